Source: an optimization exercise on an open RTL-to-GDS flow (aim: a short achievable clock period and few clock cycles). Production flows keep margins and buffers that such runs may drop.
Only simulation tests tie the RTL to the original design; equivalence was not proved.
The runs stand in the order in which they began. Some may have run side by side, so a run need not build on the results above it, and the first need not be the original design.
Some runs may be left out. An edit can pass the tests and still lose a function that they never use.

File: run.sh
#!/bin/bash
# synth_recipe.tcl (not shown) runs the flow's synth.tcl, then flattens the netlist and writes it again
# the make line also repeats each setting of config.mk as NAME=value (left out here)
make -C /OpenROAD-flow-scripts/flow DESIGN_CONFIG=/design/flow/config.mk WORK_HOME=/design/flow/orfs CLKGATE_MAP_FILE= SYNTH_SCRIPT=/design/flow/synth_recipe.tcl finish
File: config.mk
export PLATFORM = sky130hd
export DESIGN_NAME = TOP_MIPS
export DESIGN_NICKNAME = TOP_MIPS
export VERILOG_FILES = /design/flow/design.v
export SDC_FILE = /design/flow/constraint.sdc
export NUM_CORES = 4
export LEC_CHECK = 0
export ABC_CLOCK_PERIOD_IN_PS = 4000
export CAP_MARGIN = 20
export CORE_MARGIN = 2
export CORE_UTILIZATION = 40
export SLEW_MARGIN = 20
File: constraint.sdc
create_clock -name core_clock -period 20.0 [get_ports {CLK}]
set_input_delay 4.0000 -clock core_clock [delete_from_list [all_inputs] [get_ports {CLK}]]
set_output_delay 4.0000 -clock core_clock [all_outputs]
set_load 0.01 [all_outputs]
File: design.v
module register_file (
  input  wire        clk,
  input  wire        reset,
  input  wire [4:0]  A1,
  input  wire [4:0]  A2,
  input  wire [4:0]  A3,
  input  wire        WE3,
  input  wire [31:0] WD3,
  output wire [31:0] RD1,
  output wire [31:0] RD2
);
  reg [31:0] regfile [1:31];
  integer i;
  assign RD1 = (A1 == 5'd0) ? 32'd0 : regfile[A1];
  assign RD2 = (A2 == 5'd0) ? 32'd0 : regfile[A2];
  always @(posedge clk or negedge reset) begin
    if (!reset) begin
      for (i = 1; i < 32; i = i + 1) regfile[i] <= 32'd0;
    end else if (WE3 && A3 != 5'd0) begin
      regfile[A3] <= WD3;
    end
  end
endmodule
module mul_s1 (input wire [31:0] a, input wire [31:0] b, output wire [176:0] r);
  wire s1_1 = (a[0] & b[28]) ^ (a[1] & b[27]);
  wire s1_2 = (a[0] & b[28]) & (a[1] & b[27]);
  wire s1_3 = (a[0] & b[29]) ^ (a[1] & b[28]) ^ (a[2] & b[27]);
  wire s1_4 = ((a[0] & b[29]) & (a[1] & b[28])) | ((a[2] & b[27]) & ((a[0] & b[29]) ^ (a[1] & b[28])));
  wire s1_5 = (a[3] & b[26]) ^ (a[4] & b[25]);
  wire s1_6 = (a[3] & b[26]) & (a[4] & b[25]);
  wire s1_7 = (a[0] & b[30]) ^ (a[1] & b[29]) ^ (a[2] & b[28]);
  wire s1_8 = ((a[0] & b[30]) & (a[1] & b[29])) | ((a[2] & b[28]) & ((a[0] & b[30]) ^ (a[1] & b[29])));
  wire s1_9 = (a[3] & b[27]) ^ (a[4] & b[26]) ^ (a[5] & b[25]);
  wire s1_10 = ((a[3] & b[27]) & (a[4] & b[26])) | ((a[5] & b[25]) & ((a[3] & b[27]) ^ (a[4] & b[26])));
  wire s1_11 = (a[6] & b[24]) ^ (a[7] & b[23]);
  wire s1_12 = (a[6] & b[24]) & (a[7] & b[23]);
  wire s1_13 = (a[0] & b[31]) ^ (a[1] & b[30]) ^ (a[2] & b[29]);
  wire s1_14 = ((a[0] & b[31]) & (a[1] & b[30])) | ((a[2] & b[29]) & ((a[0] & b[31]) ^ (a[1] & b[30])));
  wire s1_15 = (a[3] & b[28]) ^ (a[4] & b[27]) ^ (a[5] & b[26]);
  wire s1_16 = ((a[3] & b[28]) & (a[4] & b[27])) | ((a[5] & b[26]) & ((a[3] & b[28]) ^ (a[4] & b[27])));
  wire s1_17 = (a[6] & b[25]) ^ (a[7] & b[24]) ^ (a[8] & b[23]);
  wire s1_18 = ((a[6] & b[25]) & (a[7] & b[24])) | ((a[8] & b[23]) & ((a[6] & b[25]) ^ (a[7] & b[24])));
  wire s1_19 = (a[9] & b[22]) ^ (a[10] & b[21]);
  wire s1_20 = (a[9] & b[22]) & (a[10] & b[21]);
  wire s1_21 = (a[0] & b[19]) ^ (a[1] & b[18]);
  wire s1_22 = (a[0] & b[19]) & (a[1] & b[18]);
  wire s1_23 = (a[0] & b[20]) ^ (a[1] & b[19]) ^ (a[2] & b[18]);
  wire s1_24 = ((a[0] & b[20]) & (a[1] & b[19])) | ((a[2] & b[18]) & ((a[0] & b[20]) ^ (a[1] & b[19])));
  wire s1_25 = (a[3] & b[17]) ^ (a[4] & b[16]);
  wire s1_26 = (a[3] & b[17]) & (a[4] & b[16]);
  wire s1_27 = (a[0] & b[21]) ^ (a[1] & b[20]) ^ (a[2] & b[19]);
  wire s1_28 = ((a[0] & b[21]) & (a[1] & b[20])) | ((a[2] & b[19]) & ((a[0] & b[21]) ^ (a[1] & b[20])));
  wire s1_29 = (a[3] & b[18]) ^ (a[4] & b[17]) ^ (a[5] & b[16]);
  wire s1_30 = ((a[3] & b[18]) & (a[4] & b[17])) | ((a[5] & b[16]) & ((a[3] & b[18]) ^ (a[4] & b[17])));
  wire s1_31 = (a[6] & b[15]) ^ (a[7] & b[14]);
  wire s1_32 = (a[6] & b[15]) & (a[7] & b[14]);
  wire s1_33 = (a[0] & b[22]) ^ (a[1] & b[21]) ^ (a[2] & b[20]);
  wire s1_34 = ((a[0] & b[22]) & (a[1] & b[21])) | ((a[2] & b[20]) & ((a[0] & b[22]) ^ (a[1] & b[21])));
  wire s1_35 = (a[3] & b[19]) ^ (a[4] & b[18]) ^ (a[5] & b[17]);
  wire s1_36 = ((a[3] & b[19]) & (a[4] & b[18])) | ((a[5] & b[17]) & ((a[3] & b[19]) ^ (a[4] & b[18])));
  wire s1_37 = (a[6] & b[16]) ^ (a[7] & b[15]) ^ (a[8] & b[14]);
  wire s1_38 = ((a[6] & b[16]) & (a[7] & b[15])) | ((a[8] & b[14]) & ((a[6] & b[16]) ^ (a[7] & b[15])));
  wire s1_39 = (a[9] & b[13]) ^ (a[10] & b[12]);
  wire s1_40 = (a[9] & b[13]) & (a[10] & b[12]);
  wire s1_41 = (a[0] & b[23]) ^ (a[1] & b[22]) ^ (a[2] & b[21]);
  wire s1_42 = ((a[0] & b[23]) & (a[1] & b[22])) | ((a[2] & b[21]) & ((a[0] & b[23]) ^ (a[1] & b[22])));
  wire s1_43 = (a[3] & b[20]) ^ (a[4] & b[19]) ^ (a[5] & b[18]);
  wire s1_44 = ((a[3] & b[20]) & (a[4] & b[19])) | ((a[5] & b[18]) & ((a[3] & b[20]) ^ (a[4] & b[19])));
  wire s1_45 = (a[6] & b[17]) ^ (a[7] & b[16]) ^ (a[8] & b[15]);
  wire s1_46 = ((a[6] & b[17]) & (a[7] & b[16])) | ((a[8] & b[15]) & ((a[6] & b[17]) ^ (a[7] & b[16])));
  wire s1_47 = (a[9] & b[14]) ^ (a[10] & b[13]) ^ (a[11] & b[12]);
  wire s1_48 = ((a[9] & b[14]) & (a[10] & b[13])) | ((a[11] & b[12]) & ((a[9] & b[14]) ^ (a[10] & b[13])));
  wire s1_49 = (a[12] & b[11]) ^ (a[13] & b[10]);
  wire s1_50 = (a[12] & b[11]) & (a[13] & b[10]);
  wire s1_51 = (a[0] & b[24]) ^ (a[1] & b[23]) ^ (a[2] & b[22]);
  wire s1_52 = ((a[0] & b[24]) & (a[1] & b[23])) | ((a[2] & b[22]) & ((a[0] & b[24]) ^ (a[1] & b[23])));
  wire s1_53 = (a[3] & b[21]) ^ (a[4] & b[20]) ^ (a[5] & b[19]);
  wire s1_54 = ((a[3] & b[21]) & (a[4] & b[20])) | ((a[5] & b[19]) & ((a[3] & b[21]) ^ (a[4] & b[20])));
  wire s1_55 = (a[6] & b[18]) ^ (a[7] & b[17]) ^ (a[8] & b[16]);
  wire s1_56 = ((a[6] & b[18]) & (a[7] & b[17])) | ((a[8] & b[16]) & ((a[6] & b[18]) ^ (a[7] & b[17])));
  wire s1_57 = (a[9] & b[15]) ^ (a[10] & b[14]) ^ (a[11] & b[13]);
  wire s1_58 = ((a[9] & b[15]) & (a[10] & b[14])) | ((a[11] & b[13]) & ((a[9] & b[15]) ^ (a[10] & b[14])));
  wire s1_59 = (a[12] & b[12]) ^ (a[13] & b[11]) ^ (a[14] & b[10]);
  wire s1_60 = ((a[12] & b[12]) & (a[13] & b[11])) | ((a[14] & b[10]) & ((a[12] & b[12]) ^ (a[13] & b[11])));
  wire s1_61 = (a[15] & b[9]) ^ (a[16] & b[8]);
  wire s1_62 = (a[15] & b[9]) & (a[16] & b[8]);
  wire s1_63 = (a[0] & b[25]) ^ (a[1] & b[24]) ^ (a[2] & b[23]);
  wire s1_64 = ((a[0] & b[25]) & (a[1] & b[24])) | ((a[2] & b[23]) & ((a[0] & b[25]) ^ (a[1] & b[24])));
  wire s1_65 = (a[3] & b[22]) ^ (a[4] & b[21]) ^ (a[5] & b[20]);
  wire s1_66 = ((a[3] & b[22]) & (a[4] & b[21])) | ((a[5] & b[20]) & ((a[3] & b[22]) ^ (a[4] & b[21])));
  wire s1_67 = (a[6] & b[19]) ^ (a[7] & b[18]) ^ (a[8] & b[17]);
  wire s1_68 = ((a[6] & b[19]) & (a[7] & b[18])) | ((a[8] & b[17]) & ((a[6] & b[19]) ^ (a[7] & b[18])));
  wire s1_69 = (a[9] & b[16]) ^ (a[10] & b[15]) ^ (a[11] & b[14]);
  wire s1_70 = ((a[9] & b[16]) & (a[10] & b[15])) | ((a[11] & b[14]) & ((a[9] & b[16]) ^ (a[10] & b[15])));
  wire s1_71 = (a[12] & b[13]) ^ (a[13] & b[12]) ^ (a[14] & b[11]);
  wire s1_72 = ((a[12] & b[13]) & (a[13] & b[12])) | ((a[14] & b[11]) & ((a[12] & b[13]) ^ (a[13] & b[12])));
  wire s1_73 = (a[15] & b[10]) ^ (a[16] & b[9]) ^ (a[17] & b[8]);
  wire s1_74 = ((a[15] & b[10]) & (a[16] & b[9])) | ((a[17] & b[8]) & ((a[15] & b[10]) ^ (a[16] & b[9])));
  wire s1_75 = (a[18] & b[7]) ^ (a[19] & b[6]);
  wire s1_76 = (a[18] & b[7]) & (a[19] & b[6]);
  wire s1_77 = (a[0] & b[26]) ^ (a[1] & b[25]) ^ (a[2] & b[24]);
  wire s1_78 = ((a[0] & b[26]) & (a[1] & b[25])) | ((a[2] & b[24]) & ((a[0] & b[26]) ^ (a[1] & b[25])));
  wire s1_79 = (a[3] & b[23]) ^ (a[4] & b[22]) ^ (a[5] & b[21]);
  wire s1_80 = ((a[3] & b[23]) & (a[4] & b[22])) | ((a[5] & b[21]) & ((a[3] & b[23]) ^ (a[4] & b[22])));
  wire s1_81 = (a[6] & b[20]) ^ (a[7] & b[19]) ^ (a[8] & b[18]);
  wire s1_82 = ((a[6] & b[20]) & (a[7] & b[19])) | ((a[8] & b[18]) & ((a[6] & b[20]) ^ (a[7] & b[19])));
  wire s1_83 = (a[9] & b[17]) ^ (a[10] & b[16]) ^ (a[11] & b[15]);
  wire s1_84 = ((a[9] & b[17]) & (a[10] & b[16])) | ((a[11] & b[15]) & ((a[9] & b[17]) ^ (a[10] & b[16])));
  wire s1_85 = (a[12] & b[14]) ^ (a[13] & b[13]) ^ (a[14] & b[12]);
  wire s1_86 = ((a[12] & b[14]) & (a[13] & b[13])) | ((a[14] & b[12]) & ((a[12] & b[14]) ^ (a[13] & b[13])));
  wire s1_87 = (a[15] & b[11]) ^ (a[16] & b[10]) ^ (a[17] & b[9]);
  wire s1_88 = ((a[15] & b[11]) & (a[16] & b[10])) | ((a[17] & b[9]) & ((a[15] & b[11]) ^ (a[16] & b[10])));
  wire s1_89 = (a[18] & b[8]) ^ (a[19] & b[7]) ^ (a[20] & b[6]);
  wire s1_90 = ((a[18] & b[8]) & (a[19] & b[7])) | ((a[20] & b[6]) & ((a[18] & b[8]) ^ (a[19] & b[7])));
  wire s1_91 = (a[21] & b[5]) ^ (a[22] & b[4]);
  wire s1_92 = (a[21] & b[5]) & (a[22] & b[4]);
  wire s1_93 = (a[0] & b[27]) ^ (a[1] & b[26]) ^ (a[2] & b[25]);
  wire s1_94 = ((a[0] & b[27]) & (a[1] & b[26])) | ((a[2] & b[25]) & ((a[0] & b[27]) ^ (a[1] & b[26])));
  wire s1_95 = (a[3] & b[24]) ^ (a[4] & b[23]) ^ (a[5] & b[22]);
  wire s1_96 = ((a[3] & b[24]) & (a[4] & b[23])) | ((a[5] & b[22]) & ((a[3] & b[24]) ^ (a[4] & b[23])));
  wire s1_97 = (a[6] & b[21]) ^ (a[7] & b[20]) ^ (a[8] & b[19]);
  wire s1_98 = ((a[6] & b[21]) & (a[7] & b[20])) | ((a[8] & b[19]) & ((a[6] & b[21]) ^ (a[7] & b[20])));
  wire s1_99 = (a[9] & b[18]) ^ (a[10] & b[17]) ^ (a[11] & b[16]);
  wire s1_100 = ((a[9] & b[18]) & (a[10] & b[17])) | ((a[11] & b[16]) & ((a[9] & b[18]) ^ (a[10] & b[17])));
  wire s1_101 = (a[12] & b[15]) ^ (a[13] & b[14]) ^ (a[14] & b[13]);
  wire s1_102 = ((a[12] & b[15]) & (a[13] & b[14])) | ((a[14] & b[13]) & ((a[12] & b[15]) ^ (a[13] & b[14])));
  wire s1_103 = (a[15] & b[12]) ^ (a[16] & b[11]) ^ (a[17] & b[10]);
  wire s1_104 = ((a[15] & b[12]) & (a[16] & b[11])) | ((a[17] & b[10]) & ((a[15] & b[12]) ^ (a[16] & b[11])));
  wire s1_105 = (a[18] & b[9]) ^ (a[19] & b[8]) ^ (a[20] & b[7]);
  wire s1_106 = ((a[18] & b[9]) & (a[19] & b[8])) | ((a[20] & b[7]) & ((a[18] & b[9]) ^ (a[19] & b[8])));
  wire s1_107 = (a[21] & b[6]) ^ (a[22] & b[5]) ^ (a[23] & b[4]);
  wire s1_108 = ((a[21] & b[6]) & (a[22] & b[5])) | ((a[23] & b[4]) & ((a[21] & b[6]) ^ (a[22] & b[5])));
  wire s1_109 = (a[24] & b[3]) ^ (a[25] & b[2]);
  wire s1_110 = (a[24] & b[3]) & (a[25] & b[2]);
  wire s1_111 = s1_1 ^ (a[2] & b[26]) ^ (a[3] & b[25]);
  wire s1_112 = (s1_1 & (a[2] & b[26])) | ((a[3] & b[25]) & (s1_1 ^ (a[2] & b[26])));
  wire s1_113 = (a[4] & b[24]) ^ (a[5] & b[23]) ^ (a[6] & b[22]);
  wire s1_114 = ((a[4] & b[24]) & (a[5] & b[23])) | ((a[6] & b[22]) & ((a[4] & b[24]) ^ (a[5] & b[23])));
  wire s1_115 = (a[7] & b[21]) ^ (a[8] & b[20]) ^ (a[9] & b[19]);
  wire s1_116 = ((a[7] & b[21]) & (a[8] & b[20])) | ((a[9] & b[19]) & ((a[7] & b[21]) ^ (a[8] & b[20])));
  wire s1_117 = (a[10] & b[18]) ^ (a[11] & b[17]) ^ (a[12] & b[16]);
  wire s1_118 = ((a[10] & b[18]) & (a[11] & b[17])) | ((a[12] & b[16]) & ((a[10] & b[18]) ^ (a[11] & b[17])));
  wire s1_119 = (a[13] & b[15]) ^ (a[14] & b[14]) ^ (a[15] & b[13]);
  wire s1_120 = ((a[13] & b[15]) & (a[14] & b[14])) | ((a[15] & b[13]) & ((a[13] & b[15]) ^ (a[14] & b[14])));
  wire s1_121 = (a[16] & b[12]) ^ (a[17] & b[11]) ^ (a[18] & b[10]);
  wire s1_122 = ((a[16] & b[12]) & (a[17] & b[11])) | ((a[18] & b[10]) & ((a[16] & b[12]) ^ (a[17] & b[11])));
  wire s1_123 = (a[19] & b[9]) ^ (a[20] & b[8]) ^ (a[21] & b[7]);
  wire s1_124 = ((a[19] & b[9]) & (a[20] & b[8])) | ((a[21] & b[7]) & ((a[19] & b[9]) ^ (a[20] & b[8])));
  wire s1_125 = (a[22] & b[6]) ^ (a[23] & b[5]) ^ (a[24] & b[4]);
  wire s1_126 = ((a[22] & b[6]) & (a[23] & b[5])) | ((a[24] & b[4]) & ((a[22] & b[6]) ^ (a[23] & b[5])));
  wire s1_127 = (a[25] & b[3]) ^ (a[26] & b[2]) ^ (a[27] & b[1]);
  wire s1_128 = ((a[25] & b[3]) & (a[26] & b[2])) | ((a[27] & b[1]) & ((a[25] & b[3]) ^ (a[26] & b[2])));
  wire s1_129 = s1_2 ^ s1_3 ^ s1_5;
  wire s1_130 = (s1_2 & s1_3) | (s1_5 & (s1_2 ^ s1_3));
  wire s1_131 = (a[5] & b[24]) ^ (a[6] & b[23]) ^ (a[7] & b[22]);
  wire s1_132 = ((a[5] & b[24]) & (a[6] & b[23])) | ((a[7] & b[22]) & ((a[5] & b[24]) ^ (a[6] & b[23])));
  wire s1_133 = (a[8] & b[21]) ^ (a[9] & b[20]) ^ (a[10] & b[19]);
  wire s1_134 = ((a[8] & b[21]) & (a[9] & b[20])) | ((a[10] & b[19]) & ((a[8] & b[21]) ^ (a[9] & b[20])));
  wire s1_135 = (a[11] & b[18]) ^ (a[12] & b[17]) ^ (a[13] & b[16]);
  wire s1_136 = ((a[11] & b[18]) & (a[12] & b[17])) | ((a[13] & b[16]) & ((a[11] & b[18]) ^ (a[12] & b[17])));
  wire s1_137 = (a[14] & b[15]) ^ (a[15] & b[14]) ^ (a[16] & b[13]);
  wire s1_138 = ((a[14] & b[15]) & (a[15] & b[14])) | ((a[16] & b[13]) & ((a[14] & b[15]) ^ (a[15] & b[14])));
  wire s1_139 = (a[17] & b[12]) ^ (a[18] & b[11]) ^ (a[19] & b[10]);
  wire s1_140 = ((a[17] & b[12]) & (a[18] & b[11])) | ((a[19] & b[10]) & ((a[17] & b[12]) ^ (a[18] & b[11])));
  wire s1_141 = (a[20] & b[9]) ^ (a[21] & b[8]) ^ (a[22] & b[7]);
  wire s1_142 = ((a[20] & b[9]) & (a[21] & b[8])) | ((a[22] & b[7]) & ((a[20] & b[9]) ^ (a[21] & b[8])));
  wire s1_143 = (a[23] & b[6]) ^ (a[24] & b[5]) ^ (a[25] & b[4]);
  wire s1_144 = ((a[23] & b[6]) & (a[24] & b[5])) | ((a[25] & b[4]) & ((a[23] & b[6]) ^ (a[24] & b[5])));
  wire s1_145 = (a[26] & b[3]) ^ (a[27] & b[2]) ^ (a[28] & b[1]);
  wire s1_146 = ((a[26] & b[3]) & (a[27] & b[2])) | ((a[28] & b[1]) & ((a[26] & b[3]) ^ (a[27] & b[2])));
  wire s1_147 = s1_4 ^ s1_6 ^ s1_7;
  wire s1_148 = (s1_4 & s1_6) | (s1_7 & (s1_4 ^ s1_6));
  wire s1_149 = s1_9 ^ s1_11 ^ (a[8] & b[22]);
  wire s1_150 = (s1_9 & s1_11) | ((a[8] & b[22]) & (s1_9 ^ s1_11));
  wire s1_151 = (a[9] & b[21]) ^ (a[10] & b[20]) ^ (a[11] & b[19]);
  wire s1_152 = ((a[9] & b[21]) & (a[10] & b[20])) | ((a[11] & b[19]) & ((a[9] & b[21]) ^ (a[10] & b[20])));
  wire s1_153 = (a[12] & b[18]) ^ (a[13] & b[17]) ^ (a[14] & b[16]);
  wire s1_154 = ((a[12] & b[18]) & (a[13] & b[17])) | ((a[14] & b[16]) & ((a[12] & b[18]) ^ (a[13] & b[17])));
  wire s1_155 = (a[15] & b[15]) ^ (a[16] & b[14]) ^ (a[17] & b[13]);
  wire s1_156 = ((a[15] & b[15]) & (a[16] & b[14])) | ((a[17] & b[13]) & ((a[15] & b[15]) ^ (a[16] & b[14])));
  wire s1_157 = (a[18] & b[12]) ^ (a[19] & b[11]) ^ (a[20] & b[10]);
  wire s1_158 = ((a[18] & b[12]) & (a[19] & b[11])) | ((a[20] & b[10]) & ((a[18] & b[12]) ^ (a[19] & b[11])));
  wire s1_159 = (a[21] & b[9]) ^ (a[22] & b[8]) ^ (a[23] & b[7]);
  wire s1_160 = ((a[21] & b[9]) & (a[22] & b[8])) | ((a[23] & b[7]) & ((a[21] & b[9]) ^ (a[22] & b[8])));
  wire s1_161 = (a[24] & b[6]) ^ (a[25] & b[5]) ^ (a[26] & b[4]);
  wire s1_162 = ((a[24] & b[6]) & (a[25] & b[5])) | ((a[26] & b[4]) & ((a[24] & b[6]) ^ (a[25] & b[5])));
  wire s1_163 = (a[27] & b[3]) ^ (a[28] & b[2]) ^ (a[29] & b[1]);
  wire s1_164 = ((a[27] & b[3]) & (a[28] & b[2])) | ((a[29] & b[1]) & ((a[27] & b[3]) ^ (a[28] & b[2])));
  wire s1_165 = s1_8 ^ s1_10 ^ s1_12;
  wire s1_166 = (s1_8 & s1_10) | (s1_12 & (s1_8 ^ s1_10));
  wire s1_167 = s1_13 ^ s1_15 ^ s1_17;
  wire s1_168 = (s1_13 & s1_15) | (s1_17 & (s1_13 ^ s1_15));
  wire s1_169 = s1_19 ^ (a[11] & b[20]) ^ (a[12] & b[19]);
  wire s1_170 = (s1_19 & (a[11] & b[20])) | ((a[12] & b[19]) & (s1_19 ^ (a[11] & b[20])));
  wire s1_171 = (a[13] & b[18]) ^ (a[14] & b[17]) ^ (a[15] & b[16]);
  wire s1_172 = ((a[13] & b[18]) & (a[14] & b[17])) | ((a[15] & b[16]) & ((a[13] & b[18]) ^ (a[14] & b[17])));
  wire s1_173 = (a[16] & b[15]) ^ (a[17] & b[14]) ^ (a[18] & b[13]);
  wire s1_174 = ((a[16] & b[15]) & (a[17] & b[14])) | ((a[18] & b[13]) & ((a[16] & b[15]) ^ (a[17] & b[14])));
  wire s1_175 = (a[19] & b[12]) ^ (a[20] & b[11]) ^ (a[21] & b[10]);
  wire s1_176 = ((a[19] & b[12]) & (a[20] & b[11])) | ((a[21] & b[10]) & ((a[19] & b[12]) ^ (a[20] & b[11])));
  wire s1_177 = (a[22] & b[9]) ^ (a[23] & b[8]) ^ (a[24] & b[7]);
  wire s1_178 = ((a[22] & b[9]) & (a[23] & b[8])) | ((a[24] & b[7]) & ((a[22] & b[9]) ^ (a[23] & b[8])));
  wire s1_179 = (a[25] & b[6]) ^ (a[26] & b[5]) ^ (a[27] & b[4]);
  wire s1_180 = ((a[25] & b[6]) & (a[26] & b[5])) | ((a[27] & b[4]) & ((a[25] & b[6]) ^ (a[26] & b[5])));
  wire s1_181 = (a[28] & b[3]) ^ (a[29] & b[2]) ^ (a[30] & b[1]);
  wire s1_182 = ((a[28] & b[3]) & (a[29] & b[2])) | ((a[30] & b[1]) & ((a[28] & b[3]) ^ (a[29] & b[2])));
  wire s1_183 = (a[0] & b[13]) ^ (a[1] & b[12]);
  wire s1_184 = (a[0] & b[13]) & (a[1] & b[12]);
  wire s1_185 = (a[0] & b[14]) ^ (a[1] & b[13]) ^ (a[2] & b[12]);
  wire s1_186 = ((a[0] & b[14]) & (a[1] & b[13])) | ((a[2] & b[12]) & ((a[0] & b[14]) ^ (a[1] & b[13])));
  wire s1_187 = (a[3] & b[11]) ^ (a[4] & b[10]);
  wire s1_188 = (a[3] & b[11]) & (a[4] & b[10]);
  wire s1_189 = (a[0] & b[15]) ^ (a[1] & b[14]) ^ (a[2] & b[13]);
  wire s1_190 = ((a[0] & b[15]) & (a[1] & b[14])) | ((a[2] & b[13]) & ((a[0] & b[15]) ^ (a[1] & b[14])));
  wire s1_191 = (a[3] & b[12]) ^ (a[4] & b[11]) ^ (a[5] & b[10]);
  wire s1_192 = ((a[3] & b[12]) & (a[4] & b[11])) | ((a[5] & b[10]) & ((a[3] & b[12]) ^ (a[4] & b[11])));
  wire s1_193 = (a[6] & b[9]) ^ (a[7] & b[8]);
  wire s1_194 = (a[6] & b[9]) & (a[7] & b[8]);
  wire s1_195 = (a[0] & b[16]) ^ (a[1] & b[15]) ^ (a[2] & b[14]);
  wire s1_196 = ((a[0] & b[16]) & (a[1] & b[15])) | ((a[2] & b[14]) & ((a[0] & b[16]) ^ (a[1] & b[15])));
  wire s1_197 = (a[3] & b[13]) ^ (a[4] & b[12]) ^ (a[5] & b[11]);
  wire s1_198 = ((a[3] & b[13]) & (a[4] & b[12])) | ((a[5] & b[11]) & ((a[3] & b[13]) ^ (a[4] & b[12])));
  wire s1_199 = (a[6] & b[10]) ^ (a[7] & b[9]) ^ (a[8] & b[8]);
  wire s1_200 = ((a[6] & b[10]) & (a[7] & b[9])) | ((a[8] & b[8]) & ((a[6] & b[10]) ^ (a[7] & b[9])));
  wire s1_201 = (a[9] & b[7]) ^ (a[10] & b[6]);
  wire s1_202 = (a[9] & b[7]) & (a[10] & b[6]);
  wire s1_203 = (a[0] & b[17]) ^ (a[1] & b[16]) ^ (a[2] & b[15]);
  wire s1_204 = ((a[0] & b[17]) & (a[1] & b[16])) | ((a[2] & b[15]) & ((a[0] & b[17]) ^ (a[1] & b[16])));
  wire s1_205 = (a[3] & b[14]) ^ (a[4] & b[13]) ^ (a[5] & b[12]);
  wire s1_206 = ((a[3] & b[14]) & (a[4] & b[13])) | ((a[5] & b[12]) & ((a[3] & b[14]) ^ (a[4] & b[13])));
  wire s1_207 = (a[6] & b[11]) ^ (a[7] & b[10]) ^ (a[8] & b[9]);
  wire s1_208 = ((a[6] & b[11]) & (a[7] & b[10])) | ((a[8] & b[9]) & ((a[6] & b[11]) ^ (a[7] & b[10])));
  wire s1_209 = (a[9] & b[8]) ^ (a[10] & b[7]) ^ (a[11] & b[6]);
  wire s1_210 = ((a[9] & b[8]) & (a[10] & b[7])) | ((a[11] & b[6]) & ((a[9] & b[8]) ^ (a[10] & b[7])));
  wire s1_211 = (a[12] & b[5]) ^ (a[13] & b[4]);
  wire s1_212 = (a[12] & b[5]) & (a[13] & b[4]);
  wire s1_213 = (a[0] & b[18]) ^ (a[1] & b[17]) ^ (a[2] & b[16]);
  wire s1_214 = ((a[0] & b[18]) & (a[1] & b[17])) | ((a[2] & b[16]) & ((a[0] & b[18]) ^ (a[1] & b[17])));
  wire s1_215 = (a[3] & b[15]) ^ (a[4] & b[14]) ^ (a[5] & b[13]);
  wire s1_216 = ((a[3] & b[15]) & (a[4] & b[14])) | ((a[5] & b[13]) & ((a[3] & b[15]) ^ (a[4] & b[14])));
  wire s1_217 = (a[6] & b[12]) ^ (a[7] & b[11]) ^ (a[8] & b[10]);
  wire s1_218 = ((a[6] & b[12]) & (a[7] & b[11])) | ((a[8] & b[10]) & ((a[6] & b[12]) ^ (a[7] & b[11])));
  wire s1_219 = (a[9] & b[9]) ^ (a[10] & b[8]) ^ (a[11] & b[7]);
  wire s1_220 = ((a[9] & b[9]) & (a[10] & b[8])) | ((a[11] & b[7]) & ((a[9] & b[9]) ^ (a[10] & b[8])));
  wire s1_221 = (a[12] & b[6]) ^ (a[13] & b[5]) ^ (a[14] & b[4]);
  wire s1_222 = ((a[12] & b[6]) & (a[13] & b[5])) | ((a[14] & b[4]) & ((a[12] & b[6]) ^ (a[13] & b[5])));
  wire s1_223 = (a[15] & b[3]) ^ (a[16] & b[2]);
  wire s1_224 = (a[15] & b[3]) & (a[16] & b[2]);
  wire s1_225 = s1_21 ^ (a[2] & b[17]) ^ (a[3] & b[16]);
  wire s1_226 = (s1_21 & (a[2] & b[17])) | ((a[3] & b[16]) & (s1_21 ^ (a[2] & b[17])));
  wire s1_227 = (a[4] & b[15]) ^ (a[5] & b[14]) ^ (a[6] & b[13]);
  wire s1_228 = ((a[4] & b[15]) & (a[5] & b[14])) | ((a[6] & b[13]) & ((a[4] & b[15]) ^ (a[5] & b[14])));
  wire s1_229 = (a[7] & b[12]) ^ (a[8] & b[11]) ^ (a[9] & b[10]);
  wire s1_230 = ((a[7] & b[12]) & (a[8] & b[11])) | ((a[9] & b[10]) & ((a[7] & b[12]) ^ (a[8] & b[11])));
  wire s1_231 = (a[10] & b[9]) ^ (a[11] & b[8]) ^ (a[12] & b[7]);
  wire s1_232 = ((a[10] & b[9]) & (a[11] & b[8])) | ((a[12] & b[7]) & ((a[10] & b[9]) ^ (a[11] & b[8])));
  wire s1_233 = (a[13] & b[6]) ^ (a[14] & b[5]) ^ (a[15] & b[4]);
  wire s1_234 = ((a[13] & b[6]) & (a[14] & b[5])) | ((a[15] & b[4]) & ((a[13] & b[6]) ^ (a[14] & b[5])));
  wire s1_235 = (a[16] & b[3]) ^ (a[17] & b[2]) ^ (a[18] & b[1]);
  wire s1_236 = ((a[16] & b[3]) & (a[17] & b[2])) | ((a[18] & b[1]) & ((a[16] & b[3]) ^ (a[17] & b[2])));
  wire s1_237 = s1_22 ^ s1_23 ^ s1_25;
  wire s1_238 = (s1_22 & s1_23) | (s1_25 & (s1_22 ^ s1_23));
  wire s1_239 = (a[5] & b[15]) ^ (a[6] & b[14]) ^ (a[7] & b[13]);
  wire s1_240 = ((a[5] & b[15]) & (a[6] & b[14])) | ((a[7] & b[13]) & ((a[5] & b[15]) ^ (a[6] & b[14])));
  wire s1_241 = (a[8] & b[12]) ^ (a[9] & b[11]) ^ (a[10] & b[10]);
  wire s1_242 = ((a[8] & b[12]) & (a[9] & b[11])) | ((a[10] & b[10]) & ((a[8] & b[12]) ^ (a[9] & b[11])));
  wire s1_243 = (a[11] & b[9]) ^ (a[12] & b[8]) ^ (a[13] & b[7]);
  wire s1_244 = ((a[11] & b[9]) & (a[12] & b[8])) | ((a[13] & b[7]) & ((a[11] & b[9]) ^ (a[12] & b[8])));
  wire s1_245 = (a[14] & b[6]) ^ (a[15] & b[5]) ^ (a[16] & b[4]);
  wire s1_246 = ((a[14] & b[6]) & (a[15] & b[5])) | ((a[16] & b[4]) & ((a[14] & b[6]) ^ (a[15] & b[5])));
  wire s1_247 = (a[17] & b[3]) ^ (a[18] & b[2]) ^ (a[19] & b[1]);
  wire s1_248 = ((a[17] & b[3]) & (a[18] & b[2])) | ((a[19] & b[1]) & ((a[17] & b[3]) ^ (a[18] & b[2])));
  wire s1_249 = s1_24 ^ s1_26 ^ s1_27;
  wire s1_250 = (s1_24 & s1_26) | (s1_27 & (s1_24 ^ s1_26));
  wire s1_251 = s1_29 ^ s1_31 ^ (a[8] & b[13]);
  wire s1_252 = (s1_29 & s1_31) | ((a[8] & b[13]) & (s1_29 ^ s1_31));
  wire s1_253 = (a[9] & b[12]) ^ (a[10] & b[11]) ^ (a[11] & b[10]);
  wire s1_254 = ((a[9] & b[12]) & (a[10] & b[11])) | ((a[11] & b[10]) & ((a[9] & b[12]) ^ (a[10] & b[11])));
  wire s1_255 = (a[12] & b[9]) ^ (a[13] & b[8]) ^ (a[14] & b[7]);
  wire s1_256 = ((a[12] & b[9]) & (a[13] & b[8])) | ((a[14] & b[7]) & ((a[12] & b[9]) ^ (a[13] & b[8])));
  wire s1_257 = (a[15] & b[6]) ^ (a[16] & b[5]) ^ (a[17] & b[4]);
  wire s1_258 = ((a[15] & b[6]) & (a[16] & b[5])) | ((a[17] & b[4]) & ((a[15] & b[6]) ^ (a[16] & b[5])));
  wire s1_259 = (a[18] & b[3]) ^ (a[19] & b[2]) ^ (a[20] & b[1]);
  wire s1_260 = ((a[18] & b[3]) & (a[19] & b[2])) | ((a[20] & b[1]) & ((a[18] & b[3]) ^ (a[19] & b[2])));
  wire s1_261 = s1_28 ^ s1_30 ^ s1_32;
  wire s1_262 = (s1_28 & s1_30) | (s1_32 & (s1_28 ^ s1_30));
  wire s1_263 = s1_33 ^ s1_35 ^ s1_37;
  wire s1_264 = (s1_33 & s1_35) | (s1_37 & (s1_33 ^ s1_35));
  wire s1_265 = s1_39 ^ (a[11] & b[11]) ^ (a[12] & b[10]);
  wire s1_266 = (s1_39 & (a[11] & b[11])) | ((a[12] & b[10]) & (s1_39 ^ (a[11] & b[11])));
  wire s1_267 = (a[13] & b[9]) ^ (a[14] & b[8]) ^ (a[15] & b[7]);
  wire s1_268 = ((a[13] & b[9]) & (a[14] & b[8])) | ((a[15] & b[7]) & ((a[13] & b[9]) ^ (a[14] & b[8])));
  wire s1_269 = (a[16] & b[6]) ^ (a[17] & b[5]) ^ (a[18] & b[4]);
  wire s1_270 = ((a[16] & b[6]) & (a[17] & b[5])) | ((a[18] & b[4]) & ((a[16] & b[6]) ^ (a[17] & b[5])));
  wire s1_271 = (a[19] & b[3]) ^ (a[20] & b[2]) ^ (a[21] & b[1]);
  wire s1_272 = ((a[19] & b[3]) & (a[20] & b[2])) | ((a[21] & b[1]) & ((a[19] & b[3]) ^ (a[20] & b[2])));
  wire s1_273 = s1_34 ^ s1_36 ^ s1_38;
  wire s1_274 = (s1_34 & s1_36) | (s1_38 & (s1_34 ^ s1_36));
  wire s1_275 = s1_40 ^ s1_41 ^ s1_43;
  wire s1_276 = (s1_40 & s1_41) | (s1_43 & (s1_40 ^ s1_41));
  wire s1_277 = s1_45 ^ s1_47 ^ s1_49;
  wire s1_278 = (s1_45 & s1_47) | (s1_49 & (s1_45 ^ s1_47));
  wire s1_279 = (a[14] & b[9]) ^ (a[15] & b[8]) ^ (a[16] & b[7]);
  wire s1_280 = ((a[14] & b[9]) & (a[15] & b[8])) | ((a[16] & b[7]) & ((a[14] & b[9]) ^ (a[15] & b[8])));
  wire s1_281 = (a[17] & b[6]) ^ (a[18] & b[5]) ^ (a[19] & b[4]);
  wire s1_282 = ((a[17] & b[6]) & (a[18] & b[5])) | ((a[19] & b[4]) & ((a[17] & b[6]) ^ (a[18] & b[5])));
  wire s1_283 = (a[20] & b[3]) ^ (a[21] & b[2]) ^ (a[22] & b[1]);
  wire s1_284 = ((a[20] & b[3]) & (a[21] & b[2])) | ((a[22] & b[1]) & ((a[20] & b[3]) ^ (a[21] & b[2])));
  wire s1_285 = s1_42 ^ s1_44 ^ s1_46;
  wire s1_286 = (s1_42 & s1_44) | (s1_46 & (s1_42 ^ s1_44));
  wire s1_287 = s1_48 ^ s1_50 ^ s1_51;
  wire s1_288 = (s1_48 & s1_50) | (s1_51 & (s1_48 ^ s1_50));
  wire s1_289 = s1_53 ^ s1_55 ^ s1_57;
  wire s1_290 = (s1_53 & s1_55) | (s1_57 & (s1_53 ^ s1_55));
  wire s1_291 = s1_59 ^ s1_61 ^ (a[17] & b[7]);
  wire s1_292 = (s1_59 & s1_61) | ((a[17] & b[7]) & (s1_59 ^ s1_61));
  wire s1_293 = (a[18] & b[6]) ^ (a[19] & b[5]) ^ (a[20] & b[4]);
  wire s1_294 = ((a[18] & b[6]) & (a[19] & b[5])) | ((a[20] & b[4]) & ((a[18] & b[6]) ^ (a[19] & b[5])));
  wire s1_295 = (a[21] & b[3]) ^ (a[22] & b[2]) ^ (a[23] & b[1]);
  wire s1_296 = ((a[21] & b[3]) & (a[22] & b[2])) | ((a[23] & b[1]) & ((a[21] & b[3]) ^ (a[22] & b[2])));
  wire s1_297 = s1_52 ^ s1_54 ^ s1_56;
  wire s1_298 = (s1_52 & s1_54) | (s1_56 & (s1_52 ^ s1_54));
  wire s1_299 = s1_58 ^ s1_60 ^ s1_62;
  wire s1_300 = (s1_58 & s1_60) | (s1_62 & (s1_58 ^ s1_60));
  wire s1_301 = s1_63 ^ s1_65 ^ s1_67;
  wire s1_302 = (s1_63 & s1_65) | (s1_67 & (s1_63 ^ s1_65));
  wire s1_303 = s1_69 ^ s1_71 ^ s1_73;
  wire s1_304 = (s1_69 & s1_71) | (s1_73 & (s1_69 ^ s1_71));
  wire s1_305 = s1_75 ^ (a[20] & b[5]) ^ (a[21] & b[4]);
  wire s1_306 = (s1_75 & (a[20] & b[5])) | ((a[21] & b[4]) & (s1_75 ^ (a[20] & b[5])));
  wire s1_307 = (a[22] & b[3]) ^ (a[23] & b[2]) ^ (a[24] & b[1]);
  wire s1_308 = ((a[22] & b[3]) & (a[23] & b[2])) | ((a[24] & b[1]) & ((a[22] & b[3]) ^ (a[23] & b[2])));
  wire s1_309 = s1_64 ^ s1_66 ^ s1_68;
  wire s1_310 = (s1_64 & s1_66) | (s1_68 & (s1_64 ^ s1_66));
  wire s1_311 = s1_70 ^ s1_72 ^ s1_74;
  wire s1_312 = (s1_70 & s1_72) | (s1_74 & (s1_70 ^ s1_72));
  wire s1_313 = s1_76 ^ s1_77 ^ s1_79;
  wire s1_314 = (s1_76 & s1_77) | (s1_79 & (s1_76 ^ s1_77));
  wire s1_315 = s1_81 ^ s1_83 ^ s1_85;
  wire s1_316 = (s1_81 & s1_83) | (s1_85 & (s1_81 ^ s1_83));
  wire s1_317 = s1_87 ^ s1_89 ^ s1_91;
  wire s1_318 = (s1_87 & s1_89) | (s1_91 & (s1_87 ^ s1_89));
  wire s1_319 = (a[23] & b[3]) ^ (a[24] & b[2]) ^ (a[25] & b[1]);
  wire s1_320 = ((a[23] & b[3]) & (a[24] & b[2])) | ((a[25] & b[1]) & ((a[23] & b[3]) ^ (a[24] & b[2])));
  wire s1_321 = s1_78 ^ s1_80 ^ s1_82;
  wire s1_322 = (s1_78 & s1_80) | (s1_82 & (s1_78 ^ s1_80));
  wire s1_323 = s1_84 ^ s1_86 ^ s1_88;
  wire s1_324 = (s1_84 & s1_86) | (s1_88 & (s1_84 ^ s1_86));
  wire s1_325 = s1_90 ^ s1_92 ^ s1_93;
  wire s1_326 = (s1_90 & s1_92) | (s1_93 & (s1_90 ^ s1_92));
  wire s1_327 = s1_95 ^ s1_97 ^ s1_99;
  wire s1_328 = (s1_95 & s1_97) | (s1_99 & (s1_95 ^ s1_97));
  wire s1_329 = s1_101 ^ s1_103 ^ s1_105;
  wire s1_330 = (s1_101 & s1_103) | (s1_105 & (s1_101 ^ s1_103));
  wire s1_331 = s1_107 ^ s1_109 ^ (a[26] & b[1]);
  wire s1_332 = (s1_107 & s1_109) | ((a[26] & b[1]) & (s1_107 ^ s1_109));
  wire s1_333 = s1_94 ^ s1_96 ^ s1_98;
  wire s1_334 = (s1_94 & s1_96) | (s1_98 & (s1_94 ^ s1_96));
  wire s1_335 = s1_100 ^ s1_102 ^ s1_104;
  wire s1_336 = (s1_100 & s1_102) | (s1_104 & (s1_100 ^ s1_102));
  wire s1_337 = s1_106 ^ s1_108 ^ s1_110;
  wire s1_338 = (s1_106 & s1_108) | (s1_110 & (s1_106 ^ s1_108));
  wire s1_339 = s1_111 ^ s1_113 ^ s1_115;
  wire s1_340 = (s1_111 & s1_113) | (s1_115 & (s1_111 ^ s1_113));
  wire s1_341 = s1_117 ^ s1_119 ^ s1_121;
  wire s1_342 = (s1_117 & s1_119) | (s1_121 & (s1_117 ^ s1_119));
  wire s1_343 = s1_123 ^ s1_125 ^ s1_127;
  wire s1_344 = (s1_123 & s1_125) | (s1_127 & (s1_123 ^ s1_125));
  wire s1_345 = s1_112 ^ s1_114 ^ s1_116;
  wire s1_346 = (s1_112 & s1_114) | (s1_116 & (s1_112 ^ s1_114));
  wire s1_347 = s1_118 ^ s1_120 ^ s1_122;
  wire s1_348 = (s1_118 & s1_120) | (s1_122 & (s1_118 ^ s1_120));
  wire s1_349 = s1_124 ^ s1_126 ^ s1_128;
  wire s1_350 = (s1_124 & s1_126) | (s1_128 & (s1_124 ^ s1_126));
  wire s1_351 = s1_129 ^ s1_131 ^ s1_133;
  wire s1_352 = (s1_129 & s1_131) | (s1_133 & (s1_129 ^ s1_131));
  wire s1_353 = s1_135 ^ s1_137 ^ s1_139;
  wire s1_354 = (s1_135 & s1_137) | (s1_139 & (s1_135 ^ s1_137));
  wire s1_355 = s1_141 ^ s1_143 ^ s1_145;
  wire s1_356 = (s1_141 & s1_143) | (s1_145 & (s1_141 ^ s1_143));
  wire s1_357 = s1_130 ^ s1_132 ^ s1_134;
  wire s1_358 = (s1_130 & s1_132) | (s1_134 & (s1_130 ^ s1_132));
  wire s1_359 = s1_136 ^ s1_138 ^ s1_140;
  wire s1_360 = (s1_136 & s1_138) | (s1_140 & (s1_136 ^ s1_138));
  wire s1_361 = s1_142 ^ s1_144 ^ s1_146;
  wire s1_362 = (s1_142 & s1_144) | (s1_146 & (s1_142 ^ s1_144));
  wire s1_363 = s1_147 ^ s1_149 ^ s1_151;
  wire s1_364 = (s1_147 & s1_149) | (s1_151 & (s1_147 ^ s1_149));
  wire s1_365 = s1_153 ^ s1_155 ^ s1_157;
  wire s1_366 = (s1_153 & s1_155) | (s1_157 & (s1_153 ^ s1_155));
  wire s1_367 = s1_159 ^ s1_161 ^ s1_163;
  wire s1_368 = (s1_159 & s1_161) | (s1_163 & (s1_159 ^ s1_161));
  wire s1_369 = s1_148 ^ s1_150 ^ s1_152;
  wire s1_370 = (s1_148 & s1_150) | (s1_152 & (s1_148 ^ s1_150));
  wire s1_371 = s1_154 ^ s1_156 ^ s1_158;
  wire s1_372 = (s1_154 & s1_156) | (s1_158 & (s1_154 ^ s1_156));
  wire s1_373 = s1_160 ^ s1_162 ^ s1_164;
  wire s1_374 = (s1_160 & s1_162) | (s1_164 & (s1_160 ^ s1_162));
  wire s1_375 = s1_165 ^ s1_167 ^ s1_169;
  wire s1_376 = (s1_165 & s1_167) | (s1_169 & (s1_165 ^ s1_167));
  wire s1_377 = s1_171 ^ s1_173 ^ s1_175;
  wire s1_378 = (s1_171 & s1_173) | (s1_175 & (s1_171 ^ s1_173));
  wire s1_379 = s1_177 ^ s1_179 ^ s1_181;
  wire s1_380 = (s1_177 & s1_179) | (s1_181 & (s1_177 ^ s1_179));
  wire s1_381 = (a[0] & b[9]) ^ (a[1] & b[8]);
  wire s1_382 = (a[0] & b[9]) & (a[1] & b[8]);
  wire s1_383 = (a[0] & b[10]) ^ (a[1] & b[9]) ^ (a[2] & b[8]);
  wire s1_384 = ((a[0] & b[10]) & (a[1] & b[9])) | ((a[2] & b[8]) & ((a[0] & b[10]) ^ (a[1] & b[9])));
  wire s1_385 = (a[3] & b[7]) ^ (a[4] & b[6]);
  wire s1_386 = (a[3] & b[7]) & (a[4] & b[6]);
  wire s1_387 = (a[0] & b[11]) ^ (a[1] & b[10]) ^ (a[2] & b[9]);
  wire s1_388 = ((a[0] & b[11]) & (a[1] & b[10])) | ((a[2] & b[9]) & ((a[0] & b[11]) ^ (a[1] & b[10])));
  wire s1_389 = (a[3] & b[8]) ^ (a[4] & b[7]) ^ (a[5] & b[6]);
  wire s1_390 = ((a[3] & b[8]) & (a[4] & b[7])) | ((a[5] & b[6]) & ((a[3] & b[8]) ^ (a[4] & b[7])));
  wire s1_391 = (a[6] & b[5]) ^ (a[7] & b[4]);
  wire s1_392 = (a[6] & b[5]) & (a[7] & b[4]);
  wire s1_393 = (a[0] & b[12]) ^ (a[1] & b[11]) ^ (a[2] & b[10]);
  wire s1_394 = ((a[0] & b[12]) & (a[1] & b[11])) | ((a[2] & b[10]) & ((a[0] & b[12]) ^ (a[1] & b[11])));
  wire s1_395 = (a[3] & b[9]) ^ (a[4] & b[8]) ^ (a[5] & b[7]);
  wire s1_396 = ((a[3] & b[9]) & (a[4] & b[8])) | ((a[5] & b[7]) & ((a[3] & b[9]) ^ (a[4] & b[8])));
  wire s1_397 = (a[6] & b[6]) ^ (a[7] & b[5]) ^ (a[8] & b[4]);
  wire s1_398 = ((a[6] & b[6]) & (a[7] & b[5])) | ((a[8] & b[4]) & ((a[6] & b[6]) ^ (a[7] & b[5])));
  wire s1_399 = (a[9] & b[3]) ^ (a[10] & b[2]);
  wire s1_400 = (a[9] & b[3]) & (a[10] & b[2]);
  wire s1_401 = s1_183 ^ (a[2] & b[11]) ^ (a[3] & b[10]);
  wire s1_402 = (s1_183 & (a[2] & b[11])) | ((a[3] & b[10]) & (s1_183 ^ (a[2] & b[11])));
  wire s1_403 = (a[4] & b[9]) ^ (a[5] & b[8]) ^ (a[6] & b[7]);
  wire s1_404 = ((a[4] & b[9]) & (a[5] & b[8])) | ((a[6] & b[7]) & ((a[4] & b[9]) ^ (a[5] & b[8])));
  wire s1_405 = (a[7] & b[6]) ^ (a[8] & b[5]) ^ (a[9] & b[4]);
  wire s1_406 = ((a[7] & b[6]) & (a[8] & b[5])) | ((a[9] & b[4]) & ((a[7] & b[6]) ^ (a[8] & b[5])));
  wire s1_407 = (a[10] & b[3]) ^ (a[11] & b[2]) ^ (a[12] & b[1]);
  wire s1_408 = ((a[10] & b[3]) & (a[11] & b[2])) | ((a[12] & b[1]) & ((a[10] & b[3]) ^ (a[11] & b[2])));
  wire s1_409 = s1_184 ^ s1_185 ^ s1_187;
  wire s1_410 = (s1_184 & s1_185) | (s1_187 & (s1_184 ^ s1_185));
  wire s1_411 = (a[5] & b[9]) ^ (a[6] & b[8]) ^ (a[7] & b[7]);
  wire s1_412 = ((a[5] & b[9]) & (a[6] & b[8])) | ((a[7] & b[7]) & ((a[5] & b[9]) ^ (a[6] & b[8])));
  wire s1_413 = (a[8] & b[6]) ^ (a[9] & b[5]) ^ (a[10] & b[4]);
  wire s1_414 = ((a[8] & b[6]) & (a[9] & b[5])) | ((a[10] & b[4]) & ((a[8] & b[6]) ^ (a[9] & b[5])));
  wire s1_415 = (a[11] & b[3]) ^ (a[12] & b[2]) ^ (a[13] & b[1]);
  wire s1_416 = ((a[11] & b[3]) & (a[12] & b[2])) | ((a[13] & b[1]) & ((a[11] & b[3]) ^ (a[12] & b[2])));
  wire s1_417 = s1_186 ^ s1_188 ^ s1_189;
  wire s1_418 = (s1_186 & s1_188) | (s1_189 & (s1_186 ^ s1_188));
  wire s1_419 = s1_191 ^ s1_193 ^ (a[8] & b[7]);
  wire s1_420 = (s1_191 & s1_193) | ((a[8] & b[7]) & (s1_191 ^ s1_193));
  wire s1_421 = (a[9] & b[6]) ^ (a[10] & b[5]) ^ (a[11] & b[4]);
  wire s1_422 = ((a[9] & b[6]) & (a[10] & b[5])) | ((a[11] & b[4]) & ((a[9] & b[6]) ^ (a[10] & b[5])));
  wire s1_423 = (a[12] & b[3]) ^ (a[13] & b[2]) ^ (a[14] & b[1]);
  wire s1_424 = ((a[12] & b[3]) & (a[13] & b[2])) | ((a[14] & b[1]) & ((a[12] & b[3]) ^ (a[13] & b[2])));
  wire s1_425 = s1_190 ^ s1_192 ^ s1_194;
  wire s1_426 = (s1_190 & s1_192) | (s1_194 & (s1_190 ^ s1_192));
  wire s1_427 = s1_195 ^ s1_197 ^ s1_199;
  wire s1_428 = (s1_195 & s1_197) | (s1_199 & (s1_195 ^ s1_197));
  wire s1_429 = s1_201 ^ (a[11] & b[5]) ^ (a[12] & b[4]);
  wire s1_430 = (s1_201 & (a[11] & b[5])) | ((a[12] & b[4]) & (s1_201 ^ (a[11] & b[5])));
  wire s1_431 = (a[13] & b[3]) ^ (a[14] & b[2]) ^ (a[15] & b[1]);
  wire s1_432 = ((a[13] & b[3]) & (a[14] & b[2])) | ((a[15] & b[1]) & ((a[13] & b[3]) ^ (a[14] & b[2])));
  wire s1_433 = s1_196 ^ s1_198 ^ s1_200;
  wire s1_434 = (s1_196 & s1_198) | (s1_200 & (s1_196 ^ s1_198));
  wire s1_435 = s1_202 ^ s1_203 ^ s1_205;
  wire s1_436 = (s1_202 & s1_203) | (s1_205 & (s1_202 ^ s1_203));
  wire s1_437 = s1_207 ^ s1_209 ^ s1_211;
  wire s1_438 = (s1_207 & s1_209) | (s1_211 & (s1_207 ^ s1_209));
  wire s1_439 = (a[14] & b[3]) ^ (a[15] & b[2]) ^ (a[16] & b[1]);
  wire s1_440 = ((a[14] & b[3]) & (a[15] & b[2])) | ((a[16] & b[1]) & ((a[14] & b[3]) ^ (a[15] & b[2])));
  wire s1_441 = s1_204 ^ s1_206 ^ s1_208;
  wire s1_442 = (s1_204 & s1_206) | (s1_208 & (s1_204 ^ s1_206));
  wire s1_443 = s1_210 ^ s1_212 ^ s1_213;
  wire s1_444 = (s1_210 & s1_212) | (s1_213 & (s1_210 ^ s1_212));
  wire s1_445 = s1_215 ^ s1_217 ^ s1_219;
  wire s1_446 = (s1_215 & s1_217) | (s1_219 & (s1_215 ^ s1_217));
  wire s1_447 = s1_221 ^ s1_223 ^ (a[17] & b[1]);
  wire s1_448 = (s1_221 & s1_223) | ((a[17] & b[1]) & (s1_221 ^ s1_223));
  wire s1_449 = s1_214 ^ s1_216 ^ s1_218;
  wire s1_450 = (s1_214 & s1_216) | (s1_218 & (s1_214 ^ s1_216));
  wire s1_451 = s1_220 ^ s1_222 ^ s1_224;
  wire s1_452 = (s1_220 & s1_222) | (s1_224 & (s1_220 ^ s1_222));
  wire s1_453 = s1_225 ^ s1_227 ^ s1_229;
  wire s1_454 = (s1_225 & s1_227) | (s1_229 & (s1_225 ^ s1_227));
  wire s1_455 = s1_231 ^ s1_233 ^ s1_235;
  wire s1_456 = (s1_231 & s1_233) | (s1_235 & (s1_231 ^ s1_233));
  wire s1_457 = s1_226 ^ s1_228 ^ s1_230;
  wire s1_458 = (s1_226 & s1_228) | (s1_230 & (s1_226 ^ s1_228));
  wire s1_459 = s1_232 ^ s1_234 ^ s1_236;
  wire s1_460 = (s1_232 & s1_234) | (s1_236 & (s1_232 ^ s1_234));
  wire s1_461 = s1_237 ^ s1_239 ^ s1_241;
  wire s1_462 = (s1_237 & s1_239) | (s1_241 & (s1_237 ^ s1_239));
  wire s1_463 = s1_243 ^ s1_245 ^ s1_247;
  wire s1_464 = (s1_243 & s1_245) | (s1_247 & (s1_243 ^ s1_245));
  wire s1_465 = s1_238 ^ s1_240 ^ s1_242;
  wire s1_466 = (s1_238 & s1_240) | (s1_242 & (s1_238 ^ s1_240));
  wire s1_467 = s1_244 ^ s1_246 ^ s1_248;
  wire s1_468 = (s1_244 & s1_246) | (s1_248 & (s1_244 ^ s1_246));
  wire s1_469 = s1_249 ^ s1_251 ^ s1_253;
  wire s1_470 = (s1_249 & s1_251) | (s1_253 & (s1_249 ^ s1_251));
  wire s1_471 = s1_255 ^ s1_257 ^ s1_259;
  wire s1_472 = (s1_255 & s1_257) | (s1_259 & (s1_255 ^ s1_257));
  wire s1_473 = s1_250 ^ s1_252 ^ s1_254;
  wire s1_474 = (s1_250 & s1_252) | (s1_254 & (s1_250 ^ s1_252));
  wire s1_475 = s1_256 ^ s1_258 ^ s1_260;
  wire s1_476 = (s1_256 & s1_258) | (s1_260 & (s1_256 ^ s1_258));
  wire s1_477 = s1_261 ^ s1_263 ^ s1_265;
  wire s1_478 = (s1_261 & s1_263) | (s1_265 & (s1_261 ^ s1_263));
  wire s1_479 = s1_267 ^ s1_269 ^ s1_271;
  wire s1_480 = (s1_267 & s1_269) | (s1_271 & (s1_267 ^ s1_269));
  wire s1_481 = s1_262 ^ s1_264 ^ s1_266;
  wire s1_482 = (s1_262 & s1_264) | (s1_266 & (s1_262 ^ s1_264));
  wire s1_483 = s1_268 ^ s1_270 ^ s1_272;
  wire s1_484 = (s1_268 & s1_270) | (s1_272 & (s1_268 ^ s1_270));
  wire s1_485 = s1_273 ^ s1_275 ^ s1_277;
  wire s1_486 = (s1_273 & s1_275) | (s1_277 & (s1_273 ^ s1_275));
  wire s1_487 = s1_279 ^ s1_281 ^ s1_283;
  wire s1_488 = (s1_279 & s1_281) | (s1_283 & (s1_279 ^ s1_281));
  wire s1_489 = s1_274 ^ s1_276 ^ s1_278;
  wire s1_490 = (s1_274 & s1_276) | (s1_278 & (s1_274 ^ s1_276));
  wire s1_491 = s1_280 ^ s1_282 ^ s1_284;
  wire s1_492 = (s1_280 & s1_282) | (s1_284 & (s1_280 ^ s1_282));
  wire s1_493 = s1_285 ^ s1_287 ^ s1_289;
  wire s1_494 = (s1_285 & s1_287) | (s1_289 & (s1_285 ^ s1_287));
  wire s1_495 = s1_291 ^ s1_293 ^ s1_295;
  wire s1_496 = (s1_291 & s1_293) | (s1_295 & (s1_291 ^ s1_293));
  wire s1_497 = s1_286 ^ s1_288 ^ s1_290;
  wire s1_498 = (s1_286 & s1_288) | (s1_290 & (s1_286 ^ s1_288));
  wire s1_499 = s1_292 ^ s1_294 ^ s1_296;
  wire s1_500 = (s1_292 & s1_294) | (s1_296 & (s1_292 ^ s1_294));
  wire s1_501 = s1_297 ^ s1_299 ^ s1_301;
  wire s1_502 = (s1_297 & s1_299) | (s1_301 & (s1_297 ^ s1_299));
  wire s1_503 = s1_303 ^ s1_305 ^ s1_307;
  wire s1_504 = (s1_303 & s1_305) | (s1_307 & (s1_303 ^ s1_305));
  wire s1_505 = s1_298 ^ s1_300 ^ s1_302;
  wire s1_506 = (s1_298 & s1_300) | (s1_302 & (s1_298 ^ s1_300));
  wire s1_507 = s1_304 ^ s1_306 ^ s1_308;
  wire s1_508 = (s1_304 & s1_306) | (s1_308 & (s1_304 ^ s1_306));
  wire s1_509 = s1_309 ^ s1_311 ^ s1_313;
  wire s1_510 = (s1_309 & s1_311) | (s1_313 & (s1_309 ^ s1_311));
  wire s1_511 = s1_315 ^ s1_317 ^ s1_319;
  wire s1_512 = (s1_315 & s1_317) | (s1_319 & (s1_315 ^ s1_317));
  wire s1_513 = s1_310 ^ s1_312 ^ s1_314;
  wire s1_514 = (s1_310 & s1_312) | (s1_314 & (s1_310 ^ s1_312));
  wire s1_515 = s1_316 ^ s1_318 ^ s1_320;
  wire s1_516 = (s1_316 & s1_318) | (s1_320 & (s1_316 ^ s1_318));
  wire s1_517 = s1_321 ^ s1_323 ^ s1_325;
  wire s1_518 = (s1_321 & s1_323) | (s1_325 & (s1_321 ^ s1_323));
  wire s1_519 = s1_327 ^ s1_329 ^ s1_331;
  wire s1_520 = (s1_327 & s1_329) | (s1_331 & (s1_327 ^ s1_329));
  wire s1_521 = s1_322 ^ s1_324 ^ s1_326;
  wire s1_522 = (s1_322 & s1_324) | (s1_326 & (s1_322 ^ s1_324));
  wire s1_523 = s1_328 ^ s1_330 ^ s1_332;
  wire s1_524 = (s1_328 & s1_330) | (s1_332 & (s1_328 ^ s1_330));
  wire s1_525 = s1_333 ^ s1_335 ^ s1_337;
  wire s1_526 = (s1_333 & s1_335) | (s1_337 & (s1_333 ^ s1_335));
  wire s1_527 = s1_339 ^ s1_341 ^ s1_343;
  wire s1_528 = (s1_339 & s1_341) | (s1_343 & (s1_339 ^ s1_341));
  wire s1_529 = s1_334 ^ s1_336 ^ s1_338;
  wire s1_530 = (s1_334 & s1_336) | (s1_338 & (s1_334 ^ s1_336));
  wire s1_531 = s1_340 ^ s1_342 ^ s1_344;
  wire s1_532 = (s1_340 & s1_342) | (s1_344 & (s1_340 ^ s1_342));
  wire s1_533 = s1_345 ^ s1_347 ^ s1_349;
  wire s1_534 = (s1_345 & s1_347) | (s1_349 & (s1_345 ^ s1_347));
  wire s1_535 = s1_351 ^ s1_353 ^ s1_355;
  wire s1_536 = (s1_351 & s1_353) | (s1_355 & (s1_351 ^ s1_353));
  wire s1_537 = s1_346 ^ s1_348 ^ s1_350;
  wire s1_538 = (s1_346 & s1_348) | (s1_350 & (s1_346 ^ s1_348));
  wire s1_539 = s1_352 ^ s1_354 ^ s1_356;
  wire s1_540 = (s1_352 & s1_354) | (s1_356 & (s1_352 ^ s1_354));
  wire s1_541 = s1_357 ^ s1_359 ^ s1_361;
  wire s1_542 = (s1_357 & s1_359) | (s1_361 & (s1_357 ^ s1_359));
  wire s1_543 = s1_363 ^ s1_365 ^ s1_367;
  wire s1_544 = (s1_363 & s1_365) | (s1_367 & (s1_363 ^ s1_365));
  wire s1_545 = s1_358 ^ s1_360 ^ s1_362;
  wire s1_546 = (s1_358 & s1_360) | (s1_362 & (s1_358 ^ s1_360));
  wire s1_547 = s1_364 ^ s1_366 ^ s1_368;
  wire s1_548 = (s1_364 & s1_366) | (s1_368 & (s1_364 ^ s1_366));
  wire s1_549 = s1_369 ^ s1_371 ^ s1_373;
  wire s1_550 = (s1_369 & s1_371) | (s1_373 & (s1_369 ^ s1_371));
  wire s1_551 = s1_375 ^ s1_377 ^ s1_379;
  wire s1_552 = (s1_375 & s1_377) | (s1_379 & (s1_375 ^ s1_377));
  wire s1_553 = (a[0] & b[6]) ^ (a[1] & b[5]);
  wire s1_554 = (a[0] & b[6]) & (a[1] & b[5]);
  wire s1_555 = (a[0] & b[7]) ^ (a[1] & b[6]) ^ (a[2] & b[5]);
  wire s1_556 = ((a[0] & b[7]) & (a[1] & b[6])) | ((a[2] & b[5]) & ((a[0] & b[7]) ^ (a[1] & b[6])));
  wire s1_557 = (a[3] & b[4]) ^ (a[4] & b[3]);
  wire s1_558 = (a[3] & b[4]) & (a[4] & b[3]);
  wire s1_559 = (a[0] & b[8]) ^ (a[1] & b[7]) ^ (a[2] & b[6]);
  wire s1_560 = ((a[0] & b[8]) & (a[1] & b[7])) | ((a[2] & b[6]) & ((a[0] & b[8]) ^ (a[1] & b[7])));
  wire s1_561 = (a[3] & b[5]) ^ (a[4] & b[4]) ^ (a[5] & b[3]);
  wire s1_562 = ((a[3] & b[5]) & (a[4] & b[4])) | ((a[5] & b[3]) & ((a[3] & b[5]) ^ (a[4] & b[4])));
  wire s1_563 = (a[6] & b[2]) ^ (a[7] & b[1]);
  wire s1_564 = (a[6] & b[2]) & (a[7] & b[1]);
  wire s1_565 = s1_381 ^ (a[2] & b[7]) ^ (a[3] & b[6]);
  wire s1_566 = (s1_381 & (a[2] & b[7])) | ((a[3] & b[6]) & (s1_381 ^ (a[2] & b[7])));
  wire s1_567 = (a[4] & b[5]) ^ (a[5] & b[4]) ^ (a[6] & b[3]);
  wire s1_568 = ((a[4] & b[5]) & (a[5] & b[4])) | ((a[6] & b[3]) & ((a[4] & b[5]) ^ (a[5] & b[4])));
  wire s1_569 = (a[7] & b[2]) ^ (a[8] & b[1]) ^ (a[9] & b[0]);
  wire s1_570 = ((a[7] & b[2]) & (a[8] & b[1])) | ((a[9] & b[0]) & ((a[7] & b[2]) ^ (a[8] & b[1])));
  wire s1_571 = s1_382 ^ s1_383 ^ s1_385;
  wire s1_572 = (s1_382 & s1_383) | (s1_385 & (s1_382 ^ s1_383));
  wire s1_573 = (a[5] & b[5]) ^ (a[6] & b[4]) ^ (a[7] & b[3]);
  wire s1_574 = ((a[5] & b[5]) & (a[6] & b[4])) | ((a[7] & b[3]) & ((a[5] & b[5]) ^ (a[6] & b[4])));
  wire s1_575 = (a[8] & b[2]) ^ (a[9] & b[1]) ^ (a[10] & b[0]);
  wire s1_576 = ((a[8] & b[2]) & (a[9] & b[1])) | ((a[10] & b[0]) & ((a[8] & b[2]) ^ (a[9] & b[1])));
  wire s1_577 = s1_384 ^ s1_386 ^ s1_387;
  wire s1_578 = (s1_384 & s1_386) | (s1_387 & (s1_384 ^ s1_386));
  wire s1_579 = s1_389 ^ s1_391 ^ (a[8] & b[3]);
  wire s1_580 = (s1_389 & s1_391) | ((a[8] & b[3]) & (s1_389 ^ s1_391));
  wire s1_581 = (a[9] & b[2]) ^ (a[10] & b[1]) ^ (a[11] & b[0]);
  wire s1_582 = ((a[9] & b[2]) & (a[10] & b[1])) | ((a[11] & b[0]) & ((a[9] & b[2]) ^ (a[10] & b[1])));
  wire s1_583 = s1_388 ^ s1_390 ^ s1_392;
  wire s1_584 = (s1_388 & s1_390) | (s1_392 & (s1_388 ^ s1_390));
  wire s1_585 = s1_393 ^ s1_395 ^ s1_397;
  wire s1_586 = (s1_393 & s1_395) | (s1_397 & (s1_393 ^ s1_395));
  wire s1_587 = s1_399 ^ (a[11] & b[1]) ^ (a[12] & b[0]);
  wire s1_588 = (s1_399 & (a[11] & b[1])) | ((a[12] & b[0]) & (s1_399 ^ (a[11] & b[1])));
  wire s1_589 = s1_394 ^ s1_396 ^ s1_398;
  wire s1_590 = (s1_394 & s1_396) | (s1_398 & (s1_394 ^ s1_396));
  wire s1_591 = s1_400 ^ s1_401 ^ s1_403;
  wire s1_592 = (s1_400 & s1_401) | (s1_403 & (s1_400 ^ s1_401));
  wire s1_593 = s1_405 ^ s1_407 ^ (a[13] & b[0]);
  wire s1_594 = (s1_405 & s1_407) | ((a[13] & b[0]) & (s1_405 ^ s1_407));
  wire s1_595 = s1_402 ^ s1_404 ^ s1_406;
  wire s1_596 = (s1_402 & s1_404) | (s1_406 & (s1_402 ^ s1_404));
  wire s1_597 = s1_408 ^ s1_409 ^ s1_411;
  wire s1_598 = (s1_408 & s1_409) | (s1_411 & (s1_408 ^ s1_409));
  wire s1_599 = s1_413 ^ s1_415 ^ (a[14] & b[0]);
  wire s1_600 = (s1_413 & s1_415) | ((a[14] & b[0]) & (s1_413 ^ s1_415));
  wire s1_601 = s1_410 ^ s1_412 ^ s1_414;
  wire s1_602 = (s1_410 & s1_412) | (s1_414 & (s1_410 ^ s1_412));
  wire s1_603 = s1_416 ^ s1_417 ^ s1_419;
  wire s1_604 = (s1_416 & s1_417) | (s1_419 & (s1_416 ^ s1_417));
  wire s1_605 = s1_421 ^ s1_423 ^ (a[15] & b[0]);
  wire s1_606 = (s1_421 & s1_423) | ((a[15] & b[0]) & (s1_421 ^ s1_423));
  wire s1_607 = s1_418 ^ s1_420 ^ s1_422;
  wire s1_608 = (s1_418 & s1_420) | (s1_422 & (s1_418 ^ s1_420));
  wire s1_609 = s1_424 ^ s1_425 ^ s1_427;
  wire s1_610 = (s1_424 & s1_425) | (s1_427 & (s1_424 ^ s1_425));
  wire s1_611 = s1_429 ^ s1_431 ^ (a[16] & b[0]);
  wire s1_612 = (s1_429 & s1_431) | ((a[16] & b[0]) & (s1_429 ^ s1_431));
  wire s1_613 = s1_426 ^ s1_428 ^ s1_430;
  wire s1_614 = (s1_426 & s1_428) | (s1_430 & (s1_426 ^ s1_428));
  wire s1_615 = s1_432 ^ s1_433 ^ s1_435;
  wire s1_616 = (s1_432 & s1_433) | (s1_435 & (s1_432 ^ s1_433));
  wire s1_617 = s1_437 ^ s1_439 ^ (a[17] & b[0]);
  wire s1_618 = (s1_437 & s1_439) | ((a[17] & b[0]) & (s1_437 ^ s1_439));
  wire s1_619 = s1_434 ^ s1_436 ^ s1_438;
  wire s1_620 = (s1_434 & s1_436) | (s1_438 & (s1_434 ^ s1_436));
  wire s1_621 = s1_440 ^ s1_441 ^ s1_443;
  wire s1_622 = (s1_440 & s1_441) | (s1_443 & (s1_440 ^ s1_441));
  wire s1_623 = s1_445 ^ s1_447 ^ (a[18] & b[0]);
  wire s1_624 = (s1_445 & s1_447) | ((a[18] & b[0]) & (s1_445 ^ s1_447));
  wire s1_625 = s1_442 ^ s1_444 ^ s1_446;
  wire s1_626 = (s1_442 & s1_444) | (s1_446 & (s1_442 ^ s1_444));
  wire s1_627 = s1_448 ^ s1_449 ^ s1_451;
  wire s1_628 = (s1_448 & s1_449) | (s1_451 & (s1_448 ^ s1_449));
  wire s1_629 = s1_453 ^ s1_455 ^ (a[19] & b[0]);
  wire s1_630 = (s1_453 & s1_455) | ((a[19] & b[0]) & (s1_453 ^ s1_455));
  wire s1_631 = s1_450 ^ s1_452 ^ s1_454;
  wire s1_632 = (s1_450 & s1_452) | (s1_454 & (s1_450 ^ s1_452));
  wire s1_633 = s1_456 ^ s1_457 ^ s1_459;
  wire s1_634 = (s1_456 & s1_457) | (s1_459 & (s1_456 ^ s1_457));
  wire s1_635 = s1_461 ^ s1_463 ^ (a[20] & b[0]);
  wire s1_636 = (s1_461 & s1_463) | ((a[20] & b[0]) & (s1_461 ^ s1_463));
  wire s1_637 = s1_458 ^ s1_460 ^ s1_462;
  wire s1_638 = (s1_458 & s1_460) | (s1_462 & (s1_458 ^ s1_460));
  wire s1_639 = s1_464 ^ s1_465 ^ s1_467;
  wire s1_640 = (s1_464 & s1_465) | (s1_467 & (s1_464 ^ s1_465));
  wire s1_641 = s1_469 ^ s1_471 ^ (a[21] & b[0]);
  wire s1_642 = (s1_469 & s1_471) | ((a[21] & b[0]) & (s1_469 ^ s1_471));
  wire s1_643 = s1_466 ^ s1_468 ^ s1_470;
  wire s1_644 = (s1_466 & s1_468) | (s1_470 & (s1_466 ^ s1_468));
  wire s1_645 = s1_472 ^ s1_473 ^ s1_475;
  wire s1_646 = (s1_472 & s1_473) | (s1_475 & (s1_472 ^ s1_473));
  wire s1_647 = s1_477 ^ s1_479 ^ (a[22] & b[0]);
  wire s1_648 = (s1_477 & s1_479) | ((a[22] & b[0]) & (s1_477 ^ s1_479));
  wire s1_649 = s1_474 ^ s1_476 ^ s1_478;
  wire s1_650 = (s1_474 & s1_476) | (s1_478 & (s1_474 ^ s1_476));
  wire s1_651 = s1_480 ^ s1_481 ^ s1_483;
  wire s1_652 = (s1_480 & s1_481) | (s1_483 & (s1_480 ^ s1_481));
  wire s1_653 = s1_485 ^ s1_487 ^ (a[23] & b[0]);
  wire s1_654 = (s1_485 & s1_487) | ((a[23] & b[0]) & (s1_485 ^ s1_487));
  wire s1_655 = s1_482 ^ s1_484 ^ s1_486;
  wire s1_656 = (s1_482 & s1_484) | (s1_486 & (s1_482 ^ s1_484));
  wire s1_657 = s1_488 ^ s1_489 ^ s1_491;
  wire s1_658 = (s1_488 & s1_489) | (s1_491 & (s1_488 ^ s1_489));
  wire s1_659 = s1_493 ^ s1_495 ^ (a[24] & b[0]);
  wire s1_660 = (s1_493 & s1_495) | ((a[24] & b[0]) & (s1_493 ^ s1_495));
  wire s1_661 = s1_490 ^ s1_492 ^ s1_494;
  wire s1_662 = (s1_490 & s1_492) | (s1_494 & (s1_490 ^ s1_492));
  wire s1_663 = s1_496 ^ s1_497 ^ s1_499;
  wire s1_664 = (s1_496 & s1_497) | (s1_499 & (s1_496 ^ s1_497));
  wire s1_665 = s1_501 ^ s1_503 ^ (a[25] & b[0]);
  wire s1_666 = (s1_501 & s1_503) | ((a[25] & b[0]) & (s1_501 ^ s1_503));
  wire s1_667 = s1_498 ^ s1_500 ^ s1_502;
  wire s1_668 = (s1_498 & s1_500) | (s1_502 & (s1_498 ^ s1_500));
  wire s1_669 = s1_504 ^ s1_505 ^ s1_507;
  wire s1_670 = (s1_504 & s1_505) | (s1_507 & (s1_504 ^ s1_505));
  wire s1_671 = s1_509 ^ s1_511 ^ (a[26] & b[0]);
  wire s1_672 = (s1_509 & s1_511) | ((a[26] & b[0]) & (s1_509 ^ s1_511));
  wire s1_673 = s1_506 ^ s1_508 ^ s1_510;
  wire s1_674 = (s1_506 & s1_508) | (s1_510 & (s1_506 ^ s1_508));
  wire s1_675 = s1_512 ^ s1_513 ^ s1_515;
  wire s1_676 = (s1_512 & s1_513) | (s1_515 & (s1_512 ^ s1_513));
  wire s1_677 = s1_517 ^ s1_519 ^ (a[27] & b[0]);
  wire s1_678 = (s1_517 & s1_519) | ((a[27] & b[0]) & (s1_517 ^ s1_519));
  wire s1_679 = s1_514 ^ s1_516 ^ s1_518;
  wire s1_680 = (s1_514 & s1_516) | (s1_518 & (s1_514 ^ s1_516));
  wire s1_681 = s1_520 ^ s1_521 ^ s1_523;
  wire s1_682 = (s1_520 & s1_521) | (s1_523 & (s1_520 ^ s1_521));
  wire s1_683 = s1_525 ^ s1_527 ^ (a[28] & b[0]);
  wire s1_684 = (s1_525 & s1_527) | ((a[28] & b[0]) & (s1_525 ^ s1_527));
  wire s1_685 = s1_522 ^ s1_524 ^ s1_526;
  wire s1_686 = (s1_522 & s1_524) | (s1_526 & (s1_522 ^ s1_524));
  wire s1_687 = s1_528 ^ s1_529 ^ s1_531;
  wire s1_688 = (s1_528 & s1_529) | (s1_531 & (s1_528 ^ s1_529));
  wire s1_689 = s1_533 ^ s1_535 ^ (a[29] & b[0]);
  wire s1_690 = (s1_533 & s1_535) | ((a[29] & b[0]) & (s1_533 ^ s1_535));
  wire s1_691 = s1_530 ^ s1_532 ^ s1_534;
  wire s1_692 = (s1_530 & s1_532) | (s1_534 & (s1_530 ^ s1_532));
  wire s1_693 = s1_536 ^ s1_537 ^ s1_539;
  wire s1_694 = (s1_536 & s1_537) | (s1_539 & (s1_536 ^ s1_537));
  wire s1_695 = s1_541 ^ s1_543 ^ (a[30] & b[0]);
  wire s1_696 = (s1_541 & s1_543) | ((a[30] & b[0]) & (s1_541 ^ s1_543));
  wire s1_697 = s1_538 ^ s1_540 ^ s1_542;
  wire s1_698 = (s1_538 & s1_540) | (s1_542 & (s1_538 ^ s1_540));
  wire s1_699 = s1_544 ^ s1_545 ^ s1_547;
  wire s1_700 = (s1_544 & s1_545) | (s1_547 & (s1_544 ^ s1_545));
  wire s1_701 = s1_549 ^ s1_551 ^ (a[31] & b[0]);
  wire s1_702 = (s1_549 & s1_551) | ((a[31] & b[0]) & (s1_549 ^ s1_551));
  assign r[0] = (a[0] & b[0]);
  assign r[1] = (a[0] & b[1]);
  assign r[2] = (a[1] & b[0]);
  assign r[3] = (a[0] & b[2]);
  assign r[4] = (a[1] & b[1]);
  assign r[5] = (a[2] & b[0]);
  assign r[6] = (a[0] & b[3]);
  assign r[7] = (a[1] & b[2]);
  assign r[8] = (a[2] & b[1]);
  assign r[9] = (a[3] & b[0]);
  assign r[10] = (a[0] & b[4]);
  assign r[11] = (a[1] & b[3]);
  assign r[12] = (a[2] & b[2]);
  assign r[13] = (a[3] & b[1]);
  assign r[14] = (a[4] & b[0]);
  assign r[15] = (a[0] & b[5]);
  assign r[16] = (a[1] & b[4]);
  assign r[17] = (a[2] & b[3]);
  assign r[18] = (a[3] & b[2]);
  assign r[19] = (a[4] & b[1]);
  assign r[20] = (a[5] & b[0]);
  assign r[21] = s1_553;
  assign r[22] = (a[2] & b[4]);
  assign r[23] = (a[3] & b[3]);
  assign r[24] = (a[4] & b[2]);
  assign r[25] = (a[5] & b[1]);
  assign r[26] = (a[6] & b[0]);
  assign r[27] = s1_554;
  assign r[28] = s1_555;
  assign r[29] = s1_557;
  assign r[30] = (a[5] & b[2]);
  assign r[31] = (a[6] & b[1]);
  assign r[32] = (a[7] & b[0]);
  assign r[33] = s1_556;
  assign r[34] = s1_558;
  assign r[35] = s1_559;
  assign r[36] = s1_561;
  assign r[37] = s1_563;
  assign r[38] = (a[8] & b[0]);
  assign r[39] = s1_560;
  assign r[40] = s1_562;
  assign r[41] = s1_564;
  assign r[42] = s1_565;
  assign r[43] = s1_567;
  assign r[44] = s1_569;
  assign r[45] = s1_566;
  assign r[46] = s1_568;
  assign r[47] = s1_570;
  assign r[48] = s1_571;
  assign r[49] = s1_573;
  assign r[50] = s1_575;
  assign r[51] = s1_572;
  assign r[52] = s1_574;
  assign r[53] = s1_576;
  assign r[54] = s1_577;
  assign r[55] = s1_579;
  assign r[56] = s1_581;
  assign r[57] = s1_578;
  assign r[58] = s1_580;
  assign r[59] = s1_582;
  assign r[60] = s1_583;
  assign r[61] = s1_585;
  assign r[62] = s1_587;
  assign r[63] = s1_584;
  assign r[64] = s1_586;
  assign r[65] = s1_588;
  assign r[66] = s1_589;
  assign r[67] = s1_591;
  assign r[68] = s1_593;
  assign r[69] = s1_590;
  assign r[70] = s1_592;
  assign r[71] = s1_594;
  assign r[72] = s1_595;
  assign r[73] = s1_597;
  assign r[74] = s1_599;
  assign r[75] = s1_596;
  assign r[76] = s1_598;
  assign r[77] = s1_600;
  assign r[78] = s1_601;
  assign r[79] = s1_603;
  assign r[80] = s1_605;
  assign r[81] = s1_602;
  assign r[82] = s1_604;
  assign r[83] = s1_606;
  assign r[84] = s1_607;
  assign r[85] = s1_609;
  assign r[86] = s1_611;
  assign r[87] = s1_608;
  assign r[88] = s1_610;
  assign r[89] = s1_612;
  assign r[90] = s1_613;
  assign r[91] = s1_615;
  assign r[92] = s1_617;
  assign r[93] = s1_614;
  assign r[94] = s1_616;
  assign r[95] = s1_618;
  assign r[96] = s1_619;
  assign r[97] = s1_621;
  assign r[98] = s1_623;
  assign r[99] = s1_620;
  assign r[100] = s1_622;
  assign r[101] = s1_624;
  assign r[102] = s1_625;
  assign r[103] = s1_627;
  assign r[104] = s1_629;
  assign r[105] = s1_626;
  assign r[106] = s1_628;
  assign r[107] = s1_630;
  assign r[108] = s1_631;
  assign r[109] = s1_633;
  assign r[110] = s1_635;
  assign r[111] = s1_632;
  assign r[112] = s1_634;
  assign r[113] = s1_636;
  assign r[114] = s1_637;
  assign r[115] = s1_639;
  assign r[116] = s1_641;
  assign r[117] = s1_638;
  assign r[118] = s1_640;
  assign r[119] = s1_642;
  assign r[120] = s1_643;
  assign r[121] = s1_645;
  assign r[122] = s1_647;
  assign r[123] = s1_644;
  assign r[124] = s1_646;
  assign r[125] = s1_648;
  assign r[126] = s1_649;
  assign r[127] = s1_651;
  assign r[128] = s1_653;
  assign r[129] = s1_650;
  assign r[130] = s1_652;
  assign r[131] = s1_654;
  assign r[132] = s1_655;
  assign r[133] = s1_657;
  assign r[134] = s1_659;
  assign r[135] = s1_656;
  assign r[136] = s1_658;
  assign r[137] = s1_660;
  assign r[138] = s1_661;
  assign r[139] = s1_663;
  assign r[140] = s1_665;
  assign r[141] = s1_662;
  assign r[142] = s1_664;
  assign r[143] = s1_666;
  assign r[144] = s1_667;
  assign r[145] = s1_669;
  assign r[146] = s1_671;
  assign r[147] = s1_668;
  assign r[148] = s1_670;
  assign r[149] = s1_672;
  assign r[150] = s1_673;
  assign r[151] = s1_675;
  assign r[152] = s1_677;
  assign r[153] = s1_674;
  assign r[154] = s1_676;
  assign r[155] = s1_678;
  assign r[156] = s1_679;
  assign r[157] = s1_681;
  assign r[158] = s1_683;
  assign r[159] = s1_680;
  assign r[160] = s1_682;
  assign r[161] = s1_684;
  assign r[162] = s1_685;
  assign r[163] = s1_687;
  assign r[164] = s1_689;
  assign r[165] = s1_686;
  assign r[166] = s1_688;
  assign r[167] = s1_690;
  assign r[168] = s1_691;
  assign r[169] = s1_693;
  assign r[170] = s1_695;
  assign r[171] = s1_692;
  assign r[172] = s1_694;
  assign r[173] = s1_696;
  assign r[174] = s1_697;
  assign r[175] = s1_699;
  assign r[176] = s1_701;
endmodule
module mul_s2 (input wire [176:0] r, output wire [31:0] p);
  wire s2_1 = r[10] ^ r[11];
  wire s2_2 = r[10] & r[11];
  wire s2_3 = r[15] ^ r[16] ^ r[17];
  wire s2_4 = (r[15] & r[16]) | (r[17] & (r[15] ^ r[16]));
  wire s2_5 = r[18] ^ r[19];
  wire s2_6 = r[18] & r[19];
  wire s2_7 = r[21] ^ r[22] ^ r[23];
  wire s2_8 = (r[21] & r[22]) | (r[23] & (r[21] ^ r[22]));
  wire s2_9 = r[24] ^ r[25] ^ r[26];
  wire s2_10 = (r[24] & r[25]) | (r[26] & (r[24] ^ r[25]));
  wire s2_11 = r[27] ^ r[28] ^ r[29];
  wire s2_12 = (r[27] & r[28]) | (r[29] & (r[27] ^ r[28]));
  wire s2_13 = r[30] ^ r[31] ^ r[32];
  wire s2_14 = (r[30] & r[31]) | (r[32] & (r[30] ^ r[31]));
  wire s2_15 = r[33] ^ r[34] ^ r[35];
  wire s2_16 = (r[33] & r[34]) | (r[35] & (r[33] ^ r[34]));
  wire s2_17 = r[36] ^ r[37] ^ r[38];
  wire s2_18 = (r[36] & r[37]) | (r[38] & (r[36] ^ r[37]));
  wire s2_19 = r[39] ^ r[40] ^ r[41];
  wire s2_20 = (r[39] & r[40]) | (r[41] & (r[39] ^ r[40]));
  wire s2_21 = r[42] ^ r[43] ^ r[44];
  wire s2_22 = (r[42] & r[43]) | (r[44] & (r[42] ^ r[43]));
  wire s2_23 = r[45] ^ r[46] ^ r[47];
  wire s2_24 = (r[45] & r[46]) | (r[47] & (r[45] ^ r[46]));
  wire s2_25 = r[48] ^ r[49] ^ r[50];
  wire s2_26 = (r[48] & r[49]) | (r[50] & (r[48] ^ r[49]));
  wire s2_27 = r[51] ^ r[52] ^ r[53];
  wire s2_28 = (r[51] & r[52]) | (r[53] & (r[51] ^ r[52]));
  wire s2_29 = r[54] ^ r[55] ^ r[56];
  wire s2_30 = (r[54] & r[55]) | (r[56] & (r[54] ^ r[55]));
  wire s2_31 = r[57] ^ r[58] ^ r[59];
  wire s2_32 = (r[57] & r[58]) | (r[59] & (r[57] ^ r[58]));
  wire s2_33 = r[60] ^ r[61] ^ r[62];
  wire s2_34 = (r[60] & r[61]) | (r[62] & (r[60] ^ r[61]));
  wire s2_35 = r[63] ^ r[64] ^ r[65];
  wire s2_36 = (r[63] & r[64]) | (r[65] & (r[63] ^ r[64]));
  wire s2_37 = r[66] ^ r[67] ^ r[68];
  wire s2_38 = (r[66] & r[67]) | (r[68] & (r[66] ^ r[67]));
  wire s2_39 = r[69] ^ r[70] ^ r[71];
  wire s2_40 = (r[69] & r[70]) | (r[71] & (r[69] ^ r[70]));
  wire s2_41 = r[72] ^ r[73] ^ r[74];
  wire s2_42 = (r[72] & r[73]) | (r[74] & (r[72] ^ r[73]));
  wire s2_43 = r[75] ^ r[76] ^ r[77];
  wire s2_44 = (r[75] & r[76]) | (r[77] & (r[75] ^ r[76]));
  wire s2_45 = r[78] ^ r[79] ^ r[80];
  wire s2_46 = (r[78] & r[79]) | (r[80] & (r[78] ^ r[79]));
  wire s2_47 = r[81] ^ r[82] ^ r[83];
  wire s2_48 = (r[81] & r[82]) | (r[83] & (r[81] ^ r[82]));
  wire s2_49 = r[84] ^ r[85] ^ r[86];
  wire s2_50 = (r[84] & r[85]) | (r[86] & (r[84] ^ r[85]));
  wire s2_51 = r[87] ^ r[88] ^ r[89];
  wire s2_52 = (r[87] & r[88]) | (r[89] & (r[87] ^ r[88]));
  wire s2_53 = r[90] ^ r[91] ^ r[92];
  wire s2_54 = (r[90] & r[91]) | (r[92] & (r[90] ^ r[91]));
  wire s2_55 = r[93] ^ r[94] ^ r[95];
  wire s2_56 = (r[93] & r[94]) | (r[95] & (r[93] ^ r[94]));
  wire s2_57 = r[96] ^ r[97] ^ r[98];
  wire s2_58 = (r[96] & r[97]) | (r[98] & (r[96] ^ r[97]));
  wire s2_59 = r[99] ^ r[100] ^ r[101];
  wire s2_60 = (r[99] & r[100]) | (r[101] & (r[99] ^ r[100]));
  wire s2_61 = r[102] ^ r[103] ^ r[104];
  wire s2_62 = (r[102] & r[103]) | (r[104] & (r[102] ^ r[103]));
  wire s2_63 = r[105] ^ r[106] ^ r[107];
  wire s2_64 = (r[105] & r[106]) | (r[107] & (r[105] ^ r[106]));
  wire s2_65 = r[108] ^ r[109] ^ r[110];
  wire s2_66 = (r[108] & r[109]) | (r[110] & (r[108] ^ r[109]));
  wire s2_67 = r[111] ^ r[112] ^ r[113];
  wire s2_68 = (r[111] & r[112]) | (r[113] & (r[111] ^ r[112]));
  wire s2_69 = r[114] ^ r[115] ^ r[116];
  wire s2_70 = (r[114] & r[115]) | (r[116] & (r[114] ^ r[115]));
  wire s2_71 = r[117] ^ r[118] ^ r[119];
  wire s2_72 = (r[117] & r[118]) | (r[119] & (r[117] ^ r[118]));
  wire s2_73 = r[120] ^ r[121] ^ r[122];
  wire s2_74 = (r[120] & r[121]) | (r[122] & (r[120] ^ r[121]));
  wire s2_75 = r[123] ^ r[124] ^ r[125];
  wire s2_76 = (r[123] & r[124]) | (r[125] & (r[123] ^ r[124]));
  wire s2_77 = r[126] ^ r[127] ^ r[128];
  wire s2_78 = (r[126] & r[127]) | (r[128] & (r[126] ^ r[127]));
  wire s2_79 = r[129] ^ r[130] ^ r[131];
  wire s2_80 = (r[129] & r[130]) | (r[131] & (r[129] ^ r[130]));
  wire s2_81 = r[132] ^ r[133] ^ r[134];
  wire s2_82 = (r[132] & r[133]) | (r[134] & (r[132] ^ r[133]));
  wire s2_83 = r[135] ^ r[136] ^ r[137];
  wire s2_84 = (r[135] & r[136]) | (r[137] & (r[135] ^ r[136]));
  wire s2_85 = r[138] ^ r[139] ^ r[140];
  wire s2_86 = (r[138] & r[139]) | (r[140] & (r[138] ^ r[139]));
  wire s2_87 = r[141] ^ r[142] ^ r[143];
  wire s2_88 = (r[141] & r[142]) | (r[143] & (r[141] ^ r[142]));
  wire s2_89 = r[144] ^ r[145] ^ r[146];
  wire s2_90 = (r[144] & r[145]) | (r[146] & (r[144] ^ r[145]));
  wire s2_91 = r[147] ^ r[148] ^ r[149];
  wire s2_92 = (r[147] & r[148]) | (r[149] & (r[147] ^ r[148]));
  wire s2_93 = r[150] ^ r[151] ^ r[152];
  wire s2_94 = (r[150] & r[151]) | (r[152] & (r[150] ^ r[151]));
  wire s2_95 = r[153] ^ r[154] ^ r[155];
  wire s2_96 = (r[153] & r[154]) | (r[155] & (r[153] ^ r[154]));
  wire s2_97 = r[156] ^ r[157] ^ r[158];
  wire s2_98 = (r[156] & r[157]) | (r[158] & (r[156] ^ r[157]));
  wire s2_99 = r[159] ^ r[160] ^ r[161];
  wire s2_100 = (r[159] & r[160]) | (r[161] & (r[159] ^ r[160]));
  wire s2_101 = r[162] ^ r[163] ^ r[164];
  wire s2_102 = (r[162] & r[163]) | (r[164] & (r[162] ^ r[163]));
  wire s2_103 = r[165] ^ r[166] ^ r[167];
  wire s2_104 = (r[165] & r[166]) | (r[167] & (r[165] ^ r[166]));
  wire s2_105 = r[168] ^ r[169] ^ r[170];
  wire s2_106 = (r[168] & r[169]) | (r[170] & (r[168] ^ r[169]));
  wire s2_107 = r[171] ^ r[172] ^ r[173];
  wire s2_108 = (r[171] & r[172]) | (r[173] & (r[171] ^ r[172]));
  wire s2_109 = r[174] ^ r[175] ^ r[176];
  wire s2_110 = (r[174] & r[175]) | (r[176] & (r[174] ^ r[175]));
  wire s2_111 = r[6] ^ r[7];
  wire s2_112 = r[6] & r[7];
  wire s2_113 = s2_1 ^ r[12] ^ r[13];
  wire s2_114 = (s2_1 & r[12]) | (r[13] & (s2_1 ^ r[12]));
  wire s2_115 = s2_2 ^ s2_3 ^ s2_5;
  wire s2_116 = (s2_2 & s2_3) | (s2_5 & (s2_2 ^ s2_3));
  wire s2_117 = s2_4 ^ s2_6 ^ s2_7;
  wire s2_118 = (s2_4 & s2_6) | (s2_7 & (s2_4 ^ s2_6));
  wire s2_119 = s2_8 ^ s2_10 ^ s2_11;
  wire s2_120 = (s2_8 & s2_10) | (s2_11 & (s2_8 ^ s2_10));
  wire s2_121 = s2_12 ^ s2_14 ^ s2_15;
  wire s2_122 = (s2_12 & s2_14) | (s2_15 & (s2_12 ^ s2_14));
  wire s2_123 = s2_16 ^ s2_18 ^ s2_19;
  wire s2_124 = (s2_16 & s2_18) | (s2_19 & (s2_16 ^ s2_18));
  wire s2_125 = s2_20 ^ s2_22 ^ s2_23;
  wire s2_126 = (s2_20 & s2_22) | (s2_23 & (s2_20 ^ s2_22));
  wire s2_127 = s2_24 ^ s2_26 ^ s2_27;
  wire s2_128 = (s2_24 & s2_26) | (s2_27 & (s2_24 ^ s2_26));
  wire s2_129 = s2_28 ^ s2_30 ^ s2_31;
  wire s2_130 = (s2_28 & s2_30) | (s2_31 & (s2_28 ^ s2_30));
  wire s2_131 = s2_32 ^ s2_34 ^ s2_35;
  wire s2_132 = (s2_32 & s2_34) | (s2_35 & (s2_32 ^ s2_34));
  wire s2_133 = s2_36 ^ s2_38 ^ s2_39;
  wire s2_134 = (s2_36 & s2_38) | (s2_39 & (s2_36 ^ s2_38));
  wire s2_135 = s2_40 ^ s2_42 ^ s2_43;
  wire s2_136 = (s2_40 & s2_42) | (s2_43 & (s2_40 ^ s2_42));
  wire s2_137 = s2_44 ^ s2_46 ^ s2_47;
  wire s2_138 = (s2_44 & s2_46) | (s2_47 & (s2_44 ^ s2_46));
  wire s2_139 = s2_48 ^ s2_50 ^ s2_51;
  wire s2_140 = (s2_48 & s2_50) | (s2_51 & (s2_48 ^ s2_50));
  wire s2_141 = s2_52 ^ s2_54 ^ s2_55;
  wire s2_142 = (s2_52 & s2_54) | (s2_55 & (s2_52 ^ s2_54));
  wire s2_143 = s2_56 ^ s2_58 ^ s2_59;
  wire s2_144 = (s2_56 & s2_58) | (s2_59 & (s2_56 ^ s2_58));
  wire s2_145 = s2_60 ^ s2_62 ^ s2_63;
  wire s2_146 = (s2_60 & s2_62) | (s2_63 & (s2_60 ^ s2_62));
  wire s2_147 = s2_64 ^ s2_66 ^ s2_67;
  wire s2_148 = (s2_64 & s2_66) | (s2_67 & (s2_64 ^ s2_66));
  wire s2_149 = s2_68 ^ s2_70 ^ s2_71;
  wire s2_150 = (s2_68 & s2_70) | (s2_71 & (s2_68 ^ s2_70));
  wire s2_151 = s2_72 ^ s2_74 ^ s2_75;
  wire s2_152 = (s2_72 & s2_74) | (s2_75 & (s2_72 ^ s2_74));
  wire s2_153 = s2_76 ^ s2_78 ^ s2_79;
  wire s2_154 = (s2_76 & s2_78) | (s2_79 & (s2_76 ^ s2_78));
  wire s2_155 = s2_80 ^ s2_82 ^ s2_83;
  wire s2_156 = (s2_80 & s2_82) | (s2_83 & (s2_80 ^ s2_82));
  wire s2_157 = s2_84 ^ s2_86 ^ s2_87;
  wire s2_158 = (s2_84 & s2_86) | (s2_87 & (s2_84 ^ s2_86));
  wire s2_159 = s2_88 ^ s2_90 ^ s2_91;
  wire s2_160 = (s2_88 & s2_90) | (s2_91 & (s2_88 ^ s2_90));
  wire s2_161 = s2_92 ^ s2_94 ^ s2_95;
  wire s2_162 = (s2_92 & s2_94) | (s2_95 & (s2_92 ^ s2_94));
  wire s2_163 = s2_96 ^ s2_98 ^ s2_99;
  wire s2_164 = (s2_96 & s2_98) | (s2_99 & (s2_96 ^ s2_98));
  wire s2_165 = s2_100 ^ s2_102 ^ s2_103;
  wire s2_166 = (s2_100 & s2_102) | (s2_103 & (s2_100 ^ s2_102));
  wire s2_167 = s2_104 ^ s2_106 ^ s2_107;
  wire s2_168 = (s2_104 & s2_106) | (s2_107 & (s2_104 ^ s2_106));
  wire s2_169 = r[3] ^ r[4];
  wire s2_170 = r[3] & r[4];
  wire s2_171 = s2_111 ^ r[8] ^ r[9];
  wire s2_172 = (s2_111 & r[8]) | (r[9] & (s2_111 ^ r[8]));
  wire s2_173 = s2_112 ^ s2_113 ^ r[14];
  wire s2_174 = (s2_112 & s2_113) | (r[14] & (s2_112 ^ s2_113));
  wire s2_175 = s2_114 ^ s2_115 ^ r[20];
  wire s2_176 = (s2_114 & s2_115) | (r[20] & (s2_114 ^ s2_115));
  wire s2_177 = s2_116 ^ s2_117 ^ s2_9;
  wire s2_178 = (s2_116 & s2_117) | (s2_9 & (s2_116 ^ s2_117));
  wire s2_179 = s2_118 ^ s2_119 ^ s2_13;
  wire s2_180 = (s2_118 & s2_119) | (s2_13 & (s2_118 ^ s2_119));
  wire s2_181 = s2_120 ^ s2_121 ^ s2_17;
  wire s2_182 = (s2_120 & s2_121) | (s2_17 & (s2_120 ^ s2_121));
  wire s2_183 = s2_122 ^ s2_123 ^ s2_21;
  wire s2_184 = (s2_122 & s2_123) | (s2_21 & (s2_122 ^ s2_123));
  wire s2_185 = s2_124 ^ s2_125 ^ s2_25;
  wire s2_186 = (s2_124 & s2_125) | (s2_25 & (s2_124 ^ s2_125));
  wire s2_187 = s2_126 ^ s2_127 ^ s2_29;
  wire s2_188 = (s2_126 & s2_127) | (s2_29 & (s2_126 ^ s2_127));
  wire s2_189 = s2_128 ^ s2_129 ^ s2_33;
  wire s2_190 = (s2_128 & s2_129) | (s2_33 & (s2_128 ^ s2_129));
  wire s2_191 = s2_130 ^ s2_131 ^ s2_37;
  wire s2_192 = (s2_130 & s2_131) | (s2_37 & (s2_130 ^ s2_131));
  wire s2_193 = s2_132 ^ s2_133 ^ s2_41;
  wire s2_194 = (s2_132 & s2_133) | (s2_41 & (s2_132 ^ s2_133));
  wire s2_195 = s2_134 ^ s2_135 ^ s2_45;
  wire s2_196 = (s2_134 & s2_135) | (s2_45 & (s2_134 ^ s2_135));
  wire s2_197 = s2_136 ^ s2_137 ^ s2_49;
  wire s2_198 = (s2_136 & s2_137) | (s2_49 & (s2_136 ^ s2_137));
  wire s2_199 = s2_138 ^ s2_139 ^ s2_53;
  wire s2_200 = (s2_138 & s2_139) | (s2_53 & (s2_138 ^ s2_139));
  wire s2_201 = s2_140 ^ s2_141 ^ s2_57;
  wire s2_202 = (s2_140 & s2_141) | (s2_57 & (s2_140 ^ s2_141));
  wire s2_203 = s2_142 ^ s2_143 ^ s2_61;
  wire s2_204 = (s2_142 & s2_143) | (s2_61 & (s2_142 ^ s2_143));
  wire s2_205 = s2_144 ^ s2_145 ^ s2_65;
  wire s2_206 = (s2_144 & s2_145) | (s2_65 & (s2_144 ^ s2_145));
  wire s2_207 = s2_146 ^ s2_147 ^ s2_69;
  wire s2_208 = (s2_146 & s2_147) | (s2_69 & (s2_146 ^ s2_147));
  wire s2_209 = s2_148 ^ s2_149 ^ s2_73;
  wire s2_210 = (s2_148 & s2_149) | (s2_73 & (s2_148 ^ s2_149));
  wire s2_211 = s2_150 ^ s2_151 ^ s2_77;
  wire s2_212 = (s2_150 & s2_151) | (s2_77 & (s2_150 ^ s2_151));
  wire s2_213 = s2_152 ^ s2_153 ^ s2_81;
  wire s2_214 = (s2_152 & s2_153) | (s2_81 & (s2_152 ^ s2_153));
  wire s2_215 = s2_154 ^ s2_155 ^ s2_85;
  wire s2_216 = (s2_154 & s2_155) | (s2_85 & (s2_154 ^ s2_155));
  wire s2_217 = s2_156 ^ s2_157 ^ s2_89;
  wire s2_218 = (s2_156 & s2_157) | (s2_89 & (s2_156 ^ s2_157));
  wire s2_219 = s2_158 ^ s2_159 ^ s2_93;
  wire s2_220 = (s2_158 & s2_159) | (s2_93 & (s2_158 ^ s2_159));
  wire s2_221 = s2_160 ^ s2_161 ^ s2_97;
  wire s2_222 = (s2_160 & s2_161) | (s2_97 & (s2_160 ^ s2_161));
  wire s2_223 = s2_162 ^ s2_163 ^ s2_101;
  wire s2_224 = (s2_162 & s2_163) | (s2_101 & (s2_162 ^ s2_163));
  wire s2_225 = s2_164 ^ s2_165 ^ s2_105;
  wire s2_226 = (s2_164 & s2_165) | (s2_105 & (s2_164 ^ s2_165));
  wire s2_227 = s2_166 ^ s2_167 ^ s2_109;
  wire s2_228 = (s2_166 & s2_167) | (s2_109 & (s2_166 ^ s2_167));
  wire [31:0] x = {s2_226, s2_224, s2_222, s2_220, s2_218, s2_216, s2_214, s2_212, s2_210, s2_208, s2_206, s2_204, s2_202, s2_200, s2_198, s2_196, s2_194, s2_192, s2_190, s2_188, s2_186, s2_184, s2_182, s2_180, s2_178, s2_176, s2_174, s2_172, s2_170, s2_169, r[1], r[0]};
  wire [31:0] y = {s2_227, s2_225, s2_223, s2_221, s2_219, s2_217, s2_215, s2_213, s2_211, s2_209, s2_207, s2_205, s2_203, s2_201, s2_199, s2_197, s2_195, s2_193, s2_191, s2_189, s2_187, s2_185, s2_183, s2_181, s2_179, s2_177, s2_175, s2_173, s2_171, r[5], r[2], 1'b0};
  assign p = x + y;
endmodule
module TOP_MIPS (
    input           CLK,
    input           Reset,
    output   [31:0] imem_addr,
    input    [31:0] imem_rdata,
    output   [31:0] dmem_addr,
    output   [31:0] dmem_wdata,
    output          dmem_we,
    input    [31:0] dmem_rdata
);
    localparam MB = 177;    
    reg  [31:0] pcF;
    reg  [31:0] instD, pcp4D;
    reg  [31:0] rsvE, rtvE, immE;
    reg  [4:0]  destE;
    reg         wrE, isLwE, isSwE, isMulE, isSubE, isSltE, useImmE, fwdAE, fwdBE;
    reg  [31:0] aluOutM, wdataM;
    reg  [4:0]  destM;
    reg         wrM, isLwM, isMulM, weM;
    reg  [MB-1:0] rowsM;
    wire [31:0] pcp4F  = pcF + 32'd4;
    wire [31:0] instF  = imem_rdata;
    wire        jF     = (instF[31:26] == 6'b000010);
    wire [31:0] jtargF = {pcp4F[31:28], instF[25:0], 2'b00};
    wire [5:0]  opD  = instD[31:26];
    wire [4:0]  rsD  = instD[25:21];
    wire [4:0]  rtD  = instD[20:16];
    wire [4:0]  rdD  = instD[15:11];
    wire [5:0]  fnD  = instD[5:0];
    wire [31:0] immD = {{16{instD[15]}}, instD[15:0]};
    wire isRD    = (opD == 6'h00);
    wire isAddiD = (opD == 6'h08);
    wire isLwD   = (opD == 6'h23);
    wire isSwD   = (opD == 6'h2B);
    wire isBeqD  = (opD == 6'h04);
    wire isMulD  = isRD & (fnD == 6'h1C);
    wire isSubD  = isRD & (fnD == 6'h22);
    wire isSltD  = isRD & (fnD == 6'h2A);
    wire sameD   = (rsD == rtD);
    wire [4:0] destD = isRD ? rdD : rtD;
    wire       wrD   = (isRD | isAddiD | isLwD) & (destD != 5'd0);
    wire useRsD = isRD | isAddiD | isLwD | isSwD | (isBeqD & ~sameD);
    wire useRtD = isRD | isSwD | (isBeqD & ~sameD);
    wire [31:0] rfA, rfB;
    wire [31:0] resultM;
    register_file rf (
        .clk(CLK), .reset(Reset),
        .A1(rsD), .A2(rtD),
        .A3(destM), .WE3(wrM), .WD3(resultM),
        .RD1(rfA), .RD2(rfB)
    );
    wire eA = wrE & (destE == rsD);
    wire eB = wrE & (destE == rtD);
    wire mA = wrM & (destM == rsD);
    wire mB = wrM & (destM == rtD);
    wire [31:0] rsvD = mA ? resultM : rfA;
    wire [31:0] rtvD = mB ? resultM : rfB;
    wire lmE = (isLwE | isMulE) & wrE;
    wire lmM = (isLwM | isMulM) & wrM;
    wire stallD = (lmE & ((useRsD & eA) | (useRtD & eB)))
                | (isBeqD & ~sameD & lmM & (mA | mB));
    wire [31:0] aluResE;
    wire [31:0] brA = eA ? aluResE : mA ? aluOutM : rfA;
    wire [31:0] brB = eB ? aluResE : mB ? aluOutM : rfB;
    wire        brTakenD = isBeqD & (sameD | (brA == brB)) & ~stallD;
    wire [31:0] brTargD  = pcp4D + {immD[29:0], 2'b00};
    always @(posedge CLK or negedge Reset) begin
        if (!Reset) begin
            pcF   <= 32'd0;
            instD <= 32'd0;
            pcp4D <= 32'd0;
        end else if (!stallD) begin
            pcF   <= brTakenD ? brTargD : jF ? jtargF : pcp4F;
            instD <= (brTakenD | jF) ? 32'd0 : instF;
            pcp4D <= pcp4F;
        end
    end
    always @(posedge CLK or negedge Reset) begin
        if (!Reset) begin
            rsvE <= 32'd0; rtvE <= 32'd0; immE <= 32'd0; destE <= 5'd0;
            wrE <= 1'b0; isLwE <= 1'b0; isSwE <= 1'b0; isMulE <= 1'b0;
            isSubE <= 1'b0; isSltE <= 1'b0; useImmE <= 1'b0; fwdAE <= 1'b0; fwdBE <= 1'b0;
        end else begin
            rsvE    <= rsvD;
            rtvE    <= rtvD;
            immE    <= immD;
            destE   <= destD;
            wrE     <= wrD & ~stallD;
            isLwE   <= isLwD & ~stallD;
            isSwE   <= isSwD & ~stallD;
            isMulE  <= isMulD & ~stallD;
            isSubE  <= isSubD;
            isSltE  <= isSltD;
            useImmE <= isAddiD | isLwD | isSwD;
            fwdAE   <= eA & ~stallD;
            fwdBE   <= eB & ~stallD;
        end
    end
    wire [31:0] srcA = fwdAE ? aluOutM : rsvE;
    wire [31:0] srcB = fwdBE ? aluOutM : rtvE;
    wire [31:0] opB  = useImmE ? immE : srcB;
    wire [31:0] sumE = srcA + opB;
    wire [32:0] difE = {1'b0, srcA} - {1'b0, srcB};
    assign aluResE = isSubE ? difE[31:0] : isSltE ? {31'd0, difE[32]} : sumE;
    wire [MB-1:0] rowsE;
    mul_s1 mul1 (.a(srcA), .b(srcB), .r(rowsE));
    always @(posedge CLK or negedge Reset) begin
        if (!Reset) begin
            aluOutM <= 32'd0; wdataM <= 32'd0; destM <= 5'd0;
            wrM <= 1'b0; isLwM <= 1'b0; isMulM <= 1'b0; weM <= 1'b0;
            rowsM <= {MB{1'b0}};
        end else begin
            aluOutM <= aluResE;
            wdataM  <= srcB;
            destM   <= destE;
            wrM     <= wrE;
            isLwM   <= isLwE;
            isMulM  <= isMulE;
            weM     <= isSwE;
            rowsM   <= rowsE;
        end
    end
    wire [31:0] mulResM;
    mul_s2 mul2 (.r(rowsM), .p(mulResM));
    assign resultM = isLwM ? dmem_rdata : isMulM ? mulResM : aluOutM;
    assign imem_addr  = pcF;
    assign dmem_addr  = aluOutM;
    assign dmem_wdata = wdataM;
    assign dmem_we    = weM;
endmodule
==> out/qor.yml, run 1 <==
post-cts-setup-buffers: 0
wl_um: 458000
dp_hpwl_um: 299100
clock.fmax_mhz: 116.9
via_count: 85785
crit_family: "compound AO/OA/AOI/OAI gates"
required_ns: 20.75
cp_max_fo: 36
synthDominantCellAreaShare: 0.4091
critPathKind: "reg -> reg"
finalHoldViolCount: 0
portBuffers: 162
setup_viol: 0
vias_per_cell: 6.777
syn-num-nets: 10375
clockRootBuffer: "clkbuf_16"
hold_start: "isLwE$_DFF_PN0_"
critPathBufInv: 5
clock_latency_ns: 0.93
yosysUniqueCellTypes: 108
drt_first_pass_iters: 12
start_util: 0.4030
dieArea_sq_um: 222700
outcome: "no timing/DRC/antenna violations"
grt_pass1_vias: 81469
drive_above_1_share: 0.09447
synth_ff_type: "dfrtp_1"
grt_max_degree: 174
fin_tns_setup_ns: 0
multi_input_area_sq_um: 47550
end_kind: "flop"
yosys.area.top_type: "dfrtp_1"
post_drt_wl_per_cell_um: 36.18
drt_iter0_markers: 16340
final_period_minus_worst_setup_slack_ns: 8.551
holdWs_ns: 0.3987
critPathMaxStageDelay_ns: 0.98
hold_buffers: 0
grt_pass1_wl_um: 635100
worst_pin_slew_ns: 1.347
cts_tree: "done"
min_path_cells: 0
worstHoldPathType: "reg -> reg"
num_rows: 171
synth-seq-cells: 1432
finalClockSkew_ns: 0.1113
finalCritPeriodShare: 0.4275
cap_violations: 0
slowest_stage: "a21oi_4"
core_area_sq_um: 217400
ys_warn_count: 3
layout_common_cells: "dfrtp_1 (1418), nand2_1 (1334), o21ai_0 (1162)"
yosysSeqAreaShare: 0.4091
gp_congestion: 1.031
post-route-util: 0.4564
fillers: 20813
layout.cells.most_common: "dfrtp_1"
avgSynthCellArea_sq_um: 9.002
syn_inst: 9731
reg2reg_to: "instD[12]$_DFFE_PN0N_"
area.sequential_sq_um: 35860
grt.overflow.total: 0
cts_made_buffers: 165
netlist_top_cells_area: "dfrtp_1 (41%), fa_1 (9.4%), o21ai_0 (6.7%)"
hold_end: "isLwM$_DFF_PN0_"
rsz0062_at_grt: "no"
synth_async_sr_flop_share: 1.000
cts_max_path_buffers: 3
clk_pin_slew_ns: 0.06
syn_to_final_growth_pct: 13.25
route.detailed.drc: 0
reg2reg_from: "fwdBE$_DFF_PN0_"
reg2reg_depth: 25
synth_area_sq_um: 87590
synth_edf_count: 0
die_w_um: 472.0
nNetsFinal: 10252
r2r_setup_slack_ns: 11.45
cpMostUsedCell: "o211ai_1"
slew_violations: 0
grt_usage: 0.4024
slew_headroom: 0.09598
io_pins: 163
grt_antenna_before_repair: 50
clock_sinks: 1432
post_cts_resized: 0
ant_nets: 0
cp.arrival_ns: 9.30
fp.dieH_um: 472.0
htree_levels: 4
critPathLaunchType: "flop"
metal layers:
layer / GRT usage / up-vias / part of all wire
met5: 0.001947 / - / 0.00084
met4: 0.2606 / 26 / 0.083
met3: 0.1722 / 2306 / 0.15
met2: 0.5499 / 7727 / 0.39
met1: 0.5166 / 41830 / 0.37
li1: - / 33896 / -
registers in the layout (all words and copies together), names as in the netlist, 5 cells and up:
register and cells:
aluOutM 32, pcp4D 32, pcF 32, destM 5, rtvE 32, instD 32, rf.regfile 992, immE 16
rsvE 32, destE 5, wdataM 32, rowsM 177
synthesized netlist by cell type, types with 47 or more instances:
cell          n
a21oi_1     297
a211oi_1     61
nor4_1       68
clkbuf_1    596
fa_1        410
a22o_1       79
xor2_1       89
and3_1      507
buf_2       113
o21bai_1     47
mux2i_1     106
inv_1       529
nor2_1      697
a22oi_1     381
nand3_1     289
dfrtp_1    1432
xnor2_1     141
nor3_1       73
ha_1        168
a221oi_1     74
a21o_1       57
o21ai_0    1166
nand2_1    1357
a2111oi_0   132
nand4_1     167
cells by family after synthesis:
logic type | after synthesis | synth area share
flops | 1432 | 0.4091
xor+xnor | 230 | 0.02300
fa+ha+maj | 578 | 0.1177
compound gates | 2623 | 0.1899
mux | 137 | 0.01610
simple gates | 3426 | 0.1850
buf+inv | 1305 | 0.05929
layout make-up:
cell class,instances,area share
Sequential cell,1432,0.3615
Antenna cell,55,0.001387
Clock inverter,88,0.01356
Clock buffer,220,0.04693
Multi-Input combinational cell,6994,0.4794
Inverter,535,0.02024
Timing Repair Buffer,480,0.04108
Tap cell,2854,0.03600
metrics by stage:
step,cells,setup WS [ns],area [sq um]
after floorplan,9731,13.44,87590
after global placement,12294,11.76,93010
after detailed placement,12295,11.61,93040
after CTS,12603,11.55,99050
after global routing,12608,11.03,99080
final,12658,11.45,99200
worst max path at each step:
stage	startpoint	endpoint	slack, ns	cells past startpoint
after floorplan	fwdBE$_DFF_PN0_	instD[10]$_DFFE_PN0N_	13.44	24
after global placement	fwdBE$_DFF_PN0_	instD[2]$_DFFE_PN0N_	11.76	24
after detailed placement	fwdBE$_DFF_PN0_	instD[1]$_DFFE_PN0N_	11.61	25
after CTS	fwdBE$_DFF_PN0_	instD[13]$_DFFE_PN0N_	11.55	25
after global routing	fwdBE$_DFF_PN0_	instD[12]$_DFFE_PN0N_	11.03	25
final	fwdBE$_DFF_PN0_	instD[12]$_DFFE_PN0N_	11.45	25
Testbench counts, summed over its fixed seeds: cycles 18,543.
Power of run 1 is not shown: the default activity estimate is doubtful for this run.
==> run 2: changes to the inputs <==
--- a/design.v
+++ b/design.v
@@ -1,27 +1,72 @@
+module adder #(parameter W = 32, parameter L = 5) (
+    input  wire [W-1:0] A,
+    input  wire [W-1:0] B,
+    input  wire         CI,
+    output wire [W-1:0] S,
+    output wire         CO
+);
+    wire [W-1:0] g [0:L];
+    wire [W-1:0] p [0:L];
+    assign g[0] = A & B;
+    assign p[0] = A ^ B;
+    genvar k, i;
+    generate
+        for (k = 0; k < L; k = k + 1) begin : lvl
+            for (i = 0; i < W; i = i + 1) begin : bit_
+                if (i >= (1 << k)) begin : comb
+                    assign g[k+1][i] = g[k][i] | (p[k][i] & g[k][i - (1 << k)]);
+                    assign p[k+1][i] = p[k][i] & p[k][i - (1 << k)];
+                end else begin : pass
+                    assign g[k+1][i] = g[k][i];
+                    assign p[k+1][i] = p[k][i];
+                end
+            end
+        end
+    endgenerate
+    wire [W:0] c;
+    assign c[0] = CI;
+    generate
+        for (i = 0; i < W; i = i + 1) begin : cy
+            assign c[i+1] = g[L][i] | (p[L][i] & CI);
+        end
+    endgenerate
+    assign S  = p[0] ^ c[W-1:0];
+    assign CO = c[W];
+endmodule
 module register_file (
   input  wire        clk,
   input  wire        reset,
-  input  wire [4:0]  A1,
-  input  wire [4:0]  A2,
+  input  wire [31:1] A1,
+  input  wire [31:1] A2,
   input  wire [4:0]  A3,
   input  wire        WE3,
   input  wire [31:0] WD3,
-  output wire [31:0] RD1,
-  output wire [31:0] RD2
+  output reg  [31:0] RD1,
+  output reg  [31:0] RD2,
+  output reg  [31:1] valid
 );
   reg [31:0] regfile [1:31];
   integer i;
-  assign RD1 = (A1 == 5'd0) ? 32'd0 : regfile[A1];
-  assign RD2 = (A2 == 5'd0) ? 32'd0 : regfile[A2];
+  always @(*) begin
+    RD1 = 32'd0;
+    RD2 = 32'd0;
+    for (i = 1; i < 32; i = i + 1) begin
+      RD1 = RD1 | ({32{A1[i]}} & regfile[i]);
+      RD2 = RD2 | ({32{A2[i]}} & regfile[i]);
+    end
+  end
+  always @(posedge clk) begin
+    if (WE3 && A3 != 5'd0) regfile[A3] <= WD3;
+  end
   always @(posedge clk or negedge reset) begin
     if (!reset) begin
-      for (i = 1; i < 32; i = i + 1) regfile[i] <= 32'd0;
+      valid <= 31'd0;
     end else if (WE3 && A3 != 5'd0) begin
-      regfile[A3] <= WD3;
+      valid[A3] <= 1'b1;
     end
   end
 endmodule
-module mul_s1 (input wire [31:0] a, input wire [31:0] b, output wire [176:0] r);
+module mul_s1 (input wire [31:0] a, input wire [31:0] b, output wire [92:0] r);
   wire s1_1 = (a[0] & b[28]) ^ (a[1] & b[27]);
   wire s1_2 = (a[0] & b[28]) & (a[1] & b[27]);
   wire s1_3 = (a[0] & b[29]) ^ (a[1] & b[28]) ^ (a[2] & b[27]);
@@ -724,416 +769,332 @@
   wire s1_700 = (s1_544 & s1_545) | (s1_547 & (s1_544 ^ s1_545));
   wire s1_701 = s1_549 ^ s1_551 ^ (a[31] & b[0]);
   wire s1_702 = (s1_549 & s1_551) | ((a[31] & b[0]) & (s1_549 ^ s1_551));
+  wire s1_703 = (a[0] & b[4]) ^ (a[1] & b[3]);
+  wire s1_704 = (a[0] & b[4]) & (a[1] & b[3]);
+  wire s1_705 = (a[0] & b[5]) ^ (a[1] & b[4]) ^ (a[2] & b[3]);
+  wire s1_706 = ((a[0] & b[5]) & (a[1] & b[4])) | ((a[2] & b[3]) & ((a[0] & b[5]) ^ (a[1] & b[4])));
+  wire s1_707 = (a[3] & b[2]) ^ (a[4] & b[1]);
+  wire s1_708 = (a[3] & b[2]) & (a[4] & b[1]);
+  wire s1_709 = s1_553 ^ (a[2] & b[4]) ^ (a[3] & b[3]);
+  wire s1_710 = (s1_553 & (a[2] & b[4])) | ((a[3] & b[3]) & (s1_553 ^ (a[2] & b[4])));
+  wire s1_711 = (a[4] & b[2]) ^ (a[5] & b[1]) ^ (a[6] & b[0]);
+  wire s1_712 = ((a[4] & b[2]) & (a[5] & b[1])) | ((a[6] & b[0]) & ((a[4] & b[2]) ^ (a[5] & b[1])));
+  wire s1_713 = s1_554 ^ s1_555 ^ s1_557;
+  wire s1_714 = (s1_554 & s1_555) | (s1_557 & (s1_554 ^ s1_555));
+  wire s1_715 = (a[5] & b[2]) ^ (a[6] & b[1]) ^ (a[7] & b[0]);
+  wire s1_716 = ((a[5] & b[2]) & (a[6] & b[1])) | ((a[7] & b[0]) & ((a[5] & b[2]) ^ (a[6] & b[1])));
+  wire s1_717 = s1_556 ^ s1_558 ^ s1_559;
+  wire s1_718 = (s1_556 & s1_558) | (s1_559 & (s1_556 ^ s1_558));
+  wire s1_719 = s1_561 ^ s1_563 ^ (a[8] & b[0]);
+  wire s1_720 = (s1_561 & s1_563) | ((a[8] & b[0]) & (s1_561 ^ s1_563));
+  wire s1_721 = s1_560 ^ s1_562 ^ s1_564;
+  wire s1_722 = (s1_560 & s1_562) | (s1_564 & (s1_560 ^ s1_562));
+  wire s1_723 = s1_565 ^ s1_567 ^ s1_569;
+  wire s1_724 = (s1_565 & s1_567) | (s1_569 & (s1_565 ^ s1_567));
+  wire s1_725 = s1_566 ^ s1_568 ^ s1_570;
+  wire s1_726 = (s1_566 & s1_568) | (s1_570 & (s1_566 ^ s1_568));
+  wire s1_727 = s1_571 ^ s1_573 ^ s1_575;
+  wire s1_728 = (s1_571 & s1_573) | (s1_575 & (s1_571 ^ s1_573));
+  wire s1_729 = s1_572 ^ s1_574 ^ s1_576;
+  wire s1_730 = (s1_572 & s1_574) | (s1_576 & (s1_572 ^ s1_574));
+  wire s1_731 = s1_577 ^ s1_579 ^ s1_581;
+  wire s1_732 = (s1_577 & s1_579) | (s1_581 & (s1_577 ^ s1_579));
+  wire s1_733 = s1_578 ^ s1_580 ^ s1_582;
+  wire s1_734 = (s1_578 & s1_580) | (s1_582 & (s1_578 ^ s1_580));
+  wire s1_735 = s1_583 ^ s1_585 ^ s1_587;
+  wire s1_736 = (s1_583 & s1_585) | (s1_587 & (s1_583 ^ s1_585));
+  wire s1_737 = s1_584 ^ s1_586 ^ s1_588;
+  wire s1_738 = (s1_584 & s1_586) | (s1_588 & (s1_584 ^ s1_586));
+  wire s1_739 = s1_589 ^ s1_591 ^ s1_593;
+  wire s1_740 = (s1_589 & s1_591) | (s1_593 & (s1_589 ^ s1_591));
+  wire s1_741 = s1_590 ^ s1_592 ^ s1_594;
+  wire s1_742 = (s1_590 & s1_592) | (s1_594 & (s1_590 ^ s1_592));
+  wire s1_743 = s1_595 ^ s1_597 ^ s1_599;
+  wire s1_744 = (s1_595 & s1_597) | (s1_599 & (s1_595 ^ s1_597));
+  wire s1_745 = s1_596 ^ s1_598 ^ s1_600;
+  wire s1_746 = (s1_596 & s1_598) | (s1_600 & (s1_596 ^ s1_598));
+  wire s1_747 = s1_601 ^ s1_603 ^ s1_605;
+  wire s1_748 = (s1_601 & s1_603) | (s1_605 & (s1_601 ^ s1_603));
+  wire s1_749 = s1_602 ^ s1_604 ^ s1_606;
+  wire s1_750 = (s1_602 & s1_604) | (s1_606 & (s1_602 ^ s1_604));
+  wire s1_751 = s1_607 ^ s1_609 ^ s1_611;
+  wire s1_752 = (s1_607 & s1_609) | (s1_611 & (s1_607 ^ s1_609));
+  wire s1_753 = s1_608 ^ s1_610 ^ s1_612;
+  wire s1_754 = (s1_608 & s1_610) | (s1_612 & (s1_608 ^ s1_610));
+  wire s1_755 = s1_613 ^ s1_615 ^ s1_617;
+  wire s1_756 = (s1_613 & s1_615) | (s1_617 & (s1_613 ^ s1_615));
+  wire s1_757 = s1_614 ^ s1_616 ^ s1_618;
+  wire s1_758 = (s1_614 & s1_616) | (s1_618 & (s1_614 ^ s1_616));
+  wire s1_759 = s1_619 ^ s1_621 ^ s1_623;
+  wire s1_760 = (s1_619 & s1_621) | (s1_623 & (s1_619 ^ s1_621));
+  wire s1_761 = s1_620 ^ s1_622 ^ s1_624;
+  wire s1_762 = (s1_620 & s1_622) | (s1_624 & (s1_620 ^ s1_622));
+  wire s1_763 = s1_625 ^ s1_627 ^ s1_629;
+  wire s1_764 = (s1_625 & s1_627) | (s1_629 & (s1_625 ^ s1_627));
+  wire s1_765 = s1_626 ^ s1_628 ^ s1_630;
+  wire s1_766 = (s1_626 & s1_628) | (s1_630 & (s1_626 ^ s1_628));
+  wire s1_767 = s1_631 ^ s1_633 ^ s1_635;
+  wire s1_768 = (s1_631 & s1_633) | (s1_635 & (s1_631 ^ s1_633));
+  wire s1_769 = s1_632 ^ s1_634 ^ s1_636;
+  wire s1_770 = (s1_632 & s1_634) | (s1_636 & (s1_632 ^ s1_634));
+  wire s1_771 = s1_637 ^ s1_639 ^ s1_641;
+  wire s1_772 = (s1_637 & s1_639) | (s1_641 & (s1_637 ^ s1_639));
+  wire s1_773 = s1_638 ^ s1_640 ^ s1_642;
+  wire s1_774 = (s1_638 & s1_640) | (s1_642 & (s1_638 ^ s1_640));
+  wire s1_775 = s1_643 ^ s1_645 ^ s1_647;
+  wire s1_776 = (s1_643 & s1_645) | (s1_647 & (s1_643 ^ s1_645));
+  wire s1_777 = s1_644 ^ s1_646 ^ s1_648;
+  wire s1_778 = (s1_644 & s1_646) | (s1_648 & (s1_644 ^ s1_646));
+  wire s1_779 = s1_649 ^ s1_651 ^ s1_653;
+  wire s1_780 = (s1_649 & s1_651) | (s1_653 & (s1_649 ^ s1_651));
+  wire s1_781 = s1_650 ^ s1_652 ^ s1_654;
+  wire s1_782 = (s1_650 & s1_652) | (s1_654 & (s1_650 ^ s1_652));
+  wire s1_783 = s1_655 ^ s1_657 ^ s1_659;
+  wire s1_784 = (s1_655 & s1_657) | (s1_659 & (s1_655 ^ s1_657));
+  wire s1_785 = s1_656 ^ s1_658 ^ s1_660;
+  wire s1_786 = (s1_656 & s1_658) | (s1_660 & (s1_656 ^ s1_658));
+  wire s1_787 = s1_661 ^ s1_663 ^ s1_665;
+  wire s1_788 = (s1_661 & s1_663) | (s1_665 & (s1_661 ^ s1_663));
+  wire s1_789 = s1_662 ^ s1_664 ^ s1_666;
+  wire s1_790 = (s1_662 & s1_664) | (s1_666 & (s1_662 ^ s1_664));
+  wire s1_791 = s1_667 ^ s1_669 ^ s1_671;
+  wire s1_792 = (s1_667 & s1_669) | (s1_671 & (s1_667 ^ s1_669));
+  wire s1_793 = s1_668 ^ s1_670 ^ s1_672;
+  wire s1_794 = (s1_668 & s1_670) | (s1_672 & (s1_668 ^ s1_670));
+  wire s1_795 = s1_673 ^ s1_675 ^ s1_677;
+  wire s1_796 = (s1_673 & s1_675) | (s1_677 & (s1_673 ^ s1_675));
+  wire s1_797 = s1_674 ^ s1_676 ^ s1_678;
+  wire s1_798 = (s1_674 & s1_676) | (s1_678 & (s1_674 ^ s1_676));
+  wire s1_799 = s1_679 ^ s1_681 ^ s1_683;
+  wire s1_800 = (s1_679 & s1_681) | (s1_683 & (s1_679 ^ s1_681));
+  wire s1_801 = s1_680 ^ s1_682 ^ s1_684;
+  wire s1_802 = (s1_680 & s1_682) | (s1_684 & (s1_680 ^ s1_682));
+  wire s1_803 = s1_685 ^ s1_687 ^ s1_689;
+  wire s1_804 = (s1_685 & s1_687) | (s1_689 & (s1_685 ^ s1_687));
+  wire s1_805 = s1_686 ^ s1_688 ^ s1_690;
+  wire s1_806 = (s1_686 & s1_688) | (s1_690 & (s1_686 ^ s1_688));
+  wire s1_807 = s1_691 ^ s1_693 ^ s1_695;
+  wire s1_808 = (s1_691 & s1_693) | (s1_695 & (s1_691 ^ s1_693));
+  wire s1_809 = s1_692 ^ s1_694 ^ s1_696;
+  wire s1_810 = (s1_692 & s1_694) | (s1_696 & (s1_692 ^ s1_694));
+  wire s1_811 = s1_697 ^ s1_699 ^ s1_701;
+  wire s1_812 = (s1_697 & s1_699) | (s1_701 & (s1_697 ^ s1_699));
+  wire s1_813 = (a[0] & b[3]) ^ (a[1] & b[2]);
+  wire s1_814 = (a[0] & b[3]) & (a[1] & b[2]);
+  wire s1_815 = s1_703 ^ (a[2] & b[2]) ^ (a[3] & b[1]);
+  wire s1_816 = (s1_703 & (a[2] & b[2])) | ((a[3] & b[1]) & (s1_703 ^ (a[2] & b[2])));
+  wire s1_817 = s1_704 ^ s1_705 ^ s1_707;
+  wire s1_818 = (s1_704 & s1_705) | (s1_707 & (s1_704 ^ s1_705));
+  wire s1_819 = s1_706 ^ s1_708 ^ s1_709;
+  wire s1_820 = (s1_706 & s1_708) | (s1_709 & (s1_706 ^ s1_708));
+  wire s1_821 = s1_710 ^ s1_712 ^ s1_713;
+  wire s1_822 = (s1_710 & s1_712) | (s1_713 & (s1_710 ^ s1_712));
+  wire s1_823 = s1_714 ^ s1_716 ^ s1_717;
+  wire s1_824 = (s1_714 & s1_716) | (s1_717 & (s1_714 ^ s1_716));
+  wire s1_825 = s1_718 ^ s1_720 ^ s1_721;
+  wire s1_826 = (s1_718 & s1_720) | (s1_721 & (s1_718 ^ s1_720));
+  wire s1_827 = s1_722 ^ s1_724 ^ s1_725;
+  wire s1_828 = (s1_722 & s1_724) | (s1_725 & (s1_722 ^ s1_724));
+  wire s1_829 = s1_726 ^ s1_728 ^ s1_729;
+  wire s1_830 = (s1_726 & s1_728) | (s1_729 & (s1_726 ^ s1_728));
+  wire s1_831 = s1_730 ^ s1_732 ^ s1_733;
+  wire s1_832 = (s1_730 & s1_732) | (s1_733 & (s1_730 ^ s1_732));
+  wire s1_833 = s1_734 ^ s1_736 ^ s1_737;
+  wire s1_834 = (s1_734 & s1_736) | (s1_737 & (s1_734 ^ s1_736));
+  wire s1_835 = s1_738 ^ s1_740 ^ s1_741;
+  wire s1_836 = (s1_738 & s1_740) | (s1_741 & (s1_738 ^ s1_740));
+  wire s1_837 = s1_742 ^ s1_744 ^ s1_745;
+  wire s1_838 = (s1_742 & s1_744) | (s1_745 & (s1_742 ^ s1_744));
+  wire s1_839 = s1_746 ^ s1_748 ^ s1_749;
+  wire s1_840 = (s1_746 & s1_748) | (s1_749 & (s1_746 ^ s1_748));
+  wire s1_841 = s1_750 ^ s1_752 ^ s1_753;
+  wire s1_842 = (s1_750 & s1_752) | (s1_753 & (s1_750 ^ s1_752));
+  wire s1_843 = s1_754 ^ s1_756 ^ s1_757;
+  wire s1_844 = (s1_754 & s1_756) | (s1_757 & (s1_754 ^ s1_756));
+  wire s1_845 = s1_758 ^ s1_760 ^ s1_761;
+  wire s1_846 = (s1_758 & s1_760) | (s1_761 & (s1_758 ^ s1_760));
+  wire s1_847 = s1_762 ^ s1_764 ^ s1_765;
+  wire s1_848 = (s1_762 & s1_764) | (s1_765 & (s1_762 ^ s1_764));
+  wire s1_849 = s1_766 ^ s1_768 ^ s1_769;
+  wire s1_850 = (s1_766 & s1_768) | (s1_769 & (s1_766 ^ s1_768));
+  wire s1_851 = s1_770 ^ s1_772 ^ s1_773;
+  wire s1_852 = (s1_770 & s1_772) | (s1_773 & (s1_770 ^ s1_772));
+  wire s1_853 = s1_774 ^ s1_776 ^ s1_777;
+  wire s1_854 = (s1_774 & s1_776) | (s1_777 & (s1_774 ^ s1_776));
+  wire s1_855 = s1_778 ^ s1_780 ^ s1_781;
+  wire s1_856 = (s1_778 & s1_780) | (s1_781 & (s1_778 ^ s1_780));
+  wire s1_857 = s1_782 ^ s1_784 ^ s1_785;
+  wire s1_858 = (s1_782 & s1_784) | (s1_785 & (s1_782 ^ s1_784));
+  wire s1_859 = s1_786 ^ s1_788 ^ s1_789;
+  wire s1_860 = (s1_786 & s1_788) | (s1_789 & (s1_786 ^ s1_788));
+  wire s1_861 = s1_790 ^ s1_792 ^ s1_793;
+  wire s1_862 = (s1_790 & s1_792) | (s1_793 & (s1_790 ^ s1_792));
+  wire s1_863 = s1_794 ^ s1_796 ^ s1_797;
+  wire s1_864 = (s1_794 & s1_796) | (s1_797 & (s1_794 ^ s1_796));
+  wire s1_865 = s1_798 ^ s1_800 ^ s1_801;
+  wire s1_866 = (s1_798 & s1_800) | (s1_801 & (s1_798 ^ s1_800));
+  wire s1_867 = s1_802 ^ s1_804 ^ s1_805;
+  wire s1_868 = (s1_802 & s1_804) | (s1_805 & (s1_802 ^ s1_804));
+  wire s1_869 = s1_806 ^ s1_808 ^ s1_809;
+  wire s1_870 = (s1_806 & s1_808) | (s1_809 & (s1_806 ^ s1_808));
   assign r[0] = (a[0] & b[0]);
   assign r[1] = (a[0] & b[1]);
   assign r[2] = (a[1] & b[0]);
   assign r[3] = (a[0] & b[2]);
   assign r[4] = (a[1] & b[1]);
   assign r[5] = (a[2] & b[0]);
-  assign r[6] = (a[0] & b[3]);
-  assign r[7] = (a[1] & b[2]);
-  assign r[8] = (a[2] & b[1]);
-  assign r[9] = (a[3] & b[0]);
-  assign r[10] = (a[0] & b[4]);
-  assign r[11] = (a[1] & b[3]);
-  assign r[12] = (a[2] & b[2]);
-  assign r[13] = (a[3] & b[1]);
-  assign r[14] = (a[4] & b[0]);
-  assign r[15] = (a[0] & b[5]);
-  assign r[16] = (a[1] & b[4]);
-  assign r[17] = (a[2] & b[3]);
-  assign r[18] = (a[3] & b[2]);
-  assign r[19] = (a[4] & b[1]);
-  assign r[20] = (a[5] & b[0]);
-  assign r[21] = s1_553;
-  assign r[22] = (a[2] & b[4]);
-  assign r[23] = (a[3] & b[3]);
-  assign r[24] = (a[4] & b[2]);
-  assign r[25] = (a[5] & b[1]);
-  assign r[26] = (a[6] & b[0]);
-  assign r[27] = s1_554;
-  assign r[28] = s1_555;
-  assign r[29] = s1_557;
-  assign r[30] = (a[5] & b[2]);
-  assign r[31] = (a[6] & b[1]);
-  assign r[32] = (a[7] & b[0]);
-  assign r[33] = s1_556;
-  assign r[34] = s1_558;
-  assign r[35] = s1_559;
-  assign r[36] = s1_561;
-  assign r[37] = s1_563;
-  assign r[38] = (a[8] & b[0]);
-  assign r[39] = s1_560;
-  assign r[40] = s1_562;
-  assign r[41] = s1_564;
-  assign r[42] = s1_565;
-  assign r[43] = s1_567;
-  assign r[44] = s1_569;
-  assign r[45] = s1_566;
-  assign r[46] = s1_568;
-  assign r[47] = s1_570;
-  assign r[48] = s1_571;
-  assign r[49] = s1_573;
-  assign r[50] = s1_575;
-  assign r[51] = s1_572;
-  assign r[52] = s1_574;
-  assign r[53] = s1_576;
-  assign r[54] = s1_577;
-  assign r[55] = s1_579;
-  assign r[56] = s1_581;
-  assign r[57] = s1_578;
-  assign r[58] = s1_580;
-  assign r[59] = s1_582;
-  assign r[60] = s1_583;
-  assign r[61] = s1_585;
-  assign r[62] = s1_587;
-  assign r[63] = s1_584;
-  assign r[64] = s1_586;
-  assign r[65] = s1_588;
-  assign r[66] = s1_589;
-  assign r[67] = s1_591;
-  assign r[68] = s1_593;
-  assign r[69] = s1_590;
-  assign r[70] = s1_592;
-  assign r[71] = s1_594;
-  assign r[72] = s1_595;
-  assign r[73] = s1_597;
-  assign r[74] = s1_599;
-  assign r[75] = s1_596;
-  assign r[76] = s1_598;
-  assign r[77] = s1_600;
-  assign r[78] = s1_601;
-  assign r[79] = s1_603;
-  assign r[80] = s1_605;
-  assign r[81] = s1_602;
-  assign r[82] = s1_604;
-  assign r[83] = s1_606;
-  assign r[84] = s1_607;
-  assign r[85] = s1_609;
-  assign r[86] = s1_611;
-  assign r[87] = s1_608;
-  assign r[88] = s1_610;
-  assign r[89] = s1_612;
-  assign r[90] = s1_613;
-  assign r[91] = s1_615;
-  assign r[92] = s1_617;
-  assign r[93] = s1_614;
-  assign r[94] = s1_616;
-  assign r[95] = s1_618;
-  assign r[96] = s1_619;
-  assign r[97] = s1_621;
-  assign r[98] = s1_623;
-  assign r[99] = s1_620;
-  assign r[100] = s1_622;
-  assign r[101] = s1_624;
-  assign r[102] = s1_625;
-  assign r[103] = s1_627;
-  assign r[104] = s1_629;
-  assign r[105] = s1_626;
-  assign r[106] = s1_628;
-  assign r[107] = s1_630;
-  assign r[108] = s1_631;
-  assign r[109] = s1_633;
-  assign r[110] = s1_635;
-  assign r[111] = s1_632;
-  assign r[112] = s1_634;
-  assign r[113] = s1_636;
-  assign r[114] = s1_637;
-  assign r[115] = s1_639;
-  assign r[116] = s1_641;
-  assign r[117] = s1_638;
-  assign r[118] = s1_640;
-  assign r[119] = s1_642;
-  assign r[120] = s1_643;
-  assign r[121] = s1_645;
-  assign r[122] = s1_647;
-  assign r[123] = s1_644;
-  assign r[124] = s1_646;
-  assign r[125] = s1_648;
-  assign r[126] = s1_649;
-  assign r[127] = s1_651;
-  assign r[128] = s1_653;
-  assign r[129] = s1_650;
-  assign r[130] = s1_652;
-  assign r[131] = s1_654;
-  assign r[132] = s1_655;
-  assign r[133] = s1_657;
-  assign r[134] = s1_659;
-  assign r[135] = s1_656;
-  assign r[136] = s1_658;
-  assign r[137] = s1_660;
-  assign r[138] = s1_661;
-  assign r[139] = s1_663;
-  assign r[140] = s1_665;
-  assign r[141] = s1_662;
-  assign r[142] = s1_664;
-  assign r[143] = s1_666;
-  assign r[144] = s1_667;
-  assign r[145] = s1_669;
-  assign r[146] = s1_671;
-  assign r[147] = s1_668;
-  assign r[148] = s1_670;
-  assign r[149] = s1_672;
-  assign r[150] = s1_673;
-  assign r[151] = s1_675;
-  assign r[152] = s1_677;
-  assign r[153] = s1_674;
-  assign r[154] = s1_676;
-  assign r[155] = s1_678;
-  assign r[156] = s1_679;
-  assign r[157] = s1_681;
-  assign r[158] = s1_683;
-  assign r[159] = s1_680;
-  assign r[160] = s1_682;
-  assign r[161] = s1_684;
-  assign r[162] = s1_685;
-  assign r[163] = s1_687;
-  assign r[164] = s1_689;
-  assign r[165] = s1_686;
-  assign r[166] = s1_688;
-  assign r[167] = s1_690;
-  assign r[168] = s1_691;
-  assign r[169] = s1_693;
-  assign r[170] = s1_695;
-  assign r[171] = s1_692;
-  assign r[172] = s1_694;
-  assign r[173] = s1_696;
-  assign r[174] = s1_697;
-  assign r[175] = s1_699;
-  assign r[176] = s1_701;
+  assign r[6] = s1_813;
+  assign r[7] = (a[2] & b[1]);
+  assign r[8] = (a[3] & b[0]);
+  assign r[9] = s1_814;
+  assign r[10] = s1_815;
+  assign r[11] = (a[4] & b[0]);
+  assign r[12] = s1_816;
+  assign r[13] = s1_817;
+  assign r[14] = (a[5] & b[0]);
+  assign r[15] = s1_818;
+  assign r[16] = s1_819;
+  assign r[17] = s1_711;
+  assign r[18] = s1_820;
+  assign r[19] = s1_821;
+  assign r[20] = s1_715;
+  assign r[21] = s1_822;
+  assign r[22] = s1_823;
+  assign r[23] = s1_719;
+  assign r[24] = s1_824;
+  assign r[25] = s1_825;
+  assign r[26] = s1_723;
+  assign r[27] = s1_826;
+  assign r[28] = s1_827;
+  assign r[29] = s1_727;
+  assign r[30] = s1_828;
+  assign r[31] = s1_829;
+  assign r[32] = s1_731;
+  assign r[33] = s1_830;
+  assign r[34] = s1_831;
+  assign r[35] = s1_735;
+  assign r[36] = s1_832;
+  assign r[37] = s1_833;
+  assign r[38] = s1_739;
+  assign r[39] = s1_834;
+  assign r[40] = s1_835;
+  assign r[41] = s1_743;
+  assign r[42] = s1_836;
+  assign r[43] = s1_837;
+  assign r[44] = s1_747;
+  assign r[45] = s1_838;
+  assign r[46] = s1_839;
+  assign r[47] = s1_751;
+  assign r[48] = s1_840;
+  assign r[49] = s1_841;
+  assign r[50] = s1_755;
+  assign r[51] = s1_842;
+  assign r[52] = s1_843;
+  assign r[53] = s1_759;
+  assign r[54] = s1_844;
+  assign r[55] = s1_845;
+  assign r[56] = s1_763;
+  assign r[57] = s1_846;
+  assign r[58] = s1_847;
+  assign r[59] = s1_767;
+  assign r[60] = s1_848;
+  assign r[61] = s1_849;
+  assign r[62] = s1_771;
+  assign r[63] = s1_850;
+  assign r[64] = s1_851;
+  assign r[65] = s1_775;
+  assign r[66] = s1_852;
+  assign r[67] = s1_853;
+  assign r[68] = s1_779;
+  assign r[69] = s1_854;
+  assign r[70] = s1_855;
+  assign r[71] = s1_783;
+  assign r[72] = s1_856;
+  assign r[73] = s1_857;
+  assign r[74] = s1_787;
+  assign r[75] = s1_858;
+  assign r[76] = s1_859;
+  assign r[77] = s1_791;
+  assign r[78] = s1_860;
+  assign r[79] = s1_861;
+  assign r[80] = s1_795;
+  assign r[81] = s1_862;
+  assign r[82] = s1_863;
+  assign r[83] = s1_799;
+  assign r[84] = s1_864;
+  assign r[85] = s1_865;
+  assign r[86] = s1_803;
+  assign r[87] = s1_866;
+  assign r[88] = s1_867;
+  assign r[89] = s1_807;
+  assign r[90] = s1_868;
+  assign r[91] = s1_869;
+  assign r[92] = s1_811;
 endmodule
-module mul_s2 (input wire [176:0] r, output wire [31:0] p);
-  wire s2_1 = r[10] ^ r[11];
-  wire s2_2 = r[10] & r[11];
-  wire s2_3 = r[15] ^ r[16] ^ r[17];
-  wire s2_4 = (r[15] & r[16]) | (r[17] & (r[15] ^ r[16]));
-  wire s2_5 = r[18] ^ r[19];
-  wire s2_6 = r[18] & r[19];
-  wire s2_7 = r[21] ^ r[22] ^ r[23];
-  wire s2_8 = (r[21] & r[22]) | (r[23] & (r[21] ^ r[22]));
-  wire s2_9 = r[24] ^ r[25] ^ r[26];
-  wire s2_10 = (r[24] & r[25]) | (r[26] & (r[24] ^ r[25]));
-  wire s2_11 = r[27] ^ r[28] ^ r[29];
-  wire s2_12 = (r[27] & r[28]) | (r[29] & (r[27] ^ r[28]));
-  wire s2_13 = r[30] ^ r[31] ^ r[32];
-  wire s2_14 = (r[30] & r[31]) | (r[32] & (r[30] ^ r[31]));
-  wire s2_15 = r[33] ^ r[34] ^ r[35];
-  wire s2_16 = (r[33] & r[34]) | (r[35] & (r[33] ^ r[34]));
-  wire s2_17 = r[36] ^ r[37] ^ r[38];
-  wire s2_18 = (r[36] & r[37]) | (r[38] & (r[36] ^ r[37]));
-  wire s2_19 = r[39] ^ r[40] ^ r[41];
-  wire s2_20 = (r[39] & r[40]) | (r[41] & (r[39] ^ r[40]));
-  wire s2_21 = r[42] ^ r[43] ^ r[44];
-  wire s2_22 = (r[42] & r[43]) | (r[44] & (r[42] ^ r[43]));
-  wire s2_23 = r[45] ^ r[46] ^ r[47];
-  wire s2_24 = (r[45] & r[46]) | (r[47] & (r[45] ^ r[46]));
-  wire s2_25 = r[48] ^ r[49] ^ r[50];
-  wire s2_26 = (r[48] & r[49]) | (r[50] & (r[48] ^ r[49]));
-  wire s2_27 = r[51] ^ r[52] ^ r[53];
-  wire s2_28 = (r[51] & r[52]) | (r[53] & (r[51] ^ r[52]));
-  wire s2_29 = r[54] ^ r[55] ^ r[56];
-  wire s2_30 = (r[54] & r[55]) | (r[56] & (r[54] ^ r[55]));
-  wire s2_31 = r[57] ^ r[58] ^ r[59];
-  wire s2_32 = (r[57] & r[58]) | (r[59] & (r[57] ^ r[58]));
-  wire s2_33 = r[60] ^ r[61] ^ r[62];
-  wire s2_34 = (r[60] & r[61]) | (r[62] & (r[60] ^ r[61]));
-  wire s2_35 = r[63] ^ r[64] ^ r[65];
-  wire s2_36 = (r[63] & r[64]) | (r[65] & (r[63] ^ r[64]));
-  wire s2_37 = r[66] ^ r[67] ^ r[68];
-  wire s2_38 = (r[66] & r[67]) | (r[68] & (r[66] ^ r[67]));
-  wire s2_39 = r[69] ^ r[70] ^ r[71];
-  wire s2_40 = (r[69] & r[70]) | (r[71] & (r[69] ^ r[70]));
-  wire s2_41 = r[72] ^ r[73] ^ r[74];
-  wire s2_42 = (r[72] & r[73]) | (r[74] & (r[72] ^ r[73]));
-  wire s2_43 = r[75] ^ r[76] ^ r[77];
-  wire s2_44 = (r[75] & r[76]) | (r[77] & (r[75] ^ r[76]));
-  wire s2_45 = r[78] ^ r[79] ^ r[80];
-  wire s2_46 = (r[78] & r[79]) | (r[80] & (r[78] ^ r[79]));
-  wire s2_47 = r[81] ^ r[82] ^ r[83];
-  wire s2_48 = (r[81] & r[82]) | (r[83] & (r[81] ^ r[82]));
-  wire s2_49 = r[84] ^ r[85] ^ r[86];
-  wire s2_50 = (r[84] & r[85]) | (r[86] & (r[84] ^ r[85]));
-  wire s2_51 = r[87] ^ r[88] ^ r[89];
-  wire s2_52 = (r[87] & r[88]) | (r[89] & (r[87] ^ r[88]));
-  wire s2_53 = r[90] ^ r[91] ^ r[92];
-  wire s2_54 = (r[90] & r[91]) | (r[92] & (r[90] ^ r[91]));
-  wire s2_55 = r[93] ^ r[94] ^ r[95];
-  wire s2_56 = (r[93] & r[94]) | (r[95] & (r[93] ^ r[94]));
-  wire s2_57 = r[96] ^ r[97] ^ r[98];
-  wire s2_58 = (r[96] & r[97]) | (r[98] & (r[96] ^ r[97]));
-  wire s2_59 = r[99] ^ r[100] ^ r[101];
-  wire s2_60 = (r[99] & r[100]) | (r[101] & (r[99] ^ r[100]));
-  wire s2_61 = r[102] ^ r[103] ^ r[104];
-  wire s2_62 = (r[102] & r[103]) | (r[104] & (r[102] ^ r[103]));
-  wire s2_63 = r[105] ^ r[106] ^ r[107];
-  wire s2_64 = (r[105] & r[106]) | (r[107] & (r[105] ^ r[106]));
-  wire s2_65 = r[108] ^ r[109] ^ r[110];
-  wire s2_66 = (r[108] & r[109]) | (r[110] & (r[108] ^ r[109]));
-  wire s2_67 = r[111] ^ r[112] ^ r[113];
-  wire s2_68 = (r[111] & r[112]) | (r[113] & (r[111] ^ r[112]));
-  wire s2_69 = r[114] ^ r[115] ^ r[116];
-  wire s2_70 = (r[114] & r[115]) | (r[116] & (r[114] ^ r[115]));
-  wire s2_71 = r[117] ^ r[118] ^ r[119];
-  wire s2_72 = (r[117] & r[118]) | (r[119] & (r[117] ^ r[118]));
-  wire s2_73 = r[120] ^ r[121] ^ r[122];
-  wire s2_74 = (r[120] & r[121]) | (r[122] & (r[120] ^ r[121]));
-  wire s2_75 = r[123] ^ r[124] ^ r[125];
-  wire s2_76 = (r[123] & r[124]) | (r[125] & (r[123] ^ r[124]));
-  wire s2_77 = r[126] ^ r[127] ^ r[128];
-  wire s2_78 = (r[126] & r[127]) | (r[128] & (r[126] ^ r[127]));
-  wire s2_79 = r[129] ^ r[130] ^ r[131];
-  wire s2_80 = (r[129] & r[130]) | (r[131] & (r[129] ^ r[130]));
-  wire s2_81 = r[132] ^ r[133] ^ r[134];
-  wire s2_82 = (r[132] & r[133]) | (r[134] & (r[132] ^ r[133]));
-  wire s2_83 = r[135] ^ r[136] ^ r[137];
-  wire s2_84 = (r[135] & r[136]) | (r[137] & (r[135] ^ r[136]));
-  wire s2_85 = r[138] ^ r[139] ^ r[140];
-  wire s2_86 = (r[138] & r[139]) | (r[140] & (r[138] ^ r[139]));
-  wire s2_87 = r[141] ^ r[142] ^ r[143];
-  wire s2_88 = (r[141] & r[142]) | (r[143] & (r[141] ^ r[142]));
-  wire s2_89 = r[144] ^ r[145] ^ r[146];
-  wire s2_90 = (r[144] & r[145]) | (r[146] & (r[144] ^ r[145]));
-  wire s2_91 = r[147] ^ r[148] ^ r[149];
-  wire s2_92 = (r[147] & r[148]) | (r[149] & (r[147] ^ r[148]));
-  wire s2_93 = r[150] ^ r[151] ^ r[152];
-  wire s2_94 = (r[150] & r[151]) | (r[152] & (r[150] ^ r[151]));
-  wire s2_95 = r[153] ^ r[154] ^ r[155];
-  wire s2_96 = (r[153] & r[154]) | (r[155] & (r[153] ^ r[154]));
-  wire s2_97 = r[156] ^ r[157] ^ r[158];
-  wire s2_98 = (r[156] & r[157]) | (r[158] & (r[156] ^ r[157]));
-  wire s2_99 = r[159] ^ r[160] ^ r[161];
-  wire s2_100 = (r[159] & r[160]) | (r[161] & (r[159] ^ r[160]));
-  wire s2_101 = r[162] ^ r[163] ^ r[164];
-  wire s2_102 = (r[162] & r[163]) | (r[164] & (r[162] ^ r[163]));
-  wire s2_103 = r[165] ^ r[166] ^ r[167];
-  wire s2_104 = (r[165] & r[166]) | (r[167] & (r[165] ^ r[166]));
-  wire s2_105 = r[168] ^ r[169] ^ r[170];
-  wire s2_106 = (r[168] & r[169]) | (r[170] & (r[168] ^ r[169]));
-  wire s2_107 = r[171] ^ r[172] ^ r[173];
-  wire s2_108 = (r[171] & r[172]) | (r[173] & (r[171] ^ r[172]));
-  wire s2_109 = r[174] ^ r[175] ^ r[176];
-  wire s2_110 = (r[174] & r[175]) | (r[176] & (r[174] ^ r[175]));
-  wire s2_111 = r[6] ^ r[7];
-  wire s2_112 = r[6] & r[7];
-  wire s2_113 = s2_1 ^ r[12] ^ r[13];
-  wire s2_114 = (s2_1 & r[12]) | (r[13] & (s2_1 ^ r[12]));
-  wire s2_115 = s2_2 ^ s2_3 ^ s2_5;
-  wire s2_116 = (s2_2 & s2_3) | (s2_5 & (s2_2 ^ s2_3));
-  wire s2_117 = s2_4 ^ s2_6 ^ s2_7;
-  wire s2_118 = (s2_4 & s2_6) | (s2_7 & (s2_4 ^ s2_6));
-  wire s2_119 = s2_8 ^ s2_10 ^ s2_11;
-  wire s2_120 = (s2_8 & s2_10) | (s2_11 & (s2_8 ^ s2_10));
-  wire s2_121 = s2_12 ^ s2_14 ^ s2_15;
-  wire s2_122 = (s2_12 & s2_14) | (s2_15 & (s2_12 ^ s2_14));
-  wire s2_123 = s2_16 ^ s2_18 ^ s2_19;
-  wire s2_124 = (s2_16 & s2_18) | (s2_19 & (s2_16 ^ s2_18));
-  wire s2_125 = s2_20 ^ s2_22 ^ s2_23;
-  wire s2_126 = (s2_20 & s2_22) | (s2_23 & (s2_20 ^ s2_22));
-  wire s2_127 = s2_24 ^ s2_26 ^ s2_27;
-  wire s2_128 = (s2_24 & s2_26) | (s2_27 & (s2_24 ^ s2_26));
-  wire s2_129 = s2_28 ^ s2_30 ^ s2_31;
-  wire s2_130 = (s2_28 & s2_30) | (s2_31 & (s2_28 ^ s2_30));
-  wire s2_131 = s2_32 ^ s2_34 ^ s2_35;
-  wire s2_132 = (s2_32 & s2_34) | (s2_35 & (s2_32 ^ s2_34));
-  wire s2_133 = s2_36 ^ s2_38 ^ s2_39;
-  wire s2_134 = (s2_36 & s2_38) | (s2_39 & (s2_36 ^ s2_38));
-  wire s2_135 = s2_40 ^ s2_42 ^ s2_43;
-  wire s2_136 = (s2_40 & s2_42) | (s2_43 & (s2_40 ^ s2_42));
-  wire s2_137 = s2_44 ^ s2_46 ^ s2_47;
-  wire s2_138 = (s2_44 & s2_46) | (s2_47 & (s2_44 ^ s2_46));
-  wire s2_139 = s2_48 ^ s2_50 ^ s2_51;
-  wire s2_140 = (s2_48 & s2_50) | (s2_51 & (s2_48 ^ s2_50));
-  wire s2_141 = s2_52 ^ s2_54 ^ s2_55;
-  wire s2_142 = (s2_52 & s2_54) | (s2_55 & (s2_52 ^ s2_54));
-  wire s2_143 = s2_56 ^ s2_58 ^ s2_59;
-  wire s2_144 = (s2_56 & s2_58) | (s2_59 & (s2_56 ^ s2_58));
-  wire s2_145 = s2_60 ^ s2_62 ^ s2_63;
-  wire s2_146 = (s2_60 & s2_62) | (s2_63 & (s2_60 ^ s2_62));
-  wire s2_147 = s2_64 ^ s2_66 ^ s2_67;
-  wire s2_148 = (s2_64 & s2_66) | (s2_67 & (s2_64 ^ s2_66));
-  wire s2_149 = s2_68 ^ s2_70 ^ s2_71;
-  wire s2_150 = (s2_68 & s2_70) | (s2_71 & (s2_68 ^ s2_70));
-  wire s2_151 = s2_72 ^ s2_74 ^ s2_75;
-  wire s2_152 = (s2_72 & s2_74) | (s2_75 & (s2_72 ^ s2_74));
-  wire s2_153 = s2_76 ^ s2_78 ^ s2_79;
-  wire s2_154 = (s2_76 & s2_78) | (s2_79 & (s2_76 ^ s2_78));
-  wire s2_155 = s2_80 ^ s2_82 ^ s2_83;
-  wire s2_156 = (s2_80 & s2_82) | (s2_83 & (s2_80 ^ s2_82));
-  wire s2_157 = s2_84 ^ s2_86 ^ s2_87;
-  wire s2_158 = (s2_84 & s2_86) | (s2_87 & (s2_84 ^ s2_86));
-  wire s2_159 = s2_88 ^ s2_90 ^ s2_91;
-  wire s2_160 = (s2_88 & s2_90) | (s2_91 & (s2_88 ^ s2_90));
-  wire s2_161 = s2_92 ^ s2_94 ^ s2_95;
-  wire s2_162 = (s2_92 & s2_94) | (s2_95 & (s2_92 ^ s2_94));
-  wire s2_163 = s2_96 ^ s2_98 ^ s2_99;
-  wire s2_164 = (s2_96 & s2_98) | (s2_99 & (s2_96 ^ s2_98));
-  wire s2_165 = s2_100 ^ s2_102 ^ s2_103;
-  wire s2_166 = (s2_100 & s2_102) | (s2_103 & (s2_100 ^ s2_102));
-  wire s2_167 = s2_104 ^ s2_106 ^ s2_107;
-  wire s2_168 = (s2_104 & s2_106) | (s2_107 & (s2_104 ^ s2_106));
-  wire s2_169 = r[3] ^ r[4];
-  wire s2_170 = r[3] & r[4];
-  wire s2_171 = s2_111 ^ r[8] ^ r[9];
-  wire s2_172 = (s2_111 & r[8]) | (r[9] & (s2_111 ^ r[8]));
-  wire s2_173 = s2_112 ^ s2_113 ^ r[14];
-  wire s2_174 = (s2_112 & s2_113) | (r[14] & (s2_112 ^ s2_113));
-  wire s2_175 = s2_114 ^ s2_115 ^ r[20];
-  wire s2_176 = (s2_114 & s2_115) | (r[20] & (s2_114 ^ s2_115));
-  wire s2_177 = s2_116 ^ s2_117 ^ s2_9;
-  wire s2_178 = (s2_116 & s2_117) | (s2_9 & (s2_116 ^ s2_117));
-  wire s2_179 = s2_118 ^ s2_119 ^ s2_13;
-  wire s2_180 = (s2_118 & s2_119) | (s2_13 & (s2_118 ^ s2_119));
-  wire s2_181 = s2_120 ^ s2_121 ^ s2_17;
-  wire s2_182 = (s2_120 & s2_121) | (s2_17 & (s2_120 ^ s2_121));
-  wire s2_183 = s2_122 ^ s2_123 ^ s2_21;
-  wire s2_184 = (s2_122 & s2_123) | (s2_21 & (s2_122 ^ s2_123));
-  wire s2_185 = s2_124 ^ s2_125 ^ s2_25;
-  wire s2_186 = (s2_124 & s2_125) | (s2_25 & (s2_124 ^ s2_125));
-  wire s2_187 = s2_126 ^ s2_127 ^ s2_29;
-  wire s2_188 = (s2_126 & s2_127) | (s2_29 & (s2_126 ^ s2_127));
-  wire s2_189 = s2_128 ^ s2_129 ^ s2_33;
-  wire s2_190 = (s2_128 & s2_129) | (s2_33 & (s2_128 ^ s2_129));
-  wire s2_191 = s2_130 ^ s2_131 ^ s2_37;
-  wire s2_192 = (s2_130 & s2_131) | (s2_37 & (s2_130 ^ s2_131));
-  wire s2_193 = s2_132 ^ s2_133 ^ s2_41;
-  wire s2_194 = (s2_132 & s2_133) | (s2_41 & (s2_132 ^ s2_133));
-  wire s2_195 = s2_134 ^ s2_135 ^ s2_45;
-  wire s2_196 = (s2_134 & s2_135) | (s2_45 & (s2_134 ^ s2_135));
-  wire s2_197 = s2_136 ^ s2_137 ^ s2_49;
-  wire s2_198 = (s2_136 & s2_137) | (s2_49 & (s2_136 ^ s2_137));
-  wire s2_199 = s2_138 ^ s2_139 ^ s2_53;
-  wire s2_200 = (s2_138 & s2_139) | (s2_53 & (s2_138 ^ s2_139));
-  wire s2_201 = s2_140 ^ s2_141 ^ s2_57;
-  wire s2_202 = (s2_140 & s2_141) | (s2_57 & (s2_140 ^ s2_141));
-  wire s2_203 = s2_142 ^ s2_143 ^ s2_61;
-  wire s2_204 = (s2_142 & s2_143) | (s2_61 & (s2_142 ^ s2_143));
-  wire s2_205 = s2_144 ^ s2_145 ^ s2_65;
-  wire s2_206 = (s2_144 & s2_145) | (s2_65 & (s2_144 ^ s2_145));
-  wire s2_207 = s2_146 ^ s2_147 ^ s2_69;
-  wire s2_208 = (s2_146 & s2_147) | (s2_69 & (s2_146 ^ s2_147));
-  wire s2_209 = s2_148 ^ s2_149 ^ s2_73;
-  wire s2_210 = (s2_148 & s2_149) | (s2_73 & (s2_148 ^ s2_149));
-  wire s2_211 = s2_150 ^ s2_151 ^ s2_77;
-  wire s2_212 = (s2_150 & s2_151) | (s2_77 & (s2_150 ^ s2_151));
-  wire s2_213 = s2_152 ^ s2_153 ^ s2_81;
-  wire s2_214 = (s2_152 & s2_153) | (s2_81 & (s2_152 ^ s2_153));
-  wire s2_215 = s2_154 ^ s2_155 ^ s2_85;
-  wire s2_216 = (s2_154 & s2_155) | (s2_85 & (s2_154 ^ s2_155));
-  wire s2_217 = s2_156 ^ s2_157 ^ s2_89;
-  wire s2_218 = (s2_156 & s2_157) | (s2_89 & (s2_156 ^ s2_157));
-  wire s2_219 = s2_158 ^ s2_159 ^ s2_93;
-  wire s2_220 = (s2_158 & s2_159) | (s2_93 & (s2_158 ^ s2_159));
-  wire s2_221 = s2_160 ^ s2_161 ^ s2_97;
-  wire s2_222 = (s2_160 & s2_161) | (s2_97 & (s2_160 ^ s2_161));
-  wire s2_223 = s2_162 ^ s2_163 ^ s2_101;
-  wire s2_224 = (s2_162 & s2_163) | (s2_101 & (s2_162 ^ s2_163));
-  wire s2_225 = s2_164 ^ s2_165 ^ s2_105;
-  wire s2_226 = (s2_164 & s2_165) | (s2_105 & (s2_164 ^ s2_165));
-  wire s2_227 = s2_166 ^ s2_167 ^ s2_109;
-  wire s2_228 = (s2_166 & s2_167) | (s2_109 & (s2_166 ^ s2_167));
-  wire [31:0] x = {s2_226, s2_224, s2_222, s2_220, s2_218, s2_216, s2_214, s2_212, s2_210, s2_208, s2_206, s2_204, s2_202, s2_200, s2_198, s2_196, s2_194, s2_192, s2_190, s2_188, s2_186, s2_184, s2_182, s2_180, s2_178, s2_176, s2_174, s2_172, s2_170, s2_169, r[1], r[0]};
-  wire [31:0] y = {s2_227, s2_225, s2_223, s2_221, s2_219, s2_217, s2_215, s2_213, s2_211, s2_209, s2_207, s2_205, s2_203, s2_201, s2_199, s2_197, s2_195, s2_193, s2_191, s2_189, s2_187, s2_185, s2_183, s2_181, s2_179, s2_177, s2_175, s2_173, s2_171, r[5], r[2], 1'b0};
-  assign p = x + y;
+module mul_s2 (input wire [92:0] r, output wire [31:0] p);
+  wire s2_1 = r[3] ^ r[4];
+  wire s2_2 = r[3] & r[4];
+  wire s2_3 = r[6] ^ r[7] ^ r[8];
+  wire s2_4 = (r[6] & r[7]) | (r[8] & (r[6] ^ r[7]));
+  wire s2_5 = r[9] ^ r[10] ^ r[11];
+  wire s2_6 = (r[9] & r[10]) | (r[11] & (r[9] ^ r[10]));
+  wire s2_7 = r[12] ^ r[13] ^ r[14];
+  wire s2_8 = (r[12] & r[13]) | (r[14] & (r[12] ^ r[13]));
+  wire s2_9 = r[15] ^ r[16] ^ r[17];
+  wire s2_10 = (r[15] & r[16]) | (r[17] & (r[15] ^ r[16]));
+  wire s2_11 = r[18] ^ r[19] ^ r[20];
+  wire s2_12 = (r[18] & r[19]) | (r[20] & (r[18] ^ r[19]));
+  wire s2_13 = r[21] ^ r[22] ^ r[23];
+  wire s2_14 = (r[21] & r[22]) | (r[23] & (r[21] ^ r[22]));
+  wire s2_15 = r[24] ^ r[25] ^ r[26];
+  wire s2_16 = (r[24] & r[25]) | (r[26] & (r[24] ^ r[25]));
+  wire s2_17 = r[27] ^ r[28] ^ r[29];
+  wire s2_18 = (r[27] & r[28]) | (r[29] & (r[27] ^ r[28]));
+  wire s2_19 = r[30] ^ r[31] ^ r[32];
+  wire s2_20 = (r[30] & r[31]) | (r[32] & (r[30] ^ r[31]));
+  wire s2_21 = r[33] ^ r[34] ^ r[35];
+  wire s2_22 = (r[33] & r[34]) | (r[35] & (r[33] ^ r[34]));
+  wire s2_23 = r[36] ^ r[37] ^ r[38];
+  wire s2_24 = (r[36] & r[37]) | (r[38] & (r[36] ^ r[37]));
+  wire s2_25 = r[39] ^ r[40] ^ r[41];
+  wire s2_26 = (r[39] & r[40]) | (r[41] & (r[39] ^ r[40]));
+  wire s2_27 = r[42] ^ r[43] ^ r[44];
+  wire s2_28 = (r[42] & r[43]) | (r[44] & (r[42] ^ r[43]));
+  wire s2_29 = r[45] ^ r[46] ^ r[47];
+  wire s2_30 = (r[45] & r[46]) | (r[47] & (r[45] ^ r[46]));
+  wire s2_31 = r[48] ^ r[49] ^ r[50];
+  wire s2_32 = (r[48] & r[49]) | (r[50] & (r[48] ^ r[49]));
+  wire s2_33 = r[51] ^ r[52] ^ r[53];
+  wire s2_34 = (r[51] & r[52]) | (r[53] & (r[51] ^ r[52]));
+  wire s2_35 = r[54] ^ r[55] ^ r[56];
+  wire s2_36 = (r[54] & r[55]) | (r[56] & (r[54] ^ r[55]));
+  wire s2_37 = r[57] ^ r[58] ^ r[59];
+  wire s2_38 = (r[57] & r[58]) | (r[59] & (r[57] ^ r[58]));
+  wire s2_39 = r[60] ^ r[61] ^ r[62];
+  wire s2_40 = (r[60] & r[61]) | (r[62] & (r[60] ^ r[61]));
+  wire s2_41 = r[63] ^ r[64] ^ r[65];
+  wire s2_42 = (r[63] & r[64]) | (r[65] & (r[63] ^ r[64]));
+  wire s2_43 = r[66] ^ r[67] ^ r[68];
+  wire s2_44 = (r[66] & r[67]) | (r[68] & (r[66] ^ r[67]));
+  wire s2_45 = r[69] ^ r[70] ^ r[71];
+  wire s2_46 = (r[69] & r[70]) | (r[71] & (r[69] ^ r[70]));
+  wire s2_47 = r[72] ^ r[73] ^ r[74];
+  wire s2_48 = (r[72] & r[73]) | (r[74] & (r[72] ^ r[73]));
+  wire s2_49 = r[75] ^ r[76] ^ r[77];
+  wire s2_50 = (r[75] & r[76]) | (r[77] & (r[75] ^ r[76]));
+  wire s2_51 = r[78] ^ r[79] ^ r[80];
+  wire s2_52 = (r[78] & r[79]) | (r[80] & (r[78] ^ r[79]));
+  wire s2_53 = r[81] ^ r[82] ^ r[83];
+  wire s2_54 = (r[81] & r[82]) | (r[83] & (r[81] ^ r[82]));
+  wire s2_55 = r[84] ^ r[85] ^ r[86];
+  wire s2_56 = (r[84] & r[85]) | (r[86] & (r[84] ^ r[85]));
+  wire s2_57 = r[87] ^ r[88] ^ r[89];
+  wire s2_58 = (r[87] & r[88]) | (r[89] & (r[87] ^ r[88]));
+  wire s2_59 = r[90] ^ r[91] ^ r[92];
+  wire s2_60 = (r[90] & r[91]) | (r[92] & (r[90] ^ r[91]));
+  wire [31:0] x = {s2_58, s2_56, s2_54, s2_52, s2_50, s2_48, s2_46, s2_44, s2_42, s2_40, s2_38, s2_36, s2_34, s2_32, s2_30, s2_28, s2_26, s2_24, s2_22, s2_20, s2_18, s2_16, s2_14, s2_12, s2_10, s2_8, s2_6, s2_4, s2_2, s2_1, r[1], r[0]};
+  wire [31:0] y = {s2_59, s2_57, s2_55, s2_53, s2_51, s2_49, s2_47, s2_45, s2_43, s2_41, s2_39, s2_37, s2_35, s2_33, s2_31, s2_29, s2_27, s2_25, s2_23, s2_21, s2_19, s2_17, s2_15, s2_13, s2_11, s2_9, s2_7, s2_5, s2_3, r[5], r[2], 1'b0};
+  adder #(32) fin (.A(x), .B(y), .CI(1'b0), .S(p), .CO());
 endmodule
 module TOP_MIPS (
     input           CLK,
@@ -1145,18 +1106,25 @@
     output          dmem_we,
     input    [31:0] dmem_rdata
 );
-    localparam MB = 177;    
+    localparam MB = 93;     
     reg  [31:0] pcF;
     reg  [31:0] instD, pcp4D;
-    reg  [31:0] rsvE, rtvE, immE;
+    reg         validD;              
+    reg  [31:1] rsOhD, rtOhD;        
+    wire [31:1] rfValid;             
+    reg         eA, eB, mA, mB;      
+    reg  [31:0] aE, bE, maE, mbE;    
+    reg  [31:0] addrE, wdataE;       
     reg  [4:0]  destE;
-    reg         wrE, isLwE, isSwE, isMulE, isSubE, isSltE, useImmE, fwdAE, fwdBE;
-    reg  [31:0] aluOutM, wdataM;
+    reg         wrE, isLwE, isMulE, weE, cinE, isSltE;
+    reg  [31:0] resM;                
     reg  [4:0]  destM;
-    reg         wrM, isLwM, isMulM, weM;
+    reg         wrM, isMulM;
     reg  [MB-1:0] rowsM;
     wire [31:0] pcp4F  = pcF + 32'd4;
     wire [31:0] instF  = imem_rdata;
+    wire [4:0]  rsF    = instF[25:21];
+    wire [4:0]  rtF    = instF[20:16];
     wire        jF     = (instF[31:26] == 6'b000010);
     wire [31:0] jtargF = {pcp4F[31:28], instF[25:0], 2'b00};
     wire [5:0]  opD  = instD[31:26];
@@ -1165,103 +1133,161 @@
     wire [4:0]  rdD  = instD[15:11];
     wire [5:0]  fnD  = instD[5:0];
     wire [31:0] immD = {{16{instD[15]}}, instD[15:0]};
-    wire isRD    = (opD == 6'h00);
-    wire isAddiD = (opD == 6'h08);
-    wire isLwD   = (opD == 6'h23);
-    wire isSwD   = (opD == 6'h2B);
-    wire isBeqD  = (opD == 6'h04);
+    wire isRD    = validD & (opD == 6'h00);
+    wire isAddiD = validD & (opD == 6'h08);
+    wire isLwD   = validD & (opD == 6'h23);
+    wire isSwD   = validD & (opD == 6'h2B);
+    wire isBeqD  = validD & (opD == 6'h04);
     wire isMulD  = isRD & (fnD == 6'h1C);
     wire isSubD  = isRD & (fnD == 6'h22);
     wire isSltD  = isRD & (fnD == 6'h2A);
+    wire isMemD  = isLwD | isSwD;
     wire sameD   = (rsD == rtD);
+    wire brCmpD  = isBeqD & ~sameD;              
     wire [4:0] destD = isRD ? rdD : rtD;
     wire       wrD   = (isRD | isAddiD | isLwD) & (destD != 5'd0);
-    wire useRsD = isRD | isAddiD | isLwD | isSwD | (isBeqD & ~sameD);
-    wire useRtD = isRD | isSwD | (isBeqD & ~sameD);
+    wire useRsD = isRD | isAddiD | isMemD | brCmpD;
+    wire useRtD = isRD | isSwD | brCmpD;
     wire [31:0] rfA, rfB;
     wire [31:0] resultM;
     register_file rf (
-        .clk(CLK), .reset(Reset),
-        .A1(rsD), .A2(rtD),
+        .clk(CLK), .reset(Reset), .valid(rfValid),
+        .A1(rsOhD), .A2(rtOhD),
         .A3(destM), .WE3(wrM), .WD3(resultM),
         .RD1(rfA), .RD2(rfB)
     );
-    wire eA = wrE & (destE == rsD);
-    wire eB = wrE & (destE == rtD);
-    wire mA = wrM & (destM == rsD);
-    wire mB = wrM & (destM == rtD);
-    wire [31:0] rsvD = mA ? resultM : rfA;
-    wire [31:0] rtvD = mB ? resultM : rfB;
-    wire lmE = (isLwE | isMulE) & wrE;
-    wire lmM = (isLwM | isMulM) & wrM;
-    wire stallD = (lmE & ((useRsD & eA) | (useRtD & eB)))
-                | (isBeqD & ~sameD & lmM & (mA | mB));
+    wire lwE  = isLwE & wrE;
+    wire mulE = isMulE & wrE;
+    wire mulM = isMulM & wrM;
+    wire stallD = (mulE & ((useRsD & eA) | (useRtD & eB)))
+                | (lwE & ((isMemD & eA) | (brCmpD & (eA | eB))))
+                | (isMemD & ((isSltE & eA) | (isMulM & mA)))
+                | (brCmpD & mulM & (mA | mB));
+    wire [31:0] earlyA = (mA & ~isMulM) ? resM : rfA;
+    wire [31:0] earlyB = (mB & ~isMulM) ? resM : rfB;
     wire [31:0] aluResE;
-    wire [31:0] brA = eA ? aluResE : mA ? aluOutM : rfA;
-    wire [31:0] brB = eB ? aluResE : mB ? aluOutM : rfB;
-    wire        brTakenD = isBeqD & (sameD | (brA == brB)) & ~stallD;
-    wire [31:0] brTargD  = pcp4D + {immD[29:0], 2'b00};
+    wire [31:0] mulResM;
+    wire ldA  = eA & isLwE;                      
+    wire ldB  = eB & isLwE;
+    wire muA  = ~eA & mA & isMulM;
+    wire muB  = ~eB & mB & isMulM;
+    wire [31:0] midA = eA ? aluResE : muA ? mulResM : earlyA;
+    wire [31:0] midB = eB ? aluResE : muB ? mulResM : earlyB;
+    wire [31:0] rsvD = ldA ? dmem_rdata : midA;
+    wire [31:0] rtvD = ldB ? dmem_rdata : midB;
+    wire        invD = isSubD | isSltD;          
+    wire [31:0] opbD = (ldB & ~isAddiD) ? (dmem_rdata ^ {32{invD}}) :
+                       isAddiD ? immD : (midB ^ {32{invD}});
+    wire [31:0] addrRfD, addrFwD;
+    adder #(32) agu (.A(earlyA), .B(immD), .CI(1'b0), .S(addrRfD), .CO());
+    wire [31:0] csS = aE ^ bE ^ immD;
+    wire [31:0] csC = (aE & bE) | (aE & immD) | (bE & immD);
+    adder #(32) aguF (.A(csS), .B({csC[30:0], cinE}), .CI(1'b0), .S(addrFwD), .CO());
+    wire [31:0] addrD = eA ? addrFwD : addrRfD;
+    wire eqN  = (earlyA == earlyB);
+    wire eqEA = aluEq(earlyB);
+    wire eqEB = aluEq(earlyA);
+    wire eqD  = sameD | (eA ? eqEA : eB ? eqEB : eqN);
+    wire        brTakenD = isBeqD & eqD & ~stallD;
+    wire [31:0] brTargD;
+    adder #(32) brAdd (.A(pcp4D), .B({immD[29:0], 2'b00}), .CI(1'b0), .S(brTargD), .CO());
     always @(posedge CLK or negedge Reset) begin
         if (!Reset) begin
-            pcF   <= 32'd0;
-            instD <= 32'd0;
-            pcp4D <= 32'd0;
+            pcF    <= 32'd0;
+            validD <= 1'b0;
         end else if (!stallD) begin
-            pcF   <= brTakenD ? brTargD : jF ? jtargF : pcp4F;
-            instD <= (brTakenD | jF) ? 32'd0 : instF;
+            pcF    <= brTakenD ? brTargD : jF ? jtargF : pcp4F;
+            validD <= ~brTakenD;
+        end
+    end
+    wire [31:1] wrOhM = wrM ? onehot(destM) : 31'd0;
+    always @(posedge CLK) begin
+        if (!stallD) begin
+            instD <= instF;
             pcp4D <= pcp4F;
+            rsOhD <= onehot(rsF) & (rfValid | wrOhM);
+            rtOhD <= onehot(rtF) & (rfValid | wrOhM);
+        end else begin
+            rsOhD <= rsOhD | (onehot(rsD) & wrOhM);
+            rtOhD <= rtOhD | (onehot(rtD) & wrOhM);
         end
     end
     always @(posedge CLK or negedge Reset) begin
         if (!Reset) begin
-            rsvE <= 32'd0; rtvE <= 32'd0; immE <= 32'd0; destE <= 5'd0;
-            wrE <= 1'b0; isLwE <= 1'b0; isSwE <= 1'b0; isMulE <= 1'b0;
-            isSubE <= 1'b0; isSltE <= 1'b0; useImmE <= 1'b0; fwdAE <= 1'b0; fwdBE <= 1'b0;
+            eA <= 1'b0; eB <= 1'b0; mA <= 1'b0; mB <= 1'b0;
+        end else if (stallD) begin
+            eA <= 1'b0;                  
+            eB <= 1'b0;
+            mA <= eA;                    
+            mB <= eB;
+        end else begin
+            eA <= wrD & (destD == rsF);
+            eB <= wrD & (destD == rtF);
+            mA <= wrE & (destE == rsF);
+            mB <= wrE & (destE == rtF);
+        end
+    end
+    function [31:1] onehot(input [4:0] r);
+        integer k;
+        begin
+            for (k = 1; k < 32; k = k + 1) onehot[k] = (r == k);
+        end
+    endfunction
+    always @(posedge CLK or negedge Reset) begin
+        if (!Reset) begin
+            wrE <= 1'b0; isLwE <= 1'b0; isMulE <= 1'b0; weE <= 1'b0;
         end else begin
-            rsvE    <= rsvD;
-            rtvE    <= rtvD;
-            immE    <= immD;
-            destE   <= destD;
             wrE     <= wrD & ~stallD;
             isLwE   <= isLwD & ~stallD;
-            isSwE   <= isSwD & ~stallD;
             isMulE  <= isMulD & ~stallD;
-            isSubE  <= isSubD;
-            isSltE  <= isSltD;
-            useImmE <= isAddiD | isLwD | isSwD;
-            fwdAE   <= eA & ~stallD;
-            fwdBE   <= eB & ~stallD;
+            weE     <= isSwD & ~stallD;
         end
     end
-    wire [31:0] srcA = fwdAE ? aluOutM : rsvE;
-    wire [31:0] srcB = fwdBE ? aluOutM : rtvE;
-    wire [31:0] opB  = useImmE ? immE : srcB;
-    wire [31:0] sumE = srcA + opB;
-    wire [32:0] difE = {1'b0, srcA} - {1'b0, srcB};
-    assign aluResE = isSubE ? difE[31:0] : isSltE ? {31'd0, difE[32]} : sumE;
+    always @(posedge CLK) begin
+        aE      <= rsvD;
+        bE      <= opbD;
+        maE     <= isMulD ? rsvD : 32'd0;     
+        mbE     <= isMulD ? rtvD : 32'd0;
+        addrE   <= addrD;
+        wdataE  <= rtvD;
+        destE   <= destD;
+        cinE    <= invD;
+        isSltE  <= isSltD;
+    end
+    wire [31:0] sumE;
+    wire        coE;
+    adder #(32) addE (.A(aE), .B(bE), .CI(cinE), .S(sumE), .CO(coE));
+    assign aluResE = isSltE ? {31'd0, ~coE} : sumE;    
+    wire [31:0] axbE = aE ^ bE;
+    wire [31:0] aabE = aE & bE;
+    function aluEq(input [31:0] k);
+        reg [31:0] t, c;
+        begin
+            t = axbE ^ k;                        
+            c = aabE | (axbE & t);               
+            if (isSltE) aluEq = (k[31:1] == 31'd0) & (k[0] == ~coE);
+            else        aluEq = (t[0] == cinE) & (t[31:1] == c[30:0]);
+        end
+    endfunction
     wire [MB-1:0] rowsE;
-    mul_s1 mul1 (.a(srcA), .b(srcB), .r(rowsE));
+    mul_s1 mul1 (.a(maE), .b(mbE), .r(rowsE));
     always @(posedge CLK or negedge Reset) begin
         if (!Reset) begin
-            aluOutM <= 32'd0; wdataM <= 32'd0; destM <= 5'd0;
-            wrM <= 1'b0; isLwM <= 1'b0; isMulM <= 1'b0; weM <= 1'b0;
-            rowsM <= {MB{1'b0}};
+            wrM <= 1'b0; isMulM <= 1'b0;
         end else begin
-            aluOutM <= aluResE;
-            wdataM  <= srcB;
-            destM   <= destE;
             wrM     <= wrE;
-            isLwM   <= isLwE;
             isMulM  <= isMulE;
-            weM     <= isSwE;
-            rowsM   <= rowsE;
         end
     end
-    wire [31:0] mulResM;
+    always @(posedge CLK) begin
+        resM    <= isLwE ? dmem_rdata : aluResE;
+        destM   <= destE;
+        rowsM   <= rowsE;
+    end
     mul_s2 mul2 (.r(rowsM), .p(mulResM));
-    assign resultM = isLwM ? dmem_rdata : isMulM ? mulResM : aluOutM;
+    assign resultM = isMulM ? mulResM : resM;
     assign imem_addr  = pcF;
-    assign dmem_addr  = aluOutM;
-    assign dmem_wdata = wdataM;
-    assign dmem_we    = weM;
+    assign dmem_addr  = addrE;
+    assign dmem_wdata = wdataE;
+    assign dmem_we    = weE;
 endmodule
==> flow/run.sh (new file) <==
#!/bin/bash
set -euo pipefail
bash standard.sh synth > synth.log 2>&1
bash standard.sh SETUP_SLACK_MARGIN=14.8 finish > layout.log 2>&1
==> standard.sh (new file) <==
#!/bin/bash
# synth_recipe.tcl (not shown) runs the flow's synth.tcl, then flattens the netlist and writes it again
# the make line also repeats each setting of config.mk as NAME=value (left out here)
make -C /OpenROAD-flow-scripts/flow DESIGN_CONFIG=/design/flow/config.mk WORK_HOME=/design/flow/orfs CLKGATE_MAP_FILE= SYNTH_SCRIPT=/design/flow/synth_recipe.tcl "${@:-finish}"
--- a/config.mk
+++ b/config.mk
@@ -10,3 +10,4 @@
 export CORE_MARGIN = 2
 export CORE_UTILIZATION = 40
 export SLEW_MARGIN = 20
+export TNS_END_PERCENT = 50
removed: run.sh
==> run 2 against run 1 <==
Net effect:
- critical endpoint is now pcF[4]$_DFFE_PN0P_
- first-iteration DRC count shrank 6.5%
- non-clock buffer count shrank 53
- sequential cell count grew 89
- wire length shrank 13%
- worst setup slack gained 3.0 ns
- final cell count shrank 17%
==> out/qor.yml, run 2 <==
outcome: "no timing/DRC/antenna violations"
slowest_stage: "dfxtp_2"
cts_max_path_buffers: 3  # unchanged
layout.cells.most_common: "edfxtp_1"
grt.overflow.total: 0  # unchanged
synthDominantCellAreaShare: 0.3691  # -0.04000
ant_nets: 0  # unchanged
wl_um: 399900  # -13%
start_util: 0.4015  # -0.001453
finalClockSkew_ns: 0.08462  # -0.02671 ns
clk_pin_slew_ns: 0.06  # about the same
grt_pass1_wl_um: 545500  # -14%
worst_pin_slew_ns: 1.330  # -0.01705 ns
setup_ws_ns: 14.50  # +3.048 ns
syn-num-nets: 8111  # -22%
gp_congestion: 1.033  # +0.20%
yosysSeqAreaShare: 0.4818  # +0.07266
layout_common_cells: "edfxtp_1 (1056), inv_1 (558), and2_1 (547)"
cap_violations: 0  # unchanged
largestRegisters: "rf.regfile x992, rowsM x93"
drive_above_1_share: 0.1247  # +0.03022
top_register: "rf.regfile"
rsz0062_at_grt: "yes"
stdcell_count: 10526  # -17%
nNetsFinal: 8262  # -19%
die_w_um: 467.5  # -0.96%
finalCritPeriodShare: 0.2751  # -0.1524
clock_sinks: 1521  # +6.2%
setup_viol: 0  # unchanged
htree_levels: 4  # unchanged
num_rows: 170  # -0.58%
largest_reg_flops: 992  # unchanged
holdWs_ns: 0.4049  # +0.006212 ns
slew_violations: 0  # unchanged
fp.dieH_um: 467.5  # -0.96%
netlist_top_cells_area: "edfxtp_1 (37%), fa_1 (11%), dfxtp_1 (9.1%)"
cpMostUsedCell: "nand4_1"
dpl.cell_count: 10105  # -18%
syn_to_final_growth_pct: 14.44
synth-seq-cells: 1521  # +6.2%
cp.arrival_ns: 6.26  # -3.04 ns
synth_async_sr_flop_share: 0.04865  # -0.9513
grt_usage: 0.3569  # -0.04559
synth_edf_count: 1056  # +1056
core_area_sq_um: 214000  # -1.6%
cts_tree: "done"
fin_tns_setup_ns: 0  # unchanged
grt_max_degree: 101  # -42%
slew_headroom: 0.1122  # +0.01620
required_ns: 20.76  # about the same
yosys.area.top_type: "edfxtp_1"
end_kind: "flop"
route.detailed.drc: 0  # unchanged
hold_buffers: 0  # unchanged
synth_ff_type: "edfxtp_1"
via_count: 72685  # -15%
io_pins: 163  # unchanged
portBuffers: 162  # unchanged
clock_latency_ns: 0.88  # -0.05 ns
yosysUniqueCellTypes: 89  # -18%
final_period_minus_worst_setup_slack_ns: 5.503  # -3.048 ns
vias_per_cell: 6.905  # +1.9%
yosysMostFrequentCell: "edfxtp_1"
ys_warn_count: 3  # unchanged
avgSynthCellArea_sq_um: 11.65  # +29%
clockRootBuffer: "clkbuf_16"
drt_first_pass_iters: 15  # +3
grt_antenna_before_repair: 29  # -42%
drt_iter0_markers: 15273  # -6.5%
post_drt_wl_per_cell_um: 37.99  # +5.0%
synthTopCellsByCount: "edfxtp_1 (1056), inv_1 (560), and2_1 (547)"
grt_pass1_vias: 70527  # -13%
cp_max_fo: 27  # -25%
pre_cts_slack_ns: 13.10  # +1.492 ns
clock.fmax_mhz: 181.7  # +55%
cts_made_buffers: 165  # unchanged
worstHoldPathType: "reg -> reg"
critPathLaunchType: "flop"
syn_inst: 7375  # -24%
critPathMaxStageDelay_ns: 0.90  # -0.08 ns
synth_area_sq_um: 85910  # -1.9%
dieArea_sq_um: 218500  # -1.9%
finalHoldViolCount: 0  # unchanged
dp_hpwl_um: 240000  # -20%
crit_chain: "buf_6, a22o_1, a221oi_1, nand4_1, o32a_1, inv_1, fa_1, xor2_1, nand4_1, nor4_1, nand4_1, nor2_1, a211o_1, and2_1, buf_6, nor2_4, a221o_1"
critPathKind: "reg -> reg"
run 2: cell types whose count changed after synthesis, sizes merged, moves of 391 or more:
cell and delta:
and2 +529, and3 -467, dfrtp -1358, dfxtp +391, edfxtp +1056, nand2 -981
nor2 -438, o21ai -1016
run 2: logic make-up (layout without fill, tap and decap cells):
group / Yosys count / count (layout) / synth area share
compound gates: 1877 / 1879 / 0.1667
xor+xnor: 371 / 371 / 0.03830
fa+ha+maj: 672 / 672 / 0.1400
buf+inv: 1009 / 1295 / 0.04810
flops: 1521 / 1521 / 0.4818
mux: 75 / 75 / 0.009292
other cells: 0 / 21 / 0
simple gates: 1850 / 1854 / 0.1158
run 2: metrics by stage:
step	area, sq um	util
final	98320	0.4595
after global placement	90730	0.4240
after CTS	97580	0.4560
after detailed placement	90760	0.4241
after floorplan	85960	-
after global routing	98270	0.4593
run 2: worst max-delay path: cells and delay by family (launching register included):
family          cells  cell delay [ns]
compound gates      5             1.33
fa+ha+maj           1             0.55
flops               1             0.90
xor+xnor            1             0.27
buf+inv             3             0.96
simple gates        7             1.31
run 2: layer usage:
layer | share of wire | wire (um) | global-route usage | vias up
met5 | 0.0015 | 598 | 0.01515 | -
met4 | 0.088 | 35120 | 0.2264 | 22
met3 | 0.17 | 68020 | 0.1733 | 2243
met2 | 0.40 | 158000 | 0.4925 | 7126
met1 | 0.35 | 138100 | 0.4415 | 35569
li1 | - | - | - | 27725
run 2: path summary, 6_finish.rpt:
kind,start,end,slack (ns),depth (start not counted)
hold / removal,destE[4]$_DFF_P_,destM[4]$_DFF_P_,0.40,0
hold reg to reg,destE[4]$_DFF_P_,destM[4]$_DFF_P_,0.40,0
max in group asynchronous,Reset,eA$_DFF_PN0_,15.79,2
setup reg to reg,rtOhD[3]$_DFF_P_,pcF[4]$_DFFE_PN0P_,14.50,17
setup / recovery,rtOhD[3]$_DFF_P_,pcF[4]$_DFFE_PN0P_,14.50,17
min in group asynchronous,Reset,pcF[10]$_DFFE_PN0P_,2.93,1
run 2: cell type report:
class	count	area [sq um]
flip-flops and latches	1521	41670
repair buffers	427	4164
inverters	560	2107
fillers	19432	115700
clock buffers	215	4482
well taps	2838	3551
diodes	21	52.55
clock inverters	93	1116
multi-input cells	4851	41180
run 2: repair_timing:
item,CTS,global route
cloned,9,4
pin swaps,34,24
resized for setup,471,261
buffers inserted,57,21
endpoints found under the hold margin,0,0
endpoints found under the setup margin,167,219
Testbench counts for the RTL of run 2, summed over its fixed seeds: cycles 17,775.
Power of run 2 is not shown: the default activity estimate is doubtful for this run.
==> run 3: changes to the inputs <==
--- a/design.v
+++ b/design.v
@@ -36,8 +36,10 @@
 module register_file (
   input  wire        clk,
   input  wire        reset,
-  input  wire [31:1] A1,
+  input  wire [31:1] A1,           
   input  wire [31:1] A2,
+  input  wire [31:1] A1n,          
+  input  wire [31:1] A2n,
   input  wire [4:0]  A3,
   input  wire        WE3,
   input  wire [31:0] WD3,
@@ -51,8 +53,8 @@
     RD1 = 32'd0;
     RD2 = 32'd0;
     for (i = 1; i < 32; i = i + 1) begin
-      RD1 = RD1 | ({32{A1[i]}} & regfile[i]);
-      RD2 = RD2 | ({32{A2[i]}} & regfile[i]);
+      RD1 = RD1 | ({{16{~A1n[i]}}, {16{A1[i]}}} & regfile[i]);
+      RD2 = RD2 | ({{16{~A2n[i]}}, {16{A2[i]}}} & regfile[i]);
     end
   end
   always @(posedge clk) begin
@@ -1108,12 +1110,15 @@
 );
     localparam MB = 93;     
     reg  [31:0] pcF;
+    reg  [31:0] pcOut;               
     reg  [31:0] instD, pcp4D;
     reg         validD;              
     reg  [31:1] rsOhD, rtOhD;        
+    reg  [31:1] rsOhDn, rtOhDn;      
     wire [31:1] rfValid;             
     reg         eA, eB, mA, mB;      
     reg  [31:0] aE, bE, maE, mbE;    
+    reg  [31:0] axbE, aabE;          
     reg  [31:0] addrE, wdataE;       
     reg  [4:0]  destE;
     reg         wrE, isLwE, isMulE, weE, cinE, isSltE;
@@ -1152,7 +1157,7 @@
     wire [31:0] resultM;
     register_file rf (
         .clk(CLK), .reset(Reset), .valid(rfValid),
-        .A1(rsOhD), .A2(rtOhD),
+        .A1(rsOhD), .A2(rtOhD), .A1n(rsOhDn), .A2n(rtOhDn),
         .A3(destM), .WE3(wrM), .WD3(resultM),
         .RD1(rfA), .RD2(rfB)
     );
@@ -1200,16 +1205,26 @@
             validD <= ~brTakenD;
         end
     end
+    always @(posedge CLK) begin
+        if (!Reset)
+            pcOut <= 32'd0;
+        else if (!stallD)
+            pcOut <= brTakenD ? brTargD : jF ? jtargF : pcp4F;
+    end
     wire [31:1] wrOhM = wrM ? onehot(destM) : 31'd0;
     always @(posedge CLK) begin
         if (!stallD) begin
-            instD <= instF;
-            pcp4D <= pcp4F;
-            rsOhD <= onehot(rsF) & (rfValid | wrOhM);
-            rtOhD <= onehot(rtF) & (rfValid | wrOhM);
+            instD  <= instF;
+            pcp4D  <= pcp4F;
+            rsOhD  <= onehot(rsF) & (rfValid | wrOhM);
+            rtOhD  <= onehot(rtF) & (rfValid | wrOhM);
+            rsOhDn <= ~(onehot(rsF) & (rfValid | wrOhM));
+            rtOhDn <= ~(onehot(rtF) & (rfValid | wrOhM));
         end else begin
-            rsOhD <= rsOhD | (onehot(rsD) & wrOhM);
-            rtOhD <= rtOhD | (onehot(rtD) & wrOhM);
+            rsOhD  <= rsOhD | (onehot(rsD) & wrOhM);
+            rtOhD  <= rtOhD | (onehot(rtD) & wrOhM);
+            rsOhDn <= rsOhDn & ~(onehot(rsD) & wrOhM);
+            rtOhDn <= rtOhDn & ~(onehot(rtD) & wrOhM);
         end
     end
     always @(posedge CLK or negedge Reset) begin
@@ -1246,6 +1261,8 @@
     always @(posedge CLK) begin
         aE      <= rsvD;
         bE      <= opbD;
+        axbE    <= rsvD ^ opbD;
+        aabE    <= rsvD & opbD;
         maE     <= isMulD ? rsvD : 32'd0;     
         mbE     <= isMulD ? rtvD : 32'd0;
         addrE   <= addrD;
@@ -1258,8 +1275,6 @@
     wire        coE;
     adder #(32) addE (.A(aE), .B(bE), .CI(cinE), .S(sumE), .CO(coE));
     assign aluResE = isSltE ? {31'd0, ~coE} : sumE;    
-    wire [31:0] axbE = aE ^ bE;
-    wire [31:0] aabE = aE & bE;
     function aluEq(input [31:0] k);
         reg [31:0] t, c;
         begin
@@ -1286,7 +1301,7 @@
     end
     mul_s2 mul2 (.r(rowsM), .p(mulResM));
     assign resultM = isMulM ? mulResM : resM;
-    assign imem_addr  = pcF;
+    assign imem_addr  = pcOut;
     assign dmem_addr  = addrE;
     assign dmem_wdata = wdataE;
     assign dmem_we    = weE;
==> flow/run.sh (replaced) <==
#!/bin/bash
set -euo pipefail
bash standard.sh synth > synth.log 2>&1
bash standard.sh SETUP_SLACK_MARGIN=15 "BUFFER_PORTS_ARGS=-buffer_cell sky130_fd_sc_hd__buf_4" finish > layout.log 2>&1
--- a/config.mk
+++ b/config.mk
@@ -8,6 +8,6 @@
 export ABC_CLOCK_PERIOD_IN_PS = 4000
 export CAP_MARGIN = 20
 export CORE_MARGIN = 2
-export CORE_UTILIZATION = 40
+export CORE_UTILIZATION = 50
 export SLEW_MARGIN = 20
-export TNS_END_PERCENT = 50
+export TNS_END_PERCENT = 100
==> run 3 against run 2 <==
Net effect:
- still clean on timing, DRC and antenna
- synthesized cell count up 12%
- global-route usage is 9.9 points higher
- die area down 14%
- critical path depth down 16
- area after synthesis grew 7.6%
- sequential cell count rose by 157
- via count is 6.6% higher
- non-clock buffer count is 11 higher
- final cell count increased by 5.7%
- worst hold slack gained 0.015 ns
- critical path type is now reg -> out
==> out/qor.yml, run 3 <==
cts_max_path_buffers: 3  # unchanged
synth-compound-area-share: 0.1461  # -0.02060
synth_ff_type: "edfxtp_1"
worst_pin_slew_ns: 1.299  # -0.03120 ns
avgSynthCellArea_sq_um: 11.16  # -4.2%
dpl_cell_area_sq_um: 97150  # +7.0%
grt_pass1_wl_um: 590800  # +8.3%
clock.fmax_mhz: 183.5  # +0.97%
cp_max_fo: 1  # -96%
synth_area_sq_um: 92460  # +7.6%
synthDominantCellAreaShare: 0.3429  # -0.02615
fillers: 15587  # -20%
drive_above_1_share: 0.1370  # +0.01230
critPathBufInv: 1  # -2
cts_tree: "done"
yosysMostFrequentCell: "edfxtp_1"
critPathLaunchType: "flop"
synth_mux_area_frac: 0.009986  # +0.0006948
yosysUniqueCellTypes: 95  # +6.7%
start_util: 0.5040  # +0.1025
synth_adder_area_share: 0.1347  # -0.005346
netlist_top_cells_area: "edfxtp_1 (34%), dfxtp_1 (12%), fa_1 (9.6%)"
required_ns: 16.00  # -4.76 ns
synth_edf_count: 1056  # unchanged
clock_latency_ns: 0.89  # about the same
setup_viol: 0  # unchanged
finalHoldViolCount: 0  # unchanged
wl_um: 436100  # +9.1%
grt_usage: 0.4558  # +0.09895
cts_made_buffers: 183  # +11%
route.detailed.drc: 0  # unchanged
setup_ws_ns: 14.55  # +0.05310 ns
outcome: "no timing/DRC/antenna violations"
clockRootBuffer: "clkbuf_16"
syn-num-nets: 9082  # +12%
slowest_stage: "dfxtp_4"
yosysSeqAreaShare: 0.4816  # about the same
htree_levels: 4  # unchanged
drt_iter0_markers: 14168  # -7.2%
syn_to_final_growth_pct: 13.96
fp.dieH_um: 434.0  # -7.1%
grt_antenna_before_repair: 34  # +17%
fin_tns_setup_ns: 0  # unchanged
layout.cells.most_common: "edfxtp_1"
pre_cts_slack_ns: 13.43  # +0.3319 ns
clock_sinks: 1678  # +10%
cp.arrival_ns: 1.45  # -4.81 ns
hold_buffers: 0  # unchanged
rsz0062_at_grt: "yes"
synthSimpleGateAreaFrac: 0.1405  # +0.02468
finalClockSkew_ns: 0.08468  # +0.00005160 ns
final_period_minus_worst_setup_slack_ns: 5.450  # -0.05310 ns
grt_max_degree: 98  # -3.0%
vias_per_cell: 6.964  # +0.85%
design_area_sq_um: 105400  # +7.2%
critPathKind: "reg -> out"
largestRegisters: "rf.regfile x992, rowsM x93"
grt.overflow.total: 0  # unchanged
cap_violations: 0  # unchanged
crit_family: "flip-flops"
gp_congestion: 1.017  # -1.6%
core_area_sq_um: 183500  # -14%
synthTopCellsByCount: "edfxtp_1 (1056), inv_1 (800), and2_1 (560)"
drt_first_pass_iters: 12  # -3
top_register: "rf.regfile"
dieArea_sq_um: 188400  # -14%
ys_warn_count: 3  # unchanged
largest_reg_flops: 992  # unchanged
via_count: 77457  # +6.6%
end_kind: "output port"
portBuffers: 162  # unchanged
synth-seq-cells: 1678  # +10%
crit_chain: "buf_6"
slew_headroom: 0.1342  # +0.02199
synth_top_family_by_area: "compound AO/OA/AOI/OAI gates"
ant_nets: 0  # unchanged
layout_common_cells: "edfxtp_1 (1056), inv_1 (789), and2_1 (539)"
num_rows: 157  # -7.6%
critPathMaxStageDelay_ns: 0.48  # -0.42 ns
clk_pin_slew_ns: 0.06  # about the same
worstHoldPathType: "reg -> reg"
syn_inst: 8286  # +12%
dp_hpwl_um: 279200  # +16%
io_pins: 163  # unchanged
finalCritPeriodShare: 0.2725  # -0.002655
grt_pass1_vias: 73860  # +4.7%
synth_async_sr_flop_share: 0.04410  # -0.004552
nNetsFinal: 9258  # +12%
slew_violations: 0  # unchanged
die_w_um: 434.0  # -7.1%
post_drt_wl_per_cell_um: 39.21  # +3.2%
synth-xor-area-share: 0.03344  # -0.004865
yosys.area.top_type: "edfxtp_1"
[run 3: cell count changes after synthesis, sizes merged, moves of 133 or more]
cell    previous run  this run
dfxtp            391       548
inv              560       812
a221oi           313       157
a22oi            348       174
nand2b            32       314
nor2b             28       161
[run 3: path summary, 6_finish.rpt]
| kind | from | end | slack [ns] | depth (start not counted) |
|---|---|---|---|---|
| min reg2reg | isMulE$_DFF_PN0_ | isMulM$_DFF_PN0_ | 0.42 | 0 |
| max reg2reg | rsOhDn[14]$_DFF_P_ | pcF[30]$_DFFE_PN0P_ | 14.89 | 16 |
| min in group asynchronous | Reset | weE$_DFF_PN0_ | 3.08 | 1 |
| min | isMulE$_DFF_PN0_ | isMulM$_DFF_PN0_ | 0.42 | 0 |
| max in group asynchronous | Reset | rf.valid[21]$_DFFE_PN0P_ | 15.74 | 2 |
| max | wdataE[0]$_DFF_P_ | dmem_wdata[0] | 14.55 | 1 |
[run 3: metal layers]
| layer | global-route usage | wire [um] | vias up |
|---|---|---|---|
| met5 | 0 | 99 | - |
| met4 | 0.3148 | 38570 | 16 |
| met3 | 0.1584 | 64570 | 2055 |
| met2 | 0.6498 | 179600 | 7175 |
| met1 | 0.5803 | 153300 | 38028 |
| li1 | - | - | 30183 |
[run 3: final cells by class]
class	count	area (sq um)	share of cell area
Sequential cell	1678	44850	0.4257
Multi-Input combinational cell	5348	44110	0.4186
Clock buffer	237	4987	0.04733
Timing Repair Buffer	438	3870	0.03673
Inverter	813	3097	0.02939
Tap cell	2464	3083	0.02926
Clock inverter	107	1274	0.01209
Antenna cell	38	95.09	0.0009025
[run 3: repair_timing]
item,in CTS,in global routing
pin swaps,9,17
gates cloned,1,2
resized for setup,283,120
setup buffers,22,29
endpoints found under the setup margin,219,235
[run 3: cells by family (layout without fill, tap and decap cells)]
family          after synthesis  count (layout)
buf+inv                    1261            1595
simple gates               2365            2366
compound gates             1811            1811
flops                      1678            1678
mux                          88              88
fa+ha+maj                   730             730
xor+xnor                    353             353
other cells                   0              38
[run 3: through the flow]
| stage | instances | hold slack [ns] | utilization |
|---|---|---|---|
| floorplan | 8286 | 0.3694 | - |
| global placement | 10687 | 0.4124 | 0.5294 |
| detailed placement | 10687 | 0.3889 | 0.5295 |
| CTS | 11054 | 0.4142 | 0.5693 |
| global route | 11091 | 0.4436 | 0.5739 |
| finish | 11123 | 0.4203 | 0.5743 |
Testbench counts for the RTL of run 3, summed over its fixed seeds: cycles 17,775.
Power of run 3 is not shown: the default activity estimate is doubtful for this run.
==> run 4: changes to the inputs <==
--- a/config.mk
+++ b/config.mk
@@ -8,6 +8,6 @@
 export ABC_CLOCK_PERIOD_IN_PS = 4000
 export CAP_MARGIN = 20
 export CORE_MARGIN = 2
-export CORE_UTILIZATION = 50
+export CORE_UTILIZATION = 40
 export SLEW_MARGIN = 20
 export TNS_END_PERCENT = 100
==> run 4 against run 3 <==
Net effect:
- critical path depth is the same
- final area grew 0.40%
- core utilization shrank 11 points
- wire length grew 1.7%
- maximum frequency is essentially flat
- first-iteration DRC count grew 0.87%
- area after synthesis is the same
- critical endpoint is now dmem_wdata[19]
==> out/qor.yml, run 4 <==
nNetsFinal: 9239  # -0.21%
synthDominantCellAreaShare: 0.3429  # unchanged
cap_violations: 0  # unchanged
crit_chain: "buf_6"
netlist_top_cells_area: "edfxtp_1 (34%), dfxtp_1 (12%), fa_1 (9.6%)"
dpl_cell_area_sq_um: 97920  # +0.79%
grt_antenna_before_repair: 39  # +15%
clk_pin_slew_ns: 0.07  # about the same
synth_edf_count: 1056  # unchanged
slew_headroom: 0.1069  # -0.02730
yosys.area.top_type: "edfxtp_1"
worst_pin_slew_ns: 1.340  # +0.04096 ns
wl_met2_um: 180900  # +0.72%
grt_pass1_wl_um: 601100  # +1.7%
syn_inst: 8286  # unchanged
grt_max_degree: 87  # -11%
outcome: "no timing/DRC/antenna violations"
portBuffers: 162  # unchanged
slew_violations: 0  # unchanged
synthTopCellsByCount: "edfxtp_1 (1056), inv_1 (800), and2_1 (560)"
slowest_stage: "dfxtp_4"
cts_made_buffers: 180  # -1.6%
r2r_setup_slack_ns: 14.94  # +0.05 ns
synth-seq-cells: 1678  # unchanged
clockRootBuffer: "clkbuf_16"
top_register: "rf.regfile"
synth_async_sr_flop_share: 0.04410  # unchanged
holdWs_ns: 0.4166  # -0.003641 ns
syn_to_final_growth_pct: 14.41
fin_tns_setup_ns: 0  # unchanged
cts_max_path_buffers: 3  # unchanged
drive_above_1_share: 0.1372  # +0.0002342
dieArea_sq_um: 235000  # +25%
hold_buffers: 0  # unchanged
fp.dieH_um: 484.8  # +12%
yosysSeqAreaShare: 0.4816  # unchanged
grt_pass1_vias: 74369  # +0.69%
route.detailed.drc: 0  # unchanged
crit_family: "flip-flops"
largest_reg_flops: 992  # unchanged
gp_congestion: 1.011  # -0.65%
synth_ff_type: "edfxtp_1"
setup_viol: 0  # unchanged
cp_max_fo: 1  # unchanged
design_area_sq_um: 105800  # +0.40%
grt_usage: 0.3665  # -0.08929
drt_iter0_markers: 14291  # +0.87%
ys_warn_count: 3  # unchanged
clock.fmax_mhz: 183.4  # about the same
avgSynthCellArea_sq_um: 11.16  # unchanged
drt_first_pass_iters: 8  # -4
clock_sinks: 1678  # unchanged
synth_area_sq_um: 92460  # unchanged
clock_latency_ns: 0.89  # about the same
min_path_cells: 0  # unchanged
grt.overflow.total: 0  # unchanged
dp_hpwl_um: 284000  # +1.7%
highest_layer: "met5"
via_count: 78101  # +0.83%
start_util: 0.4022  # -0.1018
required_ns: 16.00  # about the same
htree_levels: 4  # unchanged
critPathLaunchType: "flop"
finalHoldViolCount: 0  # unchanged
core_area_sq_um: 229900  # +25%
route.met3.wl_um: 67660  # +4.8%
num_rows: 176  # +12%
largestRegisters: "rf.regfile x992, rowsM x93"
worstHoldPathType: "reg -> reg"
ant_nets: 0  # unchanged
fillers: 21134  # +36%
rsz0062_at_grt: "yes"
finalClockSkew_ns: 0.04761  # -0.03706 ns
final_period_minus_worst_setup_slack_ns: 5.451  # +0.001400 ns
worst-path-stages: 1  # unchanged
cts_tree: "done"
end_kind: "output port"
yosysUniqueCellTypes: 95  # unchanged
critPathBufInv: 1  # unchanged
yosysMostFrequentCell: "edfxtp_1"
vias_per_cell: 6.701  # -3.8%
wl_um: 443600  # +1.7%
die_w_um: 484.8  # +12%
cp.arrival_ns: 1.45  # about the same
post_drt_wl_per_cell_um: 38.06  # -2.9%
drt-met1-wl_um: 158700  # +3.6%
critPathKind: "reg -> out"
reg2reg_depth: 16  # unchanged
finalCritPeriodShare: 0.2726  # about the same
syn-num-nets: 9082  # unchanged
critPathMaxStageDelay_ns: 0.46  # -0.02 ns
layout_common_cells: "edfxtp_1 (1056), inv_1 (791), and2_1 (538)"
layout.cells.most_common: "edfxtp_1"
io_pins: 163  # unchanged
-- run 4: path summary, 6_finish.rpt --
| path | from | end |
|---|---|---|
| worst max-delay path | wdataE[19]$_DFF_P_ | dmem_wdata[19] |
| worst min-delay path | isMulE$_DFF_PN0_ | isMulM$_DFF_PN0_ |
| worst max register to register | rsOhD[13]$_DFF_P_ | addrE[26]$_DFF_P_ |
| worst min register to register | isMulE$_DFF_PN0_ | isMulM$_DFF_PN0_ |
| max in group asynchronous | Reset | rf.valid[26]$_DFFE_PN0P_ |
| min in group asynchronous | Reset | weE$_DFF_PN0_ |
-- run 4: layout make-up --
class                           count  area, sq um  area share
Timing Repair Buffer              422         3757     0.03552
Antenna cell                       30        75.07   0.0007097
Clock buffer                      219         4845     0.04580
Multi-Input combinational cell   5348        43970      0.4157
Clock inverter                    119         1395     0.01319
Inverter                          813         3095     0.02926
Sequential cell                  1678        44860      0.4241
Tap cell                         3026         3786     0.03579
-- run 4: cells by family (layout without fill, tap and decap cells) --
group                    Yosys count  after routing  synth area share
flip-flops                      1678           1678            0.4816
XOR/XNOR                         353            353           0.03344
buffers and inverters           1261           1573           0.05368
multiplexers                      88             88          0.009986
AND/OR/NAND/NOR                 2365           2366            0.1405
other                              0             30                 0
adder cells (fa/ha/maj)          730            730            0.1347
AO/OA/AOI/OAI                   1811           1811            0.1461
-- run 4: through the flow --
stage          instances    util  setup WS (ns)
6_report           11655  0.4601          14.55
5_1_grt            11629  0.4599          14.54
4_1_cts            11602  0.4570          14.52
3_5_place_dp       11252  0.4259          13.90
3_3_place_gp       11250  0.4257          13.83
2_1_floorplan       8286       -          14.72
-- run 4: per-layer routing --
layer | track usage | vias up
met1 | 0.4685 | 38608
met2 | 0.5227 | 7354
met5 | 0.001837 | -
li1 | - | 30129
met4 | 0.2288 | 22
met3 | 0.1362 | 1988
-- run 4: repair_timing --
item	4_1_cts	5_1_grt
endpoints found under the setup margin	186	266
cloned	1	1
pin swaps	0	10
buffers inserted	11	22
gates resized for setup	274	91
Power of run 4 is not shown: the default activity estimate is doubtful for this run.
==> run 5: changes to the inputs <==
--- a/config.mk
+++ b/config.mk
@@ -9,5 +9,7 @@
 export CAP_MARGIN = 20
 export CORE_MARGIN = 2
 export CORE_UTILIZATION = 40
+export CTS_CLUSTER_DIAMETER = 100
+export CTS_CLUSTER_SIZE = 20
 export SLEW_MARGIN = 20
 export TNS_END_PERCENT = 100
==> run 5 against run 4 <==
Net effect:
- first-iteration DRC count decreased by 1.4%
- die area unchanged
- non-clock buffer count up 4
- area after synthesis unchanged
- critical endpoint unchanged
- still clean
- clock-buffer cell count shrank 67
- global-route usage decreased by 0.31 points
- sequential cell count unchanged
- final cell count fell by 1.4%
==> out/qor.yml, run 5 <==
outcome: "no timing/DRC/antenna violations"
clk_pin_slew_ns: 0.09  # +0.02 ns
vias_per_cell: 6.694  # about the same
post_drt_wl_per_cell_um: 38.32  # +0.69%
grt_pass1_vias: 73384  # -1.3%
design_area_sq_um: 102400  # -3.2%
layout_common_cells: "edfxtp_1 (1056), inv_1 (792), and2_1 (538)"
critPathLaunchType: "flop"
finalHoldViolCount: 0  # unchanged
syn-num-nets: 9082  # unchanged
critPathBufInv: 1  # unchanged
cp_max_fo: 1  # unchanged
wl_um: 440200  # -0.77%
cts_max_path_buffers: 3  # unchanged
start_util: 0.4022  # unchanged
gp_congestion: 1.011  # unchanged
slew_violations: 0  # unchanged
setup_viol: 0  # unchanged
crit_chain: "buf_6"
fillers: 21417  # +1.3%
io_pins: 163  # unchanged
yosysSeqAreaShare: 0.4816  # unchanged
largestRegisters: "rf.regfile x992, rowsM x93"
synth_edf_count: 1056  # unchanged
via_count: 76899  # -1.5%
slowest_stage: "dfxtp_4"
grt_max_degree: 87  # unchanged
clockRootBuffer: "clkbuf_16"
crit_family: "flip-flops"
netlist_top_cells_area: "edfxtp_1 (34%), dfxtp_1 (12%), fa_1 (9.6%)"
syn_inst: 8286  # unchanged
avgSynthCellArea_sq_um: 11.16  # unchanged
finalClockSkew_ns: 0.04924  # +0.001626 ns
dpl_cell_area_sq_um: 97920  # unchanged
drt_first_pass_iters: 17  # +9
cts_made_buffers: 98  # -46%
worst_pin_slew_ns: 1.332  # -0.007649 ns
cts_tree: "done"
largest_reg_flops: 992  # unchanged
clock.fmax_mhz: 185.1  # +0.89%
nNetsFinal: 9161  # -0.84%
clock_latency_ns: 0.83  # -0.06 ns
die_w_um: 484.8  # unchanged
synth_adder_area_share: 0.1347  # unchanged
ant_nets: 0  # unchanged
ys_warn_count: 3  # unchanged
critPathKind: "reg -> out"
core_area_sq_um: 229900  # unchanged
finalCritPeriodShare: 0.2702  # -0.002405
cap_violations: 0  # unchanged
synth_area_sq_um: 92460  # unchanged
critPathMaxStageDelay_ns: 0.47  # about the same
required_ns: 16.00  # about the same
end_kind: "output port"
fp.dieH_um: 484.8  # unchanged
grt_usage: 0.3634  # -0.003127
layout.cells.most_common: "edfxtp_1"
fin_tns_setup_ns: 0  # unchanged
synth-compound-area-share: 0.1461  # unchanged
worstHoldPathType: "reg -> reg"
stdcell_count: 11487  # -1.4%
synth_ff_type: "edfxtp_1"
top_register: "rf.regfile"
yosys.area.top_type: "edfxtp_1"
htree_levels: 3  # -1
synth_top_family_by_area: "compound AO/OA/AOI/OAI gates"
yosysUniqueCellTypes: 95  # unchanged
grt_antenna_before_repair: 34  # -13%
portBuffers: 162  # unchanged
dp_hpwl_um: 284000  # unchanged
dpl.cell_count: 11252  # unchanged
route.detailed.drc: 0  # unchanged
clock_sinks: 1678  # unchanged
synthSimpleGateAreaFrac: 0.1405  # unchanged
drive_above_1_share: 0.1190  # -0.01820
grt_pass1_wl_um: 595900  # -0.87%
cp.arrival_ns: 1.40  # -0.05 ns
drt_iter0_markers: 14095  # -1.4%
synthDominantCellAreaShare: 0.3429  # unchanged
yosysMostFrequentCell: "edfxtp_1"
final_period_minus_worst_setup_slack_ns: 5.403  # -0.04810 ns
synth-xor-area-share: 0.03344  # unchanged
synthTopCellsByCount: "edfxtp_1 (1056), inv_1 (800), and2_1 (560)"
rsz0062_at_grt: "yes"
syn_to_final_growth_pct: 10.78
synth-seq-cells: 1678  # unchanged
synth_async_sr_flop_share: 0.04410  # unchanged
synth_mux_area_frac: 0.009986  # unchanged
dieArea_sq_um: 235000  # unchanged
num_rows: 176  # unchanged
slew_headroom: 0.1120  # +0.005099
grt.overflow.total: 0  # unchanged
==> run 5: cell counts after synthesis <==
No cell type changed its count.
==> run 5: kinds of logic after synthesis <==
| kind of cell | after synthesis |
|---|---|
| and+or+nand+nor | 2365 |
| AOI/OAI and AO/OA | 1811 |
| DFF | 1678 |
| buffers and inverters | 1261 |
| adders and majority gates | 730 |
| xor gates and xnor gates | 353 |
| muxes | 88 |
==> run 5: layout make-up <==
cell class,instances,area (sq um),area share
tap,3026,3786,0.03696
clock buffer,152,2686,0.02623
timing repair buffer,426,3749,0.03660
multi-input combinational,5348,43950,0.4291
sequential,1678,44860,0.4380
clock inverter,18,240.2,0.002345
antenna,26,65.06,0.0006352
inverter,813,3092,0.03018
==> run 5: routing by layer <==
| metal | global-route usage | vias to the layer above | part of all wire | wire length (um) |
|---|---|---|---|---|
| li1 | - | 29842 | - | - |
| met1 | 0.4648 | 38177 | 0.36 | 158600 |
| met2 | 0.5164 | 6981 | 0.41 | 178800 |
| met3 | 0.1310 | 1875 | 0.15 | 65070 |
| met4 | 0.2373 | 24 | 0.085 | 37460 |
| met5 | 0.0004082 | - | 0.00050 | 220 |
==> run 5: worst paths after layout <==
check                                   startpoint                        to  slack [ns]  depth (start not counted)
worst max-delay path            wdataE[19]$_DFF_P_            dmem_wdata[19]       14.60                          1
worst min-delay path              isMulE$_DFF_PN0_          isMulM$_DFF_PN0_        0.43                          0
worst min register to register    isMulE$_DFF_PN0_          isMulM$_DFF_PN0_        0.43                          0
min in group asynchronous                    Reset             weE$_DFF_PN0_        3.18                          1
max in group asynchronous                    Reset  rf.valid[20]$_DFFE_PN0P_       15.84                          2
worst max register to register  rsOhDn[22]$_DFF_P_       pcF[27]$_DFFE_PN0P_       14.86                         17
==> run 5: through the flow <==
step	util	hold slack [ns]	worst slack, ns
after floorplan	-	0.3694	14.72
after global placement	0.4257	0.4104	13.83
after detailed placement	0.4259	0.4012	13.90
after CTS	0.4428	0.4214	14.56
after global routing	0.4453	0.4333	14.59
final	0.4455	0.4306	14.60
==> run 5: what timing repair did <==
item                       4_1_cts  5_1_grt
pin swaps                        0        9
gates resized for setup        269       88
setup endpoints to repair      188      304
buffers inserted                14       24
hold buffers                     0        0
gates cloned                     1        0
Power of run 5 is not shown: the default activity estimate is doubtful for this run.
==> run 6: changes to the inputs <==
--- a/config.mk
+++ b/config.mk
@@ -10,6 +10,6 @@
 export CORE_MARGIN = 2
 export CORE_UTILIZATION = 40
 export CTS_CLUSTER_DIAMETER = 100
-export CTS_CLUSTER_SIZE = 20
+export CTS_CLUSTER_SIZE = 25
 export SLEW_MARGIN = 20
 export TNS_END_PERCENT = 100
==> run 6 against run 5 <==
Net effect:
- clock skew shrank 0.0050 ns
- sequential cell count is the same
- global-route usage barely moved
- die area did not move
- synthesized cell count did not move
- critical endpoint unchanged
==> out/qor.yml, run 6 <==
outcome: "no timing/DRC/antenna violations"
vias_per_cell: 6.697  # about the same
clock.fmax_mhz: 185.3  # +0.13%
largestRegisters: "rf.regfile x992, rowsM x93"
core_area_sq_um: 229900  # unchanged
critPathBufInv: 1  # unchanged
yosys.area.top_type: "edfxtp_1"
holdWs_ns: 0.4174  # -0.01319 ns
synth_ff_type: "edfxtp_1"
portBuffers: 162  # unchanged
grt_max_degree: 87  # unchanged
clock_latency_ns: 0.81  # -0.02 ns
layout_common_cells: "edfxtp_1 (1056), inv_1 (789), and2_1 (538)"
grt_usage: 0.3632  # about the same
top_register: "rf.regfile"
crit_chain: "buf_6"
worst_pin_slew_ns: 1.216  # -0.1165 ns
fp.dieH_um: 484.8  # unchanged
synthTopCellsByCount: "edfxtp_1 (1056), inv_1 (800), and2_1 (560)"
cap_violations: 0  # unchanged
clock_sinks: 1678  # unchanged
yosysSeqAreaShare: 0.4816  # unchanged
netlist_top_cells_area: "edfxtp_1 (34%), dfxtp_1 (12%), fa_1 (9.6%)"
largest_reg_flops: 992  # unchanged
cts_made_buffers: 83  # -15%
synth_area_sq_um: 92460  # unchanged
critPathMaxStageDelay_ns: 0.47  # about the same
nNetsFinal: 9151  # -0.11%
finalHoldViolCount: 0  # unchanged
via_count: 76855  # -0.057%
critPathLaunchType: "flop"
cp.arrival_ns: 1.40  # about the same
syn_to_final_growth_pct: 10.66
slowest_stage: "dfxtp_4"
io_pins: 163  # unchanged
syn-num-nets: 9082  # unchanged
synth_async_sr_flop_share: 0.04410  # unchanged
hold_buffers: 0  # unchanged
final_period_minus_worst_setup_slack_ns: 5.396  # -0.006900 ns
num_rows: 176  # unchanged
post_drt_wl_per_cell_um: 38.29  # about the same
wl_um: 439400  # -0.19%
drt_iter0_markers: 13792  # -2.1%
dp_hpwl_um: 284000  # unchanged
gp_congestion: 1.011  # unchanged
dpl_cell_area_sq_um: 97920  # unchanged
grt_antenna_before_repair: 33  # -2.9%
clockRootBuffer: "clkbuf_16"
finalCritPeriodShare: 0.2698  # -0.0003450
synth-seq-cells: 1678  # unchanged
clk_pin_slew_ns: 0.10  # about the same
grt_pass1_vias: 73233  # -0.21%
route.detailed.drc: 0  # unchanged
crit_family: "flip-flops"
ys_warn_count: 3  # unchanged
cp_max_fo: 1  # unchanged
end_kind: "output port"
cts_tree: "done"
worstHoldPathType: "reg -> reg"
slew_violations: 0  # unchanged
fin_tns_setup_ns: 0  # unchanged
avgSynthCellArea_sq_um: 11.16  # unchanged
finalClockSkew_ns: 0.04420  # -0.005037 ns
yosysUniqueCellTypes: 95  # unchanged
start_util: 0.4022  # unchanged
drt_first_pass_iters: 14  # -3
syn_inst: 8286  # unchanged
grt_pass1_wl_um: 595100  # -0.12%
drive_above_1_share: 0.1197  # +0.0006587
slew_headroom: 0.1897  # +0.07769
die_w_um: 484.8  # unchanged
critPathKind: "reg -> out"
rsz0062_at_grt: "yes"
layout.cells.most_common: "edfxtp_1"
cts_max_path_buffers: 3  # unchanged
required_ns: 16.00  # about the same
htree_levels: 3  # unchanged
ant_nets: 0  # unchanged
grt.overflow.total: 0  # unchanged
dieArea_sq_um: 235000  # unchanged
setup_viol: 0  # unchanged
design_area_sq_um: 102300  # -0.11%
yosysMostFrequentCell: "edfxtp_1"
synthDominantCellAreaShare: 0.3429  # unchanged
synth_edf_count: 1056  # unchanged
## run 6: cell counts after synthesis
Identical to the previous run, type by type.
## run 6: layout make-up
cell class	instances	area, sq um
fill	21443	127600
sequential	1678	44860
multi-input combinational	5348	43980
timing repair buffer	431	3867
tap	3026	3786
inverter	813	3103
clock buffer	131	2342
clock inverter	21	305.3
antenna	28	70.07
## run 6: through the flow
stage | cells | utilization | setup slack [ns]
after floorplan | 8286 | - | 14.72
after global placement | 11250 | 0.4257 | 13.83
after detailed placement | 11252 | 0.4259 | 13.90
after CTS | 11419 | 0.4415 | 14.57
after global routing | 11449 | 0.4448 | 14.60
final | 11476 | 0.4451 | 14.60
## run 6: path summary, 6_finish.rpt
kind	startpoint	end	slack [ns]	cells past startpoint
setup / recovery	wdataE[19]$_DFF_P_	dmem_wdata[19]	14.60	1
hold / removal	isMulE$_DFF_PN0_	isMulM$_DFF_PN0_	0.42	0
setup reg to reg	rsOhDn[22]$_DFF_P_	pcOut[30]$_SDFFE_PN0P_	14.87	17
hold reg to reg	isMulE$_DFF_PN0_	isMulM$_DFF_PN0_	0.42	0
max in group asynchronous	Reset	eA$_DFF_PN0_	15.84	2
min in group asynchronous	Reset	pcF[4]$_DFFE_PN0P_	3.19	1
## run 6: routing by layer
metal | vias to the layer above | track usage | routed length [um]
li1 | 29811 | - | -
met1 | 38147 | 0.4681 | 158000
met2 | 6959 | 0.5153 | 177600
met3 | 1920 | 0.1286 | 65120
met4 | 18 | 0.2327 | 38450
met5 | - | 0.003878 | 187
## run 6: timing repair
action                                  CTS  global route
endpoints found under the setup margin  187           296
setup buffers                            14            28
cloned                                    1             0
pin swaps                                 1             7
gates resized for setup                 269           100
## run 6: kinds of logic after synthesis
kind of cell | count (synthesis) | share of synthesized area
multiplexers | 88 | 0.009986
XOR/XNOR | 353 | 0.03344
adder cells (fa/ha/maj) | 730 | 0.1347
AO/OA/AOI/OAI | 1811 | 0.1461
buffers and inverters | 1261 | 0.05368
AND/OR/NAND/NOR | 2365 | 0.1405
flip-flops | 1678 | 0.4816
Power of run 6 is not shown: the default activity estimate is doubtful for this run.

static timing again, ports no longer ideal:
The flow's constraints put no driver on any port. The routed layouts listed below were extracted and timed again, unchanged, in two steps. Step 1 assumes that a clkbuf_16 drives the clock port and a buf_2 every other input. Step 2 adds t to the input delays and takes it off the output delays; t is the mean of the earliest and latest rising clock arrival at the registers after step 1. Input paths then give back, and output paths get back, about the clock's delay inside the block. Slacks: ideal ports / drivers / drivers and shift; pairs: ideal ports / drivers.
| run | shift t [ns] | setup slack, ns | cell pins on the clock port's net |
|---|---|---|---|
| run 1 | 0.968 | 11.449 / 11.449 / 11.449 | 1 |
| run 2 | 0.941 | 14.497 / 14.428 / 13.688 | 1 |
| run 3 | 0.942 | 14.550 / 14.457 / 14.115 | 1 |
| run 4 | 0.964 | 14.549 / 14.456 / 13.963 | 1 |
| run 5 | 0.906 | 14.597 / 14.499 / 14.026 | 1 |
| run 6 | 0.888 | 14.604 / 14.507 / 14.012 | 1 |
After both steps setup and hold are still met in every run listed. The setup slack of run 2, which loses most, moves by -0.069 ns with the drivers and by -0.809 ns with both steps.
